Source: an optimization exercise on an open RTL-to-GDS flow (aim: small area). Production flows keep margins and buffers that such runs may drop.
Function was checked by simulation only, so behaviour that the tests miss may differ from the original.
The runs stand in the order in which they began. Some may have run side by side, so a run need not build on the results above it, and the first need not be the original design.
The series may have gaps, and a smaller design here may also do less where the tests do not look.
Power is estimated from default activity; no workload was simulated.

===== design/flow/design.v =====
module altera_up_avalon_video_vga_timing (
	clk,
	ce,
	reset,
	red_to_vga_display,
	green_to_vga_display,
	blue_to_vga_display,
	color_select,
	read_enable,
	end_of_active_frame,
	end_of_frame,
	vga_blank,					 
	vga_c_sync,					 
	vga_h_sync,					 
	vga_v_sync,					 
	vga_data_enable,			 
	vga_red,						 
	vga_green,	 				 
	vga_blue,	   			 
	vga_color_data	   		 
);
parameter CW								= 9;
parameter H_ACTIVE 						= 640;
parameter H_FRONT_PORCH					=  16;
parameter H_SYNC							=  96;
parameter H_BACK_PORCH 					=  48;
parameter H_TOTAL 						= 800;
parameter V_ACTIVE 						= 480;
parameter V_FRONT_PORCH					=  10;
parameter V_SYNC							=   2;
parameter V_BACK_PORCH 					=  33;
parameter V_TOTAL							= 525;
parameter PW								= 10;			 
parameter PIXEL_COUNTER_INCREMENT	= 10'h001;
parameter LW								= 10;			 
parameter LINE_COUNTER_INCREMENT		= 10'h001;
input						clk;
input						ce;
input						reset;
input			[CW: 0]	red_to_vga_display;
input			[CW: 0]	green_to_vga_display;
input			[CW: 0]	blue_to_vga_display;
input			[ 3: 0]	color_select;
output					read_enable;
output reg				end_of_active_frame;
output reg				end_of_frame;
output reg				vga_blank;			 
output reg				vga_c_sync;			 
output reg				vga_h_sync;			 
output reg				vga_v_sync;			 
output reg				vga_data_enable;	 
output reg	[CW: 0]	vga_red;				 
output reg	[CW: 0]	vga_green;			 
output reg	[CW: 0]	vga_blue;  	 		 
output reg	[CW: 0]	vga_color_data;	 
reg			[PW:1]	pixel_counter;
reg			[LW:1]	line_counter;
reg						early_hsync_pulse;
reg						early_vsync_pulse;
reg						hsync_pulse;
reg						vsync_pulse;
reg						csync_pulse;
reg						hblanking_pulse;
reg						vblanking_pulse;
reg						blanking_pulse;
always @ (posedge clk) if (ce)
begin
	if (reset)
	begin
		vga_c_sync			<= 1'b1;
		vga_blank			<= 1'b1;
		vga_h_sync			<= 1'b1;
		vga_v_sync			<= 1'b1;
		vga_red				<= {(CW + 1){1'b0}};
		vga_green			<= {(CW + 1){1'b0}};
		vga_blue				<= {(CW + 1){1'b0}};
		vga_color_data		<= {(CW + 1){1'b0}};
	end
	else
	begin
		vga_blank			<= ~blanking_pulse;
		vga_c_sync			<= ~csync_pulse;
		vga_h_sync			<= ~hsync_pulse;
		vga_v_sync			<= ~vsync_pulse;
		vga_data_enable	<= ~blanking_pulse;
		if (blanking_pulse)
		begin
			vga_red			<= {(CW + 1){1'b0}};
			vga_green		<= {(CW + 1){1'b0}};
			vga_blue			<= {(CW + 1){1'b0}};
			vga_color_data	<= {(CW + 1){1'b0}};
		end
		else
		begin
			vga_red			<= red_to_vga_display;
			vga_green		<= green_to_vga_display;
			vga_blue			<= blue_to_vga_display;
			vga_color_data	<= ({(CW + 1){color_select[0]}} & red_to_vga_display) |
									({(CW + 1){color_select[1]}} & green_to_vga_display) |
									({(CW + 1){color_select[2]}} & blue_to_vga_display);
		end
	end
end
always @ (posedge clk) if (ce)
begin
	if (reset)
	begin
		pixel_counter	<= H_TOTAL - 3;  
		line_counter	<= V_TOTAL - 1;  
	end
	else
	begin
		if (pixel_counter == (H_TOTAL - 1))
		begin
			pixel_counter <= {PW{1'b0}};
			if (line_counter == (V_TOTAL - 1))
				line_counter <= {LW{1'b0}};
			else
				line_counter <= line_counter + LINE_COUNTER_INCREMENT;
		end
		else 
			pixel_counter <= pixel_counter + PIXEL_COUNTER_INCREMENT;
	end
end
always @ (posedge clk) if (ce) 
begin
	if (reset)
	begin
		end_of_active_frame <= 1'b0;
		end_of_frame		<= 1'b0;
	end
	else
	begin
		if ((line_counter == (V_ACTIVE - 1)) &&
			(pixel_counter == (H_ACTIVE - 2)))
			end_of_active_frame <= 1'b1;
		else
			end_of_active_frame <= 1'b0;
		if ((line_counter == (V_TOTAL - 1)) && 
			(pixel_counter == (H_TOTAL - 2)))
			end_of_frame <= 1'b1;
		else
			end_of_frame <= 1'b0;
	end
end
always @ (posedge clk) if (ce) 
begin
	if (reset)
	begin
		early_hsync_pulse <= 1'b0;
		early_vsync_pulse <= 1'b0;
		hsync_pulse <= 1'b0;
		vsync_pulse <= 1'b0;
		csync_pulse	<= 1'b0;
	end
	else
	begin
		if (pixel_counter == (H_ACTIVE + H_FRONT_PORCH - 2))
			early_hsync_pulse <= 1'b1;	
		else if (pixel_counter == (H_TOTAL - H_BACK_PORCH - 2))
			early_hsync_pulse <= 1'b0;	
		if ((line_counter == (V_ACTIVE + V_FRONT_PORCH - 1)) && 
				(pixel_counter == (H_TOTAL - 2)))
			early_vsync_pulse <= 1'b1;
		else if ((line_counter == (V_TOTAL - V_BACK_PORCH - 1)) && 
				(pixel_counter == (H_TOTAL - 2)))
			early_vsync_pulse <= 1'b0;
		hsync_pulse <= early_hsync_pulse;
		vsync_pulse <= early_vsync_pulse;
		csync_pulse <= early_hsync_pulse ^ early_vsync_pulse;
	end
end
always @ (posedge clk) if (ce) 
begin
	if (reset)
	begin
		hblanking_pulse	<= 1'b1;
		vblanking_pulse	<= 1'b1;
		blanking_pulse	<= 1'b1;
	end
	else
	begin
		if (pixel_counter == (H_ACTIVE - 2))
			hblanking_pulse	<= 1'b1;
		else if (pixel_counter == (H_TOTAL - 2))
			hblanking_pulse	<= 1'b0;
		if ((line_counter == (V_ACTIVE - 1)) &&
				(pixel_counter == (H_TOTAL - 2))) 
			vblanking_pulse	<= 1'b1;
		else if ((line_counter == (V_TOTAL - 1)) &&
				(pixel_counter == (H_TOTAL - 2))) 
			vblanking_pulse	<= 1'b0;
		blanking_pulse		<= hblanking_pulse | vblanking_pulse;
	end
end
assign read_enable = ~blanking_pulse;
endmodule
module video_driver
	#(parameter WIDTH = 640, parameter HEIGHT = 480)
	(CLOCK_50, reset, x, y, r, g, b, VGA_R, VGA_G, VGA_B, VGA_BLANK_N, VGA_CLK, VGA_HS, VGA_SYNC_N, VGA_VS); 
	input CLOCK_50;
	input reset;
	output reg [9:0] x;
	output reg [8:0] y;
	input [7:0] r, g, b;
	output [7:0] VGA_R;
	output [7:0] VGA_G;
	output [7:0] VGA_B;
	output VGA_BLANK_N;
	output VGA_CLK;
	output VGA_HS;
	output VGA_SYNC_N;
	output VGA_VS;
	localparam integer X_BLOCK = 640 / WIDTH;
	localparam integer Y_BLOCK = 480 / HEIGHT;
	localparam integer BLOCK = X_BLOCK < Y_BLOCK ? X_BLOCK : Y_BLOCK;
	localparam integer X_SPAN = WIDTH * BLOCK;
	localparam integer Y_SPAN = HEIGHT * BLOCK;
	localparam integer X_START = (640 - X_SPAN) / 2;
	localparam integer Y_START = (480 - Y_SPAN) / 2;
	localparam integer X_STOP = X_START + X_SPAN;
	localparam integer Y_STOP = Y_START + Y_SPAN;
	localparam integer BLOCK_STOP = BLOCK - 1;
	wire read_enable;
	wire end_of_active_frame;
	wire end_of_frame;
	wire vga_blank;
	wire vga_c_sync;
	wire vga_h_sync;
	wire vga_v_sync;
	wire vga_data_enable;
	wire [9:0] vga_red10, vga_green10, vga_blue10;
	reg read_enable_last;
	reg CLOCK_25;
	reg [9:0] xt;
	reg [8:0] yt;
	reg [9:0] xd;
	reg [8:0] yd;
	always @(posedge CLOCK_50)
		if(reset)
			CLOCK_25 <= 1'b0;
		else
			CLOCK_25 <= ~CLOCK_25;
	wire pix_ce = ~CLOCK_25;
	always @(posedge CLOCK_50) if(pix_ce) begin
		if(reset) begin
			xt <= 0;
			yt <= 0;
			xd <= 0;
			yd <= 0;
			x <= 0;
			y <= 0;
			read_enable_last <= 1'b0;
		end else begin
			read_enable_last <= read_enable;
			if(read_enable) begin
				xt <= xt + 1'b1;
				if(xt >= X_START && xt < X_STOP) begin
					if(xd == BLOCK_STOP) begin
						xd <= 10'b0;
						x <= x + 1'b1;
					end else begin
						xd <= xd + 1'b1;
					end
				end else begin
					xd <= 10'b0;
					x <= 10'b0;
				end
			end else begin
				xt <= 10'b0;
				xd <= 10'b0;
				x <= 10'b0;
			end
			if(end_of_active_frame) begin
				yt <= 9'b111111111;
				yd <= 9'b0;
				y <= 9'b0;
			end else begin
				if(read_enable_last & ~read_enable) begin
					yt <= yt + 1'b1;
					if(yt >= Y_START && yt < Y_STOP) begin
						if(yd == BLOCK_STOP) begin
							yd <= 9'b0;
							y <= y + 1'b1;
						end else begin
							yd <= yd + 1'b1;
						end
					end else begin
						yd <= 9'b0;
						y <= 9'b0;
					end
				end
			end
		end
	end
	assign VGA_BLANK_N = vga_blank;
	assign VGA_CLK = CLOCK_25;
	assign VGA_HS = vga_h_sync;
	assign VGA_SYNC_N = 1'b0;
	assign VGA_VS = vga_v_sync;
	assign VGA_R = vga_red10[9:2];
	assign VGA_G = vga_green10[9:2];
	assign VGA_B = vga_blue10[9:2];
	reg [7:0] rout, gout, bout;
	always @(posedge CLOCK_50) if(pix_ce) begin
		if(xt >= X_START && xt < X_STOP && yt >= Y_START && yt < Y_STOP) begin
			rout <= r;
			gout <= g;
			bout <= b;
		end else begin
			rout <= 8'b0;
			gout <= 8'b0;
			bout <= 8'b0;
		end
	end
	altera_up_avalon_video_vga_timing video (
		.clk(CLOCK_50),
		.ce(pix_ce),
		.reset(reset),
		.red_to_vga_display({rout,2'b00}),
		.green_to_vga_display({gout,2'b00}),
		.blue_to_vga_display({bout,2'b00}),
		.color_select(4'b1111),
		.read_enable(read_enable),
		.end_of_active_frame(end_of_active_frame),
		.end_of_frame(end_of_frame),
		.vga_blank(vga_blank),					 
		.vga_c_sync(vga_c_sync),				 
		.vga_h_sync(vga_h_sync),				 
		.vga_v_sync(vga_v_sync),				 
		.vga_data_enable(vga_data_enable),			 
		.vga_red(vga_red10),			 
		.vga_green(vga_green10),	 	 
		.vga_blue(vga_blue10),	   	 
		.vga_color_data()	   	 
	);
endmodule
module user_input(pressed, clk, button);
   output reg pressed;
	input clk, button;
   reg ps;
	reg ns;
	parameter off = 1'b0, on = 1'b1;
	always @(*)
	   case(ps)
		   off: if (button) ns = on;
			     else ns = off;
			on: if (button) ns = on;
			    else ns = off;
			default ns = off;
		endcase	
	always @(posedge clk) begin
	   pressed <= (~ps & button);
	   ps <= ns;
	end
endmodule
module pikachu(clk, rst, x, y, r, g, b, x0, y0, chosen);
	input clk, rst, chosen;
	input [9:0] x, x0;
	input [8:0] y, y0;
	output reg [7:0] r, g, b;
	parameter scale = 11;
	always @(posedge clk) if(rst) begin
		r <= 8'b11111111;
		g <= 8'b11111111;
		b <= 8'b11111111;
	end else begin
		if(chosen) begin
			if(x <= x0 + 10'b0011001000 & x > x0 & y <= y0 + 9'b011001000 & y > y0) begin
				if(y > y0 & y <= y0 + scale) begin
					if((x > x0 + scale*2 & x <= x0 + scale*4) | (x > x0 + 11*scale & x <= x0 + 13*scale)) begin
						r <= 8'b00001111;
						g <= 8'b00001111;
						b <= 8'b00001111;
					end else begin 
						r <= 8'b11111111;
						g <= 8'b11111111;
						b <= 8'b11111111;
					end
				end else if(y > y0 + scale & y <= y0 + scale*2) begin
					if((x > x0 + scale*2 & x <= x0 + 3*scale) | (x > x0 + scale*4 & x <= x0 + 5*scale) | 
							(x > x0 + 10*scale & x <= x0 + 11*scale) | (x > x0 + 12*scale & x <= x0 + 13*scale)) begin
						r <= 8'b00001111;  
						g <= 8'b00001111;
						b <= 8'b00001111;
					end else if((x > x0 + 3*scale & x <= x0 + scale*4) | (x > x0 + 11*scale & x <= x0 + 12*scale)) begin
						r <= 8'b11111111;  
						g <= 8'b11111111;
						b <= 8'b00000000;
					end else begin 
						r <= 8'b11111111;
						g <= 8'b11111111;
						b <= 8'b11111111;
					end 
				end else if(y > y0 + scale*2 & y <= y0 + 3*scale) begin
					if((x <= x0 + 3*scale) | (x > x0 + 5*scale & x <= x0 + 10*scale) | (x > x0 + 12*scale & x <= x0 + 13*scale)) begin
						r <= 8'b00001111;  
						g <= 8'b00001111;
						b <= 8'b00001111;
					end else if((x > x0 + 3*scale & x <= x0 + 5*scale) | (x > x0 + 10*scale & x <= x0 + 12*scale)) begin
						r <= 8'b11111111;  
						g <= 8'b11111111;
						b <= 8'b00000000;
					end else begin 
						r <= 8'b11111111;
						g <= 8'b11111111;
						b <= 8'b11111111;
					end
				end else if(y > y0 + 3*scale & y <= y0 + scale*4) begin
					if((x <= x0 + scale) | (x > x0 + scale*2 & x <= x0+ scale*4) | (x > x0 + 11*scale & x <= x0 + 12*scale)) begin
						r <= 8'b00001111;  
						g <= 8'b00001111;
						b <= 8'b00001111;
					end else if((x > x0 + scale & x <= x0 + scale*2) | (x > x0 + scale*4 & x <= x0 + 11*scale)) begin 
						r <= 8'b11111111;  
						g <= 8'b11111111;
						b <= 8'b00000000;
					end else begin 
						r <= 8'b11111111;
						g <= 8'b11111111;
						b <= 8'b11111111;
					end
				end else if(y > y0 + scale*4 & y <= y0 + 5*scale) begin
					if((x <= x0 + scale) | (x > x0 + 3*scale & x <= x0 + scale*4) | (x > x0 + 5*scale & x <= x0 + 6*scale) | 
							(x > x0 + 9*scale & x <= x0 + 10*scale) | (x > x0 + 11*scale & x <= x0 + 12*scale)) begin
						r <= 8'b00001111;  
						g <= 8'b00001111;
						b <= 8'b00001111;
					end else if((x > x0 + scale & x <= x0 + 3*scale) | (x > x0 + scale*4 & x <= x0 + 5*scale) | (x > x0 + 6*scale & x <= x0 + 9*scale) |
										(x > x0 + 10*scale & x <= x0 + 11*scale)) begin
						r <= 8'b11111111;  
						g <= 8'b11111111;
						b <= 8'b00000000;		
					end else begin 
						r <= 8'b11111111;
						g <= 8'b11111111;
						b <= 8'b11111111;
					end 
				end else if(y > y0 + 5*scale & y <= y0 + 6*scale) begin
					if((x > x0 + scale & x <= x0 + scale*4) | (x > x0 + 7*scale & x <= x0 + 8*scale) | (x > x0 + 11*scale & x <= x0 + 13*scale)) begin
						r <= 8'b00001111;
						g <= 8'b00001111;
						b <= 8'b00001111;
					end else if ((x > x0 + scale*4 & x <= x0 + 7*scale) | (x > x0 + 8*scale & x <= x0 + 11*scale)) begin
						r <= 8'b11111111;
						g <= 8'b11111111;
						b <= 8'b00000000;
					end else begin 
						r <= 8'b11111111;
						g <= 8'b11111111;
						b <= 8'b11111111;
					end
				end else if(y > y0 + 6*scale & y <= y0 + 7*scale) begin
					if((x > x0 + scale*2 & x <= x0 + 3*scale) | (x > x0 + 6*scale & x <= x0 + 9*scale) | (x > x0 + 12*scale & x <= x0 + 13*scale)) begin
						r <= 8'b00001111;
						g <= 8'b00001111;
						b <= 8'b00001111;
					end else if ((x > x0 + 3*scale & x <= x0 + scale*4) | (x > x0 + 5*scale & x <= x0 + 6*scale) | (x > x0 + 9*scale & x <= x0 + 10*scale) | (x > x0 + 11*scale & x <= x0 + 12*scale)) begin
						r <= 8'b11111111;
						g <= 8'b11111111;
						b <= 8'b00000000;
					end else if ((x > x0 + scale*4 & x <= x0 + 5*scale) | (x > x0 + 10*scale & x <= x0 + 11*scale)) begin
						r <= 8'b11111111;  
						g <= 8'b00000000;
						b <= 8'b00000000;
					end else begin 
						r <= 8'b11111111;
						g <= 8'b11111111;
						b <= 8'b11111111;
					end
				end else if(y > y0 + 7*scale & y <= y0 + 8*scale) begin
					if((x > x0 + scale*2 & x <= x0 + 3*scale) | (x > x0 + 12*scale & x <= x0 + 13*scale)) begin
						r <= 8'b00001111;
						g <= 8'b00001111;
						b <= 8'b00001111;
					end else if (x > x0 + 3*scale & x <= x0 + 12*scale) begin
						r <= 8'b11111111;
						g <= 8'b11111111;
						b <= 8'b00000000;
					end else begin 
						r <= 8'b11111111;
						g <= 8'b11111111;
						b <= 8'b11111111;
					end
				end else if(y > y0 + 8*scale & y <= y0 + 9*scale) begin
					if((x > x0 + scale*2 & x <= x0 + 3*scale) | (x > x0 + 5*scale & x <= x0 + 6*scale) | (x > x0 + 9*scale & x <= x0 + 10*scale) | (x > x0 + 12*scale & x <= x0 + 13*scale)) begin
						r <= 8'b00001111;
						g <= 8'b00001111;
						b <= 8'b00001111;
					end else if ((x > x0 + 3*scale & x <= x0 + 5*scale) | (x > x0 + 6*scale & x <= x0 + 9*scale) | (x > x0 + 10*scale & x <= x0 + 12*scale)) begin
						r <= 8'b11111111;
						g <= 8'b11111111;
						b <= 8'b00000000;
					end else begin 
						r <= 8'b11111111;
						g <= 8'b11111111;
						b <= 8'b11111111;
					end
				end else if(y > y0 + 9*scale & y <= y0 + 10*scale) begin
					if((x > x0 + scale*2 & x <= x0 + 3*scale) | (x > x0 + scale*4 & x <= x0 + 6*scale) | (x > x0 + 9*scale & x <= x0 + 11*scale) | (x > x0 + 12*scale & x <= x0 + 13*scale)) begin
						r <= 8'b00001111;
						g <= 8'b00001111;
						b <= 8'b00001111;
					end else if ((x > x0 + 3*scale & x <= x0 + scale*4) | (x > x0 + 6*scale & x <= x0 + 9*scale) | (x > x0 + 11*scale & x <= x0 + 12*scale)) begin
						r <= 8'b11111111;
						g <= 8'b11111111;
						b <= 8'b00000000;
					end else begin 
						r <= 8'b11111111;
						g <= 8'b11111111;
						b <= 8'b11111111;
					end
				end else if(y > y0 + 10*scale & y <= y0 + 11*scale) begin
					if((x > x0 + scale*2 & x <= x0 + 3*scale) | (x > x0 + 12*scale & x <= x0 + 13*scale)) begin
						r <= 8'b00001111;
						g <= 8'b00001111;
						b <= 8'b00001111;
					end else if (x > x0 + 3*scale & x <= x0 + 12*scale) begin
						r <= 8'b11111111;
						g <= 8'b11111111;
						b <= 8'b00000000;
					end else begin 
						r <= 8'b11111111;
						g <= 8'b11111111;
						b <= 8'b11111111;
					end
				end else if(y > y0 + 11*scale & y <= y0 + 12*scale) begin
					if((x > x0 + 3*scale & x <= x0 +scale*4) | (x > x0 + 6*scale & x <= x0 + 9*scale) | (x > x0 + 11*scale & x <= x0 + 12*scale)) begin
						r <= 8'b00001111;
						g <= 8'b00001111;
						b <= 8'b00001111;
					end else if ((x > x0 + scale*4 & x <= x0 + 6*scale) | (x > x0 + 9*scale & x <= x0 + 11*scale)) begin
						r <= 8'b11111111;
						g <= 8'b11111111;
						b <= 8'b00000000;
					end else begin 
						r <= 8'b11111111;
						g <= 8'b11111111;
						b <= 8'b11111111;
					end
				end else if(y > y0 + 12*scale & y <= y0 + 13*scale) begin
					if((x > x0 + scale*4 & x <= x0 + 6*scale) | (x > x0 + 9*scale & x <= x0 + 11*scale)) begin
						r <= 8'b00001111;
						g <= 8'b00001111;
						b <= 8'b00001111;
					end else begin 
						r <= 8'b11111111;
						g <= 8'b11111111;
						b <= 8'b11111111;
					end 
				end 
			end 
		end else begin 
			r <= 8'b11111111;
			g <= 8'b11111111;
			b <= 8'b11111111;
		end
	end 
endmodule 
module mushroom(clk, rst, x, y, r, g, b, x0, y0, chosen);
	input clk, rst, chosen;
	input [9:0] x, x0;
	input [8:0] y, y0;
	output reg [7:0] r, g, b;
	parameter scale = 8;
	always @(posedge clk) if(rst) begin
		r <= 8'b11111111;
		g <= 8'b11111111;
		b <= 8'b11111111;
	end else begin
		if(chosen) begin
			if(x <= x0 + 10'b0011001000 & x > x0 & y <= y0 + 9'b011001000 & y > y0) begin
				if(y > y0 & y <= y0 + scale) begin
					if(x > x0 + 5*scale & x <= x0 + 11*scale) begin
						r <= 8'b00001111;
						g <= 8'b00001111;
						b <= 8'b00001111;
					end else begin
						r <= 8'b11111111;
						g <= 8'b11111111;
						b <= 8'b11111111;
					end
				end else if (y > y0 + scale & y <= y0 + 2*scale) begin
					if((x > x0 + 3*scale & x <= x0 + 6*scale) | (x > x0 + 10*scale & x <= x0 + 13*scale)) begin
						r <= 8'b00001111;
						g <= 8'b00001111;
						b <= 8'b00001111;
					end else if (x > x0 + 7*scale & x <= x0 + 9*scale) begin
						r <= 8'b00001111;
						g <= 8'b10011001;
						b <= 8'b00001111;
					end else begin
						r <= 8'b11111111;
						g <= 8'b11111111;
						b <= 8'b11111111;
					end
				end else if (y > y0 + 2*scale & y <= y0 + 3*scale) begin
					if((x > x0 + 2*scale & x <= x0 + 4*scale) | (x > x0 + 12*scale & x <= x0 + 14*scale)) begin
						r <= 8'b00001111;
						g <= 8'b00001111;
						b <= 8'b00001111;
					end else if (x > x0 + 7*scale & x <= x0 + 9*scale) begin
						r <= 8'b00001111;
						g <= 8'b10011001;
						b <= 8'b00001111;
					end else begin
						r <= 8'b11111111;
						g <= 8'b11111111;
						b <= 8'b11111111;
					end
				end else if (y > y0 + 3*scale & y <= y0 + 4*scale) begin
					if((x > x0 + scale & x <= x0 + 3*scale) | (x > x0 + 13*scale & x <= x0 + 15*scale)) begin
						r <= 8'b00001111;
						g <= 8'b00001111;
						b <= 8'b00001111;
					end else if ((x > x0 + 3*scale & x <= x0 + 4*scale) | (x > x0 + 6*scale & x <= x0 + 10*scale) | (x > x0 + 12*scale & x <= x0 + 13*scale)) begin
						r <= 8'b00001111;
						g <= 8'b10011001;
						b <= 8'b00001111;
					end else begin
						r <= 8'b11111111;
						g <= 8'b11111111;
						b <= 8'b11111111;
					end
				end else if (y > y0 + 4*scale & y <= y0 + 5*scale) begin
					if((x > x0 + scale & x <= x0 + 2*scale) | (x > x0 + 14*scale & x <= x0 + 15*scale)) begin
						r <= 8'b00001111;
						g <= 8'b00001111;
						b <= 8'b00001111;
					end else if (x > x0 + 3*scale & x <= x0 + 13*scale) begin
						r <= 8'b00001111;
						g <= 8'b10011001;
						b <= 8'b00001111;
					end else begin
						r <= 8'b11111111;
						g <= 8'b11111111;
						b <= 8'b11111111;
					end
				end else if (y > y0 + 5*scale & y <= y0 + 6*scale) begin
					if((x > x0 & x <= x0 + 2*scale) | (x > x0 + 14*scale & x <= x0 + 16*scale)) begin
						r <= 8'b00001111;
						g <= 8'b00001111;
						b <= 8'b00001111;
					end else if ((x > x0 + 4*scale & x <= x0 + 6*scale) | (x > x0 + 10*scale & x <= x0 + 12*scale)) begin
						r <= 8'b00001111;
						g <= 8'b10011001;
						b <= 8'b00001111;
					end else begin
						r <= 8'b11111111;
						g <= 8'b11111111;
						b <= 8'b11111111;
					end
				end else if (y > y0 + 6*scale & y <= y0 + 9*scale) begin
					if((x > x0 & x <= x0 + 1*scale) | (x > x0 + 15*scale & x <= x0 + 16*scale)) begin
						r <= 8'b00001111;
						g <= 8'b00001111;
						b <= 8'b00001111;
					end else if ((x > x0 + 4*scale & x <= x0 + 5*scale) | (x > x0 + 11*scale & x <= x0 + 12*scale)) begin
						r <= 8'b00001111;
						g <= 8'b10011001;
						b <= 8'b00001111;
					end else begin
						r <= 8'b11111111;
						g <= 8'b11111111;
						b <= 8'b11111111;
					end
				end else if (y > y0 + 9*scale & y <= y0 + 10*scale) begin
					if((x > x0 & x <= x0 + 1*scale) | (x > x0 + 15*scale & x <= x0 + 16*scale)) begin
						r <= 8'b00001111;
						g <= 8'b00001111;
						b <= 8'b00001111;
					end else if ((x > x0 + scale & x <= x0 + 6*scale) | (x > x0 + 10*scale & x <= x0 + 15*scale)) begin
						r <= 8'b00001111;
						g <= 8'b10011001;
						b <= 8'b00001111;
					end else begin
						r <= 8'b11111111;
						g <= 8'b11111111;
						b <= 8'b11111111;
					end
				end else if (y > y0 + 10*scale & y <= y0 + 11*scale) begin
					if((x > x0 & x <= x0 + 1*scale) | (x > x0 + 3*scale & x <= x0 + 13*scale) | (x > x0 + 15*scale & x <= x0 + 16*scale)) begin
						r <= 8'b00001111;
						g <= 8'b00001111;
						b <= 8'b00001111;
					end else if ((x > x0 + scale & x <= x0 + 3*scale) | (x > x0 + 13*scale & x <= x0 + 15*scale)) begin
						r <= 8'b00001111;
						g <= 8'b10011001;
						b <= 8'b00001111;
					end else begin
						r <= 8'b11111111;
						g <= 8'b11111111;
						b <= 8'b11111111;
					end
				end else if (y > y0 + 11*scale & y <= y0 + 12*scale) begin
					if((x > x0 & x <= x0 + 4*scale) | (x > x0 + 6*scale & x <= x0 + 7*scale) | (x > x0 + 9*scale & x <= x0 + 10*scale) | (x > x0 + 12*scale & x <= x0 + 16*scale)) begin
						r <= 8'b00001111;
						g <= 8'b00001111;
						b <= 8'b00001111;
					end else if ((x > x0 + 4*scale & x <= x0 + 6*scale) | (x > x0 + 7*scale & x <= x0 + 9*scale) | (x > x0 + 10*scale & x <= x0 + 12*scale)) begin
						r <= 8'b11111111;  
						g <= 8'b11101101;
						b <= 8'b11001100;
					end else begin
						r <= 8'b11111111;
						g <= 8'b11111111;
						b <= 8'b11111111;
					end
				end else if (y > y0 + 12*scale & y <= y0 + 13*scale) begin
					if((x > x0 + scale & x <= x0 + 3*scale) | (x > x0 + 6*scale & x <= x0 + 7*scale) | (x > x0 + 9*scale & x <= x0 + 10*scale) | (x > x0 + 13*scale & x <= x0 + 15*scale)) begin
						r <= 8'b00001111;
						g <= 8'b00001111;
						b <= 8'b00001111;
					end else if ((x > x0 + 3*scale & x <= x0 + 6*scale) | (x > x0 + 7*scale & x <= x0 + 9*scale) | (x > x0 + 10*scale & x <= x0 + 13*scale)) begin
						r <= 8'b11111111;  
						g <= 8'b11101101;
						b <= 8'b11001100;
					end else begin
						r <= 8'b11111111;
						g <= 8'b11111111;
						b <= 8'b11111111;
					end
				end else if (y > y0 + 13*scale & y <= y0 + 14*scale) begin
					if((x > x0 + 2*scale & x <= x0 + 3*scale) | (x > x0 + 13*scale & x <= x0 + 14*scale)) begin
						r <= 8'b00001111;
						g <= 8'b00001111;
						b <= 8'b00001111;
					end else if (x > x0 + 3*scale & x <= x0 + 13*scale) begin
						r <= 8'b11111111;  
						g <= 8'b11101101;
						b <= 8'b11001100;
					end else begin
						r <= 8'b11111111;
						g <= 8'b11111111;
						b <= 8'b11111111;
					end
				end else if (y > y0 + 14*scale & y <= y0 + 15*scale) begin
					if((x > x0 + 2*scale & x <= x0 + 4*scale) | (x > x0 + 12*scale & x <= x0 + 14*scale)) begin
						r <= 8'b00001111;
						g <= 8'b00001111;
						b <= 8'b00001111;
					end else if (x > x0 + 4*scale & x <= x0 + 12*scale) begin
						r <= 8'b11111111;  
						g <= 8'b11101101;
						b <= 8'b11001100;
					end else begin
						r <= 8'b11111111;
						g <= 8'b11111111;
						b <= 8'b11111111;
					end
				end else if (y > y0 + 15*scale & y <= y0 + 16*scale) begin
					if(x > x0 + 3*scale & x <= x0 + 13*scale) begin
						r <= 8'b00001111;
						g <= 8'b00001111;
						b <= 8'b00001111;
					end else begin
						r <= 8'b11111111;
						g <= 8'b11111111;
						b <= 8'b11111111;
					end
				end
			end 
		end else begin
			r <= 8'b11111111;
			g <= 8'b11111111;
			b <= 8'b11111111;
		end
	end 
endmodule 
module kirby(clk, rst, x, y, r, g, b, x0, y0, chosen);
	input clk, rst, chosen;
	input [9:0] x, x0;
	input [8:0] y, y0;
	output reg [7:0] r, g, b;
	parameter scale = 8;
always @(posedge clk) if(rst) begin
		r <= 8'b11111111;
		g <= 8'b11111111;
		b <= 8'b11111111;
	end else begin
		if(chosen) begin
			if(x <= x0 + 10'b0011001000 & x > x0 & y <= y0 + 9'b011001000 & y > y0) begin
				if(y > y0 & y <= y0 + scale) begin
					if((x > x0 + 2*scale & x <= x0 + 4*scale) | (x > x0 + 5*scale & x <= x0 + 10*scale)) begin
						r <= 8'b00001111;
						g <= 8'b00001111;
						b <= 8'b00001111;
					end else begin
						r <= 8'b11111111;
						g <= 8'b11111111;
						b <= 8'b11111111;
					end
				end else if (y > y0 + scale & y <= y0 + 2*scale) begin
					if((x > x0 + 1*scale & x <= x0 + 2*scale) | (x > x0 + 4*scale & x <= x0 + 5*scale) | (x > x0 + 10*scale & x <= x0 + 12*scale)) begin
						r <= 8'b00001111;
						g <= 8'b00001111;
						b <= 8'b00001111;
					end else if ((x > x0 + 2*scale & x <= x0 + 4*scale) | (x > x0 + 5*scale & x <= x0 + 10*scale)) begin
						r <= 8'b11111111;
						g <= 8'b00110011;
						b <= 8'b00110011;
					end else begin
						r <= 8'b11111111;
						g <= 8'b11111111;
						b <= 8'b11111111;
					end
				end else if (y > y0 + 2*scale & y <= y0 + 3*scale) begin
					if((x > x0 & x <= x0 + scale) | (x > x0 + 3*scale & x <= x0 + 4*scale) | (x > x0 + 12*scale & x <= x0 + 13*scale)) begin
						r <= 8'b00001111;
						g <= 8'b00001111;
						b <= 8'b00001111;
					end else if ((x > x0 + scale & x <= x0 + 3*scale) | (x > x0 + 4*scale & x <= x0 + 12*scale)) begin
						r <= 8'b11111111;
						g <= 8'b00110011;
						b <= 8'b00110011;
					end else begin
						r <= 8'b11111111;
						g <= 8'b11111111;
						b <= 8'b11111111;
					end
				end else if (y > y0 + 3*scale & y <= y0 + 5*scale) begin
					if((x > x0 & x <= x0 + scale) | (x > x0 + 6*scale & x <= x0 + 7*scale) | (x > x0 + 8*scale & x <= x0 + 9*scale) | (x > x0 + 13*scale & x <= x0 + 14*scale)) begin
						r <= 8'b00001111;
						g <= 8'b00001111;
						b <= 8'b00001111;
					end else if ((x > x0 + scale & x <= x0 + 6*scale) | (x > x0 + 7*scale & x <= x0 + 8*scale) | (x > x0 + 9*scale & x <= x0 + 13*scale)) begin
						r <= 8'b11111111;
						g <= 8'b00110011;
						b <= 8'b00110011;
					end else begin
						r <= 8'b11111111;
						g <= 8'b11111111;
						b <= 8'b11111111;
					end
				end else if (y > y0 + 5*scale & y <= y0 + 6*scale) begin
					if((x > x0 & x <= x0 + scale) | (x > x0 + 6*scale & x <= x0 + 7*scale) | (x > x0 + 8*scale & x <= x0 + 9*scale) | (x > x0 + 14*scale & x <= x0 + 15*scale)) begin
						r <= 8'b00001111;
						g <= 8'b00001111;
						b <= 8'b00001111;
					end else if ((x > x0 + scale & x <= x0 + 6*scale) | (x > x0 + 7*scale & x <= x0 + 8*scale) | (x > x0 + 9*scale & x <= x0 + 14*scale)) begin
						r <= 8'b11111111;
						g <= 8'b00110011;
						b <= 8'b00110011;
					end else begin
						r <= 8'b11111111;
						g <= 8'b11111111;
						b <= 8'b11111111;
					end
				end else if (y > y0 + 6*scale & y <= y0 + 7*scale) begin
					if((x > x0 & x <= x0 + scale) | (x > x0 + 15*scale & x <= x0 + 16*scale)) begin
						r <= 8'b00001111;
						g <= 8'b00001111;
						b <= 8'b00001111;
					end else if ((x > x0 + scale & x <= x0 + 4*scale) | (x > x0 + 6*scale & x <= x0 + 9*scale) | (x > x0 + 11*scale & x <= x0 + 15*scale)) begin
						r <= 8'b11111111;
						g <= 8'b00110011;
						b <= 8'b00110011;
					end else if ((x > x0 + 4*scale & x <= x0 + 6*scale) | (x > x0 + 9*scale & x <= x0 + 11*scale)) begin
						r <= 8'b11111111;
						g <= 8'b00001111;
						b <= 8'b00001111;
					end else begin
						r <= 8'b11111111;
						g <= 8'b11111111;
						b <= 8'b11111111;
					end
				end else if (y > y0 + 7*scale & y <= y0 + 8*scale) begin
					if((x > x0 & x <= x0 + scale) | (x > x0 + 7*scale & x <= x0 + 8*scale) | (x > x0 + 15*scale & x <= x0 + 16*scale)) begin
						r <= 8'b00001111;
						g <= 8'b00001111;
						b <= 8'b00001111;
					end else if ((x > x0 + scale & x <= x0 + 7*scale) | (x > x0 + 8*scale & x <= x0 + 15*scale)) begin
						r <= 8'b11111111;
						g <= 8'b00110011;
						b <= 8'b00110011;
					end else begin
						r <= 8'b11111111;
						g <= 8'b11111111;
						b <= 8'b11111111;
					end
				end else if (y > y0 + 8*scale & y <= y0 + 9*scale) begin
					if((x > x0 + scale & x <= x0 + 2*scale) | (x > x0 + 7*scale & x <= x0 + 8*scale) | (x > x0 + 15*scale & x <= x0 + 16*scale)) begin
						r <= 8'b00001111;
						g <= 8'b00001111;
						b <= 8'b00001111;
					end else if ((x > x0 + 2*scale & x <= x0 + 7*scale) | (x > x0 + 8*scale & x <= x0 + 15*scale)) begin
						r <= 8'b11111111;
						g <= 8'b00110011;
						b <= 8'b00110011;
					end else begin
						r <= 8'b11111111;
						g <= 8'b11111111;
						b <= 8'b11111111;
					end
				end else if (y > y0 + 9*scale & y <= y0 + 10*scale) begin
					if((x > x0 + scale & x <= x0 + 2*scale) | (x > x0 + 12*scale & x <= x0 + 15*scale)) begin
						r <= 8'b00001111;
						g <= 8'b00001111;
						b <= 8'b00001111;
					end else if (x > x0 + 2*scale & x <= x0 + 12*scale) begin
						r <= 8'b11111111;
						g <= 8'b00110011;
						b <= 8'b00110011;
					end else begin
						r <= 8'b11111111;
						g <= 8'b11111111;
						b <= 8'b11111111;
					end	
				end else if (y > y0 + 10*scale & y <= y0 + 11*scale) begin
					if((x > x0 + scale & x <= x0 + 2*scale) | (x > x0 + 11*scale & x <= x0 + 12*scale) | (x > x0 + 15*scale & x <= x0 + 16*scale)) begin
						r <= 8'b00001111;
						g <= 8'b00001111;
						b <= 8'b00001111;
					end else if (x > x0 + 2*scale & x <= x0 + 11*scale) begin
						r <= 8'b11111111;
						g <= 8'b00110011;
						b <= 8'b00110011;
					end else if (x > x0 + 12*scale & x <= x0 + 15*scale) begin
						r <= 8'b11111111;
						g <= 8'b00001111;
						b <= 8'b00001111;
					end else begin
						r <= 8'b11111111;
						g <= 8'b11111111;
						b <= 8'b11111111;
					end	
				end else if (y > y0 + 11*scale & y <= y0 + 12*scale) begin
					if((x > x0 + 2*scale & x <= x0 + 3*scale) | (x > x0 + 10*scale & x <= x0 + 11*scale) | (x > x0 + 15*scale & x <= x0 + 16*scale)) begin
						r <= 8'b00001111;
						g <= 8'b00001111;
						b <= 8'b00001111;
					end else if (x > x0 + 3*scale & x <= x0 + 10*scale) begin
						r <= 8'b11111111;
						g <= 8'b00110011;
						b <= 8'b00110011;
					end else if (x > x0 + 11*scale & x <= x0 + 15*scale) begin
						r <= 8'b11111111;
						g <= 8'b00001111;
						b <= 8'b00001111;
					end else begin
						r <= 8'b11111111;
						g <= 8'b11111111;
						b <= 8'b11111111;
					end				
				end else if (y > y0 + 12*scale & y <= y0 + 13*scale) begin
					if((x > x0 + 2*scale & x <= x0 + 4*scale) | (x > x0 + 10*scale & x <= x0 + 11*scale) | (x > x0 + 15*scale & x <= x0 + 16*scale)) begin
						r <= 8'b00001111;
						g <= 8'b00001111;
						b <= 8'b00001111;
					end else if (x > x0 + 4*scale & x <= x0 + 10*scale) begin
						r <= 8'b11111111;
						g <= 8'b00110011;
						b <= 8'b00110011;
					end else if (x > x0 + 11*scale & x <= x0 + 15*scale) begin
						r <= 8'b11111111;
						g <= 8'b00001111;
						b <= 8'b00001111;
					end else begin
						r <= 8'b11111111;
						g <= 8'b11111111;
						b <= 8'b11111111;
					end		
				end else if (y > y0 + 13*scale & y <= y0 + 14*scale) begin
					if((x > x0 + scale & x <= x0 + 2*scale) | (x > x0 + 4*scale & x <= x0 + 6*scale) | (x > x0 + 9*scale & x <= x0 + 10*scale) | (x > x0 + 14*scale & x <= x0 + 15*scale)) begin
						r <= 8'b00001111;
						g <= 8'b00001111;
						b <= 8'b00001111;
					end else if (x > x0 + 6*scale & x <= x0 + 9*scale) begin
						r <= 8'b11111111;
						g <= 8'b00110011;
						b <= 8'b00110011;
					end else if ((x > x0 + 2*scale & x <= x0 + 4*scale) | (x > x0 + 10*scale & x <= x0 + 14*scale)) begin
						r <= 8'b11111111;
						g <= 8'b00001111;
						b <= 8'b00001111;
					end else begin
						r <= 8'b11111111;
						g <= 8'b11111111;
						b <= 8'b11111111;
					end	
				end else if (y > y0 + 14*scale & y <= y0 + 15*scale) begin
					if((x > x0 & x <= x0 + scale) | (x > x0 + 6*scale & x <= x0 + 11*scale) | (x > x0 + 13*scale & x <= x0 + 14*scale)) begin
						r <= 8'b00001111;
						g <= 8'b00001111;
						b <= 8'b00001111;
					end else if ((x > x0 + scale & x <= x0 + 6*scale) | (x > x0 + 11*scale & x <= x0 + 13*scale)) begin
						r <= 8'b11111111;
						g <= 8'b00001111;
						b <= 8'b00001111;
					end else begin
						r <= 8'b11111111;
						g <= 8'b11111111;
						b <= 8'b11111111;
					end	
				end else if (y > y0 + 15*scale & y <= y0 + 16*scale) begin
					if((x > x0 + scale & x <= x0 + 7*scale) | (x > x0 + 10*scale & x <= x0 + 13*scale)) begin
						r <= 8'b00001111;
						g <= 8'b00001111;
						b <= 8'b00001111;
					end else begin
						r <= 8'b11111111;
						g <= 8'b11111111;
						b <= 8'b11111111;
					end	
				end
			end 
		end else begin
			r <= 8'b11111111;
			g <= 8'b11111111;
			b <= 8'b11111111;
		end
	end 
endmodule 
module squirtle(clk, rst, x, y, r, g, b, x0, y0, chosen);
	input clk, rst, chosen;
	input [9:0] x, x0;
	input [8:0] y, y0;
	output reg [7:0] r, g, b;
	parameter scale = 6;
always @(posedge clk) if(rst) begin
		r <= 8'b11111111;
		g <= 8'b11111111;
		b <= 8'b11111111;
	end else begin
		if(chosen) begin
			if(x <= x0 + 10'b0011001000 & x > x0 & y <= y0 + 9'b011001000 & y > y0) begin
				if(y > y0 & y <= y0 + scale) begin
					if((x > x0 + 2*scale & x <= x0 + 5*scale) | (x > x0 + 14*scale & x <= x0 + 18*scale)) begin
						r <= 8'b00001111;
						g <= 8'b00001111;
						b <= 8'b00001111;
					end else begin
						r <= 8'b11111111;
						g <= 8'b11111111;
						b <= 8'b11111111;
					end
				end else if (y > y0 + scale & y <= y0 + 2*scale) begin
					if((x > x0 + 1*scale & x <= x0 + 2*scale) | (x > x0 + 5*scale & x <= x0 + 6*scale) | (x > x0 + 12*scale & x <= x0 + 14*scale) | (x > x0 + 18*scale & x <= x0 + 19*scale)) begin
						r <= 8'b00001111;
						g <= 8'b00001111;
						b <= 8'b00001111;
					end else if ((x > x0 + 2*scale & x <= x0 + 5*scale) | (x > x0 + 14*scale & x <= x0 + 18*scale)) begin
						r <= 8'b00000000;
						g <= 8'b11111111;
						b <= 8'b11111111;
					end else begin
						r <= 8'b11111111;
						g <= 8'b11111111;
						b <= 8'b11111111;
					end
				end else if (y > y0 + 2*scale & y <= y0 + 3*scale) begin
					if((x > x0 & x <= x0 + scale) | (x > x0 + 6*scale & x <= x0 + 7*scale) | (x > x0 + 10*scale & x <= x0 + 12*scale) | (x > x0 + 19*scale & x <= x0 + 20*scale)) begin
						r <= 8'b00001111;
						g <= 8'b00001111;
						b <= 8'b00001111;
					end else if ((x > x0 + scale & x <= x0 + 6*scale) | (x > x0 + 12*scale & x <= x0 + 19*scale)) begin
						r <= 8'b00000000;
						g <= 8'b11111111;
						b <= 8'b11111111;
					end else begin
						r <= 8'b11111111;
						g <= 8'b11111111;
						b <= 8'b11111111;
					end
				end else if (y > y0 + 3*scale & y <= y0 + 4*scale) begin
					if((x > x0 & x <= x0 + scale) | (x > x0 + 2*scale & x <= x0 + 3*scale) | (x > x0 + 6*scale & x <= x0 + 7*scale) | (x > x0 + 8*scale & x <= x0 + 10*scale) | (x > x0 + 11*scale & x <= x0 + 12*scale) | (x > x0 + 19*scale & x <= x0 + 20*scale)) begin
						r <= 8'b00001111;
						g <= 8'b00001111;
						b <= 8'b00001111;
					end else if ((x > x0 + scale & x <= x0 + 2*scale) | (x > x0 + 3*scale & x <= x0 + 6*scale) | (x > x0 + 12*scale & x <= x0 + 19*scale)) begin
						r <= 8'b00000000;
						g <= 8'b11111111;
						b <= 8'b11111111;
					end else if (x > x0 + 10*scale & x <= x0 + 11*scale) begin
						r <= 8'b11111111;  
						g <= 8'b11001100;
						b <= 8'b00000000;
					end else begin
						r <= 8'b11111111;
						g <= 8'b11111111;
						b <= 8'b11111111;
					end
				end else if (y > y0 + 4*scale & y <= y0 + 5*scale) begin
					if((x > x0 & x <= x0 + scale) | (x > x0 + 3*scale & x <= x0 + 4*scale) | (x > x0 + 7*scale & x <= x0 + 8*scale) | (x > x0 + 20*scale & x <= x0 + 21*scale)) begin
						r <= 8'b00001111;
						g <= 8'b00001111;
						b <= 8'b00001111;
					end else if ((x > x0 + scale & x <= x0 + 3*scale) | (x > x0 + 4*scale & x <= x0 + 7*scale) | (x > x0 + 11*scale & x <= x0 + 19*scale)) begin
						r <= 8'b00000000;
						g <= 8'b11111111;
						b <= 8'b11111111;
					end else if ((x > x0 + 8*scale & x <= x0 + 11*scale) | (x > x0 + 19*scale & x <= x0 + 20*scale)) begin
						r <= 8'b11111111;  
						g <= 8'b11001100;
						b <= 8'b00000000;
					end else begin
						r <= 8'b11111111;
						g <= 8'b11111111;
						b <= 8'b11111111;
					end
				end else if (y > y0 + 5*scale & y <= y0 + 6*scale) begin
					if((x > x0 + scale & x <= x0 + 2*scale) | (x > x0 + 3*scale & x <= x0 + 4*scale) | (x > x0 + 6*scale & x <= x0 + 7*scale) | (x > x0 + 20*scale & x <= x0 + 21*scale)) begin
						r <= 8'b00001111;
						g <= 8'b00001111;
						b <= 8'b00001111;
					end else if ((x > x0 + 2*scale & x <= x0 + 3*scale) | (x > x0 + 4*scale & x <= x0 + 6*scale) | (x > x0 + 10*scale & x <= x0 + 14*scale) | (x > x0 + 16*scale & x <= x0 + 20*scale)) begin
						r <= 8'b00000000;
						g <= 8'b11111111;
						b <= 8'b11111111;
					end else if ((x > x0 + 7*scale & x <= x0 + 10*scale) | (x > x0 + 14*scale & x <= x0 + 15*scale)) begin
						r <= 8'b11111111;  
						g <= 8'b11001100;
						b <= 8'b00000000;
					end else begin
						r <= 8'b11111111;
						g <= 8'b11111111;
						b <= 8'b11111111;
					end
				end else if (y > y0 + 6*scale & y <= y0 + 7*scale) begin
					if((x > x0 + 2*scale & x <= x0 + 5*scale) | (x > x0 + 6*scale & x <= x0 + 7*scale) | (x > x0 + 15*scale & x <= x0 + 16*scale) | (x > x0 + 20*scale & x <= x0 + 21*scale)) begin
						r <= 8'b00001111;
						g <= 8'b00001111;
						b <= 8'b00001111;
					end else if ((x > x0 + 5*scale & x <= x0 + 6*scale) | (x > x0 + 10*scale & x <= x0 + 14*scale) | (x > x0 + 16*scale & x <= x0 + 20*scale)) begin
						r <= 8'b00000000;
						g <= 8'b11111111;
						b <= 8'b11111111;
					end else if ((x > x0 + 7*scale & x <= x0 + 10*scale) | (x > x0 + 14*scale & x <= x0 + 15*scale)) begin
						r <= 8'b11111111;  
						g <= 8'b11001100;
						b <= 8'b00000000;
					end else begin
						r <= 8'b11111111;
						g <= 8'b11111111;
						b <= 8'b11111111;
					end
				end else if (y > y0 + 7*scale & y <= y0 + 8*scale) begin
					if((x > x0 + 4*scale & x <= x0 +6*scale) | (x > x0 + 10*scale & x <= x0 + 11*scale) | (x > x0 + 15*scale & x <= x0 + 16*scale) | (x > x0 + 19*scale & x <= x0 + 20*scale)) begin
						r <= 8'b00001111;
						g <= 8'b00001111;
						b <= 8'b00001111;
					end else if ((x > x0 + 9*scale & x <= x0 + 10*scale) | (x > x0 + 11*scale & x <= x0 + 14*scale) | (x > x0 + 16*scale & x <= x0 + 19*scale)) begin
						r <= 8'b00000000;
						g <= 8'b11111111;
						b <= 8'b11111111;
					end else if ((x > x0 + 6*scale & x <= x0 + 9*scale) | (x > x0 + 14*scale & x <= x0 + 15*scale)) begin
						r <= 8'b11111111;  
						g <= 8'b11001100;
						b <= 8'b00000000;
					end else begin
						r <= 8'b11111111;
						g <= 8'b11111111;
						b <= 8'b11111111;
					end
				end else if (y > y0 + 8*scale & y <= y0 + 9*scale) begin
					if((x > x0 + 5*scale & x <= x0 + 6*scale) | (x > x0 + 11*scale & x <= x0 + 13*scale) | (x > x0 + 17*scale & x <= x0 + 19*scale)) begin
						r <= 8'b00001111;
						g <= 8'b00001111;
						b <= 8'b00001111;
					end else if ((x > x0 + 8*scale & x <= x0 + 11*scale) | (x > x0 + 13*scale & x <= x0 +17*scale)) begin
						r <= 8'b00000000;
						g <= 8'b11111111;
						b <= 8'b11111111;
					end else if (x > x0 + 6*scale & x <= x0 + 8*scale) begin
						r <= 8'b11111111;  
						g <= 8'b11001100;
						b <= 8'b00000000;
					end else begin
						r <= 8'b11111111;
						g <= 8'b11111111;
						b <= 8'b11111111;
					end
				end else if (y > y0 + 9*scale & y <= y0 + 10*scale) begin
					if((x > x0 + 5*scale & x <= x0 + 6*scale) | (x > x0 + 13*scale & x <= x0 + 17*scale) | (x > x0 + 18*scale & x <= x0 + 19*scale)) begin
						r <= 8'b00001111;
						g <= 8'b00001111;
						b <= 8'b00001111;
					end else if ((x > x0 + 8*scale & x <= x0 + 13*scale) | (x > x0 + 17*scale & x <= x0 +18*scale)) begin
						r <= 8'b00000000;
						g <= 8'b11111111;
						b <= 8'b11111111;
					end else if (x > x0 + 6*scale & x <= x0 + 8*scale) begin
						r <= 8'b11111111;  
						g <= 8'b11001100;
						b <= 8'b00000000;
					end else begin
						r <= 8'b11111111;
						g <= 8'b11111111;
						b <= 8'b11111111;
					end
				end else if (y > y0 + 10*scale & y <= y0 + 11*scale) begin
					if((x > x0 + 5*scale & x <= x0 + 6*scale) | (x > x0 + 9*scale & x <= x0 + 10*scale) | (x > x0 + 13*scale & x <= x0 + 15*scale) | (x > x0 + 17*scale & x <= x0 + 18*scale)) begin
						r <= 8'b00001111;
						g <= 8'b00001111;
						b <= 8'b00001111;
					end else if ((x > x0 + 8*scale & x <= x0 + 9*scale) | (x > x0 + 10*scale & x <= x0 +13*scale)) begin
						r <= 8'b00000000;
						g <= 8'b11111111;
						b <= 8'b11111111;
					end else if (x > x0 + 6*scale & x <= x0 + 8*scale) begin
						r <= 8'b11111111;  
						g <= 8'b11001100;
						b <= 8'b00000000;
					end else if (x > x0 + 15*scale & x <= x0 + 17*scale) begin
						r <= 8'b11111111;
						g <= 8'b11111111;
						b <= 8'b00000000;
					end else begin
						r <= 8'b11111111;
						g <= 8'b11111111;
						b <= 8'b11111111;
					end
				end else if (y > y0 + 11*scale & y <= y0 + 12*scale) begin
					if((x > x0 + 5*scale & x <= x0 + 6*scale) | (x > x0 + 9*scale & x <= x0 + 13*scale) | (x > x0 + 16*scale & x <= x0 + 17*scale)) begin
						r <= 8'b00001111;
						g <= 8'b00001111;
						b <= 8'b00001111;
					end else if ((x > x0 + 8*scale & x <= x0 + 9*scale)) begin
						r <= 8'b00000000;
						g <= 8'b11111111;
						b <= 8'b11111111;
					end else if (x > x0 + 6*scale & x <= x0 + 8*scale) begin
						r <= 8'b11111111;  
						g <= 8'b11001100;
						b <= 8'b00000000;
					end else if (x > x0 + 13*scale & x <= x0 + 16*scale) begin
						r <= 8'b11111111;
						g <= 8'b11111111;
						b <= 8'b00000000;
					end else begin
						r <= 8'b11111111;
						g <= 8'b11111111;
						b <= 8'b11111111;
					end
				end else if (y > y0 + 12*scale & y <= y0 + 13*scale) begin
					if((x > x0 + 6*scale & x <= x0 + 7*scale) | (x > x0 + 8*scale & x <= x0 + 9*scale) | (x > x0 + 14*scale & x <= x0 + 16*scale) | (x > x0 + 17*scale & x <= x0 + 18*scale)) begin
						r <= 8'b00001111;
						g <= 8'b00001111;
						b <= 8'b00001111;
					end else if ((x > x0 + 7*scale & x <= x0 + 8*scale) | (x > x0 + 16*scale & x <= x0 + 17*scale)) begin
						r <= 8'b00000000;
						g <= 8'b11111111;
						b <= 8'b11111111;
					end else if (x > x0 + 9*scale & x <= x0 + 14*scale) begin
						r <= 8'b11111111;
						g <= 8'b11111111;
						b <= 8'b00000000;
					end else begin
						r <= 8'b11111111;
						g <= 8'b11111111;
						b <= 8'b11111111;
					end
				end else if (y > y0 + 13*scale & y <= y0 + 14*scale) begin
					if((x > x0 + 6*scale & x <= x0 + 7*scale) | (x > x0 + 8*scale & x <= x0 + 9*scale) | (x > x0 + 12*scale & x <= x0 + 17*scale)) begin
						r <= 8'b00001111;
						g <= 8'b00001111;
						b <= 8'b00001111;
					end else if ((x > x0 + 7*scale & x <= x0 + 8*scale) | (x > x0 + 9*scale & x <= x0 + 10*scale)) begin
						r <= 8'b00000000;
						g <= 8'b11111111;
						b <= 8'b11111111;
					end else if (x > x0 + 10*scale & x <= x0 + 12*scale) begin
						r <= 8'b11111111;
						g <= 8'b11111111;
						b <= 8'b00000000;
					end else begin
						r <= 8'b11111111;
						g <= 8'b11111111;
						b <= 8'b11111111;
					end
				end else if (y > y0 + 14*scale & y <= y0 + 15*scale) begin
					if((x > x0 + 7*scale & x <= x0 + 9*scale) | (x > x0 + 10*scale & x <= x0 + 13*scale)) begin
						r <= 8'b00001111;
						g <= 8'b00001111;
						b <= 8'b00001111;
					end else if (x > x0 + 9*scale & x <= x0 + 10*scale) begin
						r <= 8'b00000000;
						g <= 8'b11111111;
						b <= 8'b11111111;
					end else begin
						r <= 8'b11111111;
						g <= 8'b11111111;
						b <= 8'b11111111;
					end
				end else if (y > y0 + 15*scale & y <= y0 + 16*scale) begin
					if((x > x0 + 7*scale & x <= x0 + 8*scale) | (x > x0 + 11*scale & x <= x0 + 12*scale)) begin
						r <= 8'b00001111;
						g <= 8'b00001111;
						b <= 8'b00001111;
					end else if (x > x0 + 8*scale & x <= x0 + 11*scale) begin
						r <= 8'b00000000;
						g <= 8'b11111111;
						b <= 8'b11111111;
					end else begin
						r <= 8'b11111111;
						g <= 8'b11111111;
						b <= 8'b11111111;
					end
				end else if (y > y0 + 16*scale & y <= y0 + 17*scale) begin
					if(x > x0 + 7*scale & x <= x0 + 12*scale) begin
						r <= 8'b00001111;
						g <= 8'b00001111;
						b <= 8'b00001111;
					end else begin
						r <= 8'b11111111;
						g <= 8'b11111111;
						b <= 8'b11111111;
					end	
				end
			end 
		end else begin
			r <= 8'b11111111;
			g <= 8'b11111111;
			b <= 8'b11111111;
		end
	end 
endmodule 
module hulk(clk, rst, x, y, r, g, b, x0, y0, chosen);
	input clk, rst, chosen;
	input [9:0] x, x0;
	input [8:0] y, y0;
	output reg [7:0] r, g, b;
	parameter scale = 6;
always @(posedge clk) if(rst) begin
		r <= 8'b11111111;
		g <= 8'b11111111;
		b <= 8'b11111111;
	end else begin
		if(chosen) begin
			if(x <= x0 + 10'b0011001000 & x > x0 & y <= y0 + 9'b011001000 & y > y0) begin
				if(y > y0 & y <= y0 + scale) begin
					if((x > x0 + 4*scale & x <= x0 + 12*scale)) begin
						r <= 8'b00001111;
						g <= 8'b00001111;
						b <= 8'b00001111;
					end else begin
						r <= 8'b11111111;
						g <= 8'b11111111;
						b <= 8'b11111111;
					end
				end else if (y > y0 + scale & y <= y0 + 2*scale) begin
					if((x > x0 + 3*scale & x <= x0 + 4*scale) | (x > x0 + 12*scale & x <= x0 + 13*scale)) begin
						r <= 8'b00001111;
						g <= 8'b00001111;
						b <= 8'b00001111;
					end else if ((x > x0 + 4*scale & x <= x0 + 12*scale)) begin
						r <= 8'b01000000;
						g <= 8'b01000000;
						b <= 8'b01000000;
					end else begin
						r <= 8'b11111111;
						g <= 8'b11111111;
						b <= 8'b11111111;
					end
				end else if (y > y0 + 2*scale & y <= y0 + 4*scale) begin
					if((x > x0 + 2*scale & x <= x0 + 3*scale) | (x > x0 + 13*scale & x <= x0 + 14*scale)) begin
						r <= 8'b00001111;
						g <= 8'b00001111;
						b <= 8'b00001111;
					end else if ((x > x0 + 3*scale & x <= x0 + 13*scale)) begin
						r <= 8'b01000000;
						g <= 8'b01000000;
						b <= 8'b01000000;
					end else begin
						r <= 8'b11111111;
						g <= 8'b11111111;
						b <= 8'b11111111;
					end
				end else if (y > y0 + 4*scale & y <= y0 + 5*scale) begin
					if((x > x0 + 2*scale & x <= x0 + 3*scale) | (x > x0 + 13*scale & x <= x0 + 14*scale)) begin
						r <= 8'b00001111;
						g <= 8'b00001111;
						b <= 8'b00001111;
					end else if ((x > x0 + 3*scale & x <= x0 + 4*scale) | (x > x0 + 10*scale & x <= x0 + 13*scale)) begin
						r <= 8'b01000000;
						g <= 8'b01000000;
						b <= 8'b01000000;
					end else if ((x > x0 + 4*scale & x <= x0 + 10*scale)) begin
						r <= 8'b00000000;
						g <= 8'b01100110;
						b <= 8'b00000000;
					end else begin
						r <= 8'b11111111;
						g <= 8'b11111111;
						b <= 8'b11111111;
					end
				end else if (y > y0 + 5*scale & y <= y0 + 6*scale) begin
					if((x > x0 + 2*scale & x <= x0 + 3*scale) | (x > x0 + 13*scale & x <= x0 + 14*scale)) begin
						r <= 8'b00001111;
						g <= 8'b00001111;
						b <= 8'b00001111;
					end else if ((x > x0 + 3*scale & x <= x0 + 4*scale) | (x > x0 + 11*scale & x <= x0 + 13*scale)) begin
						r <= 8'b01000000;
						g <= 8'b01000000;
						b <= 8'b01000000;
					end else if ((x > x0 + 4*scale & x <= x0 + 11*scale)) begin
						r <= 8'b00000000;
						g <= 8'b01100110;
						b <= 8'b00000000;
					end else begin
						r <= 8'b11111111;
						g <= 8'b11111111;
						b <= 8'b11111111;
					end
				end else if (y > y0 + 6*scale & y <= y0 + 7*scale) begin
					if((x > x0 + 2*scale & x <= x0 + 3*scale) | (x > x0 + 5*scale & x <= x0 + 6*scale) | (x > x0 + 9*scale & x <= x0 + 10*scale) | (x > x0 + 13*scale & x <= x0 + 14*scale)) begin
						r <= 8'b00001111;
						g <= 8'b00001111;
						b <= 8'b00001111;
					end else if ((x > x0 + 3*scale & x <= x0 + 4*scale) | (x > x0 + 11*scale & x <= x0 + 12*scale)) begin
						r <= 8'b01000000;
						g <= 8'b01000000;
						b <= 8'b01000000;
					end else if ((x > x0 + 4*scale & x <= x0 + 5*scale) | (x > x0 + 6*scale & x <= x0 + 9*scale) | (x > x0 + 10*scale & x <= x0 + 11*scale) | (x > x0 + 12*scale & x <= x0 + 13*scale)) begin
						r <= 8'b00000000;
						g <= 8'b01100110;
						b <= 8'b00000000;
					end else begin
						r <= 8'b11111111;
						g <= 8'b11111111;
						b <= 8'b11111111;
					end
				end else if (y > y0 + 7*scale & y <= y0 + 8*scale) begin
					if((x > x0 + 2*scale & x <= x0 + 3*scale) | (x > x0 + 13*scale & x <= x0 + 14*scale)) begin
						r <= 8'b00001111;
						g <= 8'b00001111;
						b <= 8'b00001111;
					end else if ((x > x0 + 3*scale & x <= x0 + 13*scale)) begin
						r <= 8'b00000000;
						g <= 8'b01100110;
						b <= 8'b00000000;
					end else begin
						r <= 8'b11111111;
						g <= 8'b11111111;
						b <= 8'b11111111;
					end
				end else if (y > y0 + 8*scale & y <= y0 + 9*scale) begin
					if((x > x0 + 2*scale & x <= x0 + 3*scale) | (x > x0 + 5*scale & x <= x0 + 10*scale) | (x > x0 + 13*scale & x <= x0 + 14*scale)) begin
						r <= 8'b00001111;
						g <= 8'b00001111;
						b <= 8'b00001111;
					end else if ((x > x0 + 3*scale & x <= x0 + 5*scale) | (x > x0 + 10*scale & x <= x0 + 13*scale)) begin
						r <= 8'b00000000;
						g <= 8'b01100110;
						b <= 8'b00000000;
					end else begin
						r <= 8'b11111111;
						g <= 8'b11111111;
						b <= 8'b11111111;
					end
				end else if (y > y0 + 9*scale & y <= y0 + 10*scale) begin
					if((x > x0 + 2*scale & x <= x0 + 3*scale) | (x > x0 + 13*scale & x <= x0 + 14*scale)) begin
						r <= 8'b00001111;
						g <= 8'b00001111;
						b <= 8'b00001111;
					end else if ((x > x0 + 3*scale & x <= x0 + 13*scale)) begin
						r <= 8'b00000000;
						g <= 8'b01100110;
						b <= 8'b00000000;
					end else begin
						r <= 8'b11111111;
						g <= 8'b11111111;
						b <= 8'b11111111;
					end	
				end else if (y > y0 + 10*scale & y <= y0 + 11*scale) begin
					if((x > x0 + 2*scale & x <= x0 + 4*scale) | (x > x0 + 12*scale & x <= x0 + 14*scale)) begin
						r <= 8'b00001111;
						g <= 8'b00001111;
						b <= 8'b00001111;
					end else if ((x > x0 + 4*scale & x <= x0 + 12*scale)) begin
						r <= 8'b00000000;
						g <= 8'b01100110;
						b <= 8'b00000000;
					end else begin
						r <= 8'b11111111;
						g <= 8'b11111111;
						b <= 8'b11111111;
					end	
				end else if (y > y0 + 11*scale & y <= y0 + 12*scale) begin
					if((x > x0 + 2*scale & x <= x0 + 3*scale) | (x > x0 + 4*scale & x <= x0 + 12*scale) | (x > x0 + 13*scale & x <= x0 + 14*scale)) begin
						r <= 8'b00001111;
						g <= 8'b00001111;
						b <= 8'b00001111;
					end else if ((x > x0 + 3*scale & x <= x0 + 4*scale) | (x > x0 + 12*scale & x <= x0 + 13*scale)) begin
						r <= 8'b00000000;
						g <= 8'b01100110;
						b <= 8'b00000000;
					end else begin
						r <= 8'b11111111;
						g <= 8'b11111111;
						b <= 8'b11111111;
					end
				end else if (y > y0 + 12*scale & y <= y0 + 13*scale) begin
					if((x > x0 + 1*scale & x <= x0 + 2*scale) | (x > x0 + 14*scale & x <= x0 + 15*scale)) begin
						r <= 8'b00001111;
						g <= 8'b00001111;
						b <= 8'b00001111;
					end else if ((x > x0 + 2*scale & x <= x0 + 14*scale)) begin
						r <= 8'b00000000;
						g <= 8'b01100110;
						b <= 8'b00000000;
					end else begin
						r <= 8'b11111111;
						g <= 8'b11111111;
						b <= 8'b11111111;
					end
				end else if (y > y0 + 13*scale & y <= y0 + 14*scale) begin
					if((x > x0 & x <= x0 + scale) | (x > x0 + 11*scale & x <= x0 + 12*scale) | (x > x0 + 15*scale & x <= x0 + 16*scale)) begin
						r <= 8'b00001111;
						g <= 8'b00001111;
						b <= 8'b00001111;
					end else if ((x > x0 + scale & x <= x0 + 11*scale) | (x > x0 + 12*scale & x <= x0 + 15*scale)) begin
						r <= 8'b00000000;
						g <= 8'b01100110;
						b <= 8'b00000000;
					end else begin
						r <= 8'b11111111;
						g <= 8'b11111111;
						b <= 8'b11111111;
					end
				end else if (y > y0 + 14*scale & y <= y0 + 15*scale) begin
					if((x > x0 & x <= x0 + scale) | (x > x0 + 3*scale & x <= x0 + 5*scale) | (x > x0 + 11*scale & x <= x0 + 13*scale) | (x > x0 + 15*scale & x <= x0 + 16*scale)) begin
						r <= 8'b00001111;
						g <= 8'b00001111;
						b <= 8'b00001111;
					end else if ((x > x0 + scale & x <= x0 + 3*scale) | (x > x0 + 5*scale & x <= x0 + 11*scale) | (x > x0 + 13*scale & x <= x0 + 15*scale)) begin
						r <= 8'b00000000;
						g <= 8'b01100110;
						b <= 8'b00000000;
					end else begin
						r <= 8'b11111111;
						g <= 8'b11111111;
						b <= 8'b11111111;
					end
				end else if (y > y0 + 15*scale & y <= y0 + 16*scale) begin
					if((x > x0 & x <= x0 + scale) | (x > x0 + 4*scale & x <= x0 + 5*scale) | (x > x0 + 11*scale & x <= x0 + 12*scale) | (x > x0 + 15*scale & x <= x0 + 16*scale)) begin
						r <= 8'b00001111;
						g <= 8'b00001111;
						b <= 8'b00001111;
					end else if ((x > x0 + scale & x <= x0 + 4*scale) | (x > x0 + 5*scale & x <= x0 + 11*scale) | (x > x0 + 12*scale & x <= x0 + 15*scale)) begin
						r <= 8'b00000000;
						g <= 8'b01100110;
						b <= 8'b00000000;
					end else begin
						r <= 8'b11111111;
						g <= 8'b11111111;
						b <= 8'b11111111;
					end
				end else if (y > y0 + 16*scale & y <= y0 + 17*scale) begin
					if((x > x0 & x <= x0 + scale) | (x > x0 + 4*scale & x <= x0 + 5*scale) | (x > x0 + 11*scale & x <= x0 + 12*scale) | (x > x0 + 15*scale & x <= x0 + 16*scale)) begin
						r <= 8'b00001111;
						g <= 8'b00001111;
						b <= 8'b00001111;
					end else if ((x > x0 + scale & x <= x0 + 4*scale) | (x > x0 + 12*scale & x <= x0 + 15*scale)) begin
						r <= 8'b00000000;
						g <= 8'b01100110;
						b <= 8'b00000000;
					end else if ((x > x0 + 5*scale & x <= x0 + 11*scale)) begin
						r <= 8'b00110011;
						g <= 8'b00110011;
						b <= 8'b11111111;
					end else begin
						r <= 8'b11111111;
						g <= 8'b11111111;
						b <= 8'b11111111;
					end	
				end else if (y > y0 + 17*scale & y <= y0 + 18*scale) begin
					if((x > x0 + scale & x <= x0 + 5*scale) | (x > x0 + 11*scale & x <= x0 + 15*scale)) begin
						r <= 8'b00001111;
						g <= 8'b00001111;
						b <= 8'b00001111;
					end else if ((x > x0 + 5*scale & x <= x0 + 11*scale)) begin
						r <= 8'b00110011;
						g <= 8'b00110011;
						b <= 8'b11111111;
					end else begin
						r <= 8'b11111111;
						g <= 8'b11111111;
						b <= 8'b11111111;
					end	
				end else if (y > y0 + 18*scale & y <= y0 + 19*scale) begin
					if((x > x0 + 4*scale & x <= x0 + 5*scale) | (x > x0 + 7*scale & x <= x0 + 9*scale) | (x > x0 + 11*scale & x <= x0 + 12*scale)) begin
						r <= 8'b00001111;
						g <= 8'b00001111;
						b <= 8'b00001111;
					end else if ((x > x0 + 5*scale & x <= x0 + 7*scale) | (x > x0 + 9*scale & x <= x0 + 11*scale)) begin
						r <= 8'b00110011;
						g <= 8'b00110011;
						b <= 8'b11111111;
					end else begin
						r <= 8'b11111111;
						g <= 8'b11111111;
						b <= 8'b11111111;
					end		
				end else if (y > y0 + 19*scale & y <= y0 + 20*scale) begin
					if((x > x0 + 4*scale & x <= x0 + 7*scale) | (x > x0 + 9*scale & x <= x0 + 12*scale)) begin
						r <= 8'b00001111;
						g <= 8'b00001111;
						b <= 8'b00001111;
					end else begin
						r <= 8'b11111111;
						g <= 8'b11111111;
						b <= 8'b11111111;
					end	
				end
			end 
		end else begin
			r <= 8'b11111111;
			g <= 8'b11111111;
			b <= 8'b11111111;
		end
	end 
endmodule 
module ironman(clk, rst, x, y, r, g, b, x0, y0, chosen);
	input clk, rst, chosen;
	input [9:0] x, x0;
	input [8:0] y, y0;
	output reg [7:0] r, g, b;
	parameter scale = 6;
always @(posedge clk) if(rst) begin
		r <= 8'b11111111;
		g <= 8'b11111111;
		b <= 8'b11111111;
	end else begin
		if(chosen) begin
			if(x <= x0 + 10'b0011001000 & x > x0 & y <= y0 + 9'b011001000 & y > y0) begin
				if(y > y0 & y <= y0 + scale) begin
					if((x > x0 + 11*scale & x <= x0 + 17*scale)) begin
						r <= 8'b00001111;
						g <= 8'b00001111;
						b <= 8'b00001111;
					end else begin
						r <= 8'b11111111;
						g <= 8'b11111111;
						b <= 8'b11111111;
					end
				end else if (y > y0 + scale & y <= y0 + 2*scale) begin
					if((x > x0 + 10*scale & x <= x0 + 11*scale) | (x > x0 + 17*scale & x <= x0 + 18*scale)) begin
						r <= 8'b00001111;
						g <= 8'b00001111;
						b <= 8'b00001111;
					end else if ((x > x0 + 11*scale & x <= x0 + 17*scale)) begin
						r <= 8'b11111111;
						g <= 8'b00000000;
						b <= 8'b00000000;
					end else begin
						r <= 8'b11111111;
						g <= 8'b11111111;
						b <= 8'b11111111;
					end
				end else if (y > y0 + 2*scale & y <= y0 + 3*scale) begin
					if((x > x0 + 9*scale & x <= x0 + 10*scale) | (x > x0 + 18*scale & x <= x0 + 19*scale)) begin
						r <= 8'b00001111;
						g <= 8'b00001111;
						b <= 8'b00001111;
					end else if ((x > x0 + 10*scale & x <= x0 + 13*scale) | (x > x0 + 16*scale & x <= x0 + 18*scale)) begin
						r <= 8'b11111111;
						g <= 8'b00000000;
						b <= 8'b00000000;
					end else if ((x > x0 + 13*scale & x <= x0 + 16*scale)) begin
						r <= 8'b11111111;
						g <= 8'b11111111;
						b <= 8'b00000000;
					end else begin
						r <= 8'b11111111;
						g <= 8'b11111111;
						b <= 8'b11111111;
					end
				end else if (y > y0 + 3*scale & y <= y0 + 4*scale) begin
					if((x > x0 + 9*scale & x <= x0 + 10*scale) | (x > x0 + 19*scale & x <= x0 + 20*scale)) begin
						r <= 8'b00001111;
						g <= 8'b00001111;
						b <= 8'b00001111;
					end else if ((x > x0 + 10*scale & x <= x0 + 13*scale) | (x > x0 + 16*scale & x <= x0 + 18*scale)) begin
						r <= 8'b11111111;
						g <= 8'b00000000;
						b <= 8'b00000000;
					end else if ((x > x0 + 13*scale & x <= x0 + 16*scale) | (x > x0 + 18*scale & x <= x0 + 19*scale)) begin
						r <= 8'b11111111;
						g <= 8'b11111111;
						b <= 8'b00000000;
					end else begin
						r <= 8'b11111111;
						g <= 8'b11111111;
						b <= 8'b11111111;
					end
				end else if (y > y0 + 4*scale & y <= y0 + 5*scale) begin
					if((x > x0 + 8*scale & x <= x0 + 9*scale) | (x > x0 + 19*scale & x <= x0 + 20*scale)) begin
						r <= 8'b00001111;
						g <= 8'b00001111;
						b <= 8'b00001111;
					end else if ((x > x0 + 9*scale & x <= x0 + 13*scale) | (x > x0 + 16*scale & x <= x0 + 18*scale)) begin
						r <= 8'b11111111;
						g <= 8'b00000000;
						b <= 8'b00000000;
					end else if ((x > x0 + 13*scale & x <= x0 + 16*scale) | (x > x0 + 18*scale & x <= x0 + 19*scale)) begin
						r <= 8'b11111111;
						g <= 8'b11111111;
						b <= 8'b00000000;
					end else begin
						r <= 8'b11111111;
						g <= 8'b11111111;
						b <= 8'b11111111;
					end
				end else if (y > y0 + 5*scale & y <= y0 + 6*scale) begin
					if((x > x0 + 6*scale & x <= x0 + 9*scale) | (x > x0 + 19*scale & x <= x0 + 20*scale)) begin
						r <= 8'b00001111;
						g <= 8'b00001111;
						b <= 8'b00001111;
					end else if ((x > x0 + 9*scale & x <= x0 + 12*scale)) begin
						r <= 8'b11111111;
						g <= 8'b00000000;
						b <= 8'b00000000;
					end else if ((x > x0 + 12*scale & x <= x0 + 19*scale)) begin
						r <= 8'b11111111;
						g <= 8'b11111111;
						b <= 8'b00000000;
					end else begin
						r <= 8'b11111111;
						g <= 8'b11111111;
						b <= 8'b11111111;
					end
				end else if (y > y0 + 6*scale & y <= y0 + 7*scale) begin
					if((x > x0 + 4*scale & x <= x0 + 6*scale) | (x > x0 + 8*scale & x <= x0 + 9*scale) | (x > x0 + 14*scale & x <= x0 + 16*scale) | (x > x0 + 17*scale & x <= x0 + 18*scale) | (x > x0 + 19*scale & x <= x0 + 20*scale) | (x > x0 + 26*scale & x <= x0 + 28*scale)) begin
						r <= 8'b00001111;
						g <= 8'b00001111;
						b <= 8'b00001111;
					end else if ((x > x0 + 7*scale & x <= x0 + 8*scale) | (x > x0 + 9*scale & x <= x0 + 12*scale)) begin
						r <= 8'b11111111;
						g <= 8'b00000000;
						b <= 8'b00000000;
					end else if ((x > x0 + 6*scale & x <= x0 + 7*scale) | (x > x0 + 12*scale & x <= x0 + 14*scale) | (x > x0 + 16*scale & x <= x0 + 17*scale) | (x > x0 + 18*scale & x <= x0 + 19*scale)) begin
						r <= 8'b11111111;
						g <= 8'b11111111;
						b <= 8'b00000000;
					end else begin
						r <= 8'b11111111;
						g <= 8'b11111111;
						b <= 8'b11111111;
					end
				end else if (y > y0 + 7*scale & y <= y0 + 8*scale) begin
					if((x > x0 + 3*scale & x <= x0 + 4*scale) | (x > x0 + 9*scale & x <= x0 + 10*scale) | (x > x0 + 19*scale & x <= x0 + 20*scale) | (x > x0 + 25*scale & x <= x0 + 26*scale) | (x > x0 + 28*scale & x <= x0 + 29*scale)) begin
						r <= 8'b00001111;
						g <= 8'b00001111;
						b <= 8'b00001111;
					end else if ((x > x0 + 7*scale & x <= x0 + 9*scale) | (x > x0 + 10*scale & x <= x0 + 12*scale) | (x > x0 + 26*scale & x <= x0 + 28*scale)) begin
						r <= 8'b11111111;
						g <= 8'b00000000;
						b <= 8'b00000000;
					end else if ((x > x0 + 4*scale & x <= x0 + 7*scale) | (x > x0 + 12*scale & x <= x0 + 19*scale)) begin
						r <= 8'b11111111;
						g <= 8'b11111111;
						b <= 8'b00000000;
					end else begin
						r <= 8'b11111111;
						g <= 8'b11111111;
						b <= 8'b11111111;
					end
				end else if (y > y0 + 8*scale & y <= y0 + 9*scale) begin
					if((x > x0 + 2*scale & x <= x0 + 3*scale) | (x > x0 + 9*scale & x <= x0 + 10*scale) | (x > x0 + 19*scale & x <= x0 + 25*scale) | (x > x0 + 28*scale & x <= x0 + 29*scale)) begin
						r <= 8'b00001111;
						g <= 8'b00001111;
						b <= 8'b00001111;
					end else if ((x > x0 + 3*scale & x <= x0 + 4*scale) | (x > x0 + 6*scale & x <= x0 + 9*scale) | (x > x0 + 10*scale & x <= x0 + 13*scale) | (x > x0 + 18*scale & x <= x0 + 19*scale) | (x > x0 + 25*scale & x <= x0 + 26*scale)) begin
						r <= 8'b11111111;
						g <= 8'b00000000;
						b <= 8'b00000000;
					end else if ((x > x0 + 4*scale & x <= x0 + 6*scale) | (x > x0 + 13*scale & x <= x0 + 18*scale)) begin
						r <= 8'b11111111;
						g <= 8'b11111111;
						b <= 8'b00000000;
					end else begin
						r <= 8'b11111111;
						g <= 8'b11111111;
						b <= 8'b11111111;
					end
				end else if (y > y0 + 9*scale & y <= y0 + 10*scale) begin
					if((x > x0 + 2*scale & x <= x0 + 3*scale) | (x > x0 + 7*scale & x <= x0 + 8*scale) | (x > x0 + 10*scale & x <= x0 + 11*scale) | (x > x0 + 14*scale & x <= x0 + 17*scale) | (x > x0 + 18*scale & x <= x0 + 20*scale) | (x > x0 + 22*scale & x <= x0 + 23*scale) | (x > x0 + 28*scale & x <= x0 + 29*scale)) begin
						r <= 8'b00001111;
						g <= 8'b00001111;
						b <= 8'b00001111;
					end else if ((x > x0 + 3*scale & x <= x0 + 7*scale) | (x > x0 + 8*scale & x <= x0 + 10*scale) | (x > x0 + 11*scale & x <= x0 + 13*scale) | (x > x0 + 23*scale & x <= x0 + 26*scale)) begin
						r <= 8'b11111111;
						g <= 8'b00000000;
						b <= 8'b00000000;
					end else if ((x > x0 + 13*scale & x <= x0 + 14*scale) | (x > x0 + 17*scale & x <= x0 + 18*scale) | (x > x0 + 20*scale & x <= x0 + 22*scale)) begin
						r <= 8'b11111111;
						g <= 8'b11111111;
						b <= 8'b00000000;
					end else begin
						r <= 8'b11111111;
						g <= 8'b11111111;
						b <= 8'b11111111;
					end
				end else if (y > y0 + 10*scale & y <= y0 + 11*scale) begin
					if((x > x0 + 2*scale & x <= x0 + 3*scale) | (x > x0 + 6*scale & x <= x0 + 7*scale) | (x > x0 + 8*scale & x <= x0 + 9*scale) | (x > x0 + 11*scale & x <= x0 + 12*scale) | (x > x0 + 17*scale & x <= x0 + 18*scale) | (x > x0 + 22*scale & x <= x0 + 23*scale) | (x > x0 + 28*scale & x <= x0 + 29*scale)) begin
						r <= 8'b00001111;
						g <= 8'b00001111;
						b <= 8'b00001111;
					end else if ((x > x0 + 3*scale & x <= x0 + 6*scale) | (x > x0 + 7*scale & x <= x0 + 8*scale) | (x > x0 + 9*scale & x <= x0 + 11*scale) | (x > x0 + 12*scale & x <= x0 + 13*scale) | (x > x0 + 18*scale & x <= x0 + 20*scale) | (x > x0 + 23*scale & x <= x0 + 26*scale)) begin
						r <= 8'b11111111;
						g <= 8'b00000000;
						b <= 8'b00000000;
					end else if ((x > x0 + 13*scale & x <= x0 + 17*scale) | (x > x0 + 20*scale & x <= x0 + 22*scale)) begin
						r <= 8'b11111111;
						g <= 8'b11111111;
						b <= 8'b00000000;
					end else begin
						r <= 8'b11111111;
						g <= 8'b11111111;
						b <= 8'b11111111;
					end
				end else if (y > y0 + 11*scale & y <= y0 + 12*scale) begin
					if((x > x0 + 3*scale & x <= x0 + 4*scale) | (x > x0 + 6*scale & x <= x0 + 7*scale) | (x > x0 + 9*scale & x <= x0 + 10*scale) | (x > x0 + 12*scale & x <= x0 + 17*scale) | (x > x0 + 22*scale & x <= x0 + 23*scale) | (x > x0 + 28*scale & x <= x0 + 29*scale)) begin
						r <= 8'b00001111;
						g <= 8'b00001111;
						b <= 8'b00001111;
					end else if ((x > x0 + 4*scale & x <= x0 + 6*scale) | (x > x0 + 7*scale & x <= x0 + 9*scale) | (x > x0 + 10*scale & x <= x0 + 12*scale) | (x > x0 + 17*scale & x <= x0 + 22*scale) | (x > x0 + 23*scale & x <= x0 + 28*scale)) begin
						r <= 8'b11111111;
						g <= 8'b00000000;
						b <= 8'b00000000;
					end else begin
						r <= 8'b11111111;
						g <= 8'b11111111;
						b <= 8'b11111111;
					end
				end else if (y > y0 + 12*scale & y <= y0 + 13*scale) begin
					if((x > x0 + 4*scale & x <= x0 + 5*scale) | (x > x0 + 9*scale & x <= x0 + 10*scale) | (x > x0 + 17*scale & x <= x0 + 28*scale)) begin
						r <= 8'b00001111;
						g <= 8'b00001111;
						b <= 8'b00001111;
					end else if ((x > x0 + 5*scale & x <= x0 + 9*scale) | (x > x0 + 10*scale & x <= x0 + 13*scale) | (x > x0 + 16*scale & x <= x0 + 17*scale)) begin
						r <= 8'b11111111;
						g <= 8'b00000000;
						b <= 8'b00000000;
					end else begin
						r <= 8'b11111111;
						g <= 8'b11111111;
						b <= 8'b11111111;
					end
				end else if (y > y0 + 13*scale & y <= y0 + 14*scale) begin
					if((x > x0 + 5*scale & x <= x0 + 6*scale) | (x > x0 + 8*scale & x <= x0 + 9*scale) | (x > x0 + 17*scale & x <= x0 + 18*scale)) begin
						r <= 8'b00001111;
						g <= 8'b00001111;
						b <= 8'b00001111;
					end else if ((x > x0 + 6*scale & x <= x0 + 8*scale) | (x > x0 + 9*scale & x <= x0 + 14*scale) | (x > x0 + 15*scale & x <= x0 + 17*scale)) begin
						r <= 8'b11111111;
						g <= 8'b00000000;
						b <= 8'b00000000;
					end else begin
						r <= 8'b11111111;
						g <= 8'b11111111;
						b <= 8'b11111111;
					end
				end else if (y > y0 + 14*scale & y <= y0 + 15*scale) begin
					if((x > x0 + 6*scale & x <= x0 + 8*scale) | (x > x0 + 16*scale & x <= x0 + 17*scale)) begin
						r <= 8'b00001111;
						g <= 8'b00001111;
						b <= 8'b00001111;
					end else if ((x > x0 + 8*scale & x <= x0 + 16*scale)) begin
						r <= 8'b11111111;
						g <= 8'b00000000;
						b <= 8'b00000000;
					end else begin
						r <= 8'b11111111;
						g <= 8'b11111111;
						b <= 8'b11111111;
					end
				end else if (y > y0 + 15*scale & y <= y0 + 16*scale) begin
					if((x > x0 + 8*scale & x <= x0 + 9*scale) | (x > x0 + 16*scale & x <= x0 + 17*scale)) begin
						r <= 8'b00001111;
						g <= 8'b00001111;
						b <= 8'b00001111;
					end else if ((x > x0 + 9*scale & x <= x0 + 16*scale)) begin
						r <= 8'b11111111;
						g <= 8'b00000000;
						b <= 8'b00000000;
					end else begin
						r <= 8'b11111111;
						g <= 8'b11111111;
						b <= 8'b11111111;
					end
				end else if (y > y0 + 16*scale & y <= y0 + 17*scale) begin
					if((x > x0 + 7*scale & x <= x0 + 8*scale) | (x > x0 + 16*scale & x <= x0 + 17*scale)) begin
						r <= 8'b00001111;
						g <= 8'b00001111;
						b <= 8'b00001111;
					end else if ((x > x0 + 9*scale & x <= x0 + 15*scale)) begin
						r <= 8'b11111111;
						g <= 8'b00000000;
						b <= 8'b00000000;
					end else if ((x > x0 + 8*scale & x <= x0 + 9*scale) | (x > x0 + 15*scale & x <= x0 + 16*scale)) begin
						r <= 8'b11111111;
						g <= 8'b11111111;
						b <= 8'b00000000;
					end else begin
						r <= 8'b11111111;
						g <= 8'b11111111;
						b <= 8'b11111111;
					end
				end else if (y > y0 + 17*scale & y <= y0 + 18*scale) begin
					if((x > x0 + 6*scale & x <= x0 + 7*scale) | (x > x0 + 17*scale & x <= x0 + 18*scale)) begin
						r <= 8'b00001111;
						g <= 8'b00001111;
						b <= 8'b00001111;
					end else if ((x > x0 + 10*scale & x <= x0 + 14*scale)) begin
						r <= 8'b11111111;
						g <= 8'b00000000;
						b <= 8'b00000000;
					end else if ((x > x0 + 7*scale & x <= x0 + 10*scale) | (x > x0 + 14*scale & x <= x0 + 17*scale)) begin
						r <= 8'b11111111;
						g <= 8'b11111111;
						b <= 8'b00000000;
					end else begin
						r <= 8'b11111111;
						g <= 8'b11111111;
						b <= 8'b11111111;
					end
				end else if (y > y0 + 18*scale & y <= y0 + 19*scale) begin
					if((x > x0 + 5*scale & x <= x0 + 6*scale) | (x > x0 + 11*scale & x <= x0 + 13*scale) | (x > x0 + 18*scale & x <= x0 + 19*scale)) begin
						r <= 8'b00001111;
						g <= 8'b00001111;
						b <= 8'b00001111;
					end else if ((x > x0 + 6*scale & x <= x0 + 7*scale) | (x > x0 + 16*scale & x <= x0 + 18*scale)) begin
						r <= 8'b11111111;
						g <= 8'b00000000;
						b <= 8'b00000000;
					end else if ((x > x0 + 7*scale & x <= x0 + 11*scale) | (x > x0 + 13*scale & x <= x0 + 16*scale)) begin
						r <= 8'b11111111;
						g <= 8'b11111111;
						b <= 8'b00000000;
					end else begin
						r <= 8'b11111111;
						g <= 8'b11111111;
						b <= 8'b11111111;
					end
				end else if (y > y0 + 19*scale & y <= y0 + 20*scale) begin
					if((x > x0 + 3*scale & x <= x0 + 5*scale) | (x > x0 + 10*scale & x <= x0 + 11*scale) | (x > x0 + 13*scale & x <= x0 + 14*scale) | (x > x0 + 18*scale & x <= x0 + 19*scale)) begin
						r <= 8'b00001111;
						g <= 8'b00001111;
						b <= 8'b00001111;
					end else if ((x > x0 + 5*scale & x <= x0 + 8*scale) | (x > x0 + 14*scale & x <= x0 + 18*scale)) begin
						r <= 8'b11111111;
						g <= 8'b00000000;
						b <= 8'b00000000;
					end else if ((x > x0 + 8*scale & x <= x0 + 10*scale)) begin
						r <= 8'b11111111;
						g <= 8'b11111111;
						b <= 8'b00000000;
					end else begin
						r <= 8'b11111111;
						g <= 8'b11111111;
						b <= 8'b11111111;
					end
				end else if (y > y0 + 20*scale & y <= y0 + 21*scale) begin
					if((x > x0 + 1*scale & x <= x0 + 3*scale) | (x > x0 + 9*scale & x <= x0 + 10*scale) | (x > x0 + 13*scale & x <= x0 + 14*scale) | (x > x0 + 17*scale & x <= x0 + 20*scale)) begin
						r <= 8'b00001111;
						g <= 8'b00001111;
						b <= 8'b00001111;
					end else if ((x > x0 + 3*scale & x <= x0 + 9*scale) | (x > x0 + 14*scale & x <= x0 + 17*scale)) begin
						r <= 8'b11111111;
						g <= 8'b00000000;
						b <= 8'b00000000;
					end else begin
						r <= 8'b11111111;
						g <= 8'b11111111;
						b <= 8'b11111111;
					end
				end else if (y > y0 + 21*scale & y <= y0 + 22*scale) begin
					if((x > x0 & x <= x0 + scale) | (x > x0 + 8*scale & x <= x0 + 9*scale) | (x > x0 + 12*scale & x <= x0 + 13*scale) | (x > x0 + 20*scale & x <= x0 + 21*scale)) begin
						r <= 8'b00001111;
						g <= 8'b00001111;
						b <= 8'b00001111;
					end else if ((x > x0 + scale & x <= x0 + 8*scale) | (x > x0 + 13*scale & x <= x0 + 20*scale)) begin
						r <= 8'b11111111;
						g <= 8'b00000000;
						b <= 8'b00000000;
					end else begin
						r <= 8'b11111111;
						g <= 8'b11111111;
						b <= 8'b11111111;
					end
				end else if (y > y0 + 22*scale & y <= y0 + 23*scale) begin
					if((x > x0 & x <= x0 + 9*scale) | (x > x0 + 12*scale & x <= x0 + 21*scale)) begin
						r <= 8'b00001111;
						g <= 8'b00001111;
						b <= 8'b00001111;
					end else begin
						r <= 8'b11111111;
						g <= 8'b11111111;
						b <= 8'b11111111;
					end
				end
			end 
		end else begin
			r <= 8'b11111111;
			g <= 8'b11111111;
			b <= 8'b11111111;
		end
	end 
endmodule 
module mp(clk, rst, x, y, r, g, b, x0, y0, magic);
	input clk, rst;
	input [9:0] x, x0;
	input [8:0] y, y0;
	input [9:0] magic;
	output reg [7:0] r, g, b;
	always @(posedge clk) if(rst) begin
		r <= 8'b11111111;
		g <= 8'b11111111;
		b <= 8'b11111111;
	end else begin
		if(x <= x0 + 10'b0011001000 & x > x0 & y <= y0 + 9'b011001000 & y > y0) begin
			if(y > y0 & y <= y0 + 2) begin
				if((x > x0 & x <= x0 + 124)) begin
					r <= 8'b00001111;
					g <= 8'b00001111;
					b <= 8'b00001111;
				end else begin 
					r <= 8'b11111111;
					g <= 8'b11111111;
					b <= 8'b11111111;
				end
			end else if(y > y0 + 2 & y <= y0 + 12) begin
				if((x > x0 & x <= x0 + 2) | (x > x0 + 122 & x <= x0 + 124)) begin
					r <= 8'b00001111;
					g <= 8'b00001111;
					b <= 8'b00001111;
				end else if (x > x0 + 2 & x <= x0 + magic) begin
					r <= 8'b00000000;
					g <= 8'b00000000;
					b <= 8'b11111111;
				end else begin			
					r <= 8'b11111111;
					g <= 8'b11111111;
					b <= 8'b11111111;
				end
			end else if(y > y0 + 12 & y <= y0 + 14) begin
				if((x > x0 & x <= x0 + 124)) begin
					r <= 8'b00001111;
					g <= 8'b00001111;
					b <= 8'b00001111;
				end else begin 
					r <= 8'b11111111;
					g <= 8'b11111111;
					b <= 8'b11111111;
				end
			end	
		end else begin 
			r <= 8'b11111111;
			g <= 8'b11111111;
			b <= 8'b11111111;
		end
	end 
endmodule 
module blood_bar(clk, rst, x, y, r, g, b, x0, y0, blood);
	input clk, rst;
	input [9:0] x, x0;
	input [8:0] y, y0;
	input [9:0] blood;
	output reg [7:0] r, g, b;
	always @(posedge clk) if(rst) begin
		r <= 8'b11111111;
		g <= 8'b11111111;
		b <= 8'b11111111;
	end else begin
		if(x <= x0 + 10'b0011001000 & x > x0 & y <= y0 + 9'b011001000 & y > y0) begin
			if(y > y0 & y <= y0 + 2) begin
				if((x > x0 & x <= x0 + 124)) begin
					r <= 8'b00001111;
					g <= 8'b00001111;
					b <= 8'b00001111;
				end else begin 
					r <= 8'b11111111;
					g <= 8'b11111111;
					b <= 8'b11111111;
				end
			end else if(y > y0 + 2 & y <= y0 + 12) begin
				if((x > x0 & x <= x0 + 2) | (x > x0 + 122 & x <= x0 + 124)) begin
					r <= 8'b00001111;
					g <= 8'b00001111;
					b <= 8'b00001111;
				end else if (x > x0 + 2 & x <= x0 + blood) begin
					r <= 8'b11111111;
					g <= 8'b00000000;
					b <= 8'b00000000;
				end else begin			
					r <= 8'b11111111;
					g <= 8'b11111111;
					b <= 8'b11111111;
				end
			end else if(y > y0 + 12 & y <= y0 + 14) begin
				if((x > x0 & x <= x0 + 124)) begin
					r <= 8'b00001111;
					g <= 8'b00001111;
					b <= 8'b00001111;
				end else begin 
					r <= 8'b11111111;
					g <= 8'b11111111;
					b <= 8'b11111111;
				end
			end	
		end else begin 
			r <= 8'b11111111;
			g <= 8'b11111111;
			b <= 8'b11111111;
		end
	end 
endmodule 
module Menu(clk, rst, x, y, r, g, b, x0, y0);
	input clk, rst;
	input [9:0] x, x0;
	input [8:0] y, y0;
	output reg [7:0] r, g, b;
	always @(posedge clk) if(rst) begin
		r <= 8'b11111111;
		g <= 8'b11111111;
		b <= 8'b11111111;
	end else begin
		if(x <= x0 + 10'b0011001000 & x > x0 & y <= y0 + 9'b011001000 & y > y0) begin
			if(y > y0 & y <= y0 + 2) begin
				if((x > x0 & x <= x0 + 179)) begin
					r <= 8'b00000000;
					g <= 8'b00000000;
					b <= 8'b00000000;
				end else begin 
					r <= 8'b11111111;
					g <= 8'b11111111;
					b <= 8'b11111111;
				end
			end else if(y > y0 + 2 & y <= y0 + 17) begin
				if((x > x0 & x <= x0 + 2) | (x > x0 + 177 & x <= x0 + 179)) begin
					r <= 8'b00000000;
					g <= 8'b00000000;
					b <= 8'b00000000;
				end else begin			
					r <= 8'b11111111;
					g <= 8'b11111111;
					b <= 8'b11111111;
				end
			end else if(y > y0 + 17 & y <= y0 + 42) begin
				if((x > x0 & x <= x0 + 2) | (x > x0 + 177 & x <= x0 + 179)) begin
					r <= 8'b00000000;
					g <= 8'b00000000;
					b <= 8'b00000000;
				end else if((x > x0 + 97 & x <= x0 + 122)) begin
					r <= 8'b11111111;
					g <= 8'b00000000;
					b <= 8'b00000000;
				end else if (x > x0 + 137 & x <= x0 + 162) begin
					r <= 8'b00000000;
					g <= 8'b00000000;
					b <= 8'b11111111;
				end else begin			
					r <= 8'b11111111;
					g <= 8'b11111111;
					b <= 8'b11111111;
				end
			end else if(y > y0 + 42 & y <= y0 + 57) begin
				if((x > x0 & x <= x0 + 2) | (x > x0 + 177 & x <= x0 + 179)) begin
					r <= 8'b00000000;
					g <= 8'b00000000;
					b <= 8'b00000000;
				end else begin			
					r <= 8'b11111111;
					g <= 8'b11111111;
					b <= 8'b11111111;
				end
			end else if(y > y0 + 57 & y <= y0 + 82) begin
				if((x > x0 & x <= x0 + 2) | (x > x0 + 177 & x <= x0 + 179)) begin
					r <= 8'b00000000;
					g <= 8'b00000000;
					b <= 8'b00000000;
				end else if((x > x0 + 17 & x <= x0 + 42)) begin
					r <= 8'b00101111;
					g <= 8'b00101111;
					b <= 8'b00101111;
				end else if((x > x0 + 57 & x <= x0 + 82)) begin
					r <= 8'b00011111;
					g <= 8'b00011111;
					b <= 8'b00011111;
				end else if((x > x0 + 97 & x <= x0 + 122)) begin
					r <= 8'b00010011;
					g <= 8'b00010011;
					b <= 8'b00010011;
				end else if((x > x0 + 137 & x <= x0 + 162)) begin
					r <= 8'b00001100;
					g <= 8'b00001100;
					b <= 8'b00001100;
				end else begin 
					r <= 8'b11111111;
					g <= 8'b11111111;
					b <= 8'b11111111;
				end
			end else if(y > y0 + 82 & y <= y0 + 97) begin
				if((x > x0 & x <= x0 + 2) | (x > x0 + 177 & x <= x0 + 179)) begin
					r <= 8'b00000000;
					g <= 8'b00000000;
					b <= 8'b00000000;
				end else begin 
					r <= 8'b11111111;
					g <= 8'b11111111;
					b <= 8'b11111111;
				end
			end else if(y > y0 + 97 & y <= y0 + 99) begin
				if((x > x0 & x <= x0 + 179)) begin
					r <= 8'b00000000;
					g <= 8'b00000000;
					b <= 8'b00000000;
				end else begin 
					r <= 8'b11111111;
					g <= 8'b11111111;
					b <= 8'b11111111;
				end
			end
		end else begin 
			r <= 8'b11111111;
			g <= 8'b11111111;
			b <= 8'b11111111;
		end
	end 
endmodule 
module pointer_locat(clk, rst, toLeft, toRight, x, y, enter, command);
	input clk, rst;
	input toLeft, toRight;
	output reg [9:0] x;
	output reg [8:0] y;
	input enter;
	output reg [5:0] command;
	parameter case_blood = 3'b000, case_magic = 3'b001, case_1 = 3'b010, case_2 = 3'b011,
					case_3 = 3'b100, case_4 = 3'b101;
	reg [3:0] ps, ns;
	always @ (*)
		case (ps)
			case_blood: if(toLeft & ~toRight & ~enter) begin
								ns = case_4;
								command = 6'b000000;
							end else if (toRight & ~toLeft & ~enter) begin 
								ns = case_magic;
								command = 6'b000000;
							end else if (~toRight & ~toLeft & enter) begin
								ns = case_blood;
								command = 6'b010000;
							end else begin
								ns = ps;
								command = 6'b000000;
							end
			case_magic: if(toLeft & ~toRight & ~enter) begin
								ns = case_blood;
								command = 6'b000000;
							end else if (toRight & ~toLeft & ~enter) begin 
								ns = case_1;
								command = 6'b000000;
							end else if (~toRight & ~toLeft & enter) begin
								ns = case_magic;
								command = 6'b100000;
							end else begin
								ns = ps;
								command = 6'b000000;
							end
			case_1: if(toLeft & ~toRight & ~enter) begin
							ns = case_magic;
							command = 6'b000000;
						end else if (toRight & ~toLeft & ~enter) begin 
							ns = case_2;
							command = 6'b000000;
						end else if (~toRight & ~toLeft & enter) begin
							ns = case_1;
							command = 6'b000001;
						end else begin
							ns = ps;
							command = 6'b000000;
						end
			case_2: if(toLeft & ~toRight & ~enter) begin
							ns = case_1;
							command = 6'b000000;
						end else if (toRight & ~toLeft & ~enter) begin 
							ns = case_3;
							command = 6'b000000;
						end else if (~toRight & ~toLeft & enter) begin
							ns = case_2;
							command = 6'b000010;
						end else begin
							ns = ps;
							command = 6'b000000;
						end
			case_3: if(toLeft & ~toRight & ~enter) begin
							ns = case_2;
							command = 6'b000000;
						end else if (toRight & ~toLeft & ~enter) begin 
							ns = case_4;
							command = 6'b000000;
						end else if (~toRight & ~toLeft & enter) begin
							ns = case_3;
							command = 6'b000100;
						end else begin
							ns = ps;
							command = 6'b000000;
						end
			case_4: if(toLeft & ~toRight & ~enter) begin
							ns = case_3;
							command = 6'b000000;
						end else if (toRight & ~toLeft & ~enter) begin 
							ns = case_blood;
							command = 6'b000000;
						end else if (~toRight & ~toLeft & enter) begin
							ns = case_4;
							command = 6'b001000;
						end else begin
							ns = ps;
							command = 6'b000000;
						end
			default begin
						ns = case_blood;
						command = 6'b000000;
					end
		endcase
	always @ (*)
		case (ps)
			case_blood: begin 
							x = 88;
							y = 22;
							end
			case_magic: begin 
							x = 128;
							y = 22;
							end
			case_1: begin 
							x = 8;
							y = 62;
							end				
			case_2: begin 
							x = 48;
							y = 62;
							end	
			case_3: begin 
							x = 88;
							y = 62;
							end
			case_4: begin 
							x = 128;
							y = 62;
							end
			default begin 
						x = 88;
						y = 22;
					end
		endcase
		always @(posedge clk)
			if (rst)
				ps <= case_blood;
			else 
				ps <= ns;
endmodule
module pointer(clk, rst, x, y, r, g, b, x0, y0);
	input clk, rst;
	input [9:0] x, x0;
	input [8:0] y, y0;
	output reg [7:0] r, g, b;
	parameter scale = 2;
	always @(posedge clk) if(rst) begin
		r <= 8'b11111111;
		g <= 8'b11111111;
		b <= 8'b11111111;
	end else begin
		if(x <= x0 + 10'b0000001000 & x > x0 & y <= y0 + 9'b000001110 & y > y0) begin
			if(y > y0 & y <= y0 + scale) begin
				if((x > x0 & x <= x0 + scale)) begin
					r <= 8'b11111111;
					g <= 8'b10011001;
					b <= 8'b11001100;
				end else begin 
					r <= 8'b11111111;
					g <= 8'b11111111;
					b <= 8'b11111111;
				end
			end else if(y > y0 + scale & y <= y0 + 2*scale) begin
				if((x > x0 & x <= x0 + 2*scale)) begin
					r <= 8'b11111111;
					g <= 8'b10011001;
					b <= 8'b11001100;
				end else begin 
					r <= 8'b11111111;
					g <= 8'b11111111;
					b <= 8'b11111111;
				end
			end else if(y > y0 + 2*scale & y <= y0 + 3*scale) begin
				if((x > x0 & x <= x0 + 3*scale)) begin
					r <= 8'b11111111;
					g <= 8'b10011001;
					b <= 8'b11001100;
				end else begin 
					r <= 8'b11111111;
					g <= 8'b11111111;
					b <= 8'b11111111;
				end
			end else if(y > y0 + 3*scale & y <= y0 + 4*scale) begin
				if((x > x0 & x <= x0 + 4*scale)) begin
					r <= 8'b11111111;
					g <= 8'b10011001;
					b <= 8'b11001100;
				end else begin 
					r <= 8'b11111111;
					g <= 8'b11111111;
					b <= 8'b11111111;
				end
			end else if(y > y0 + 4*scale & y <= y0 + 5*scale) begin
				if((x > x0 & x <= x0 + 3*scale)) begin
					r <= 8'b11111111;
					g <= 8'b10011001;
					b <= 8'b11001100;
				end else begin 
					r <= 8'b11111111;
					g <= 8'b11111111;
					b <= 8'b11111111;
				end
			end else if(y > y0 + 5*scale & y <= y0 + 6*scale) begin
				if((x > x0 & x <= x0 + 2*scale)) begin
					r <= 8'b11111111;
					g <= 8'b10011001;
					b <= 8'b11001100;
				end else begin 
					r <= 8'b11111111;
					g <= 8'b11111111;
					b <= 8'b11111111;
				end	
			end else if(y > y0 + 6*scale & y <= y0 + 7*scale) begin
				if((x > x0 & x <= x0 + scale)) begin
					r <= 8'b11111111;
					g <= 8'b10011001;
					b <= 8'b11001100;
				end else begin 
					r <= 8'b11111111;
					g <= 8'b11111111;
					b <= 8'b11111111;
				end
			end
		end else begin 
			r <= 8'b11111111;
			g <= 8'b11111111;
			b <= 8'b11111111;
		end
	end 
endmodule 
module pokeball(clk, rst, x, y, r, g, b, x0, y0, enable);
	input clk, rst, enable;
	input [9:0] x, x0;
	input [8:0] y, y0;
	output reg [7:0] r, g, b;
	always @(posedge clk) if(rst) begin
		r <= 8'b11111111;
		g <= 8'b11111111;
		b <= 8'b11111111;
	end else begin
		if(enable) begin
			if(x <= x0 + 10'b0000001110 & x > x0 & y <= y0 + 9'b000001110 & y > y0) begin
				if(y > y0 & y <= y0 + 1) begin
					if(x > x0 + 5 & x <= x0 + 9) begin
						r <= 8'b00001111;
						g <= 8'b00001111;
						b <= 8'b00001111;
					end else begin
						r <= 8'b11111111;
						g <= 8'b11111111;
						b <= 8'b11111111;
					end
				end else if (y > y0 + 1 & y <= y0 + 2) begin
					if((x > x0 + 3 & x <= x0 + 5) | (x > x0 + 10 & x <= x0 + 11)) begin
						r <= 8'b00001111;
						g <= 8'b00001111;
						b <= 8'b00001111;
					end else if (x > x0 + 5 & x <= x0 + 10) begin
						r <= 8'b11111111;
						g <= 8'b00000000;
						b <= 8'b00000000;
					end else begin
						r <= 8'b11111111;
						g <= 8'b11111111;
						b <= 8'b11111111;
					end
				end else if (y > y0 + 2 & y <= y0 + 3) begin
					if((x > x0 + 2 & x <= x0 + 3) | (x > x0 + 11 & x <= x0 + 12)) begin
						r <= 8'b00001111;
						g <= 8'b00001111;
						b <= 8'b00001111;
					end else if (x > x0 + 3 & x <= x0 + 11) begin
						r <= 8'b11111111;
						g <= 8'b00000000;
						b <= 8'b00000000;
					end else begin
						r <= 8'b11111111;
						g <= 8'b11111111;
						b <= 8'b11111111;
					end
				end else if (y > y0 + 3 & y <= y0 + 5) begin
					if((x > x0 + 1 & x <= x0 + 2) | (x > x0 + 12 & x <= x0 + 13)) begin
						r <= 8'b00001111;
						g <= 8'b00001111;
						b <= 8'b00001111;
					end else if (x > x0 + 2 & x <= x0 + 12) begin
						r <= 8'b11111111;
						g <= 8'b00000000;
						b <= 8'b00000000;
					end else begin
						r <= 8'b11111111;
						g <= 8'b11111111;
						b <= 8'b11111111;
					end
				end else if (y > y0 + 5 & y <= y0 + 6) begin
					if((x > x0 & x <= x0 + 1) | (x > x0 + 6 & x <= x0 + 8) | (x > x0 + 13 & x <= x0 + 14)) begin
						r <= 8'b00001111;
						g <= 8'b00001111;
						b <= 8'b00001111;
					end else if ((x > x0 + 1 & x <= x0 + 6) |  (x > x0 + 8 & x <= x0 + 13))begin
						r <= 8'b11111111;
						g <= 8'b00000000;
						b <= 8'b00000000;
					end else begin
						r <= 8'b11111111;
						g <= 8'b11111111;
						b <= 8'b11111111;
					end
				end else if (y > y0 + 6 & y <= y0 + 7) begin
					if((x > x0 & x <= x0 + 1) | (x > x0 + 5 & x <= x0 + 6) | (x > x0 + 8 & x <= x0 + 9) | (x > x0 + 13 & x <= x0 + 14)) begin
						r <= 8'b00001111;
						g <= 8'b00001111;
						b <= 8'b00001111;
					end else if ((x > x0 + 1 & x <= x0 + 5) |  (x > x0 + 9 & x <= x0 + 13))begin
						r <= 8'b11111111;
						g <= 8'b00000000;
						b <= 8'b00000000;
					end else begin
						r <= 8'b11111111;
						g <= 8'b11111111;
						b <= 8'b11111111;
					end
				end else if (y > y0 + 7 & y <= y0 + 8) begin
					if((x > x0 & x <= x0 + 6) | (x > x0 + 9 & x <= x0 + 14)) begin
						r <= 8'b00001111;
						g <= 8'b00001111;
						b <= 8'b00001111;
					end else begin
						r <= 8'b11111111;
						g <= 8'b11111111;
						b <= 8'b11111111;
					end
				end else if (y > y0 + 8 & y <= y0 + 9) begin
					if((x > x0 & x <= x0 + 1) | (x > x0 + 6 & x <= x0 + 8) | (x > x0 + 13 & x <= x0 + 14)) begin
						r <= 8'b00001111;
						g <= 8'b00001111;
						b <= 8'b00001111;
					end else begin
						r <= 8'b11111111;
						g <= 8'b11111111;
						b <= 8'b11111111;
					end
				end else if (y > y0 + 9 & y <= y0 + 11) begin
					if((x > x0 + 1 & x <= x0 + 2) | (x > x0 + 12 & x <= x0 + 13)) begin
						r <= 8'b00001111;
						g <= 8'b00001111;
						b <= 8'b00001111;
					end else begin
						r <= 8'b11111111;
						g <= 8'b11111111;
						b <= 8'b11111111;
					end
				end else if (y > y0 + 11 & y <= y0 + 12) begin
					if((x > x0 + 2 & x <= x0 + 3) | (x > x0 + 11 & x <= x0 + 12)) begin
						r <= 8'b00001111;
						g <= 8'b00001111;
						b <= 8'b00001111;
					end else begin
						r <= 8'b11111111;
						g <= 8'b11111111;
						b <= 8'b11111111;
					end
				end else if (y > y0 + 12 & y <= y0 + 13) begin
					if((x > x0 + 3 & x <= x0 + 5) | (x > x0 + 9 & x <= x0 + 11)) begin
						r <= 8'b00001111;
						g <= 8'b00001111;
						b <= 8'b00001111;
					end else begin
						r <= 8'b11111111;
						g <= 8'b11111111;
						b <= 8'b11111111;
					end
				end else if(y > y0 + 13& y <= y0 + 14) begin
					if(x > x0 + 5 & x <= x0 + 9) begin
						r <= 8'b00001111;
						g <= 8'b00001111;
						b <= 8'b00001111;
					end else begin
						r <= 8'b11111111;
						g <= 8'b11111111;
						b <= 8'b11111111;
					end
				end
			end else begin
				r <= 8'b11111111;
				g <= 8'b11111111;
				b <= 8'b11111111;
			end
		end else begin
			r <= 8'b11111111;
			g <= 8'b11111111;
			b <= 8'b11111111;
		end
	end 
endmodule 
module GraphicDriver(clk, reset, VGA_HS, VGA_VS, VGA_R, VGA_G, VGA_B, VGA_SYNC_N, VGA_BLANK_N, VGA_CLK, KEY, enable, getAttack, blood1, blood2, magic, life, command);
	input clk, reset, getAttack;
	input [3:0] KEY;
	input [11:0] enable;
	input [9:0] blood1, blood2, magic;
	input [2:0] life;
	output VGA_HS, VGA_VS;
	output VGA_CLK;
	output reg  VGA_BLANK_N;
	output reg VGA_SYNC_N;
	output reg [7:0] VGA_R, VGA_G, VGA_B;
	output [5:0] command;
	wire [9:0] x;
	wire [8:0] y;
	wire [7:0] r1, g1, b1, r2, g2, b2, r3, g3, b3, r4, g4, b4, r5, g5, b5, r6, g6, b6, r7, g7, b7, r8, g8, b8, 
					r9, g9, b9, r10, g10, b10, r11, g11, b11, r12, g12, b12, r13, g13, b13, r14, g14, b14, r15, g15, b15,
					r16, g16, b16, r17, g17, b17, r18, g18, b18, r19, g19, b19, r20, g20, b20;
	reg [7:0] r, g, b;
	wire pressed1, pressed2, pressed3;
	wire [9:0] point_x;
	wire [8:0] point_y;
	reg [7:0] offset, offset2;
	video_driver vd(clk, reset, x, y, r, g, b, VGA_R, VGA_G, VGA_B, VGA_BLANK_N, VGA_CLK, VGA_HS, VGA_SYNC_N, VGA_VS);
	user_input u1 (pressed1, clk, KEY[2]);  
	user_input u2 (pressed2, clk, KEY[3]);  
	user_input u3 (pressed3, clk, KEY[0]);  
	pikachu p1(clk, reset, x, y, r1, g1, b1, 60 + offset, 275 - offset, enable[0]);
	mushroom m1(clk, reset, x, y, r3, g3, b3, 60 + offset, 275 - offset, enable[1]);
	kirby k1(clk, reset, x, y, r5, g5, b5, 60 + offset, 275 - offset, enable[2]);
	squirtle s1(clk, reset, x, y, r7, g7, b7, 60 + offset, 275 - offset, enable[3]);
	hulk h1(clk, reset, x, y, r9, g9, b9, 60 + offset, 275 - offset, enable[4]);
	ironman i1(clk, reset, x, y, r11, g11, b11, 60 + offset, 275 - offset, enable[5]);
	pikachu p2(clk, reset, x, y, r2, g2, b2, 380 - offset2, 75 + offset2, enable[6]);
	mushroom m2(clk, reset, x, y, r4, g4, b4, 380 - offset2, 75 + offset2, enable[7]);
	kirby k2(clk, reset, x, y, r6, g6, b6, 380 - offset2, 75 + offset2, enable[8]);
	squirtle s2(clk, reset, x, y, r8, g8, b8, 380 - offset2, 75 + offset2, enable[9]);
	hulk h2(clk, reset, x, y, r10, g10, b10, 380 - offset2, 75 + offset2, enable[10]);
	ironman i2(clk, reset, x, y, r12, g12, b12, 380 - offset2, 75 + offset2, enable[11]);
	mp mp(clk, reset, x, y, r13, g13, b13, 60, 244, magic);
	blood_bar bb1(clk, reset, x, y, r14, g14, b14, 380, 30, blood1);
	blood_bar bb2(clk, reset, x, y, r15, g15, b15, 60, 230, blood2);
	Menu m(clk, reset, x, y, r16, g16, b16, 350, 300);
	pointer_locat pl(clk, reset, pressed2, pressed1, point_x, point_y, ~KEY[0], command);
	pointer p(clk, reset, x, y, r17, g17, b17, 350 + point_x, 300 + point_y);
	pokeball pb1(clk, reset, x, y, r18, g18, b18, 362, 317, life[0]);
	pokeball pb2(clk, reset, x, y, r19, g19, b19, 386, 317, life[1]);
	pokeball pb3(clk, reset, x, y, r20, g20, b20, 410, 317, life[2]);
	always @(posedge clk)
		if(reset) begin
			offset <= 8'b0;
			offset2 <= 8'b0;
		end else if(enable[11:6] == 6'b000000) 
			offset <= 8'b10000000;
		else if(enable[5:0] == 6'b000000) 
			offset2 <= 8'b10000000;
		else if(~KEY[0]) 
			offset <= 8'b00001000;
		else begin
			offset <= 8'b0;
			offset2 <= 8'b0;
			end
	always @(*) 
		if(getAttack) 
			r = 8'b11111111;
		else begin
			if(r1 > r2 & r3 > r2 & r4 > r2 & r5 > r2 & r6 > r2 & r7 > r2 & r8 > r2 & r9 > r2 & r10 > r2 & r11 > r2 & r12 > r2 & r13 > r2 & r14 > r2 & r15 > r2 & r16 > r2 & r17 > r2 & r18 > r2 & r19 > r2 & r20 > r2) 
				r = r2;
			else if(r2 > r1 & r3 > r1 & r4 > r1 & r5 > r1 & r6 > r1 & r7 > r1 & r8 > r1 & r9 > r1 & r10 > r1 & r11 > r1 & r12 > r1 & r13 > r1 & r14 > r1 & r15 > r1 & r16 > r1 & r17 > r1 & r18 > r1 & r19 > r1 & r20 > r1)
				r = r1;
			else if(r1 > r3 & r2 > r3 & r4 > r3 & r5 > r3 & r6 > r3 & r7 > r3 & r8 > r3 & r9 > r3 & r10 > r3 & r11 > r3 & r12 > r3 & r13 > r3 & r14 > r3 & r15 > r3 & r16 > r3 & r17 > r3 & r18 > r3 & r19 > r3 & r20 > r3)
				r = r3;
			else if(r1 > r4 & r2 > r4 & r3 > r4 & r5 > r4 & r6 > r4 & r7 > r4 & r8 > r4 & r9 > r4 & r10 > r4 & r11 > r4 & r12 > r4 & r13 > r4 & r14 > r4 & r15 > r4 & r16 > r4 & r17 > r4 & r18 > r4 & r19 > r4 & r20 > r4)
				r = r4;
			else if(r1 > r5 & r2 > r5 & r3 > r5 & r4 > r5 & r6 > r5 & r7 > r5 & r8 > r5 & r9 > r5 & r10 > r5 & r11 > r5 & r12 > r5 & r13 > r5 & r14 > r5 & r15 > r5 & r16 > r5 & r17 > r5 & r18 > r5 & r19 > r5 & r20 > r5)
				r = r5;
			else if(r1 > r6 & r2 > r6 & r3 > r6 & r4 > r6 & r5 > r6 & r7 > r6 & r8 > r6 & r9 > r6 & r10 > r6 & r11 > r6 & r12 > r6 & r13 > r6 & r14 > r6 & r15 > r6 & r16 > r6 & r17 > r6 & r18 > r6 & r19 > r6 & r20 > r6)
				r = r6;
			else if(r1 > r7 & r2 > r7 & r3 > r7 & r4 > r7 & r5 > r7 & r6 > r7 & r8 > r7 & r9 > r7 & r10 > r7 & r11 > r7 & r12 > r7 & r13 > r7 & r14 > r7 & r15 > r7 & r16 > r7 & r17 > r7 & r18 > r7 & r19 > r7 & r20 > r7)
				r = r7;
			else if(r1 > r8 & r2 > r8 & r3 > r8 & r4 > r8 & r5 > r8 & r6 > r8 & r7 > r8 & r9 > r8 & r10 > r8 & r11 > r8 & r12 > r8 & r13 > r8 & r14 > r8 & r15 > r8 & r16 > r8 & r17 > r8 & r18 > r8 & r19 > r8 & r20 > r8)
				r = r8;
			else if(r1 > r9 & r2 > r9 & r3 > r9 & r4 > r9 & r5 > r9 & r6 > r9 & r7 > r9 & r8 > r9 & r10 > r9 & r11 > r9 & r12 > r9 & r13 > r9 & r14 > r9 & r15 > r9 & r16 > r9 & r17 > r9 & r18 > r9 & r19 > r9 & r20 > r9)
				r = r9;
			else if(r1 > r10 & r2 > r10 & r3 > r10 & r4 > r10 & r5 > r10 & r6 > r10 & r7 > r10 & r8 > r10 & r9 > r10 & r11 > r10 & r12 > r10 & r13 > r10 & r14 > r10 & r15 > r10 & r16 > r10 & r17 > r10 & r18 > r10 & r19 > r10 & r20 > r10)
				r = r10;
			else if(r1 > r11 & r2 > r11 & r3 > r11 & r4 > r11 & r5 > r11 & r6 > r11 & r7 > r11 & r8 > r11 & r9 > r11 & r10 > r11 & r12 > r11 & r13 > r11 & r14 > r11 & r15 > r11 & r16 > r11 & r17 > r11 & r18 > r11 & r19 > r11 & r20 > r11)
				r = r11;
			else if(r1 > r12 & r2 > r12 & r3 > r12 & r4 > r12 & r5 > r12 & r6 > r12 & r7 > r12 & r8 > r12 & r9 > r12 & r10 > r12 & r11 > r12 & r13 > r12 & r14 > r12 & r15 > r12 & r16 > r12 & r17 > r12 & r18 > r12 & r19 > r12 & r20 > r12)
				r = r12;
			else if(r1 > r13 & r2 > r13 & r3 > r13 & r4 > r13 & r5 > r13 & r6 > r13 & r7 > r13 & r8 > r13 & r9 > r13 & r10 > r13 & r11 > r13 & r12 > r13 & r14 > r13 & r15 > r13 & r16 > r13 & r17 > r13 & r18 > r13 & r19 > r13 & r20 > r13)
				r = r13;
			else if(r1 > r14 & r2 > r14 & r3 > r14 & r4 > r14 & r5 > r14 & r6 > r14 & r7 > r14 & r8 > r14 & r9 > r14 & r10 > r14 & r11 > r14 & r12 > r14 & r13 > r14 & r15 > r14 & r16 > r14 & r17 > r14 & r18 > r14 & r19 > r14 & r20 > r14)
				r = r14;
			else if(r1 > r15 & r2 > r15 & r3 > r15 & r4 > r15 & r5 > r15 & r6 > r15 & r7 > r15 & r8 > r15 & r9 > r15 & r10 > r15 & r11 > r15 & r12 > r15 & r13 > r15 & r14 > r15 & r16 > r15 & r17 > r15 & r18 > r15 & r19 > r15 & r20 > r15)
				r = r15;
			else if(r1 > r16 & r2 > r16 & r3 > r16 & r4 > r16 & r5 > r16 & r6 > r16 & r7 > r16 & r8 > r16 & r9 > r16 & r10 > r16 & r11 > r16 & r12 > r16 & r13 > r16 & r14 > r16 & r15 > r16 & r17 > r16 & r18 > r16 & r19 > r16 & r20 > r16)
				r = r16;
			else if(r1 > r17 & r2 > r17 & r3 > r17 & r4 > r17 & r5 > r17 & r6 > r17 & r7 > r17 & r8 > r17 & r9 > r17 & r10 > r17 & r11 > r17 & r12 > r17 & r13 > r17 & r14 > r17 & r15 > r17 & r16 > r17 & r18 > r17 & r19 > r17 & r20 > r17)
				r = r17;
			else if(r1 > r18 & r2 > r18 & r3 > r18 & r4 > r18 & r5 > r18 & r6 > r18 & r7 > r18 & r8 > r18 & r9 > r18 & r10 > r18 & r11 > r18 & r12 > r18 & r13 > r18 & r14 > r18 & r15 > r18 & r16 > r18 & r17 > r18 & r19 > r18 & r20 > r18)
				r = r18;
			else if(r1 > r19 & r2 > r19 & r3 > r19 & r4 > r19 & r5 > r19 & r6 > r19 & r7 > r19 & r8 > r19 & r9 > r19 & r10 > r19 & r11 > r19 & r12 > r19 & r13 > r19 & r14 > r19 & r15 > r19 & r16 > r19 & r17 > r19 & r18 > r19 & r20 > r19)
				r = r19;
			else 
				r = r20;
		end
	always @(*) 
		if(getAttack) 
			g = 8'b00001111;
		else begin
			if(g1 > g2 & g3 > g2 & g4 > g2 & g5 > g2 & g6 > g2 & g7 > g2 & g8 > g2 & g9 > g2 & g10 > g2 & g11 > g2 & g12 > g2 & g13 > g2 & g14 > g2 & g15 > g2 & g16 > g2 & g17 > g2 & g18 > g2 & g19 > g2 & g20 > g2) 
				g = g2;
			else if(g2 > g1 & g3 > g1 & g4 > g1 & g5 > g1 & g6 > g1 & g7 > g1 & g8 > g1 & g9 > g1 & g10 > g1 & g11 > g1 & g12 > g1 & g13 > g1 & g14 > g1 & g15 > g1 & g16 > g1 & g17 > g1 & g18 > g1 & g19 > g1 & g20 > g1)
				g = g1;
			else if(g1 > g3 & g2 > g3 & g4 > g3 & g5 > g3 & g6 > g3 & g7 > g3 & g8 > g3 & g9 > g3 & g10 > g3 & g11 > g3 & g12 > g3 & g13 > g3 & g14 > g3 & g15 > g3 & g16 > g3 & g17 > g3 & g18 > g3 & g19 > g3 & g20 > g3)
				g = g3;
			else if(g1 > g4 & g2 > g4 & g3 > g4 & g5 > g4 & g6 > g4 & g7 > g4 & g8 > g4 & g9 > g4 & g10 > g4 & g11 > g4 & g12 > g4 & g13 > g4 & g14 > g4 & g15 > g4 & g16 > g4 & g17 > g4 & g18 > g4 & g19 > g4 & g20 > g4)
				g = g4;
			else if(g1 > g5 & g2 > g5 & g3 > g5 & g4 > g5 & g6 > g5 & g7 > g5 & g8 > g5 & g9 > g5 & g10 > g5 & g11 > g5 & g12 > g5 & g13 > g5 & g14 > g5 & g15 > g5 & g16 > g5 & g17 > g5 & g18 > g5 & g19 > g5 & g20 > g5)
				g = g5;
			else if(g1 > g6 & g2 > g6 & g3 > g6 & g4 > g6 & g5 > g6 & g7 > g6 & g8 > g6 & g9 > g6 & g10 > g6 & g11 > g6 & g12 > g6 & g13 > g6 & g14 > g6 & g15 > g6 & g16 > g6 & g17 > g6 & g18 > g6 & g19 > g6 & g20 > g6)
				g = g6;
			else if(g1 > g7 & g2 > g7 & g3 > g7 & g4 > g7 & g5 > g7 & g6 > g7 & g8 > g7 & g9 > g7 & g10 > g7 & g11 > g7 & g12 > g7 & g13 > g7 & g14 > g7 & g15 > g7 & g16 > g7 & g17 > g7 & g18 > g7 & g19 > g7 & g20 > g7)
				g = g7;
			else if(g1 > g8 & g2 > g8 & g3 > g8 & g4 > g8 & g5 > g8 & g6 > g8 & g7 > g8 & g9 > g8 & g10 > g8 & g11 > g8 & g12 > g8 & g13 > g8 & g14 > g8 & g15 > g8 & g16 > g8 & g17 > g8 & g18 > g8 & g19 > g8 & g20 > g8)
				g = g8;
			else if(g1 > g9 & g2 > g9 & g3 > g9 & g4 > g9 & g5 > g9 & g6 > g9 & g7 > g9 & g8 > g9 & g10 > g9 & g11 > g9 & g12 > g9 & g13 > g9 & g14 > g9 & g15 > g9 & g16 > g9 & g17 > g9 & g18 > g9 & g19 > g9 & g20 > g9)
				g = g9;
			else if(g1 > g10 & g2 > g10 & g3 > g10 & g4 > g10 & g5 > g10 & g6 > g10 & g7 > g10 & g8 > g10 & g9 > g10 & g11 > g10 & g12 > g10 & g13 > g10 & g14 > g10 & g15 > g10 & g16 > g10 & g17 > g10 & g18 > g10 & g19 > g10 & g20 > g10)
				g = g10;
			else if(g1 > g11 & g2 > g11 & g3 > g11 & g4 > g11 & g5 > g11 & g6 > g11 & g7 > g11 & g8 > g11 & g9 > g11 & g10 > g11 & g12 > g11 & g13 > g11 & g14 > g11 & g15 > g11 & g16 > g11 & g17 > g11 & g18 > g11 & g19 > g11 & g20 > g11)
				g = g11;
			else if(g1 > g12 & g2 > g12 & g3 > g12 & g4 > g12 & g5 > g12 & g6 > g12 & g7 > g12 & g8 > g12 & g9 > g12 & g10 > g12 & g11 > g12 & g13 > g12 & g14 > g12 & g15 > g12 & g16 > g12 & g17 > g12 & g18 > g12 & g19 > g12 & g20 > g12)
				g = g12;
			else if(g1 > g13 & g2 > g13 & g3 > g13 & g4 > g13 & g5 > g13 & g6 > g13 & g7 > g13 & g8 > g13 & g9 > g13 & g10 > g13 & g11 > g13 & g12 > g13 & g14 > g13 & g15 > g13 & g16 > g13 & g17 > g13 & g18 > g13 & g19 > g13 & g20 > g13)
				g = g13;
			else if(g1 > g14 & g2 > g14 & g3 > g14 & g4 > g14 & g5 > g14 & g6 > g14 & g7 > g14 & g8 > g14 & g9 > g14 & g10 > g14 & g11 > g14 & g12 > g14 & g13 > g14 & g15 > g14 & g16 > g14 & g17 > g14 & g18 > g14 & g19 > g14 & g20 > g14)
				g = g14;
			else if(g1 > g15 & g2 > g15 & g3 > g15 & g4 > g15 & g5 > g15 & g6 > g15 & g7 > g15 & g8 > g15 & g9 > g15 & g10 > g15 & g11 > g15 & g12 > g15 & g13 > g15 & g14 > g15 & g16 > g15 & g17 > g15 & g18 > g15 & g19 > g15 & g20 > g15)
				g = g15;
			else if(g1 > g16 & g2 > g16 & g3 > g16 & g4 > g16 & g5 > g16 & g6 > g16 & g7 > g16 & g8 > g16 & g9 > g16 & g10 > g16 & g11 > g16 & g12 > g16 & g13 > g16 & g14 > g16 & g15 > g16 & g17 > g16 & g18 > g16 & g19 > g16 & g20 > g16)
				g = g16;
			else if(g1 > g17 & g2 > g17 & g3 > g17 & g4 > g17 & g5 > g17 & g6 > g17 & g7 > g17 & g8 > g17 & g9 > g17 & g10 > g17 & g11 > g17 & g12 > g17 & g13 > g17 & g14 > g17 & g15 > g17 & g16 > g17 & g18 > g17 & g19 > g17 & g20 > g17)
				g = g17;
			else if(g1 > g18 & g2 > g18 & g3 > g18 & g4 > g18 & g5 > g18 & g6 > g18 & g7 > g18 & g8 > g18 & g9 > g18 & g10 > g18 & g11 > g18 & g12 > g18 & g13 > g18 & g14 > g18 & g15 > g18 & g16 > g18 & g17 > g18 & g19 > g18 & g20 > g18)
				g = g18;
			else if(g1 > g19 & g2 > g19 & g3 > g19 & g4 > g19 & g5 > g19 & g6 > g19 & g7 > g19 & g8 > g19 & g9 > g19 & g10 > g19 & g11 > g19 & g12 > g19 & g13 > g19 & g14 > g19 & g15 > g19 & g16 > g19 & g17 > g19 & g18 > g19 & g20 > g19)
				g = g19;
			else 
				g = g20;
		end
	always @(*) 
		if(getAttack) 
			b = 8'b00001111;
		else begin
			if(b1 > b2 & b3 > b2 & b4 > b2 & b5 > b2 & b6 > b2 & b7 > b2 & b8 > b2 & b9 > b2 & b10 > b2 & b11 > b2 & b12 > b2 & b13 > b2 & b14 > b2 & b15 > b2 & b16 > b2 & b17 > b2 & b18 > b2 & b19 > b2 & b20 > b2) 
				b = b2;
			else if(b2 > b1 & b3 > b1 & b4 > b1 & b5 > b1 & b6 > b1 & b7 > b1 & b8 > b1 & b9 > b1 & b10 > b1 & b11 > b1 & b12 > b1 & b13 > b1 & b14 > b1 & b15 > b1 & b16 > b1 & b17 > b1 & b18 > b1 & b19 > b1 & b20 > b1)
				b = b1;
			else if(b1 > b3 & b2 > b3 & b4 > b3 & b5 > b3 & b6 > b3 & b7 > b3 & b8 > b3 & b9 > b3 & b10 > b3 & b11 > b3 & b12 > b3 & b13 > b3 & b14 > b3 & b15 > b3 & b16 > b3 & b17 > b3 & b18 > b3 & b19 > b3 & b20 > b3)
				b = b3;
			else if(b1 > b4 & b2 > b4 & b3 > b4 & b5 > b4 & b6 > b4 & b7 > b4 & b8 > b4 & b9 > b4 & b10 > b4 & b11 > b4 & b12 > b4 & b13 > b4 & b14 > b4 & b15 > b4 & b16 > b4 & b17 > b4 & b18 > b4 & b19 > b4 & b20 > b4)
				b = b4;
			else if(b1 > b5 & b2 > b5 & b3 > b5 & b4 > b5 & b6 > b5 & b7 > b5 & b8 > b5 & b9 > b5 & b10 > b5 & b11 > b5 & b12 > b5 & b13 > b5 & b14 > b5 & b15 > b5 & b16 > b5 & b17 > b5 & b18 > b5 & b19 > b5 & b20 > b5)
				b = b5;
			else if(b1 > b6 & b2 > b6 & b3 > b6 & b4 > b6 & b5 > b6 & b7 > b6 & b8 > b6 & b9 > b6 & b10 > b6 & b11 > b6 & b12 > b6 & b13 > b6 & b14 > b6 & b15 > b6 & b16 > b6 & b17 > b6 & b18 > b6 & b19 > b6 & b20 > b6)
				b = b6;
			else if(b1 > b7 & b2 > b7 & b3 > b7 & b4 > b7 & b5 > b7 & b6 > b7 & b8 > b7 & b9 > b7 & b10 > b7 & b11 > b7 & b12 > b7 & b13 > b7 & b14 > b7 & b15 > b7 & b16 > b7 & b17 > b7 & b18 > b7 & b19 > b7 & b20 > b7)
				b = b7;
			else if(b1 > b8 & b2 > b8 & b3 > b8 & b4 > b8 & b5 > b8 & b6 > b8 & b7 > b8 & b9 > b8 & b10 > b8 & b11 > b8 & b12 > b8 & b13 > b8 & b14 > b8 & b15 > b8 & b16 > b8 & b17 > b8 & b18 > b8 & b19 > b8 & b20 > b8)
				b = b8;
			else if(b1 > b9 & b2 > b9 & b3 > b9 & b4 > b9 & b5 > b9 & b6 > b9 & b7 > b9 & b8 > b9 & b10 > b9 & b11 > b9 & b12 > b9 & b13 > b9 & b14 > b9 & b15 > b9 & b16 > b9 & b17 > b9 & b18 > b9 & b19 > b9 & b20 > b9)
				b = b9;
			else if(b1 > b10 & b2 > b10 & b3 > b10 & b4 > b10 & b5 > b10 & b6 > b10 & b7 > b10 & b8 > b10 & b9 > b10 & b11 > b10 & b12 > b10 & b13 > b10 & b14 > b10 & b15 > b10 & b16 > b10 & b17 > b10 & b18 > b10 & b19 > b10 & b20 > b10)
				b = b10;
			else if(b1 > b11 & b2 > b11 & b3 > b11 & b4 > b11 & b5 > b11 & b6 > b11 & b7 > b11 & b8 > b11 & b9 > b11 & b10 > b11 & b12 > b11 & b13 > b11 & b14 > b11 & b15 > b11 & b16 > b11 & b17 > b11 & b18 > b11 & b19 > b11 & b20 > b11)
				b = b11;
			else if(b1 > b12 & b2 > b12 & b3 > b12 & b4 > b12 & b5 > b12 & b6 > b12 & b7 > b12 & b8 > b12 & b9 > b12 & b10 > b12 & b11 > b12 & b13 > b12 & b14 > b12 & b15 > b12 & b16 > b12 & b17 > b12 & b18 > b12 & b19 > b12 & b20 > b12)
				b = b12;
			else if(b1 > b13 & b2 > b13 & b3 > b13 & b4 > b13 & b5 > b13 & b6 > b13 & b7 > b13 & b8 > b13 & b9 > b13 & b10 > b13 & b11 > b13 & b12 > b13 & b14 > b13 & b15 > b13 & b16 > b13 & b17 > b13 & b18 > b13 & b19 > b13 & b20 > b13)
				b = b13;
			else if(b1 > b14 & b2 > b14 & b3 > b14 & b4 > b14 & b5 > b14 & b6 > b14 & b7 > b14 & b8 > b14 & b9 > b14 & b10 > b14 & b11 > b14 & b12 > b14 & b13 > b14 & b15 > b14 & b16 > b14 & b17 > b14 & b18 > b14 & b19 > b14 & b20 > b14)
				b = b14;
			else if(b1 > b15 & b2 > b15 & b3 > b15 & b4 > b15 & b5 > b15 & b6 > b15 & b7 > b15 & b8 > b15 & b9 > b15 & b10 > b15 & b11 > b15 & b12 > b15 & b13 > b15 & b14 > b15 & b16 > b15 & b17 > b15 & b18 > b15 & b19 > b15 & b20 > b15)
				b = b15;
			else if(b1 > b16 & b2 > b16 & b3 > b16 & b4 > b16 & b5 > b16 & b6 > b16 & b7 > b16 & b8 > b16 & b9 > b16 & b10 > b16 & b11 > b16 & b12 > b16 & b13 > b16 & b14 > b16 & b15 > b16 & b17 > b16 & b18 > b16 & b19 > b16 & b20 > b16)
				b = b16;
			else if(b1 > b17 & b2 > b17 & b3 > b17 & b4 > b17 & b5 > b17 & b6 > b17 & b7 > b17 & b8 > b17 & b9 > b17 & b10 > b17 & b11 > b17 & b12 > b17 & b13 > b17 & b14 > b17 & b15 > b17 & b16 > b17 & b18 > b17 & b19 > b17 & b20 > b17)
				b = b17;
			else if(b1 > b18 & b2 > b18 & b3 > b18 & b4 > b18 & b5 > b18 & b6 > b18 & b7 > b18 & b8 > b18 & b9 > b18 & b10 > b18 & b11 > b18 & b12 > b18 & b13 > b18 & b14 > b18 & b15 > b18 & b16 > b18 & b17 > b18 & b19 > b18 & b20 > b18)
				b = b18;
			else if(b1 > b19 & b2 > b19 & b3 > b19 & b4 > b19 & b5 > b19 & b6 > b19 & b7 > b19 & b8 > b19 & b9 > b19 & b10 > b19 & b11 > b19 & b12 > b19 & b13 > b19 & b14 > b19 & b15 > b19 & b16 > b19 & b17 > b19 & b18 > b19 & b20 > b19)
				b = b19;
			else 
				b = b20;
		end
endmodule

===== design/flow/run.sh =====
#!/bin/bash
# synth_recipe.tcl (not shown) runs the flow's synth.tcl, then flattens the netlist and writes it again
# the make line also repeats each setting of config.mk as NAME=value (left out here)
make -C /OpenROAD-flow-scripts/flow DESIGN_CONFIG=/design/flow/config.mk WORK_HOME=/design/flow/orfs CLKGATE_MAP_FILE= SYNTH_SCRIPT=/design/flow/synth_recipe.tcl finish

===== design/flow/constraint.sdc =====
create_clock -name core_clock -period 10.0 [get_ports {clk}]
set_input_delay 2.0000 -clock core_clock [delete_from_list [all_inputs] [get_ports {clk}]]
set_output_delay 2.0000 -clock core_clock [all_outputs]
set_load 0.01 [all_outputs]

===== design/flow/config.mk =====
export PLATFORM = sky130hd
export DESIGN_NAME = GraphicDriver
export DESIGN_NICKNAME = GraphicDriver
export VERILOG_FILES = /design/flow/design.v
export SDC_FILE = /design/flow/constraint.sdc
export NUM_CORES = 4
export LEC_CHECK = 0
export CAP_MARGIN = 20
export CORE_MARGIN = 2
export CORE_UTILIZATION = 25
export SLEW_MARGIN = 20

==> flow_metrics.tcl, run 1 <==
set metrics [dict create \
    drc 0 \
    drv_slew 0 \
    finalNonFillerCells 13192 \
    met3_usage_pct 6.25 \
    grt.met2_usage_pct 36.8 \
    ios 87 \
    drive_above_1_share_pct 6.58 \
    synth.distinct_cells 143 \
    critPathRequiredTime_ps 10540 \
    wl_per_cell_um 28.4 \
    synth_common_cells "1470 x ha_1, 755 x nand2_1, 694 x nor2_1, 684 x a21oi_1, 547 x o21ai_0" \
    post-place-cells 13117 \
    setup_tns_ps 0 \
    n_fill_cell 30529 \
    clock_sinks 250 \
    final_area_um2 77100 \
    hold_viol 0 \
    pre_cts_slack_ps 4020 \
    place_area_um2 75800 \
    synthFlopType "edfxtp_1" \
    r2r_cells 14 \
    fmax_mhz 158 \
    hold_class "reg -> reg" \
    portBuffers 84 \
    initial_core_util_pct 25.2 \
    hold_buffers 0 \
    min_to "u2.pressed" \
    worst_slack_ps 3680 \
    grt_max_degree 64 \
    clockRootBuffer "clkbuf_16" \
    fin_crit_sh_pct 63.2 \
    grtUsageMet1_pct 32.7 \
    drtAntennaViolNets 0 \
    worst_slew_pin_slew_ps 1290 \
    num_vias 82155 \
    drv_cap 0 \
    rsz0062_at_grt "no" \
    die_h_um 532 \
    synthArstFlopShare_pct 0 \
    synth.cell_area_um2 69700 \
    status "complete, no violations" \
    wl_mm 375 \
    crit_path_start_kind "flip-flop" \
    timing.final.crit_period_ps 6320 \
    ys_warn_count 56 \
    synth_top_area_share_pct 26.4 \
    synth_cells 9373 \
    synth.most_common_cell "ha_1" \
    worstPathArrival_ps 6860 \
    clk_latency_ps 690 \
    critical_path_class "reg -> reg" \
    die_area_um2 283000 \
    grt_antenna_before_repair 16 \
    p_leak_uw 0.0322 \
    ff_latch_area_um2 6320 \
    finalSetupViolCount 0 \
    grt_pass1_wl_mm 537 \
    drt_first_pass_iters 7 \
    cts_buffers 37 \
    critPathCaptureType "flip-flop" \
    clock_path_buffers 3 \
    dr.first_iter.drc_count 10772 \
    viasPerCell 6.23 \
    worst-r2r-setup-slack_ps 3680 \
    die_x_um 532 \
    gp_congestion 1.05 \
    overflow 0 \
    tritoncts "done" \
    multi_input_area_um2 60600 \
    core_um2 277000 \
    synth-seq-cells 250 \
    cp_max_fo 17 \
    synth_area_leaders "ha_1 26%, edfxtp_1 5.6%, a21oi_1 4.9%" \
    ys_seq_area_share_pct 9.03 \
    post-cts-setup-buffer-count 0 \
    nNetsFinal 10975 \
    hold_depth 1 \
    clock_skew_ps 38.5 \
    clkTransAtPathRegs_ps 60 \
    area_growth_pct 10.6 \
    yosys.area.top_type "ha_1" \
    top_usage_layer "met2" \
    rr_endpoint "i1.b[6]" \
    h-tree-depth 2 \
    grt_use_total_pct 25.1 \
    power_density_nw_per_um2 94.7 \
    hold_start "u2.ps" \
    core.rowCount 193 \
    dp_hpwl_mm 290 \
    slew_headroom_pct 13.3 \
    first_global_vias 75645 \
    synth-edff-count 129 \
    ir_worst_vdd_mv 0.148 \
    cts_resized 0 \
    synth.avg_cell_area_um2 7.44 \
    r2r_start "offset[7]" \
]
report_power, final:
group	internal, µW	switching [µW]
Combinational	1440	3190
Clock	827	639
Sequential	1140	67.5
Total	3410	3900
worst max-delay path by stage:
| stage | from | endpoint | slack, ps | cells after the start |
|---|---|---|---|---|
| after floorplan | h2.g[4] | vd.gout[5] | 5130 | 13 |
| after global placement | KEY[0] | command[4] | 4000 | 4 |
| after detailed placement | KEY[0] | command[4] | 4020 | 4 |
| after CTS | KEY[0] | command[4] | 3990 | 4 |
| after global routing | offset[7] | i1.g[3] | 3620 | 15 |
| final | offset[7] | i1.b[6] | 3680 | 14 |
critical path: stages, from the launching register on:
cell	delay (ps)
dfxtp_1	730
ha_1	560
nand2_1	110
ha_1	740
nand3_1	310
nor4_1	850
o22a_1	720
nand2_1	400
o2111ai_1	370
a2bb2oi_1	220
nor2_1	90
a22oi_1	430
nand4_1	350
nand2_1	190
a31oi_1	90
cells in the final DEF (no fill, tap or decap), types with 149 or more instances in the layout:
cell,instances
ha_1,1470
nand2_1,755
nor2_1,694
a21oi_1,683
o21ai_0,546
nand3_1,451
inv_1,343
a21o_1,333
nand4_1,280
buf_4,279
nor3_1,256
nor2b_1,251
nand2b_1,204
nor4_1,172
and3_1,149
kinds of logic after synthesis:
kind of cell | Yosys count | share of synthesized area [%]
and+or+nand+nor | 3852 | 29.6
adders and majority gates | 1470 | 26.4
other | 2 | 0.0108
AOI/OAI and AO/OA | 3013 | 29.4
muxes | 22 | 0.330
buffers and inverters | 686 | 4.25
DFF | 250 | 9.03
xor gates and xnor gates | 78 | 0.980
metrics by stage:
stage               total power (µW)  hold slack [ps]  util, %
finish                          7300              383     27.9
CTS                             7120              405     27.8
global placement                5640              371     27.4
detailed placement              5620              375     27.4
global route                    7620              414     27.8
floorplan                       3990              367        -
final cells by class:
| type | count | share of cell area, % |
|---|---|---|
| tap | 3705 | 6.01 |
| clock buffer | 44 | 1.28 |
| multi-input combinational | 8438 | 78.5 |
| sequential | 250 | 8.20 |
| clock inverter | 24 | 0.407 |
| timing repair buffer | 365 | 3.82 |
| antenna | 5 | 0.0162 |
| inverter | 361 | 1.76 |
layer usage:
metal | wire (µm) | part of all wire (%)
met4 | 28300 | 7.5
met1 | 152000 | 40
met3 | 44000 | 12
met2 | 151000 | 40
met5 | 126 | 0.034
--- run 2: outline of the changes from run 1 ---
design/flow/design.v: 2806 -> 1604 lines; modules unchanged: 0
  GraphicDriver: edited, 197 -> 1604 lines, shown in part
  removed: altera_up_avalon_video_vga_timing, video_driver, user_input, pikachu, mushroom, kirby, squirtle, hulk, ironman, mp, blood_bar, Menu, pointer_locat, pointer, pokeball
==> module GraphicDriver as of run 2, first 58 of 1604 lines <==
module GraphicDriver(clk, reset, VGA_HS, VGA_VS, VGA_R, VGA_G, VGA_B, VGA_SYNC_N, VGA_BLANK_N, VGA_CLK, KEY, enable, getAttack, blood1, blood2, magic, life, command);
	input clk, reset, getAttack;
	input [3:0] KEY;
	input [11:0] enable;
	input [9:0] blood1, blood2, magic;
	input [2:0] life;
	output VGA_HS, VGA_VS;
	output VGA_CLK;
	output VGA_BLANK_N;
	output VGA_SYNC_N;
	output [7:0] VGA_R, VGA_G, VGA_B;
	output [5:0] command;
	reg clk25, rst_d;
	reg [9:0] pc, lc;
	wire ce = ~clk25;
	always @(posedge clk) begin
		rst_d <= reset;
		if (reset) begin
			clk25 <= 1'b0;
			pc <= 10'd797;
			lc <= 10'd524;
		end else begin
			clk25 <= ~clk25;
			if (ce) begin
				if (pc == 10'd799) begin
					pc <= 10'd0;
					lc <= (lc == 10'd524) ? 10'd0 : lc + 10'd1;
				end else
					pc <= pc + 10'd1;
			end
		end
	end
	assign VGA_CLK = clk25;
	assign VGA_SYNC_N = 1'b0;
	assign VGA_HS = ~((pc >= 10'd657) & (pc <= 10'd752));
	assign VGA_VS = ~(((lc == 10'd490) & (pc != 10'd0)) | (lc == 10'd491) | ((lc == 10'd492) & (pc == 10'd0)));
	assign VGA_BLANK_N = ((pc != 10'd0) & (pc <= 10'd640) & (lc < 10'd480)) | rst_d;
	wire blank = (pc >= 10'd640) | (lc >= 10'd480);
	reg r_ps, r_pr, l_ps, l_pr;
	always @(posedge clk) begin
		r_pr <= ~r_ps & KEY[2];
		r_ps <= KEY[2];
		l_pr <= ~l_ps & KEY[3];
		l_ps <= KEY[3];
	end
	reg [2:0] ps, ns;
	reg [5:0] cmd;
	wire enter = ~KEY[0];
	wire mvL = l_pr & ~r_pr & ~enter;
	wire mvR = r_pr & ~l_pr & ~enter;
	wire sel = ~r_pr & ~l_pr & enter;
	always @* begin
		ns = ps;
		cmd = 6'b000000;
		case (ps)
			3'd0: if (mvL) ns = 3'd5; else if (mvR) ns = 3'd1; else if (sel) cmd = 6'b010000;
			3'd1: if (mvL) ns = 3'd0; else if (mvR) ns = 3'd2; else if (sel) cmd = 6'b100000;
			3'd2: if (mvL) ns = 3'd1; else if (mvR) ns = 3'd3; else if (sel) cmd = 6'b000001;
==> run 2 against run 1 <==
- via count shrank 60%
- synthesized cell count shrank 59%
- critical path type unchanged
- largest cell class unchanged
- cell area shrank 65%
- non-clock buffer count shrank 167
- routed wire length shrank 62%
- count of clock-buffer cells in the layout shrank 35
- setup slack lost 640 ps
- first-iteration DRC count shrank 52%
- total power shrank 32%
==> flow_metrics.tcl, run 2 <==
set metrics [dict create \
    synth-seq-cells 111 \
    core.rowCount 114 \
    wl_per_cell_um 27.8 \
    ff_latch_area_um2 2470 \
    overflow 0 \
    cts_buffers 9 \
    synth_top_area_share_pct 7.86 \
    synth_cells 3852 \
    die_h_um 317 \
    clk_latency_ps 420 \
    clkTransAtPathRegs_ps 100 \
    gp_congestion 1.07 \
    synth.avg_cell_area_um2 6.35 \
    tritoncts "done" \
    status "complete, no violations" \
    worstPathArrival_ps 7200 \
    drtAntennaViolNets 0 \
    viasPerCell 6.52 \
    portBuffers 84 \
    grt_antenna_before_repair 2 \
    cp_max_fo 33 \
    synth_common_cells "430 x nor2_1, 429 x nand2_1, 384 x a21oi_1, 319 x o21ai_0, 180 x nand3_1" \
    rr_endpoint "ironman1_s[0]" \
    mostFrequentLayoutCells "429 x nor2_1, 428 x nand2_1, 383 x a21oi_1" \
    wl_mm 142 \
    ir_worst_vdd_mv 0.165 \
    final_common_cell "nor2_1" \
    min_to "r_pr" \
    grt_use_total_pct 27.0 \
    clockRootBuffer "clkbuf_16" \
    timing.final.crit_period_ps 6970 \
    n_fill_cell 10904 \
    diodes 0 \
    synthArstFlopShare_pct 0 \
    drt_first_pass_iters 7 \
    grt_pass1_wl_mm 205 \
    crit_path_start_kind "flip-flop" \
    nNetsFinal 4002 \
    synth.distinct_cells 116 \
    fmax_mhz 144 \
    fin_crit_sh_pct 69.7 \
    grt_max_degree 59 \
    finalSetupViolCount 0 \
    synth.cell_area_um2 24500 \
    drv_cap 0 \
    num_vias 33261 \
    synth.most_common_cell "nor2_1" \
    hold_depth 1 \
    ys_seq_area_share_pct 10.1 \
    critical_path_class "reg -> reg" \
    drc 0 \
    slew_headroom_pct 16.9 \
    drv_slew 0 \
    post-cts-setup-buffer-count 0 \
    setup_tns_ps 0 \
    holdWs_ps 385 \
    hold_class "reg -> reg" \
    worst-r2r-setup-slack_ps 3030 \
    die_x_um 317 \
    synth_area_leaders "a21oi_1 7.9%, dfxtp_1 7.1%, ha_1 6.7%" \
    clock_path_buffers 2 \
    core_um2 96900 \
    cts_resized 0 \
    power_density_nw_per_um2 184 \
    ys_warn_count 1 \
    dp_hpwl_mm 109 \
    ios 87 \
    area_growth_pct 10.7 \
    synth-edff-count 24 \
    critPathCaptureType "flip-flop" \
    die_area_um2 100000 \
    worst_slew_pin_slew_ps 1230 \
    yosys.area.top_type "a21oi_1" \
    r2r_start "pc[1]" \
    synthFlopType "dfxtp_1" \
    initial_core_util_pct 25.3 \
    clock_sinks 111 \
    h-tree-depth 3 \
    critPathRequiredTime_ps 10230 \
    p_leak_uw 0.00971 \
    hold_buffers 0 \
    hold_viol 0 \
    r2r_cells 16 \
    drive_above_1_share_pct 6.62 \
    hold_start "r_ps" \
    rsz0062_at_grt "no" \
    clock_skew_ps 27.7 \
    dr.first_iter.drc_count 5117 \
    multi_input_area_um2 20600 \
    first_global_vias 30088 \
]
run 2: changes by cell type after synthesis, sizes merged, moves of 250 or more:
cell	change
ha	-1339
nand2	-332
a21oi	-299
a21o	-286
nand3	-271
nor2	-270
inv	-250
run 2: kinds of logic (layout without fill, tap and decap cells):
kind of cell             Yosys count  in the layout  share of synthesized area (%)
adder cells (fa/ha/maj)          140            140                           7.07
XOR/XNOR                          99             99                           3.91
multiplexers                      24             24                           1.15
flip-flops                       111            111                           10.1
AO/OA/AOI/OAI                   1454           1454                           38.6
AND/OR/NAND/NOR                 1677           1677                           33.2
other                              1              1                         0.0153
buffers and inverters            346            318                           5.98
run 2: worst max path at each step:
stage	endpoint	cells after the start	start	slack, ps
3_5_place_dp	ironman1_s[0]	16	pc[1]	3400
4_1_cts	ironman1_s[0]	16	pc[1]	3390
6_report	ironman1_s[0]	16	pc[1]	3030
2_1_floorplan	command[4]	2	KEY[0]	5300
5_1_grt	ironman1_s[0]	16	pc[1]	2880
3_3_place_gp	ironman1_s[0]	16	pc[1]	3490
run 2: power breakdown:
part	switching [µW]	leakage [µW]	internal [µW]
Sequential	24.3	0.000961	486
Clock	240	0.000150	180
Combinational	2990	0.00860	1060
Total	3260	0.00971	1730
run 2: per-layer routing:
metal  track usage [%]  up-vias  share of wire [%]
li1                  -    14492                  -
met1              35.2    15651                 39
met2              40.4     2566                 41
met3              6.61      550                 12
met4              15.2        2                6.9
met5                 0        -             0.0071
run 2: cell type report:
cell class	instances	share of cell area, %
tap	1276	5.90
inverter	104	1.44
sequential	111	9.11
multi-input combinational	3395	76.2
clock inverter	7	0.319
timing repair buffer	198	6.24
clock buffer	9	0.832
run 2: through the flow:
stage	setup WS (ps)	util, %	cell area (µm²)	cells	total power, µW
after floorplan	5300	-	24500	3852	2970
after global placement	3490	27.6	26700	5082	4340
after detailed placement	3400	27.6	26800	5083	4300
after CTS	3390	27.9	27100	5099	4730
after global routing	2880	28.0	27100	5100	5130
final	3030	28.0	27100	5100	4990
run 2: worst max-delay path, cell delays in order (launching register included):
cell	delay, ps
dfxtp_2	330
buf_4	320
inv_1	420
ha_1	420
buf_4	340
nor2b_1	600
or4_1	670
nand2_2	550
nor3_1	650
nor3_1	120
buf_4	210
o311ai_0	290
o21ai_0	140
a221oi_1	500
nor3_1	110
nor4bb_1	740
o221ai_1	320
--- run 3: outline of the changes from run 2 ---
design/flow/design.v: 1604 -> 6454 lines; modules unchanged: 0
  GraphicDriver: edited, 1604 -> 6454 lines, shown in part
==> module GraphicDriver as of run 3, first 95 of 6454 lines <==
module GraphicDriver(clk, reset, VGA_HS, VGA_VS, VGA_R, VGA_G, VGA_B, VGA_SYNC_N, VGA_BLANK_N, VGA_CLK, KEY, enable, getAttack, blood1, blood2, magic, life, command);
  input clk;
  wire clk;
  input reset;
  wire reset;
  output VGA_HS;
  wire VGA_HS;
  output VGA_VS;
  wire VGA_VS;
  output [7:0] VGA_R;
  wire [7:0] VGA_R;
  output [7:0] VGA_G;
  reg [7:0] VGA_G;
  output [7:0] VGA_B;
  wire [7:0] VGA_B;
  output VGA_SYNC_N;
  wire VGA_SYNC_N;
  output VGA_BLANK_N;
  wire VGA_BLANK_N;
  output VGA_CLK;
  reg VGA_CLK;
  input [3:0] KEY;
  wire [3:0] KEY;
  input [11:0] enable;
  wire [11:0] enable;
  input getAttack;
  wire getAttack;
  input [9:0] blood1;
  wire [9:0] blood1;
  input [9:0] blood2;
  wire [9:0] blood2;
  input [9:0] magic;
  wire [9:0] magic;
  input [2:0] life;
  wire [2:0] life;
  output [5:0] command;
  wire [5:0] command;
  wire [7:0] _0000_;
  wire [7:0] _0001_;
  wire [7:0] _0002_;
  wire _0003_;
  wire _0004_;
  wire _0005_;
  wire _0006_;
  wire _0007_;
  wire [3:0] _0008_;
  wire [3:0] _0009_;
  wire [3:0] _0010_;
  wire [3:0] _0011_;
  wire [3:0] _0012_;
  wire [3:0] _0013_;
  wire [3:0] _0014_;
  wire _0015_;
  wire _0016_;
  wire _0017_;
  wire _0018_;
  wire _0019_;
  wire _0020_;
  wire _0021_;
  wire _0022_;
  wire _0023_;
  wire _0024_;
  wire _0025_;
  wire _0026_;
  wire _0027_;
  wire _0028_;
  wire _0029_;
  wire _0030_;
  wire _0031_;
  wire _0032_;
  wire _0033_;
  wire _0034_;
  wire _0035_;
  wire _0036_;
  wire _0037_;
  wire _0038_;
  wire _0039_;
  wire _0040_;
  wire _0041_;
  wire _0042_;
  wire _0043_;
  wire _0044_;
  wire _0045_;
  wire _0046_;
  wire _0047_;
  wire _0048_;
  wire _0049_;
  wire _0050_;
  wire _0051_;
  wire _0052_;
  wire _0053_;
  wire _0054_;
  wire _0055_;
  wire _0056_;
  wire _0057_;
--- a/design/flow/config.mk
+++ b/design/flow/config.mk
@@ -6,4 +6,5 @@
 export NUM_CORES = 4
 export LEC_CHECK = 0
+export ABC_AREA = 1
 export CAP_MARGIN = 20
 export CORE_MARGIN = 2
==> run 3 against run 2 <==
- still clean
- synthesized area down 37%
- die area decreased by 37%
- first-iteration DRC count is 47% lower
- critical path type unchanged
==> flow_metrics.tcl, run 3 <==
set metrics [dict create \
    setup_tns_ps 0 \
    critPathMostFrequentCell "nand2_1" \
    p_leak_uw 0.00806 \
    slew_headroom_pct 31.8 \
    synth.avg_cell_area_um2 5.65 \
    cp_max_fo 20 \
    synth_cells 2712 \
    synth-seq-cells 111 \
    pwr-share-clk_pct 16.8 \
    drt_first_pass_iters 8 \
    power_frac_seq_pct 22.7 \
    gp_congestion 1.07 \
    die_area_um2 63300 \
    diodes 0 \
    worstPathArrival_ps 7310 \
    n_fill_cell 6929 \
    crit_path_start_kind "flip-flop" \
    slowest_stage "fa_1" \
    synthFlopType "dfxtp_1" \
    overflow 0 \
    synth_top_area_share_pct 14.8 \
    cpPeakStageDelay_ps 920 \
    grt_antenna_before_repair 0 \
    initial_core_util_pct 25.3 \
    nNetsFinal 2896 \
    h-tree-depth 3 \
    critical_path_class "reg -> reg" \
    p_sw_uw 1230 \
    clockRootBuffer "clkbuf_16" \
    hold_class "reg -> reg" \
    synth.cell_area_um2 15300 \
    hold_viol 0 \
    synth.distinct_cells 70 \
    drive_above_1_share_pct 5.16 \
    wl_mm 79.3 \
    area_growth_pct 12.4 \
    hold_start "l_ps" \
    finalPower_uw 2240 \
    grt_max_degree 34 \
    power_density_nw_per_um2 130 \
    core_um2 60500 \
    dp_hpwl_mm 65.2 \
    first_global_vias 18595 \
    synth_area_leaders "nand2_1 15%, dfxtp_1 11%, inv_1 11%" \
    mostFrequentLayoutCells "603 x nand2_1, 445 x inv_1, 345 x nor2_1" \
    synth-edff-count 24 \
    post-cts-setup-buffer-count 0 \
    die_h_um 252 \
    drc 0 \
    portBuffers 84 \
    cts_resized 0 \
    cp_num_buf_inv 4 \
    hold_buffers 0 \
    clkTransAtPathRegs_ps 90 \
    synthArstFlopShare_pct 0 \
    ys_warn_count 1 \
    clk_latency_ps 390 \
    core.rowCount 90 \
    cts_buffers 9 \
    dr.first_iter.drc_count 2727 \
    path_delay_family "simple AND/OR/NAND/NOR gates" \
    critPathCaptureType "flip-flop" \
    num_vias 20020 \
    crit_start "pc_reg[2]" \
    viasPerCell 5.63 \
    tritoncts "done" \
    critPathRequiredTime_ps 10280 \
    swShare_pct 54.7 \
    ios 87 \
    drv_cap 0 \
    synth_common_cells "603 x nand2_1, 445 x inv_1, 345 x nor2_1, 204 x o21ai_0, 188 x a21oi_1" \
    cp_cell_sequence "ha_1 > ha_1 > ha_1 > inv_4 > nand2_2 > o21ai_4 > inv_2 > nand2_1 > nand2_1 > fa_1 > inv_1 > buf_4 > nand2_2 > nor2_2 > nand2_1 > nand2_2 > nor2_1 > nand2_1 > nor4_1 > a211oi_1 > o22ai_1 > o22ai_1 > nand2_1 > a21oi_1" \
    ys_seq_area_share_pct 16.1 \
    rsz0062_at_grt "no" \
    largest_reg_flops 10 \
    clock_skew_ps 10.7 \
    clock_sinks 111 \
    timing.final.crit_period_ps 7030 \
    worst_slew_pin_slew_ps 1010 \
    final_common_cell "nand2_1" \
    ir_worst_vdd_mv 0.149 \
    p_int_uw 1020 \
    finalSetupViolCount 0 \
    fmax_mhz 142 \
    yosys.area.top_type "nand2_1" \
    r2r_start "pc_reg[2]" \
    status "complete, no violations" \
    grt_use_total_pct 24.3 \
    clock_path_buffers 2 \
    synth.most_common_cell "nand2_1" \
    wl_per_cell_um 22.3 \
    drv_slew 0 \
    grt_pass1_wl_mm 117 \
    fin_crit_sh_pct 70.3 \
    power.share.combinational_pct 60.5 \
    drtAntennaViolNets 0 \
    die_x_um 252 \
]
[run 3: cell count changes after synthesis, sizes merged, moves of 74 or more]
cell and change:
a21oi -194, inv +369, xnor2 -74, clkbuf -116
nor3 -91, o21ai -127, buf -75, nand2 +201
[run 3: metrics by stage]
step / area, µm² / util, % / hold slack (ps) / setup WS (ps) / cells
after detailed placement: 16900 / 28.0 / 373 / 3280 / 3539
after global placement: 16900 / 28.0 / 371 / 3190 / 3539
after global routing: 17200 / 28.5 / 393 / 2760 / 3555
after floorplan: 15300 / - / 366 / 5560 / 2712
after CTS: 17200 / 28.5 / 386 / 3270 / 3555
final: 17200 / 28.5 / 383 / 2970 / 3555
[run 3: final timing paths]
kind / endpoint / slack [ps] / cells past startpoint
min reg2reg: l_pr / 380 / 1
max reg2reg: hulk1_s[0] / 2970 / 24
min: l_pr / 380 / 1
max: hulk1_s[0] / 2970 / 24
[run 3: worst register-to-register path: stages, from the launching register on]
cell	delay, ps
dfxtp_1	800
ha_1	390
ha_1	270
ha_1	290
inv_4	140
nand2_2	100
o21ai_4	190
inv_2	230
nand2_1	180
nand2_1	100
fa_1	920
inv_1	90
buf_4	260
nand2_2	360
nor2_2	200
nand2_1	220
nand2_2	170
nor2_1	390
nand2_1	130
nor4_1	680
a211oi_1	100
o22ai_1	340
o22ai_1	200
nand2_1	110
a21oi_1	60
[run 3: power groups by stage]
stage / sequential (µW) / clock, µW / combinational [µW]
after floorplan: 506 / 0 / 834
after global placement: 518 / 0 / 1320
after detailed placement: 518 / 0 / 1290
after CTS: 508 / 385 / 1290
after global routing: 511 / 404 / 1450
final: 509 / 377 / 1360
[run 3: area by class of cell]
| class | count | area, µm² | area share, % |
|---|---|---|---|
| Clock buffer | 9 | 225 | 1.31 |
| Timing Repair Buffer | 96 | 931 | 5.40 |
| Clock inverter | 7 | 75.1 | 0.436 |
| Sequential cell | 111 | 2460 | 14.3 |
| Inverter | 477 | 1800 | 10.4 |
| Multi-Input combinational cell | 2073 | 10800 | 62.4 |
| Tap cell | 782 | 978 | 5.68 |
[run 3: cells by family after synthesis]
group           synth area share, %
flops                          16.1
buf+inv                        13.8
simple gates                   38.5
other cells                  0.0245
compound gates                 25.2
fa+ha+maj                      6.25
xor+xnor                      0.171
[run 3: layer usage]
| layer | global-route usage (%) | part of all wire [%] |
|---|---|---|
| met5 | 0 | 0 |
| met4 | 7.98 | 3.6 |
| met3 | 5.40 | 12 |
| met2 | 36.8 | 42 |
| met1 | 34.0 | 43 |
## Run 4: large edit since run 3, in outline
design/flow/design.v: 6454 -> 4444 lines; modules unchanged: 0
  GraphicDriver: edited, 6454 -> 2688 lines, shown in part
  sprite_rom: new, 1756 lines, not shown
==> module GraphicDriver, changes in run 4, first 103 of 6584 lines <==
@@ -11,5 +11,5 @@
   wire [7:0] VGA_R;
   output [7:0] VGA_G;
-  reg [7:0] VGA_G;
+  wire [7:0] VGA_G;
   output [7:0] VGA_B;
   wire [7:0] VGA_B;
@@ -36,19 +36,19 @@
   output [5:0] command;
   wire [5:0] command;
-  wire [7:0] _0000_;
-  wire [7:0] _0001_;
-  wire [7:0] _0002_;
+  wire _0000_;
+  wire _0001_;
+  wire _0002_;
   wire _0003_;
   wire _0004_;
-  wire _0005_;
-  wire _0006_;
-  wire _0007_;
+  wire [3:0] _0005_;
+  wire [3:0] _0006_;
+  wire [3:0] _0007_;
   wire [3:0] _0008_;
   wire [3:0] _0009_;
   wire [3:0] _0010_;
   wire [3:0] _0011_;
-  wire [3:0] _0012_;
-  wire [3:0] _0013_;
-  wire [3:0] _0014_;
+  wire _0012_;
+  wire _0013_;
+  wire _0014_;
   wire _0015_;
   wire _0016_;
@@ -1147,1856 +1147,4 @@
   wire _1109_;
   wire _1110_;
-  wire _1111_;
-  wire _1112_;
-  wire _1113_;
-  wire _1114_;
-  wire _1115_;
-  wire _1116_;
-  wire _1117_;
-  wire _1118_;
-  wire _1119_;
-  wire _1120_;
-  wire _1121_;
-  wire _1122_;
-  wire _1123_;
-  wire _1124_;
-  wire _1125_;
-  wire _1126_;
-  wire _1127_;
-  wire _1128_;
-  wire _1129_;
-  wire _1130_;
-  wire _1131_;
-  wire _1132_;
-  wire _1133_;
-  wire _1134_;
-  wire _1135_;
-  wire _1136_;
-  wire _1137_;
-  wire _1138_;
-  wire _1139_;
-  wire _1140_;
-  wire _1141_;
-  wire _1142_;
-  wire _1143_;
-  wire _1144_;
-  wire _1145_;
-  wire _1146_;
-  wire _1147_;
-  wire _1148_;
-  wire _1149_;
-  wire _1150_;
-  wire _1151_;
-  wire _1152_;
-  wire _1153_;
-  wire _1154_;
-  wire _1155_;
-  wire _1156_;
-  wire _1157_;
-  wire _1158_;
-  wire _1159_;
-  wire _1160_;
-  wire _1161_;
-  wire _1162_;
-  wire _1163_;
-  wire _1164_;
-  wire _1165_;
-  wire _1166_;
-  wire _1167_;
-  wire _1168_;
-  wire _1169_;
-  wire _1170_;
-  wire _1171_;
-  wire _1172_;
-  wire _1173_;
-  wire _1174_;
==> run 4 against run 3 <==
- still clean
- worst hold slack lost 0.65 ps
- synthesized area decreased by 6.5%
- cell area shrank 5.6%
- global-route usage rose by 0.36 points
- sequential share of layout area shrank 1.6 points
- via count is 5.1% lower
- highest routed layer is now met5
==> flow_metrics.tcl, run 4 <==
set metrics [dict create \
    dr.first_iter.drc_count 2337 \
    ys_warn_count 1 \
    fin_crit_sh_pct 68.1 \
    finalNonFillerCells 3389 \
    path_delay_family "simple AND/OR/NAND/NOR gates" \
    die_area_um2 59300 \
    mostFrequentLayoutCells "536 x nand2_1, 422 x inv_1, 335 x nor2_1" \
    final_common_cell "nand2_1" \
    p_leak_uw 0.00756 \
    grtUsageMet1_pct 32.5 \
    slew_headroom_pct 26.1 \
    cp_max_fo 15 \
    first_global_vias 17954 \
    cts_buffers 9 \
    pwr-share-clk_pct 13.2 \
    ir_worst_vdd_mv 0.0838 \
    overflow 0 \
    rsz0062_at_grt "no" \
    cpPeakStageDelay_ps 770 \
    clkTransAtPathRegs_ps 80 \
    synthFlopType "dfxtp_1" \
    grt_max_degree 29 \
    synth_cells 2564 \
    core.rowCount 87 \
    synth.most_common_cell "nand2_1" \
    drv_slew 0 \
    nNetsFinal 2734 \
    grt_use_total_pct 24.7 \
    critPathMostFrequentCell "nand2_1" \
    cp_num_buf_inv 4 \
    tritoncts "done" \
    initial_core_util_pct 25.4 \
    hold_class "reg -> reg" \
    top_usage_layer "met2" \
    cts_resized 0 \
    synth_area_leaders "nand2_1 14%, inv_1 11%, dfxtp_1 9.4%" \
    largest_reg_flops 10 \
    worstPathArrival_ps 7110 \
    p_int_uw 1040 \
    wl_mm 75.4 \
    dp_hpwl_mm 62.8 \
    synth_common_cells "536 x nand2_1, 422 x inv_1, 335 x nor2_1, 203 x o21ai_0, 198 x a21oi_1" \
    clk_latency_ps 370 \
    grt.met2_usage_pct 37.4 \
    post-place-cells 3373 \
    ios 87 \
    h-tree-depth 3 \
    core_um2 56500 \
    finalSetupViolCount 0 \
    grt_pass1_wl_mm 112 \
    synthArstFlopShare_pct 0 \
    power_density_nw_per_um2 158 \
    clock_sinks 91 \
    n_fill_cell 6507 \
    timing.final.crit_period_ps 6810 \
    area_growth_pct 13.4 \
    hold_buffers 0 \
    power_frac_seq_pct 16.7 \
    synth-edff-count 24 \
    worst_slack_ps 3190 \
    synth_top_area_share_pct 14.0 \
    slowest_stage "dfxtp_1" \
    clock_path_buffers 2 \
    drt_first_pass_iters 6 \
    power.share.combinational_pct 70.1 \
    critPathRequiredTime_ps 10300 \
    gp_congestion 1.05 \
    p_sw_uw 1540 \
    clockRootBuffer "clkbuf_16" \
    critPathCaptureType "flip-flop" \
    setup_tns_ps 0 \
    die_x_um 243 \
    portBuffers 84 \
    post-cts-setup-buffer-count 0 \
    wl_per_cell_um 22.2 \
    num_vias 18993 \
    drtAntennaViolNets 0 \
    yosys.area.top_type "nand2_1" \
    die_h_um 243 \
    status "complete, no violations" \
    synth.distinct_cells 78 \
    synth.cell_area_um2 14300 \
    clock_skew_ps 16.3 \
    fmax_mhz 147 \
    drive_above_1_share_pct 5.81 \
    synth.avg_cell_area_um2 5.59 \
    critical_path_class "reg -> reg" \
    hold_viol 0 \
    synth-seq-cells 91 \
    swShare_pct 59.7 \
    ys_seq_area_share_pct 14.4 \
    viasPerCell 5.60 \
    pre_cts_slack_ps 3350 \
    worst_slew_pin_slew_ps 1100 \
    diodes 0 \
    drv_cap 0 \
    holdWs_ps 382 \
    crit_path_start_kind "flip-flop" \
    drc 0 \
    grt_antenna_before_repair 1 \
    met3_usage_pct 4.25 \
]
run 4: cell count changes after synthesis, sizes merged, moves of 7 or more:
cell    delta
inv       -24
nor3      -36
ha        -22
buf       -15
nand3     +25
a21oi      +8
nand2     -67
o22ai     -15
o21bai    +10
o21ai     +15
nand4      -7
a31oi      +8
dfxtp     -20
run 4: logic make-up (layout without fill, tap and decap cells):
family                   count (synthesis)  after routing  synth area share (%)
AND/OR/NAND/NOR                       1254           1254                  39.3
AO/OA/AOI/OAI                          663            663                  27.6
buffers and inverters                  494            563                  13.4
flip-flops                              91             91                  14.4
adder cells (fa/ha/maj)                 54             54                  4.77
XOR/XNOR                                 7              7                 0.480
other                                    1              1                0.0262
run 4: path summary, 6_finish.rpt:
| check | from | end | slack (ps) | cells after the start |
|---|---|---|---|---|
| setup / recovery | pc_reg[3] | ironman1_s[0] | 3190 | 31 |
| hold / removal | r_ps | r_pr | 380 | 1 |
| setup reg to reg | pc_reg[3] | ironman1_s[0] | 3190 | 31 |
| hold reg to reg | r_ps | r_pr | 380 | 1 |
run 4: area by class of cell:
| type | count | area, µm² | area share, % |
|---|---|---|---|
| multi-input combinational | 1979 | 10300 | 63.6 |
| sequential | 91 | 2060 | 12.7 |
| inverter | 454 | 1710 | 10.5 |
| tap | 756 | 946 | 5.82 |
| timing repair buffer | 93 | 908 | 5.59 |
| clock buffer | 11 | 243 | 1.49 |
| clock inverter | 5 | 43.8 | 0.269 |
run 4: metal layers:
metal	routed length (µm)	share of wire, %
met5	13	0.017
met4	5160	6.8
met3	7980	11
met2	31500	42
met1	30800	41
run 4: worst reg2reg max path, delay by kind of cell (launching register included):
kind	cells	cell delay, ps
and+or+nand+nor	22	2760
adders and majority gates	3	1720
buffers and inverters	4	1310
DFF	1	770
AOI/OAI and AO/OA	2	170
run 4: metrics by stage:
| stage | cell area (µm²) | util (%) | power (µW) |
|---|---|---|---|
| 5_1_grt | 16300 | 28.8 | 2710 |
| 4_1_cts | 16300 | 28.8 | 2500 |
| 2_1_floorplan | 14300 | - | 1530 |
| 3_3_place_gp | 16000 | 28.3 | 2200 |
| 6_report | 16300 | 28.8 | 2570 |
| 3_5_place_dp | 16000 | 28.3 | 2150 |
run 4: power by group through the flow:
stage / sequential [µW] / clock (µW) / combinational [µW]
after global placement: 437 / 0 / 1760
final: 430 / 340 / 1800
after CTS: 428 / 345 / 1720
after detailed placement: 437 / 0 / 1720
after global routing: 432 / 359 / 1910
after floorplan: 419 / 0 / 1110
--- run 5: outline of the changes from run 4 ---
design/flow/design.v: 4444 -> 4223 lines; modules unchanged: 0
  GraphicDriver: edited, 2688 -> 2549 lines, shown in part
  sprite_rom: edited, 1756 -> 1674 lines, not shown
==> module GraphicDriver, changes in run 5, first 105 of 2750 lines <==
@@ -39,6 +39,6 @@
   wire _0001_;
   wire _0002_;
-  wire _0003_;
-  wire _0004_;
+  wire [3:0] _0003_;
+  wire [3:0] _0004_;
   wire [3:0] _0005_;
   wire [3:0] _0006_;
@@ -46,6 +46,6 @@
   wire [3:0] _0008_;
   wire [3:0] _0009_;
-  wire [3:0] _0010_;
-  wire [3:0] _0011_;
+  wire _0010_;
+  wire _0011_;
   wire _0012_;
   wire _0013_;
@@ -1080,71 +1080,4 @@
   wire _1042_;
   wire _1043_;
-  wire _1044_;
-  wire _1045_;
-  wire _1046_;
-  wire _1047_;
-  wire _1048_;
-  wire _1049_;
-  wire _1050_;
-  wire _1051_;
-  wire _1052_;
-  wire _1053_;
-  wire _1054_;
-  wire _1055_;
-  wire _1056_;
-  wire _1057_;
-  wire _1058_;
-  wire _1059_;
-  wire _1060_;
-  wire _1061_;
-  wire _1062_;
-  wire _1063_;
-  wire _1064_;
-  wire _1065_;
-  wire _1066_;
-  wire _1067_;
-  wire _1068_;
-  wire _1069_;
-  wire _1070_;
-  wire _1071_;
-  wire _1072_;
-  wire _1073_;
-  wire _1074_;
-  wire _1075_;
-  wire _1076_;
-  wire _1077_;
-  wire _1078_;
-  wire _1079_;
-  wire _1080_;
-  wire _1081_;
-  wire _1082_;
-  wire _1083_;
-  wire _1084_;
-  wire _1085_;
-  wire _1086_;
-  wire _1087_;
-  wire _1088_;
-  wire _1089_;
-  wire _1090_;
-  wire _1091_;
-  wire _1092_;
-  wire _1093_;
-  wire _1094_;
-  wire _1095_;
-  wire _1096_;
-  wire _1097_;
-  wire _1098_;
-  wire _1099_;
-  wire _1100_;
-  wire _1101_;
-  wire _1102_;
-  wire _1103_;
-  wire _1104_;
-  wire _1105_;
-  wire _1106_;
-  wire _1107_;
-  wire _1108_;
-  wire _1109_;
-  wire _1110_;
   reg [3:0] B_p1;
   reg [3:0] B_p2;
@@ -1157,6 +1090,5 @@
   wire [7:0] ay1;
   wire [7:0] ay2;
-  reg bb1_le;
-  reg bb2_le;
+  reg bar_le;
   wire blank;
   wire [13:0] code1;
@@ -1173,5 +1105,4 @@
   reg [9:0] lc;
   reg [2:0] life_d;
-  reg mpb_le;
   reg [1:0] mushroom1_s;
   reg [1:0] mushroom2_s;
@@ -1185,4 +1116,5 @@
==> run 5 against run 4 <==
- count of clock-buffer cells in the layout did not move
- sequential power is 5.8% higher
- core utilization rose by 0.16 points
- global-route usage grew 0.47 points
- synthesized cell count shrank 2.5%
==> flow_metrics.tcl, run 5 <==
set metrics [dict create \
    drtAntennaViolNets 0 \
    p_int_uw 1490 \
    ios 87 \
    synth_area_leaders "nand2_1 15%, inv_1 11%, dfxtp_1 9.4%" \
    drc 0 \
    mostFrequentLayoutCells "565 x nand2_1, 412 x inv_1, 313 x nor2_1" \
    dr.first_iter.drc_count 2648 \
    largest_reg_flops 10 \
    grt_use_total_pct 25.2 \
    die_area_um2 57400 \
    overflow 0 \
    synth_common_cells "565 x nand2_1, 412 x inv_1, 313 x nor2_1, 184 x o21ai_0, 179 x nand3_1" \
    wl_mm 74.0 \
    drv_cap 0 \
    synth.cell_area_um2 13900 \
    synth-xor-area-share_pct 0.306 \
    power_density_nw_per_um2 267 \
    drv_slew 0 \
    grt_antenna_before_repair 0 \
    r2r_start "lc[1]" \
    worst_slew_pin_slew_ps 1220 \
    synth_top_family_by_area "simple AND/OR/NAND/NOR gates" \
    crit_path_start_kind "flip-flop" \
    power_frac_seq_pct 10.7 \
    fin_crit_sh_pct 65.6 \
    portBuffers 84 \
    ir_worst_vdd_mv 0.136 \
    cts_buffers 9 \
    hold_start "l_ps" \
    synth.avg_cell_area_um2 5.55 \
    grt_max_degree 27 \
    synth_compound_area_share_pct 24.0 \
    cts_resized 0 \
    core.rowCount 86 \
    critPathCaptureType "flip-flop" \
    clockRootBuffer "clkbuf_16" \
    ys_warn_count 1 \
    min_to "l_pr" \
    clock_sinks 89 \
    initial_core_util_pct 25.2 \
    critPathRequiredTime_ps 10300 \
    clkTransAtPathRegs_ps 70 \
    grt_pass1_wl_mm 108 \
    h-tree-depth 3 \
    p_leak_uw 0.00750 \
    hold_viol 0 \
    synth_top_area_share_pct 15.3 \
    wl_per_cell_um 22.2 \
    pwr-share-clk_pct 8.6 \
    first_global_vias 16926 \
    core_um2 55000 \
    clock_skew_ps 10.4 \
    fmax_mhz 152 \
    hold_class "reg -> reg" \
    status "complete, no violations" \
    viasPerCell 5.53 \
    clk_latency_ps 380 \
    critical_path_class "reg -> reg" \
    finalPower_uw 4250 \
    nNetsFinal 2696 \
    hold_buffers 0 \
    slew_headroom_pct 18.1 \
    timing.final.crit_period_ps 6560 \
    synthFlopType "dfxtp_1" \
    synthMuxAreaShare_pct 0.144 \
    hold_depth 1 \
    area_growth_pct 14.6 \
    worst-r2r-setup-slack_ps 3440 \
    worstPathArrival_ps 6860 \
    tritoncts "done" \
    power.share.combinational_pct 80.7 \
    num_vias 18406 \
    finalSetupViolCount 0 \
    die_h_um 240 \
    swShare_pct 64.9 \
    synth-edff-count 24 \
    clock_path_buffers 2 \
    r2r_cells 25 \
    drive_above_1_share_pct 6.17 \
    synthAdderAreaFrac_pct 6.38 \
    synth.most_common_cell "nand2_1" \
    rsz0062_at_grt "no" \
    die_x_um 240 \
    setup_tns_ps 0 \
    gp_congestion 1.04 \
    dp_hpwl_mm 61.6 \
    rr_endpoint "ironman1_s[1]" \
    post-cts-setup-buffer-count 0 \
    drt_first_pass_iters 6 \
    cp_max_fo 12 \
    yosys.area.top_type "nand2_1" \
    synthArstFlopShare_pct 0 \
    synth_cells 2500 \
    p_sw_uw 2760 \
    synth-seq-cells 89 \
    synth.distinct_cells 74 \
    ys_seq_area_share_pct 14.6 \
    yosys.area_share.simple_pct 40.9 \
    final_common_cell "nand2_1" \
]
[run 5: cell types whose count changed in the layout (fill, tap and decap cells not counted), moves of 10 or more]
cell,delta
o21ai_0,-18
nor3_1,+36
nor2_1,-22
o21ai_1,-17
inv_1,-10
a21oi_1,-27
a31oi_1,-16
ha_1,+17
o21bai_1,-10
nand2_1,+29
[run 5: layout make-up]
cell class              instances  area, µm²
diodes                          1       2.50
clock buffers                  11        254
clock inverters                 5       60.1
fillers                      6322      39100
inverters                     451       1700
multi-input cells            1922       9970
flip-flops and latches         89       2020
well taps                     748        936
repair buffers                101        972
[run 5: cells by family (layout without fill, tap and decap cells)]
group | after synthesis | in the layout
AO/OA/AOI/OAI | 559 | 559
XOR/XNOR | 4 | 4
adder cells (fa/ha/maj) | 71 | 71
buffers and inverters | 489 | 568
flip-flops | 89 | 89
multiplexers | 2 | 2
other | 1 | 2
AND/OR/NAND/NOR | 1285 | 1285
[run 5: metrics by stage]
| stage | instance area [µm²] | util, % | std cells | hold slack (ps) | setup slack (ps) |
|---|---|---|---|---|---|
| after floorplan | 13900 | - | 2500 | 366 | 5480 |
| after global placement | 15600 | 28.3 | 3310 | 368 | 3590 |
| after detailed placement | 15600 | 28.4 | 3311 | 375 | 3720 |
| after CTS | 15900 | 28.9 | 3327 | 384 | 3690 |
| after global routing | 15900 | 28.9 | 3327 | 402 | 3140 |
| final | 15900 | 28.9 | 3328 | 382 | 3440 |
[run 5: worst max-delay path: stages, from the launching register on]
cell and delay (ps):
dfxtp_1 370, ha_1 290, inv_1 190, ha_1 420, nor2_1 190, nor2_1 450, inv_1 250, ha_1 250
ha_1 610, clkinv_1 510, nor2_1 580, a21oi_1 140, buf_4 230, inv_1 230, nand2_1 300, nor2_2 410
o311ai_0 230, a21oi_1 170, o21ai_1 110, o21ai_1 130, inv_1 50, nand2_1 60, nand2_1 60, nand2_1 50
nand2_1 50, a21oi_1 150
[run 5: power groups by stage]
stage	Sequential (µW)	Clock, µW	Combinational, µW
detailed placement	460	0	3260
CTS	452	372	3280
floorplan	431	0	2040
global placement	460	0	3350
finish	455	367	3430
global route	455	387	3650
[run 5: worst max-delay path by stage]
stage,startpoint,to,cells after the start
CTS,lc[1],ironman1_s[1],25
floorplan,KEY[0],command[2],3
detailed placement,lc[1],squirtle1_s[1],29
global route,lc[1],ironman1_s[1],25
finish,lc[1],ironman1_s[1],25
global placement,lc[1],squirtle1_s[1],29
[run 5: layer usage]
| layer | vias up | track usage, % | wire [µm] |
|---|---|---|---|
| met5 | - | 0 | 0 |
| met4 | 0 | 10.4 | 3570 |
| met3 | 216 | 4.58 | 7280 |
| met2 | 1177 | 39.4 | 31900 |
| met1 | 8514 | 33.9 | 31300 |
| li1 | 8499 | - | - |
## Run 6: large edit since run 5, in outline
design/flow/design.v: 4223 -> 4345 lines; modules unchanged: 0
  GraphicDriver: edited, 2549 -> 2647 lines, shown in part
  sprite_rom: edited, 1674 -> 1698 lines, not shown
==> module GraphicDriver, changes in run 6, first 87 of 2609 lines <==
@@ -19,5 +19,5 @@
   wire VGA_BLANK_N;
   output VGA_CLK;
-  reg VGA_CLK;
+  wire VGA_CLK;
   input [3:0] KEY;
   wire [3:0] KEY;
@@ -1080,4 +1080,50 @@
   wire _1042_;
   wire _1043_;
+  wire _1044_;
+  wire _1045_;
+  wire _1046_;
+  wire _1047_;
+  wire _1048_;
+  wire _1049_;
+  wire _1050_;
+  wire _1051_;
+  wire _1052_;
+  wire _1053_;
+  wire _1054_;
+  wire _1055_;
+  wire _1056_;
+  wire _1057_;
+  wire _1058_;
+  wire _1059_;
+  wire _1060_;
+  wire _1061_;
+  wire _1062_;
+  wire _1063_;
+  wire _1064_;
+  wire _1065_;
+  wire _1066_;
+  wire _1067_;
+  wire _1068_;
+  wire _1069_;
+  wire _1070_;
+  wire _1071_;
+  wire _1072_;
+  wire _1073_;
+  wire _1074_;
+  wire _1075_;
+  wire _1076_;
+  wire _1077_;
+  wire _1078_;
+  wire _1079_;
+  wire _1080_;
+  wire _1081_;
+  wire _1082_;
+  wire _1083_;
+  wire _1084_;
+  wire _1085_;
+  wire _1086_;
+  wire _1087_;
+  wire _1088_;
+  wire [10:0] _1089_;
   reg [3:0] B_p1;
   reg [3:0] B_p2;
@@ -1092,7 +1138,9 @@
   reg bar_le;
   wire blank;
+  reg ce;
   wire [13:0] code1;
   wire [13:0] code2;
   wire enter;
+  wire [10:0] hc;
   reg [2:0] hulk1_s;
   reg [2:0] hulk2_s;
@@ -1111,5 +1159,4 @@
   reg o2;
   reg o8;
-  wire [9:0] pc;
   reg [1:0] pikachu1_s;
   reg [1:0] pikachu2_s;
@@ -1122,1039 +1169,1039 @@
   reg [2:0] squirtle1_s;
   reg [2:0] squirtle2_s;
-  assign _0372_ = 4'h8 >> { lc[7], o128 };
-  assign _0373_ = 4'h1 >> { lc[7], o128 };
-  assign _0374_ = 4'h1 >> { _0373_, _0372_ };
-  assign _0375_ = 4'h8 >> { lc[0], lc[1] };
-  assign _0376_ = 4'h1 >> { _0375_, lc[2] };
-  assign _0377_ = 4'h2 >> { _0376_, lc[3] };
-  assign _0378_ = 4'h1 >> { _0377_, lc[4] };
-  assign _0379_ = 4'h8 >> { _0377_, lc[4] };
-  assign ay2[4] = 4'he >> { _0379_, _0378_ };
-  assign _0380_ = 4'h1 >> lc[3:2];
==> run 6 against run 5 <==
- synthesized cell count rose by 0.76%
- register-to-register slack got worse by 520 ps
- sequential cell count did not move
- fmax fell by 7.4%
- total power fell by 41%
- routed wire length fell by 6.4%
- core utilization fell by 0.20 points
- setup slack got worse by 520 ps
- clock power fell by 4%
- sequential share of layout area rose by 0.11 points
- critical path depth rose by 9
- critical endpoint is now squirtle1_s[1]
- sequential power fell by 7.5%
==> flow_metrics.tcl, run 6 <==
set metrics [dict create \
    drt_first_pass_iters 8 \
    yosys.area.top_type "nand2_1" \
    drv_cap 0 \
    synth-seq-cells 89 \
    place_area_um2 15500 \
    clockRootBuffer "clkbuf_16" \
    power_density_nw_per_um2 159 \
    fmax_mhz 141 \
    n_fill_cell 6302 \
    status "complete, no violations" \
    synthFlopType "dfxtp_1" \
    synth.most_common_cell "nand2_1" \
    synth.distinct_cells 71 \
    drtAntennaViolNets 0 \
    viasPerCell 5.55 \
    synth-edff-count 24 \
    worst_slew_pin_slew_ps 1050 \
    setup_tns_ps 0 \
    hold_depth 1 \
    h-tree-depth 3 \
    finalPower_uw 2510 \
    critical_path_class "reg -> reg" \
    core.rowCount 86 \
    synth_cells 2519 \
    drc 0 \
    overflow 0 \
    grt_use_total_pct 23.8 \
    final_util_pct 28.7 \
    first_global_vias 16876 \
    hold_buffers 0 \
    synthArstFlopShare_pct 0 \
    timing.final.crit_period_ps 7080 \
    synth_common_cells "491 x nand2_1, 436 x inv_1, 394 x nor2_1, 200 x o21ai_0, 186 x nand3_1" \
    critPathMostFrequentCell "nand2_1" \
    core_um2 54900 \
    num_vias 18267 \
    clock_sinks 89 \
    largest_reg_flops 10 \
    r2r_cells 34 \
    die_area_um2 57300 \
    worst-r2r-setup-slack_ps 2920 \
    nNetsFinal 2691 \
    die_x_um 239 \
    diodes 0 \
    synth.avg_cell_area_um2 5.50 \
    cts_buffers 9 \
    critPathRequiredTime_ps 10270 \
    fin_crit_sh_pct 70.8 \
    synth.cell_area_um2 13800 \
    post-cts-setup-buffer-count 0 \
    portBuffers 84 \
    wl_mm 69.3 \
    clock_path_buffers 2 \
    p_leak_uw 0.00727 \
    worstPathArrival_ps 7360 \
    drv_slew 0 \
    rsz0062_at_grt "no" \
    slew_headroom_pct 29.5 \
    cpPeakStageDelay_ps 550 \
    grt_max_degree 27 \
    grt_antenna_before_repair 1 \
    wl_per_cell_um 21.0 \
    dp_hpwl_mm 56.9 \
    slowest_stage "dfxtp_1" \
    clock_skew_ps 15.3 \
    final_area_um2 15800 \
    cp_max_fo 11 \
    die_h_um 239 \
    rr_endpoint "squirtle1_s[1]" \
    critPathCaptureType "flip-flop" \
    mostFrequentLayoutCells "491 x nand2_1, 436 x inv_1, 394 x nor2_1" \
    hold_start "l_ps" \
    ir_worst_vdd_mv 0.0892 \
    drive_above_1_share_pct 5.10 \
    crit_path_start_kind "flip-flop" \
    ys_warn_count 1 \
    hold_viol 0 \
    grt_pass1_wl_mm 104 \
    initial_core_util_pct 25.2 \
    gp_congestion 1.09 \
    final_common_cell "nand2_1" \
    area_growth_pct 13.9 \
    ios 87 \
    dr.first_iter.drc_count 2713 \
    r2r_start "lc[1]" \
    cts_resized 0 \
    tritoncts "done" \
    clk_latency_ps 380 \
    synth_area_leaders "nand2_1 13%, inv_1 12%, nor2_1 11%" \
    hold_class "reg -> reg" \
    synth_top_area_share_pct 13.3 \
    clkTransAtPathRegs_ps 80 \
    min_to "l_pr" \
    finalSetupViolCount 0 \
    ys_seq_area_share_pct 14.6 \
]
## run 6: cells by family (layout without fill, tap and decap cells)
kind of cell             after synthesis  in the layout  synth area share (%)
XOR/XNOR                               7              7                 0.578
AND/OR/NAND/NOR                     1252           1252                  39.3
buffers and inverters                508            579                  14.1
other                                  1              1                0.0271
adder cells (fa/ha/maj)               54             54                  4.88
flip-flops                            89             89                  14.6
AO/OA/AOI/OAI                        608            608                  26.4
## run 6: critical path: cells and delay by family, from the launching register on
| kind | cells | cell delay [ps] |
|---|---|---|
| and+or+nand+nor | 23 | 3670 |
| AOI/OAI and AO/OA | 2 | 280 |
| adders and majority gates | 5 | 1670 |
| buffers and inverters | 4 | 800 |
| DFF | 1 | 550 |
## run 6: how the worst max path moves through the flow
| stage | from | to | cells after the start |
|---|---|---|---|
| floorplan | hc_reg[3] | squirtle1_s[1] | 35 |
| global placement | lc[1] | squirtle1_s[1] | 30 |
| detailed placement | lc[1] | squirtle1_s[1] | 30 |
| CTS | lc[1] | squirtle1_s[1] | 30 |
| global route | lc[1] | squirtle1_s[1] | 30 |
| finish | lc[1] | squirtle1_s[1] | 34 |
## run 6: per-layer routing
| metal | track usage [%] | vias to the layer above | wire (µm) |
|---|---|---|---|
| met5 | 0 | - | 0 |
| met4 | 13.0 | 0 | 4470 |
| met3 | 4.78 | 249 | 7200 |
| met2 | 36.5 | 1168 | 29200 |
| met1 | 31.2 | 8295 | 28400 |
| li1 | - | 8555 | - |
## run 6: final cells by class
| type | instances | area (µm²) | area share [%] |
|---|---|---|---|
| sequential | 89 | 2020 | 12.8 |
| timing repair buffer | 99 | 953 | 6.04 |
| clock inverter | 7 | 72.6 | 0.460 |
| tap | 704 | 881 | 5.58 |
| multi-input combinational | 1922 | 9870 | 62.6 |
| clock buffer | 9 | 225 | 1.43 |
| inverter | 464 | 1750 | 11.1 |
## run 6: per-stage QoR
step,setup WS (ps),std cells,hold slack (ps)
2_1_floorplan,5190,2519,366
3_3_place_gp,3160,3278,370
3_5_place_dp,3180,3278,375
4_1_cts,3140,3294,385
5_1_grt,2430,3294,410
6_report,2920,3294,382
## run 6: power by group
part	internal (µW)	switching [µW]
logic	470	1260
registers	389	31.9
clock network	177	178
total	1040	1470
==> run 7: changes to the inputs <==
--- a/design/flow/config.mk
+++ b/design/flow/config.mk
@@ -10,3 +10,5 @@
 export CORE_MARGIN = 2
 export CORE_UTILIZATION = 25
+export CTS_BUF_LIST = sky130_fd_sc_hd__clkbuf_8
+export CTS_CLUSTER_SIZE = 25
 export SLEW_MARGIN = 20
==> run 7 against run 6 <==
- still clean on timing, DRC and antenna
- first-iteration DRC count shrank 5.0%
- die area is the same
- via count grew 0.18%
- cell count unchanged
- combinational power is essentially flat
- clock power decreased by 25%
- synthesized cell count stayed put
- setup slack worse by 70 ps
- sequential cell count did not move
- cell area decreased by 0.64%
- largest cell class unchanged
==> flow_metrics.tcl, run 7 <==
set metrics [dict create \
    status "complete, no violations" \
    synth_cells 2519 \
    dr.first_iter.drc_count 2578 \
    initial_core_util_pct 25.2 \
    nNetsFinal 2691 \
    grt_max_degree 27 \
    crit_path_start_kind "flip-flop" \
    h-tree-depth 3 \
    synthFlopType "dfxtp_1" \
    final_util_pct 28.6 \
    rsz0062_at_grt "no" \
    clockRootBuffer "clkbuf_8" \
    critPathRequiredTime_ps 10330 \
    wl_per_cell_um 21.1 \
    r2r_cells 34 \
    endpoint "squirtle1_s[1]" \
    largest_reg_flops 10 \
    num_vias 18300 \
    wl_mm 69.4 \
    critPathMostFrequentCell "nand2_1" \
    tritoncts "done" \
    ys_warn_count 1 \
    dp_hpwl_mm 56.9 \
    cpPeakStageDelay_ps 560 \
    path_delay_family "simple AND/OR/NAND/NOR gates" \
    r2r_start "lc[1]" \
    diodes 0 \
    setup_tns_ps 0 \
    drt_first_pass_iters 8 \
    mostFrequentLayoutCells "491 x nand2_1, 436 x inv_1, 394 x nor2_1" \
    clk_latency_ps 430 \
    viasPerCell 5.56 \
    synth.avg_cell_area_um2 5.50 \
    hold_class "reg -> reg" \
    first_global_vias 16870 \
    place_area_um2 15500 \
    synth_common_cells "491 x nand2_1, 436 x inv_1, 394 x nor2_1, 200 x o21ai_0, 186 x nand3_1" \
    die_h_um 239 \
    area_growth_pct 13.2 \
    grt_antenna_before_repair 1 \
    fin_crit_sh_pct 71.5 \
    synthArstFlopShare_pct 0 \
    die_x_um 239 \
    clock_skew_ps 20.3 \
    finalSetupViolCount 0 \
    final_area_um2 15700 \
    ys_seq_area_share_pct 14.6 \
    power_density_nw_per_um2 154 \
    die_area_um2 57300 \
    cp_max_fo 11 \
    clock_path_buffers 2 \
    grt_use_total_pct 23.7 \
    path_depth 34 \
    cp_num_buf_inv 4 \
    synth.most_common_cell "nand2_1" \
    slew_headroom_pct 21.7 \
    portBuffers 84 \
    finalNonFillerCells 3294 \
    critical_path_class "reg -> reg" \
    rr_endpoint "squirtle1_s[1]" \
    core_um2 54900 \
    timing.final.crit_period_ps 7150 \
    clock_sinks 89 \
    drv_cap 0 \
    overflow 0 \
    synth.cell_area_um2 13800 \
    hold_viol 0 \
    cts_buffers 9 \
    clkTransAtPathRegs_ps 110 \
    synth-edff-count 24 \
    drive_above_1_share_pct 5.10 \
    cts_resized 0 \
    gp_congestion 1.09 \
    ios 87 \
    synth-seq-cells 89 \
    worst-r2r-setup-slack_ps 2850 \
    drv_slew 0 \
    synth.distinct_cells 71 \
    ir_worst_vdd_mv 0.0862 \
    post-cts-setup-buffer-count 0 \
    yosys.area.top_type "nand2_1" \
    worstPathArrival_ps 7480 \
    fmax_mhz 140 \
    p_leak_uw 0.00722 \
    grt_pass1_wl_mm 104 \
    critPathCaptureType "flip-flop" \
    drtAntennaViolNets 0 \
    crit_start "lc[1]" \
    final_common_cell "nand2_1" \
    post-place-cells 3278 \
    worst_slew_pin_slew_ps 1140 \
    slowest_stage "dfxtp_1" \
    synth_top_area_share_pct 13.3 \
    hold_buffers 0 \
    synth_area_leaders "nand2_1 13%, inv_1 12%, nor2_1 11%" \
    core.rowCount 86 \
    drc 0 \
]
-- run 7: cell counts after synthesis --
Identical to the previous run, type by type.
-- run 7: area by class of cell --
type                    count  area, µm²
clock buffers               9        124
clock inverters             7       72.6
fillers                  6316      39200
inverters                 464       1750
multi-input cells        1922       9870
flip-flops and latches     89       2020
well taps                 704        881
repair buffers             99        953
-- run 7: where the power goes --
group	leakage (µW)	switching (µW)	internal, µW	total [µW]
sequential	0.000781	32.2	389	421
clock	0.0000985	168	98.0	266
combinational	0.00634	1260	471	1730
-- run 7: metrics by stage --
stage | setup WS, ps | power (µW) | hold WS [ps]
4_1_cts | 3140 | 2350 | 389
6_report | 2850 | 2420 | 386
3_5_place_dp | 3180 | 2080 | 375
5_1_grt | 2440 | 2570 | 416
2_1_floorplan | 5190 | 1520 | 366
3_3_place_gp | 3160 | 2110 | 370
-- run 7: logic make-up after synthesis --
family	count (synthesis)	synth area share, %
adders and majority gates	54	4.88
xor gates and xnor gates	7	0.578
buffers and inverters	508	14.1
and+or+nand+nor	1252	39.3
AOI/OAI and AO/OA	608	26.4
other	1	0.0271
DFF	89	14.6
-- run 7: how the worst min path moves through the flow --
stage	start	to	depth (start not counted)
finish	l_ps	l_pr	1
global route	l_ps	l_pr	1
CTS	l_ps	l_pr	1
detailed placement	l_ps	l_pr	1
global placement	r_ps	r_pr	1
floorplan	l_ps	l_pr	1
-- run 7: routing by layer --
metal / wire (µm) / global-route usage, % / share of wire, %
met3: 7370 / 4.60 / 11
met5: 0 / 0 / 0
met4: 4480 / 12.9 / 6.5
met1: 28400 / 31.2 / 41
met2: 29200 / 36.5 / 42

-- static timing again, ports no longer ideal --
The flow's constraints put no driver on any port. The routed layouts listed below were extracted and timed again, unchanged, in two steps.
Step 1 assumes that a clkbuf_16 drives the clock port and a buf_2 every other input.
Step 2 times the ports against the registers' clock, not the clock port: input delays grow and output delays shrink by t, the midpoint of the rising clock arrivals with the driver on.
Slacks: no drivers / after step 1 / after step 2; pairs: no drivers / after step 1.
run | t (ns) | setup slack, ns | slew at the worst register clock pin (ns)
run 1 | 0.751 | 3.676 / 3.676 / 3.676 | 0.09 / 0.09
run 2 | 0.460 | 3.033 / 3.033 / 3.033 | 0.10 / 0.10
run 3 | 0.437 | 2.966 / 2.966 / 2.966 | 0.09 / 0.09
run 4 | 0.410 | 3.189 / 3.189 / 3.189 | 0.08 / 0.08
run 5 | 0.418 | 3.437 / 3.437 / 3.437 | 0.07 / 0.07
run 6 | 0.427 | 2.916 / 2.916 / 2.916 | 0.08 / 0.08
run 7 | 0.467 | 2.846 / 2.846 / 2.846 | 0.11 / 0.11
After both steps every run listed still meets setup and hold.
